From an optimization exercise on the open Yosys and OpenROAD flow, aimed at small area; shortcuts taken in it are not production practice. RTL that was checked went through simulation tests only; none was proved equivalent to the original. The runs stand in the order in which they began. Some may have run side by side, so a run need not build on the results above it, and the first need not be the original design. Not every run is shown, and edits may drop behaviour that the tests do not exercise. For runs 11, 17 and 21, only the layout was checked, not whether the RTL still works. Power and IR drop assume default switching activity.

File: design/flow/design.v
`timescale 1ns / 1ps
module main_ctrl(clk, rst, config_load, config_done, ifmap_ready, wght_ready, op_go, op_done, bias_write,
                 psum_split_condense, maxpooling, tile_order_first, tile_order_last,
                 ifmapR, ifmapC, ofmapR, ofmapC, kernelR, kernelC, inchannel, outchannel,
                 load_wght, data_ready, sum_in_bias, tile_done, current_state,
                 ofmap_en, ofmap_addrin,
                 ifmap_en_b, wght_en_b, ofmap_en_a, ofmap_en_b, bias_en_a, bias_en_b,
                 bias_addr_b, ifmap_addr_b, wght_addr_b, ofmap_addr_a, ofmap_addr_b,
                 ifmap_wen_b, wght_wen_b, ofmap_wen_a, ofmap_wen_b, bias_wen_a, bias_wen_b);
parameter wd=8;
parameter idle=4'd0, load_tile_config=4'd1, load_data_b=4'd2, load_data=4'd3, PE_shift_wght=4'd4, slice_check=4'd5, MAC_op=4'd6, offload_ofmap=4'd7, ready_go=4'd8, pooling=4'd9;
input clk,rst, config_load, config_done, ifmap_ready, wght_ready, op_go, op_done, bias_write;
input psum_split_condense,maxpooling,tile_order_first,tile_order_last;
input [5:0] ifmapR,ifmapC,ofmapR,ofmapC;
input [2:0] kernelR,kernelC;
input [9:0] inchannel;
input [4:0] outchannel;
output load_wght,data_ready,sum_in_bias,tile_done;
reg load_wght,data_ready,tile_done;
output [3:0] current_state;
reg [3:0] current_state, next_state;
reg ifmap_loaded, wght_loaded, bias_loaded, wght_shift_done, check_done;
wire slice_done,ofmap_write;
reg [1:0] substate_slccheck;
reg [2:0] Kridx,Kcidx;
reg [5:0] Oridx,Ocidx;
reg [9:0] Psplitidx;
reg [1:0] Ochidx;
wire [9:0] n_psum_slices,npslccon,npslcinch;
wire [1:0] outchsplit;
wire [5:0] Orref,Ocref;
wire [2:0] Krref,Kcref;
wire [1:0] Ochref,ofmap_order_ovf;
wire [9:0] Psplitref;
wire [3:0] slice_order_ovf;
reg [9:0] slc_ifmap_addr_base,slc_ifmap_addr_mv,slc_iaddrb_ps,slc_iaddrb_kc;
wire [9:0] slc_ofmap_addr_sumin;
reg [9:0] slc_ofmap_addr_base,slc_ofmap_addr_mv;
reg [9:0] slc_wght_addr_base,slc_waddrb_out,slc_waddrb_kc,slc_waddrb_kr;
reg [2:0] slc_wght_addr_mv;
reg [9:0] i2dsize,krichsize,k2dichsize;
reg [9:0] o2dsize;
reg poolwrite;
wire [4:0] pool_order_ovf;
input ofmap_en;
input [9:0] ofmap_addrin;
output ifmap_en_b,wght_en_b,ofmap_en_a,ofmap_en_b,bias_en_a,bias_en_b;
reg ifmap_en_b,wght_en_b,ofmap_en_a,ofmap_en_b,bias_en_a,bias_en_b;
output bias_addr_b;
output [9:0] ifmap_addr_b;
output [9:0] wght_addr_b;
output [9:0] ofmap_addr_a,ofmap_addr_b;
output [7:0] ifmap_wen_b,wght_wen_b,bias_wen_a,bias_wen_b;
reg [7:0] ifmap_wen_b,wght_wen_b,bias_wen_a,bias_wen_b;
output [15:0] ofmap_wen_a,ofmap_wen_b;
reg [15:0] ofmap_wen_a,ofmap_wen_b;
reg [9:0] ofbufD0,ofbufD1,ofbufD2,ofbufD3,ofbufD4,ofbufD5,ofbufD6,ofbufD7,ofbufD8,ofbufD9,ofbufDa,ofbufDb,ofbufDc,ofbufDd,ofbufDe,ofbufDf,ofbufDg,ofbufDh;
reg [17:0] ofbufshift_wen,ofbufshift_done;
assign npslccon={7'd0,kernelC};
assign npslcinch={3'd0, inchannel[9:3] + ( |inchannel[2:0] ) };
assign n_psum_slices=psum_split_condense ? npslccon : npslcinch;
assign outchsplit=outchannel[4:3] + ( |outchannel[2:0] );
assign Orref=ofmapR-1'b1;
assign Ocref=ofmapC-1'b1;
assign Krref=kernelR-1'b1;
assign Kcref=kernelC-1'b1;
assign Ochref=outchsplit-1'b1;
assign Psplitref=n_psum_slices-1'b1;
assign slice_order_ovf={Ochidx==Ochref, Kcidx==Kcref, Kridx==Krref, Psplitidx==Psplitref};
assign ofmap_order_ovf={Ocidx==Ocref, Oridx==Orref};
assign pool_order_ovf={ofmap_order_ovf,slice_order_ovf[0],slice_order_ovf[2:1]};
assign sum_in_bias = tile_order_first ? ~((|Kcidx) | (|Kridx) | (|Psplitidx)) : 1'b0;
assign ifmap_addr_b=slc_ifmap_addr_base+slc_ifmap_addr_mv;
assign wght_addr_b=slc_wght_addr_base+slc_wght_addr_mv;
assign bias_addr_b=Ochidx[0];
assign slc_ofmap_addr_sumin=slc_ofmap_addr_base+slc_ofmap_addr_mv;
assign ofmap_addr_a = ofmap_en ? ofmap_addrin : slc_ofmap_addr_sumin;
assign ofmap_addr_b = maxpooling ? ofbufD0 : ofbufDh;
assign ofmap_write=ofbufshift_wen[17];
assign slice_done=ofbufshift_done[17];
always @(posedge clk) 
begin
    o2dsize<=ofmapR*ofmapC;
    i2dsize<=ifmapR*ifmapC;
    krichsize<=kernelR*n_psum_slices;
    k2dichsize<=krichsize*kernelC;
end
always @(posedge clk or posedge rst) 
begin
    if (rst) 
        current_state <= idle; 
    else 
        current_state <= next_state; 
end
always @(current_state or config_load or config_done or bias_write or data_ready or op_go or tile_done or check_done or wght_shift_done or slice_done or op_done or maxpooling or tile_order_first or tile_order_last) 
begin
    case (current_state)
        idle: 
        begin
            if (config_load) 
                next_state=load_tile_config;
            else 
                next_state=idle;
        end
        load_tile_config:
        begin
            if (config_done) 
            begin
                if (maxpooling || !tile_order_first) 
                    next_state=load_data; 
                else
                    next_state=load_data_b; 
            end
            else 
                next_state=load_tile_config;
        end
        load_data_b:
        begin
            if (bias_write) 
                next_state=load_data_b;
            else 
                next_state=load_data;
        end
        load_data:
        begin
            if (data_ready) 
                next_state=ready_go;
            else 
                next_state=load_data;
        end
        ready_go:
        begin
            if (op_go) 
                next_state=slice_check;
            else
                next_state=ready_go;
        end
        slice_check:
        begin
            if (tile_done) begin
                if (tile_order_last)
                    next_state=offload_ofmap;
                else
                    next_state=idle;
            end else begin
                if (maxpooling) 
                    next_state=pooling;
                else 
                begin
                    if (check_done) 
                        next_state=PE_shift_wght;
                    else 
                        next_state=slice_check;
                end
            end
        end
        PE_shift_wght:
        begin
            if (wght_shift_done) 
                next_state=MAC_op;
            else 
                next_state=PE_shift_wght;
        end
        MAC_op:
        begin
            if (slice_done) 
                next_state=slice_check;
            else 
                next_state=MAC_op;
        end
        offload_ofmap:
        begin
            if (op_done) 
                next_state=idle;
            else 
                next_state=offload_ofmap;
        end
        pooling:
        begin
            if (tile_done) 
                next_state=offload_ofmap;
            else
                next_state=pooling;
        end
        default: 
            next_state=idle;
    endcase
end
always @(current_state or ofmap_write or sum_in_bias or ofmap_en or poolwrite) 
begin
    ifmap_wen_b={8{1'b0}};
    wght_wen_b={8{1'b0}};
    bias_wen_b={8{1'b0}};
    ofmap_wen_a={16{1'b0}};
    case (current_state)
        idle: 
        begin
            bias_en_a=1'b0;
            bias_wen_a={8{1'b0}};
            load_wght=1'b0;
            wght_en_b=1'b0;
            bias_en_b=1'b0;
            ifmap_en_b=1'b0;
            ofmap_en_a=1'b0;
            ofmap_en_b=1'b0;
            ofmap_wen_b={16{1'b0}};
        end
        load_tile_config:
        begin
            bias_en_a=1'b0;
            bias_wen_a={8{1'b0}};
            load_wght=1'b0;
            wght_en_b=1'b0;
            bias_en_b=1'b0;
            ifmap_en_b=1'b0;
            ofmap_en_a=1'b0;
            ofmap_en_b=1'b0;
            ofmap_wen_b={16{1'b0}};
        end
        load_data_b:
        begin
            load_wght=1'b0;
            wght_en_b=1'b0;
            bias_en_b=1'b0;
            ifmap_en_b=1'b0;
            ofmap_en_a=1'b0;
            ofmap_en_b=1'b0;
            ofmap_wen_b={16{1'b0}};
            bias_en_a=1'b1;
            bias_wen_a={8{1'b1}};
        end
        load_data:
        begin
            bias_en_a=1'b0;
            bias_wen_a={8{1'b0}};
            load_wght=1'b0;
            wght_en_b=1'b0;
            bias_en_b=1'b0;
            ifmap_en_b=1'b0;
            ofmap_en_a=1'b0;
            ofmap_en_b=1'b0;
            ofmap_wen_b={16{1'b0}};
        end
        ready_go:
        begin
            bias_en_a=1'b0;
            bias_wen_a={8{1'b0}};
            load_wght=1'b0;
            wght_en_b=1'b0;
            bias_en_b=1'b0;
            ifmap_en_b=1'b0;
            ofmap_en_a=1'b0;
            ofmap_en_b=1'b0;
            ofmap_wen_b={16{1'b0}};
        end
        slice_check:
        begin
            bias_en_a=1'b0;
            bias_wen_a={8{1'b0}};
            load_wght=1'b0;
            wght_en_b=1'b0;
            bias_en_b=1'b0;
            ifmap_en_b=1'b0;
            ofmap_en_a=1'b0;
            ofmap_en_b=1'b0;
            ofmap_wen_b={16{1'b0}};
        end
        PE_shift_wght:
        begin
            bias_en_a=1'b0;
            bias_wen_a={8{1'b0}};
            load_wght=1'b1;
            wght_en_b=1'b1;
            bias_en_b=1'b0;
            ifmap_en_b=1'b0;
            ofmap_en_a=1'b0;
            ofmap_en_b=1'b0;
            ofmap_wen_b={16{1'b0}};
        end
        MAC_op:
        begin
            bias_en_a=1'b0;
            bias_wen_a={8{1'b0}};
            load_wght=1'b0;
            wght_en_b=1'b0;
            ifmap_en_b=1'b1;
            ofmap_en_b=1'b1;
            ofmap_wen_b={16{ofmap_write}};
            if (sum_in_bias) 
            begin
                bias_en_b=1'b1;
                ofmap_en_a=1'b0;
            end 
            else 
            begin
                bias_en_b=1'b0;
                ofmap_en_a=1'b1;
            end
        end
        offload_ofmap:
        begin
            bias_en_a=1'b0;
            bias_wen_a={8{1'b0}};
            load_wght=1'b0;
            wght_en_b=1'b0;
            bias_en_b=1'b0;
            ifmap_en_b=1'b0;
            ofmap_en_a=ofmap_en;
            ofmap_en_b=1'b0;
            ofmap_wen_b={16{1'b0}};
        end
        pooling:
        begin
            bias_en_a=1'b0;
            bias_wen_a={8{1'b0}};
            load_wght=1'b0;
            wght_en_b=1'b0;
            bias_en_b=1'b0;
            ifmap_en_b=1'b1;
            ofmap_en_a=1'b0;
            ofmap_en_b=1'b1;
            ofmap_wen_b={16{poolwrite}};
        end
        default: 
        begin
            bias_en_a=1'b0;
            bias_wen_a={8{1'b0}};
            load_wght=1'b0;
            wght_en_b=1'b0;
            bias_en_b=1'b0;
            ifmap_en_b=1'b1;
            ofmap_en_a=1'b0;
            ofmap_en_b=1'b0;
            ofmap_wen_b={16{1'b0}};
        end
    endcase
end
always @(posedge clk or posedge rst) 
begin
    if (rst) 
    begin
        ifmap_loaded<=1'b0;
        wght_loaded<=1'b0;
        bias_loaded<=1'b0;
        data_ready<=1'b0;
        Kridx<=3'd0;
        Kcidx<=3'd0;
        Oridx<=5'd0;
        Ocidx<=5'd0;
        Psplitidx<=10'd0;
        Ochidx<=1'b0;
        tile_done<=1'b0;
        check_done<=1'b0;
        substate_slccheck<=2'd0;
        slc_iaddrb_ps<=10'd0;
        slc_iaddrb_kc<=10'd0;
        slc_waddrb_out<=10'd0;
        slc_waddrb_kc<=10'd0;
        slc_waddrb_kr<=10'd0;
        slc_ifmap_addr_base<=10'd0;
        slc_ofmap_addr_base<=10'd0;
        slc_wght_addr_base<=10'd0;
        slc_ifmap_addr_mv<=10'd0;
        slc_ofmap_addr_mv<=10'd0;
        slc_wght_addr_mv<=3'd0;
        wght_shift_done<=1'b0;
        ofbufshift_done<=18'd0;
        ofbufshift_wen<=18'd0;
        poolwrite<=1'b0;
    end 
    else 
    begin
    case (current_state)
        idle: 
        begin
            ifmap_loaded<=1'b0;
            wght_loaded<=1'b0;
            bias_loaded<=1'b0;
            data_ready<=1'b0;
            Kridx<=3'd0;
            Kcidx<=3'd0;
            Oridx<=5'd0;
            Ocidx<=5'd0;
            Psplitidx<=10'd0;
            Ochidx<=1'b0;
            if (tile_order_last) 
                tile_done<=1'b0;
            else
                tile_done<=tile_done;
            check_done<=1'b0;
            substate_slccheck<=2'd0;
            slc_iaddrb_ps<=10'd0;
            slc_iaddrb_kc<=10'd0;
            slc_waddrb_out<=10'd0;
            slc_waddrb_kc<=10'd0;
            slc_waddrb_kr<=10'd0;
            slc_ifmap_addr_base<=10'd0;
            slc_ofmap_addr_base<=10'd0;
            slc_wght_addr_base<=10'd0;
            slc_ifmap_addr_mv<=10'd0;
            slc_ofmap_addr_mv<=10'd0;
            slc_wght_addr_mv<=3'd0;
            wght_shift_done<=1'b0;
            ofbufshift_done<=18'd0;
            ofbufshift_wen<=18'd0;
            poolwrite<=1'b0;
        end
        load_tile_config:
        begin
            ifmap_loaded<=1'b0;
            wght_loaded<=1'b0;
            bias_loaded<=1'b0;
            data_ready<=1'b0;
            Kridx<=3'd0;
            Kcidx<=3'd0;
            Oridx<=5'd0;
            Ocidx<=5'd0;
            Psplitidx<=10'd0;
            Ochidx<=1'b0;
            tile_done<=1'b0;
            check_done<=1'b0;
            substate_slccheck<=2'd0;
            slc_iaddrb_ps<=slc_iaddrb_ps;
            slc_iaddrb_kc<=slc_iaddrb_kc;
            slc_waddrb_out<=slc_waddrb_out;
            slc_waddrb_kc<=slc_waddrb_kc;
            slc_waddrb_kr<=slc_waddrb_kr;
            slc_ifmap_addr_base<=slc_ifmap_addr_base;
            slc_ofmap_addr_base<=slc_ofmap_addr_base;
            slc_wght_addr_base<=slc_wght_addr_base;
            slc_ifmap_addr_mv<=10'd0;
            slc_ofmap_addr_mv<=10'd0;
            slc_wght_addr_mv<=3'd0;
            wght_shift_done<=1'b0;
            ofbufshift_done<=18'd0;
            ofbufshift_wen<=18'd0;
            poolwrite<=1'b0;
        end
        load_data_b:
        begin
            if (ifmap_ready) 
                ifmap_loaded<=1'b1;
            else 
                ifmap_loaded<=ifmap_loaded;
            if (wght_ready) 
                wght_loaded<=1'b1;
            else 
                wght_loaded<=wght_loaded;
            if (!bias_write) 
                bias_loaded<=1'b1;
            else 
                bias_loaded<=bias_loaded;
            data_ready<=1'b0;
            Kridx<=3'd0;
            Kcidx<=3'd0;
            Oridx<=5'd0;
            Ocidx<=5'd0;
            Psplitidx<=10'd0;
            Ochidx<=1'b0;
            tile_done<=1'b0;
            check_done<=1'b0;
            substate_slccheck<=2'd0;
            slc_iaddrb_ps<=slc_iaddrb_ps;
            slc_iaddrb_kc<=slc_iaddrb_kc;
            slc_waddrb_out<=slc_waddrb_out;
            slc_waddrb_kc<=slc_waddrb_kc;
            slc_waddrb_kr<=slc_waddrb_kr;
            slc_ifmap_addr_base<=slc_ifmap_addr_base;
            slc_ofmap_addr_base<=slc_ofmap_addr_base;
            slc_wght_addr_base<=slc_wght_addr_base;
            slc_ifmap_addr_mv<=10'd0;
            slc_ofmap_addr_mv<=10'd0;
            slc_wght_addr_mv<=3'd0;
            wght_shift_done<=1'b0;
            ofbufshift_done<=18'd0;
            ofbufshift_wen<=18'd0;
            poolwrite<=1'b0;
        end
        load_data:
        begin
            if (ifmap_ready) 
                ifmap_loaded<=1'b1;
            else 
                ifmap_loaded<=ifmap_loaded;
            if (wght_ready) 
                wght_loaded<=1'b1;
            else 
                wght_loaded<=wght_loaded;
            if (!bias_write || !tile_order_first) 
                bias_loaded<=1'b1;
            else 
                bias_loaded<=bias_loaded;
            if (maxpooling) begin
                if (ifmap_loaded)
                    data_ready<=1'b1;
                else
                    data_ready<=data_ready;
            end else begin
                if (bias_loaded && ifmap_loaded && wght_loaded)
                    data_ready<=1'b1;
                else
                    data_ready<=data_ready;
            end
            Kridx<=3'd0;
            Kcidx<=3'd0;
            Oridx<=5'd0;
            Ocidx<=5'd0;
            Psplitidx<=10'd0;
            Ochidx<=1'b0;
            tile_done<=1'b0;
            check_done<=1'b0;
            substate_slccheck<=2'd0;
            slc_iaddrb_ps<=slc_iaddrb_ps;
            slc_iaddrb_kc<=slc_iaddrb_kc;
            slc_waddrb_out<=slc_waddrb_out;
            slc_waddrb_kc<=slc_waddrb_kc;
            slc_waddrb_kr<=slc_waddrb_kr;
            slc_ifmap_addr_base<=slc_ifmap_addr_base;
            slc_ofmap_addr_base<=slc_ofmap_addr_base;
            slc_wght_addr_base<=slc_wght_addr_base;
            slc_ifmap_addr_mv<=10'd0;
            slc_ofmap_addr_mv<=10'd0;
            slc_wght_addr_mv<=3'd0;
            wght_shift_done<=1'b0;
            ofbufshift_done<=18'd0;
            ofbufshift_wen<=18'd0;
            poolwrite<=1'b0;
        end
        ready_go:
        begin
            ifmap_loaded<=1'b0;
            wght_loaded<=1'b0;
            bias_loaded<=1'b0;
            data_ready<=1'b1;
            Kridx<=3'd0;
            Kcidx<=3'd0;
            Oridx<=5'd0;
            Ocidx<=5'd0;
            Ochidx<=1'b0;
            Psplitidx<=-10'd1;
            tile_done<=1'b0;
            check_done<=1'b0;
            substate_slccheck<=2'd0;
            slc_iaddrb_ps<=slc_iaddrb_ps;
            slc_iaddrb_kc<=slc_iaddrb_kc;
            slc_waddrb_out<=slc_waddrb_out;
            slc_waddrb_kc<=slc_waddrb_kc;
            slc_waddrb_kr<=slc_waddrb_kr;
            slc_ifmap_addr_base<=slc_ifmap_addr_base;
            slc_ofmap_addr_base<=slc_ofmap_addr_base;
            slc_wght_addr_base<=slc_wght_addr_base;
            slc_ifmap_addr_mv<=10'd0;
            slc_ofmap_addr_mv<=10'd0;
            slc_wght_addr_mv<=3'd0;
            wght_shift_done<=1'b0;
            ofbufshift_done<=18'd0;
            ofbufshift_wen<=18'd0;
            poolwrite<=1'b0;
        end
        slice_check:
        begin
            ifmap_loaded<=1'b0;
            wght_loaded<=1'b0;
            bias_loaded<=1'b0;
            data_ready<=1'b0;
            Oridx<=5'd0;
            Ocidx<=5'd0;
            slc_ifmap_addr_mv<=10'd0;
            slc_ofmap_addr_mv<=10'd0;
            slc_wght_addr_mv<=3'd0;
            wght_shift_done<=1'b0;
            ofbufshift_done<=18'd0;
            ofbufshift_wen<=18'd0;
            poolwrite<=1'b1;
            substate_slccheck<=substate_slccheck+1'b1;
            case (substate_slccheck)
                2'd0: 
                begin
                    check_done<=1'b0;
                    slc_ifmap_addr_base<=slc_ifmap_addr_base;
                    slc_ofmap_addr_base<=slc_ofmap_addr_base;
                    slc_wght_addr_base<=slc_wght_addr_base;
                    slc_iaddrb_ps<=slc_iaddrb_ps;
                    slc_iaddrb_kc<=slc_iaddrb_kc;
                    slc_waddrb_out<=slc_waddrb_out;
                    slc_waddrb_kc<=slc_waddrb_kc;
                    slc_waddrb_kr<=slc_waddrb_kr;
                    if (psum_split_condense) 
                    begin
                        Kcidx<=3'd0;
                        Kridx<=3'd0;
                        case ({slice_order_ovf[3],slice_order_ovf[0]})
                            2'b01: 
                            begin
                                tile_done<=tile_done;
                                Ochidx<=Ochidx+1'b1; 
                                Psplitidx<=10'd0;
                            end
                            2'b11: 
                            begin
                                tile_done<=1'b1;
                                Ochidx<=2'd0; 
                                Psplitidx<=10'd0;
                            end
                            default: 
                            begin
                                tile_done<=tile_done;
                                Ochidx<=Ochidx; 
                                Psplitidx<=Psplitidx+1'b1;
                            end
                        endcase
                    end 
                    else  
                    begin
                        case (slice_order_ovf)
                            4'b0001,4'b0101,4'b1001,4'b1101: 
                            begin
                                tile_done<=tile_done;
                                Ochidx<=Ochidx; 
                                Kcidx<=Kcidx;
                                Kridx<=Kridx+1'b1;
                                Psplitidx<=10'd0;
                            end
                            4'b0011,4'b1011: 
                            begin
                                tile_done<=tile_done;
                                Ochidx<=Ochidx; 
                                Kcidx<=Kcidx+1'b1;
                                Kridx<=3'd0;
                                Psplitidx<=10'd0;
                            end
                            4'b0111: 
                            begin
                                tile_done<=tile_done;
                                Ochidx<=Ochidx+1'b1; 
                                Kcidx<=3'd0;
                                Kridx<=3'd0;
                                Psplitidx<=10'd0;
                            end
                            4'b1111: 
                            begin
                                tile_done<=1'b1;
                                Ochidx<=2'd0; 
                                Kcidx<=3'd0;
                                Kridx<=3'd0;
                                Psplitidx<=10'd0;
                            end
                            default: 
                            begin
                                tile_done<=tile_done;
                                Ochidx<=Ochidx; 
                                Kcidx<=Kcidx;
                                Kridx<=Kridx;
                                Psplitidx<=Psplitidx+1'b1;
                            end
                        endcase
                    end
                end
                2'd1:  
                begin
                    check_done<=1'b0;
                    tile_done<=tile_done;
                    Ochidx<=Ochidx; 
                    Kcidx<=Kcidx;
                    Kridx<=Kridx;
                    Psplitidx<=Psplitidx;
                    slc_ofmap_addr_base<=Ochidx*o2dsize;
                    slc_ifmap_addr_base<=slc_ifmap_addr_base;
                    slc_wght_addr_base<=slc_wght_addr_base;
                    if (psum_split_condense) 
                    begin
                        slc_iaddrb_ps<=Psplitidx*ifmapR;
                        slc_iaddrb_kc<=10'd0;
                        slc_waddrb_out<=Ochidx*n_psum_slices; 
                        slc_waddrb_kc<=10'd0;
                        slc_waddrb_kr<=10'd0; 
                    end 
                    else 
                    begin
                        slc_iaddrb_ps<=Psplitidx*i2dsize;
                        slc_iaddrb_kc<=Kcidx*ifmapR+Kridx;
                        slc_waddrb_out<=Ochidx*k2dichsize;
                        slc_waddrb_kc<=Kcidx*krichsize;
                        slc_waddrb_kr<=Kridx*n_psum_slices; 
                    end
                end
                2'd2:  
                begin
                    check_done<=1'b1;
                    tile_done<=tile_done;
                    Ochidx<=Ochidx; 
                    Kcidx<=Kcidx;
                    Kridx<=Kridx;
                    Psplitidx<=Psplitidx;
                    slc_ofmap_addr_base<=slc_ofmap_addr_base;
                    slc_iaddrb_ps<=slc_iaddrb_ps;
                    slc_iaddrb_kc<=slc_iaddrb_kc;
                    slc_waddrb_out<=slc_waddrb_out;
                    slc_waddrb_kc<=slc_waddrb_kc;
                    slc_waddrb_kr<=slc_waddrb_kr;
                    if (psum_split_condense) 
                    begin
                        slc_ifmap_addr_base<=slc_iaddrb_ps;
                        slc_wght_addr_base<=(slc_waddrb_out+Psplitidx)<<3; 
                    end 
                    else 
                    begin
                        slc_ifmap_addr_base<=slc_iaddrb_kc+slc_iaddrb_ps;
                        slc_wght_addr_base<=(slc_waddrb_out+slc_waddrb_kc+slc_waddrb_kr+Psplitidx)<<3; 
                    end
                end
                default: 
                begin
                    check_done<=check_done;
                    tile_done<=tile_done;
                    Ochidx<=Ochidx; 
                    Kcidx<=Kcidx;
                    Kridx<=Kridx;
                    Psplitidx<=Psplitidx;
                    slc_ofmap_addr_base<=slc_ofmap_addr_base;
                    slc_ifmap_addr_base<=slc_ifmap_addr_base;
                    slc_wght_addr_base<=slc_wght_addr_base;
                    slc_iaddrb_ps<=slc_iaddrb_ps;
                    slc_iaddrb_kc<=slc_iaddrb_kc;
                    slc_waddrb_out<=slc_waddrb_out;
                    slc_waddrb_kc<=slc_waddrb_kc;
                    slc_waddrb_kr<=slc_waddrb_kr;
                end
            endcase
        end
        PE_shift_wght:
        begin
            ifmap_loaded<=1'b0;
            wght_loaded<=1'b0;
            bias_loaded<=1'b0;
            data_ready<=1'b0;
            Kridx<=Kridx;
            Kcidx<=Kcidx;
            Oridx<=Oridx;
            Ocidx<=Ocidx;
            Psplitidx<=Psplitidx;
            Ochidx<=Ochidx;
            tile_done<=1'b0;
            check_done<=1'b0;
            substate_slccheck<=2'd0;
            ofbufshift_done<=18'd0;
            ofbufshift_wen<=18'd0;
            slc_iaddrb_ps<=slc_iaddrb_ps;
            slc_iaddrb_kc<=slc_iaddrb_kc;
            slc_waddrb_out<=slc_waddrb_out;
            slc_waddrb_kc<=slc_waddrb_kc;
            slc_waddrb_kr<=slc_waddrb_kr;
            slc_ifmap_addr_base<=slc_ifmap_addr_base;
            slc_ofmap_addr_base<=slc_ofmap_addr_base;
            slc_wght_addr_base<=slc_wght_addr_base;
            slc_ifmap_addr_mv<=10'd0;
            slc_ofmap_addr_mv<=10'd0;
            poolwrite<=1'b0;
            if (slc_wght_addr_mv==3'd7) 
            begin
                slc_wght_addr_mv<=3'd0;
                wght_shift_done<=1'b1;
            end 
            else 
            begin
                slc_wght_addr_mv<=slc_wght_addr_mv+1'b1;
                wght_shift_done<=1'b0;
            end
        end
        MAC_op:
        begin
            ifmap_loaded<=1'b0;
            wght_loaded<=1'b0;
            bias_loaded<=1'b0;
            data_ready<=1'b0;
            Kridx<=Kridx;
            Kcidx<=Kcidx;
            Psplitidx<=Psplitidx;
            Ochidx<=Ochidx;
            tile_done<=1'b0;
            check_done<=1'b0;
            substate_slccheck<=2'd0;
            slc_iaddrb_ps<=slc_iaddrb_ps;
            slc_iaddrb_kc<=slc_iaddrb_kc;
            slc_waddrb_out<=slc_waddrb_out;
            slc_waddrb_kc<=slc_waddrb_kc;
            slc_waddrb_kr<=slc_waddrb_kr;
            slc_ifmap_addr_base<=slc_ifmap_addr_base;
            slc_ofmap_addr_base<=slc_ofmap_addr_base;
            slc_wght_addr_base<=slc_wght_addr_base;
            slc_wght_addr_mv<=3'd0;
            wght_shift_done<=1'b0;
            poolwrite<=1'b0;
            ofbufshift_done<=ofbufshift_done<<1;
            ofbufshift_wen<=ofbufshift_wen<<1;
            ofbufshift_wen[0]<=1'b1;
            case (ofmap_order_ovf)
                2'b01: 
                begin
                    ofbufshift_done[0]<=ofbufshift_done[0];
                    Ocidx<=Ocidx+1'b1;
                    Oridx<=5'd0;
                end
                2'b11:
                begin
                    ofbufshift_done[0]<=1'b1;
                    Ocidx<=Ocidx;
                    Oridx<=Oridx;
                end
                default: 
                begin
                    ofbufshift_done[0]<=ofbufshift_done[0];
                    Ocidx<=Ocidx;
                    Oridx<=Oridx+1'b1;
                end
            endcase
            slc_ifmap_addr_mv<=Ocidx*ifmapR+Oridx;
            slc_ofmap_addr_mv<=Ocidx*ofmapR+Oridx;
        end
        offload_ofmap:
        begin
            ifmap_loaded<=1'b0;
            wght_loaded<=1'b0;
            bias_loaded<=1'b0;
            data_ready<=1'b0;
            Kridx<=Kridx;
            Kcidx<=Kcidx;
            Psplitidx<=Psplitidx;
            tile_done<=1'b1;
            check_done<=1'b0;
            substate_slccheck<=2'd0;
            slc_iaddrb_ps<=slc_iaddrb_ps;
            slc_iaddrb_kc<=slc_iaddrb_kc;
            slc_waddrb_out<=slc_waddrb_out;
            slc_waddrb_kc<=slc_waddrb_kc;
            slc_waddrb_kr<=slc_waddrb_kr;
            slc_ifmap_addr_base<=slc_ifmap_addr_base;
            slc_ofmap_addr_base<=slc_ofmap_addr_base;
            slc_wght_addr_base<=slc_wght_addr_base;
            slc_ifmap_addr_mv<=10'd0;
            slc_wght_addr_mv<=3'd0;
            slc_ofmap_addr_mv<=10'd0;
            wght_shift_done<=1'b0;
            ofbufshift_done<=18'd0;
            ofbufshift_wen<=18'd0;
            Ochidx<=2'd0;
            Ocidx<=5'd0;
            Oridx<=5'd0;
            poolwrite<=1'b0;
        end
        pooling:
        begin
            ifmap_loaded<=1'b0;
            wght_loaded<=1'b0;
            bias_loaded<=1'b0;
            data_ready<=1'b0;
            check_done<=1'b0;
            substate_slccheck<=2'd0;
            slc_wght_addr_base<=slc_wght_addr_base;
            slc_wght_addr_mv<=3'd0;
            wght_shift_done<=1'b0;
            Ochidx<=2'd0;
            ofbufshift_done<=ofbufshift_done<<1;
            ofbufshift_wen<=ofbufshift_wen<<1;
            tile_done<=ofbufshift_done[1];
            poolwrite<=ofbufshift_wen[1];
            case (pool_order_ovf)
                5'b00001,5'b00101,5'b01001,5'b01101,5'b10001,5'b10101,5'b11001,5'b11101: 
                begin
                    Ocidx<=Ocidx;
                    Oridx<=Oridx;
                    Psplitidx<=Psplitidx;
                    Kcidx<=Kcidx+1'b1;
                    Kridx<=3'd0;
                    ofbufshift_done[0]<=1'b0;
                    ofbufshift_wen[0]<=1'b0;
                end
                5'b00011,5'b01011,5'b10011,5'b11011:
                begin
                    Ocidx<=Ocidx;
                    Oridx<=Oridx;
                    Psplitidx<=Psplitidx+1'b1;
                    Kcidx<=3'd0;
                    Kridx<=3'd0;
                    ofbufshift_done[0]<=1'b0;
                    ofbufshift_wen[0]<=1'b1;
                end
                5'b00111,5'b10111: 
                begin
                    Ocidx<=Ocidx;
                    Oridx<=Oridx+1'b1;
                    Psplitidx<=10'd0;
                    Kcidx<=3'd0;
                    Kridx<=3'd0;
                    ofbufshift_done[0]<=1'b0;
                    ofbufshift_wen[0]<=1'b1;
                end
                5'b01111: 
                begin
                    Ocidx<=Ocidx+1'b1;
                    Oridx<=5'd0;
                    Psplitidx<=10'd0;
                    Kcidx<=3'd0;
                    Kridx<=3'd0;
                    ofbufshift_done[0]<=1'b0;
                    ofbufshift_wen[0]<=1'b1;
                end
                5'b11111: 
                begin
                    Ocidx<=Ocidx;
                    Oridx<=Oridx;
                    Psplitidx<=Psplitidx;
                    Kcidx<=Kcidx;
                    Kridx<=Kridx;
                    ofbufshift_done[0]<=1'b1;
                    ofbufshift_wen[0]<=1'b1;
                end
                default: 
                begin
                    Ocidx<=Ocidx;
                    Oridx<=Oridx;
                    Psplitidx<=Psplitidx;
                    Kcidx<=Kcidx;
                    Kridx<=Kridx+1'b1;
                    ofbufshift_done[0]<=1'b0;
                    ofbufshift_wen[0]<=1'b0;
                end
            endcase
            slc_iaddrb_ps<=Psplitidx*i2dsize;
            slc_iaddrb_kc<={Ocidx[3:0],1'b0}*ifmapR+{Oridx[3:0],1'b0};
            slc_ifmap_addr_base<=slc_iaddrb_ps+slc_iaddrb_kc;
            slc_waddrb_out<=Kcidx*ifmapR+Kridx;  
            slc_waddrb_kc<=Psplitidx[1:0]*o2dsize;  
            slc_waddrb_kr<=Ocidx*ofmapR+Oridx;  
            slc_ifmap_addr_mv<=slc_waddrb_out;
            slc_ofmap_addr_base<=slc_waddrb_kc;
            slc_ofmap_addr_mv<=slc_waddrb_kr;
        end
        default: 
        begin
            ifmap_loaded<=1'b0;
            wght_loaded<=1'b0;
            bias_loaded<=1'b0;
            data_ready<=1'b0;
            Kridx<=Kridx;
            Kcidx<=Kcidx;
            Psplitidx<=Psplitidx;
            tile_done<=1'b0;
            check_done<=1'b0;
            substate_slccheck<=2'd0;
            slc_iaddrb_ps<=slc_iaddrb_ps;
            slc_iaddrb_kc<=slc_iaddrb_kc;
            slc_waddrb_out<=slc_waddrb_out;
            slc_waddrb_kc<=slc_waddrb_kc;
            slc_waddrb_kr<=slc_waddrb_kr;
            slc_ifmap_addr_base<=slc_ifmap_addr_base;
            slc_ofmap_addr_base<=slc_ofmap_addr_base;
            slc_wght_addr_base<=slc_wght_addr_base;
            slc_ifmap_addr_mv<=10'd0;
            slc_wght_addr_mv<=3'd0;
            slc_ofmap_addr_mv<=10'd0;
            wght_shift_done<=1'b0;
            ofbufshift_done<=18'd0;
            ofbufshift_wen<=18'd0;
            Ochidx<=2'd0;
            Ocidx<=5'd0;
            Oridx<=5'd0;
            poolwrite<=1'b0;
        end        
    endcase
    end
end
always @(posedge clk or posedge rst) 
begin
    if (rst) 
    begin
        ofbufD0<=10'd0;
        ofbufD1<=10'd0;
        ofbufD2<=10'd0;
        ofbufD3<=10'd0;
        ofbufD4<=10'd0;
        ofbufD5<=10'd0;
        ofbufD6<=10'd0;
        ofbufD7<=10'd0;
        ofbufD8<=10'd0;
        ofbufD9<=10'd0;
        ofbufDa<=10'd0;
        ofbufDb<=10'd0;
        ofbufDc<=10'd0;
        ofbufDe<=10'd0;
        ofbufDf<=10'd0;
        ofbufDg<=10'd0;
        ofbufDh<=10'd0;
    end 
    else 
    begin
        ofbufD0<=ofmap_addr_a;
        ofbufD1<=ofbufD0;
        ofbufD2<=ofbufD1;
        ofbufD3<=ofbufD2;
        ofbufD4<=ofbufD3;
        ofbufD5<=ofbufD4;
        ofbufD6<=ofbufD5;
        ofbufD7<=ofbufD6;
        ofbufD8<=ofbufD7;
        ofbufD9<=ofbufD8;
        ofbufDa<=ofbufD9;
        ofbufDb<=ofbufDa;
        ofbufDc<=ofbufDb;
        ofbufDe<=ofbufDc;
        ofbufDf<=ofbufDe;
        ofbufDg<=ofbufDf;
        ofbufDh<=ofbufDg;
    end
end
endmodule
File: design/flow/run.sh
#!/bin/bash
# synth_recipe.tcl (not shown) runs the flow's synth.tcl, then flattens the netlist and writes it again
# the make line also repeats each setting of config.mk as NAME=value (left out here)
make -C /OpenROAD-flow-scripts/flow DESIGN_CONFIG=/design/flow/config.mk WORK_HOME=/design/flow/orfs CLKGATE_MAP_FILE= SYNTH_SCRIPT=/design/flow/synth_recipe.tcl finish
File: design/flow/config.mk
export PLATFORM = sky130hd
export DESIGN_NAME = main_ctrl
export DESIGN_NICKNAME = main_ctrl
export VERILOG_FILES = /design/flow/design.v
export SDC_FILE = /design/flow/constraint.sdc
export NUM_CORES = 4
export LEC_CHECK = 0
export CAP_MARGIN = 20
export CORE_MARGIN = 2
export CORE_UTILIZATION = 40
export SLEW_MARGIN = 20
File: design/flow/constraint.sdc
create_clock -name core_clock -period 8.0 [get_ports {clk}]
set_input_delay 1.6000 -clock core_clock [delete_from_list [all_inputs] [get_ports {clk}]]
set_output_delay 1.6000 -clock core_clock [all_outputs]
set_load 0.01 [all_outputs]
==> results of run 1 <==
[worst paths after layout]
path,endpoint,slack (ns),cells after the start
setup / recovery,slc_ifmap_addr_mv[9],2.21,16
hold / removal,ofbufDh[6],0.34,0
setup reg to reg,slc_waddrb_kr[9],3.35,14
hold reg to reg,ofbufDh[6],0.34,0
max in group asynchronous,ofbufD7[8],4.66,4
min in group asynchronous,ofbufDh[0],1.49,2
[layout make-up]
type / instances / area (µm²)
multi-input combinational: 2033 / 16420
inverter: 327 / 1231
timing repair buffer: 180 / 1732
fill: 6546 / 38230
sequential: 390 / 9559
clock buffer: 60 / 1199
clock inverter: 16 / 236.5
tap: 940 / 1176
[logic make-up after synthesis]
kind of cell	Yosys count
other	1
and+or+nand+nor	774
AOI/OAI and AO/OA	529
xor gates and xnor gates	223
muxes	28
DFF	390
buffers and inverters	523
adders and majority gates	439
[cell usage after synthesis, drive strengths merged, types with 6 or more instances]
cell type	count	area [µm²]
a211oi	8	60.06
a21o	41	307.8
a21oi	136	680.7
a221o	6	60.06
a22o	30	262.8
a22oi	35	262.8
a31oi	11	68.82
and2	231	1445
and3	12	80.08
buf	84	568.1
clkbuf	112	420.4
dfrtp	350	8758
dfxtp	40	800.8
fa	174	3483
ha	265	3316
inv	325	1220
mux2	20	225.2
mux2i	8	80.08
nand2	336	1261
nand2b	16	100.1
nand3	25	125.1
nand4	6	37.54
nor2	84	315.3
nor2b	15	93.84
nor3	17	85.08
nor4	8	50.05
o211ai	7	52.55
o21a	9	67.56
o21ai	117	589.3
o21bai	50	375.4
o22ai	21	131.4
o31ai	14	105.1
or3	7	48.80
xnor2	165	1445
xor2	58	508.0
[power groups by stage]
stage | combinational (mW) | sequential (mW) | clock (mW)
global route | 1.62 | 2.31 | 2.15
floorplan | 1.03 | 2.25 | 0
finish | 1.45 | 2.29 | 2.01
global placement | 1.42 | 2.33 | 0
CTS | 1.46 | 2.29 | 2.06
detailed placement | 1.45 | 2.33 | 0
[critical path, stage by stage]
cell	delay, ns
clkdlybuf4s50_1	0.76
and2_1	0.40
fa_1	0.54
inv_1	0.06
fa_1	0.50
fa_1	0.54
inv_1	0.05
fa_1	0.45
ha_1	0.34
a21boi_0	0.16
o21a_1	0.20
o21ai_0	0.16
nand2b_1	0.08
a21oi_1	0.17
xnor2_1	0.13
o21ai_0	0.08
[layout by cell type (no fill, tap or decap), types with 6 or more instances in the layout]
cell type	count
inv_1	324
clkdlybuf4s50_1	147
dfrtp_1	350
o21a_1	9
clkbuf_8	8
o21ai_0	114
nand3_1	25
a22o_1	30
nand2_1	336
clkbuf_1	10
a21o_1	41
buf_4	32
mux2_2	20
nor2b_1	15
o31ai_1	14
dfxtp_1	40
nor4_1	8
o211ai_1	7
and2_1	230
nor2_1	84
o22ai_1	21
a21oi_1	136
mux2i_1	8
a211oi_1	8
nand2b_1	16
and3_1	11
conb_1	40
o21bai_1	50
nand4_1	6
ha_1	265
clkbuf_16	42
xor2_1	58
fa_1	174
xnor2_1	165
a22oi_1	35
nor3_1	17
a31oi_1	11
or3_1	6
a221o_1	6
[layer usage]
layer  track usage  routed length, µm  up-vias
met5             0                  0        -
met4       0.06081               1972        0
met3       0.02274               2707      102
met2        0.3552              35960      427
met1        0.2730              32090    10160
li1              -                  -     9532
[metrics by stage]
stage / area [µm²] / worst slack, ns / utilization
CTS: 31560 / 2.206 / 0.4522
global route: 31560 / 1.886 / 0.4522
detailed placement: 30120 / 1.607 / 0.4316
global placement: 30120 / 1.643 / 0.4316
floorplan: 28200 / 1.714 / -
finish: 31560 / 2.208 / 0.4522
==> summary.txt, run 1 <==
status complete, no violations; 1st-iter DRT viols 1,445; Root Buffer clkbuf_16; slew of the pin with the lowest slew margin about 0.96 ns; setup bufs post-CTS 0; Tot GR Track Use 0.2060; Slew headroom 0.3542; Placeable Area 69,790 µm²; Via-to-Cell Ratio 5.123; Clk pwr share 0.350; Unique masters post-synth between 70 and 80; Die Height ~270 µm; CTS resizes 0; Setup-failing EPs final 0; CP Data Arrival Time just over 6 ns; diode count 0; setup TNS 0 ns; clock-pin slew on the worst setup and hold paths about 0.060 ns; Worst VDD drop about 0.00016 V; yosys warns 1; non-filler cells, final between 3,000 and 4,000; GRT overflow 0; Final Critical Period between 5 and 6 ns; Initial Utilization 0.4020; die area around 72,000 µm²; Post-synth ARST share 0.8974; CTS H-tree depth 2; Synth Area in Compound Gates 0.1227; worst r2r src Ocidx[0]; switching share of power 0.3269; Tot Pwr around 5.8 mW; EDFF count, synth 0; Max-cap violations 0; Synth Area in Simple Gates 0.1345; # DRC 0; total clock sinks 390; Min Hold Slack around 0.34 ns; Area Overhead vs Synth 12.50%; combinational power share 0.252; Setup crit start ifmapR[5]; Clk Latency, worst-skew pair between 0.5 and 0.6 ns; hold buffer count at cts 0; TritonCTS Buffers 42; HP Start ofbufDg[6]; Detailed Place HPWL 54,620 µm; TritonCTS clock tree done; fin crit share 0.7240; Die X ~270 µm; final hold viol count 0; wire per inst 18.43 µm; startpoint types input port; largest family of logic cells by synthesized area adder cells; Max Clock Freq between 150 and 200 MHz; placed cell count a little under 4,000; Hold/Removal Path Class reg2reg; largest net degree at the start of global routing about 130; Clock Tree Buf Depth 3; # nets final around 3,500; Required @ worst endpoint between 8 and 9 ns; Leakage 15.49 nW; DRT Pass-1 Iters 5; Post-Synth XOR/XNOR Area 0.06963; Routed Antenna Nets 0; Crit Path Max Fanout 18; initial antenna violation count 0; Synth Area per Inst between 9 and 10 µm²; sequential fraction of the synthesis area 0.3408; Adder-Cell Fraction of Synth Area 0.2424; num rows 97; aggregate routed wire length between 70,000 and 80,000 µm; Largest regs ofbufshift_done (18), ofbufshift_wen (18); Cell Area, Synth between 20,000 and 30,000 µm²; synthesized flop and latch total slightly below 400; I/O pin count roughly 190; Crit Path Class in2reg; P per Cell Area 182.4 nW/µm²; RSZ-0062 raised after global routing no; Pins Over Slew Limit 0; routability cong. just under 0.9; Port Buf Inserts between 100 and 150; Seq pwr share 0.398; NetSw around 1.9 mW; prevailing post-synth register cell dfrtp_1; Internal around 3.9 mW; synthesized instance count about 2,900; mux contribution to synthesized area 0.01088; kind of end point of the critical path flip-flop; Vias 20,220; vias in the first global route between 20,000 and 25,000; share of cells above drive strength 1 0.04524; Worst Skew slightly above 0.03 ns; first-pass GRT wire length roughly 120,000 µm
==> run 2: changes to the inputs <==
==> design/flow/design.v (replaced) <==
`timescale 1ns / 1ps
module main_ctrl(clk, rst, config_load, config_done, ifmap_ready, wght_ready, op_go, op_done, bias_write,
                 psum_split_condense, maxpooling, tile_order_first, tile_order_last,
                 ifmapR, ifmapC, ofmapR, ofmapC, kernelR, kernelC, inchannel, outchannel,
                 load_wght, data_ready, sum_in_bias, tile_done, current_state,
                 ofmap_en, ofmap_addrin,
                 ifmap_en_b, wght_en_b, ofmap_en_a, ofmap_en_b, bias_en_a, bias_en_b,
                 bias_addr_b, ifmap_addr_b, wght_addr_b, ofmap_addr_a, ofmap_addr_b,
                 ifmap_wen_b, wght_wen_b, ofmap_wen_a, ofmap_wen_b, bias_wen_a, bias_wen_b);
input clk,rst, config_load, config_done, ifmap_ready, wght_ready, op_go, op_done, bias_write;
input psum_split_condense,maxpooling,tile_order_first,tile_order_last;
input [5:0] ifmapR,ifmapC,ofmapR,ofmapC;
input [2:0] kernelR,kernelC;
input [9:0] inchannel;
input [4:0] outchannel;
output load_wght,data_ready,sum_in_bias,tile_done;
output [3:0] current_state;
input ofmap_en;
input [9:0] ofmap_addrin;
output ifmap_en_b,wght_en_b,ofmap_en_a,ofmap_en_b,bias_en_a,bias_en_b;
output bias_addr_b;
output [9:0] ifmap_addr_b;
output [9:0] wght_addr_b;
output [9:0] ofmap_addr_a,ofmap_addr_b;
output [7:0] ifmap_wen_b,wght_wen_b,bias_wen_a,bias_wen_b;
output [15:0] ofmap_wen_a,ofmap_wen_b;
reg [3:0] current_state;
reg [3:0] next_state;
wire s_idle = ~current_state[3] & (current_state[2:0]==3'd0);
wire s_ltc  = ~current_state[3] & (current_state[2:0]==3'd1);
wire s_ldb  = ~current_state[3] & (current_state[2:0]==3'd2);
wire s_ld   = ~current_state[3] & (current_state[2:0]==3'd3);
wire s_pe   = ~current_state[3] & (current_state[2:0]==3'd4);
wire s_sc   = ~current_state[3] & (current_state[2:0]==3'd5);
wire s_mac  = ~current_state[3] & (current_state[2:0]==3'd6);
wire s_off  = ~current_state[3] & (current_state[2:0]==3'd7);
wire s_rg   =  current_state[3] & ~current_state[0];
wire s_pool =  current_state[3] &  current_state[0];
reg data_ready, tile_done, poolwrite;
reg ifmap_loaded, wght_loaded, bias_loaded;
reg [1:0] sub;
reg [4:0] cnt;           
reg [4:0] dc;            
reg wen0, wen1, dn0, dn1;
reg [2:0] Kr, Kc;
reg [9:0] Ps;
reg [1:0] Och;
reg [5:0] Orx, Ocx;
reg [9:0] XP;            
reg [7:0] QC;            
reg [6:0] lin;           
reg [9:0] R1, R2, R1o, R2o;
reg [9:0] D0,D1,D2,D3,D4,D5,D6,D7,D8,D9,D10,D11,D12,D13,D14,D15,D16;
wire [6:0] nps = psum_split_condense ? {4'd0,kernelC} : (inchannel[9:3] + (|inchannel[2:0]));
wire [1:0] ocs = outchannel[4:3] + (|outchannel[2:0]);
wire [9:0] Ps1 = Ps + 1'b1;
wire [2:0] Kr1 = Kr + 1'b1;
wire [2:0] Kc1 = Kc + 1'b1;
wire [1:0] Och1 = Och + 1'b1;
wire [5:0] Or1 = Orx + 1'b1;
wire [5:0] Oc1 = Ocx + 1'b1;
wire eP  = (Ps1 == {3'd0,nps});
wire eKr = (Kr1 == kernelR);
wire eKc = (Kc1 == kernelC);
wire eO  = (Och1 == ocs);
wire eOr = (Or1 == ofmapR);
wire eOc = (Oc1 == ofmapC);
assign sum_in_bias = tile_order_first & ~((|Kc) | (|Kr) | (|Ps));
wire check_done = (sub == 2'd3);
wire wght_shift_done = (cnt == 5'd8);
wire slice_done = (dc == 5'd18);
wire ofmap_write = (cnt == 5'd27);
always @(posedge clk or posedge rst)
    if (rst) current_state <= 4'd0;
    else current_state <= next_state;
always @* begin
    next_state = current_state;
    case (current_state)
        4'd0: if (config_load) next_state = 4'd1;
        4'd1: if (config_done) next_state = (maxpooling || !tile_order_first) ? 4'd3 : 4'd2;
        4'd2: if (!bias_write) next_state = 4'd3;
        4'd3: if (data_ready) next_state = 4'd8;
        4'd8: if (op_go) next_state = 4'd5;
        4'd5: begin
            if (tile_done) next_state = tile_order_last ? 4'd7 : 4'd0;
            else if (maxpooling) next_state = 4'd9;
            else if (check_done) next_state = 4'd4;
        end
        4'd4: if (wght_shift_done) next_state = 4'd6;
        4'd6: if (slice_done) next_state = 4'd5;
        4'd7: if (op_done) next_state = 4'd0;
        4'd9: if (tile_done) next_state = 4'd7;
        default: next_state = 4'd0;
    endcase
end
reg [2:0] Kr_n, Kc_n;
reg [9:0] Ps_n;
reg [1:0] Och_n;
reg [5:0] Or_n, Oc_n;
reg ps_inc, och_inc, td_set;
reg [3:0] lcorr;
wire [3:0] kri4 = kernelR * nps[3:0];
wire eKr_c = psum_split_condense | eKr;
wire eKc_c = psum_split_condense | eKc;
always @* begin
    Kr_n = Kr; Kc_n = Kc; Ps_n = Ps; Och_n = Och; Or_n = 6'd0; Oc_n = 6'd0;
    ps_inc = 1'b0; och_inc = 1'b0; td_set = 1'b0; lcorr = 4'd0;
    if (s_idle | s_ltc | s_ldb | s_ld) begin
        Kr_n = 3'd0; Kc_n = 3'd0; Ps_n = 10'd0; Och_n = 2'd0;
    end
    if (s_rg) begin
        Kr_n = 3'd0; Kc_n = 3'd0; Ps_n = 10'h3ff; Och_n = 2'd0;
    end
    if (s_off) Och_n = 2'd0;
    if (s_sc && sub == 2'd0) begin
        if (!eP) begin
            Ps_n = Ps1; ps_inc = 1'b1;
        end else begin
            Ps_n = 10'd0;
            if (!eKr_c) Kr_n = Kr1;
            else begin
                Kr_n = 3'd0;
                if (!eKc_c) begin
                    Kc_n = Kc1;
                    if (!psum_split_condense && kernelR == 3'd0) lcorr = nps[3:0];
                end else begin
                    Kc_n = 3'd0;
                    if (!psum_split_condense)
                        lcorr = (kernelR == 3'd0) ? nps[3:0] : ((kernelC == 3'd0) ? kri4 : 4'd0);
                    if (!eO) begin Och_n = Och1; och_inc = 1'b1; end
                    else begin Och_n = 2'd0; td_set = 1'b1; end
                end
            end
        end
    end
    if (s_mac) begin
        Or_n = Orx; Oc_n = Ocx;
        if (slice_done) begin
            Or_n = 6'd0; Oc_n = 6'd0;
        end else if (!(eOr && eOc)) begin
            if (eOr) begin Or_n = 6'd0; Oc_n = Oc1; end
            else Or_n = Or1;
        end
    end
    if (s_pool) begin
        Or_n = Orx; Oc_n = Ocx; Och_n = 2'd0;
        if (!eKr) Kr_n = Kr1;
        else begin
            Kr_n = 3'd0;
            if (!eKc) Kc_n = Kc1;
            else begin
                Kc_n = 3'd0;
                if (!eP) begin Ps_n = Ps1; ps_inc = 1'b1; end
                else begin
                    Ps_n = 10'd0;
                    if (!eOr) Or_n = Or1;
                    else begin
                        Or_n = 6'd0;
                        if (!eOc) Oc_n = Oc1;
                        else begin
                            Kr_n = Kr; Kc_n = Kc; Ps_n = Ps; Or_n = Orx; Oc_n = Ocx;
                            ps_inc = 1'b0;
                        end
                    end
                end
            end
        end
    end
end
wire [5:0] xstride = (psum_split_condense & ~maxpooling) ? 6'd1 : ifmapC;
wire [1:0] Q_n = maxpooling ? Ps_n[1:0] : Och_n;
wire Q_inc = maxpooling ? ps_inc : och_inc;
always @(posedge clk) begin
    Kr <= Kr_n; Kc <= Kc_n; Ps <= Ps_n; Och <= Och_n; Orx <= Or_n; Ocx <= Oc_n;
    XP <= (Ps_n == 10'd0) ? 10'd0 : (ps_inc ? XP + xstride : XP);
    QC <= (Q_n == 2'd0) ? 8'd0 : (Q_inc ? QC + ofmapC : QC);
    if (s_rg) lin <= 7'h7f;
    else if (s_sc && sub == 2'd0) lin <= lin + 1'b1 - {lcorr, 3'd0};
end
always @(posedge clk or posedge rst)
    if (rst) tile_done <= 1'b0;
    else if (s_idle) tile_done <= tile_order_last ? 1'b0 : tile_done;
    else if (s_sc) tile_done <= tile_done | td_set;
    else if (s_off) tile_done <= 1'b1;
    else if (s_pool) tile_done <= dn1;
    else tile_done <= 1'b0;
always @(posedge clk) begin
    ifmap_loaded <= (s_ldb | s_ld) & (ifmap_loaded | ifmap_ready);
    wght_loaded <= (s_ldb | s_ld) & (wght_loaded | wght_ready);
    bias_loaded <= (s_ldb & (bias_loaded | ~bias_write)) |
                   (s_ld & (bias_loaded | ~bias_write | ~tile_order_first));
    data_ready <= s_rg | (s_ld & (data_ready | (maxpooling ? ifmap_loaded : (bias_loaded & ifmap_loaded & wght_loaded))));
    sub <= s_sc ? sub + 1'b1 : 2'd0;
    cnt <= (s_pe | s_mac) ? ((cnt == 5'd27) ? cnt : cnt + 1'b1) : 5'd0;
    dc <= (s_mac & eOr & eOc) ? dc + 1'b1 : 5'd0;
    wen0 <= s_pool & eKr & eKc;
    dn0 <= s_pool & eKr & eKc & eP & eOr & eOc;
    wen1 <= wen0;
    dn1 <= dn0;
    poolwrite <= s_sc | (s_pool & wen1);
end
wire [9:0] Xi = XP + Kc + (maxpooling ? {Ocx[3:0],1'b0} : Ocx);
wire [6:0] Yi = Kr + (maxpooling ? {Orx[3:0],1'b0} : Orx);
wire [7:0] Uo = QC + Ocx;
always @(posedge clk) begin
    R1 <= Xi * ifmapR + Yi;
    R2 <= R1;
    R1o <= Uo * ofmapR + Orx;
    R2o <= R1o;
end
assign ifmap_addr_b = maxpooling ? R2 : R1;
wire [9:0] S = maxpooling ? R2o : R1o;
assign ofmap_addr_a = ofmap_en ? ofmap_addrin : S;
assign wght_addr_b = {lin, cnt[2:0]};
assign bias_addr_b = Och[0];
always @(posedge clk) begin
    D0 <= ofmap_addr_a; D1 <= D0; D2 <= D1; D3 <= D2; D4 <= D3; D5 <= D4; D6 <= D5; D7 <= D6;
    D8 <= D7; D9 <= D8; D10 <= D9; D11 <= D10; D12 <= D11; D13 <= D12; D14 <= D13; D15 <= D14; D16 <= D15;
end
assign ofmap_addr_b = maxpooling ? D0 : D16;
assign load_wght = s_pe;
assign wght_en_b = s_pe;
assign ifmap_en_b = s_mac | s_pool;
assign ofmap_en_b = s_mac | s_pool;
assign bias_en_a = s_ldb;
assign bias_wen_a = {8{s_ldb}};
assign bias_en_b = s_mac & sum_in_bias;
assign ofmap_en_a = (s_mac & ~sum_in_bias) | (s_off & ofmap_en);
assign ofmap_wen_b = {16{(s_mac & ofmap_write) | (s_pool & poolwrite)}};
assign ifmap_wen_b = 8'd0;
assign wght_wen_b = 8'd0;
assign bias_wen_b = 8'd0;
assign ofmap_wen_a = 16'd0;
endmodule
==> run 2 against run 1 <==
First-iteration DRC count is 69% lower. Design area shrank 46%. Still clean. Worst hold slack worse by 0.034 ns. Routed wire length shrank 59%. Synthesized cell count down 52%. Highest routed layer unchanged. Clock-buffer cell count decreased by 17. Area after synthesis decreased by 49%.
==> summary.txt, run 2 <==
share of the synthesized area in the top cell type 0.3752 (+0.06292); Leakage 7.368 nW (-52%); Vias 9,461 (-53%); GRT overflow 0 (unchanged); Root Buffer clkbuf_16; fin crit share 0.9048 (+0.1808); Via-to-Cell Ratio 4.716 (-7.9%); total clock sinks 291 (-25%); Clk Latency, worst-skew pair 0.52 ns (-0.06 ns); Area contributors post-synth dfxtp_1 (38%), ha_1 (8.7%), fa_1 (8.3%), xnor2_1 (4.2%), edfxtp_1 (3.8%); die area 37,280 µm² (-48%); Synth Area in Compound Gates 0.08714 (-0.03552); final hold viol count 0 (unchanged); Max-cap violations 0 (unchanged); Slew headroom 0.3351 (-0.01905); most frequent cells after synthesis dfxtp_1 (268), inv_1 (123), nand2_1 (106), ha_1 (99), nor2_1 (74); leading cell type in the layout, fill and taps excluded dfxtp_1; Synth Area in Simple Gates 0.1253 (-0.009244); routability cong. 0.8547 (-1.9%); Worst Skew 0.01810 ns (-0.01257 ns); Die Height 193.1 µm (-28%); Die X 193.1 µm (-28%); setup bufs post-CTS 0 (unchanged); cell taking the most area after synthesis dfxtp_1; Worst VDD drop 0.0002018 V (+26%); Initial Utilization 0.4040 (+0.002075); synthesized instance count 1,393 (-52%); DRT Pass-1 Iters 6 (+1); EDFF count, synth 18 (+18); NetSw 1.885 mW (+0.21%); largest family of logic cells by synthesized area adder cells; Max Clock Freq 138.2 MHz (-20%); dpl cell area 15,870 µm² (-47%); layout filler cell count 3,335 (-49%); slew of the pin with the lowest slew margin 0.9869 ns (+0.02554 ns); status complete, no violations; Crit Path Class in2reg; CP max-delay cell fa_1; switching share of power 0.3314 (+0.004467); Clk pwr share 0.293 (-0.057); I/O pin count 188 (unchanged); aggregate routed wire length 29,520 µm (-59%); critical path's largest stage delay 0.54 ns (-0.22 ns); setup TNS 0 ns (unchanged); Cell Area, Synth 14,300 µm² (-49%); Routed Antenna Nets 0 (unchanged); mux contribution to synthesized area 0.04156 (+0.03067); wire per inst 14.72 µm (-20%); 1st-iter DRT viols 445 (-69%); Port Buf Inserts 147 (unchanged); internal reg-to-reg setup slack 1.56 ns (-1.79 ns); most common cell in the synthesized netlist dfxtp_1; CTS H-tree depth 2 (unchanged); Detailed Place HPWL 22,000 µm (-60%); first-pass GRT wire length 47,550 µm (-59%); # nets final 1,745 (-50%); # DRC 0 (unchanged); kind of end point of the critical path flip-flop; combinational power share 0.346 (+0.094); Required @ worst endpoint 8.40 ns (-0.03 ns); fin util 0.4835 (+0.03130); CTS resizes 0 (unchanged); placed cell count 1,943 (-50%); TritonCTS Buffers 34 (-19%); hold buffer count at cts 0 (unchanged); startpoint types input port; num rows 69 (-29%); share of cells above drive strength 1 0.06736 (+0.02211); setup slack after layout 0.7618 ns (-1.446 ns); Synth Area per Inst 10.27 µm² (+6.4%); Unique masters post-synth 76 (+5.6%); largest net degree at the start of global routing 39 (-70%); Internal 3.804 mW (-1.8%); synthesized flop and latch total 291 (-25%); Clock Tree Buf Depth 3 (unchanged); non-filler cells, final 2,006 (-49%); sequential fraction of the synthesis area 0.4217 (+0.08091); clock-pin slew on the worst setup and hold paths 0.06 ns (about the same); P per Cell Area 332.4 nW/µm² (+82%); CP Data Arrival Time 7.64 ns (+1.42 ns); commonest cells after routing, fill and taps aside dfxtp_1 (268), clkdlybuf4s50_1 (146), inv_1 (123); area occupied by multi-input gates 7305 µm² (-56%); Final Critical Period 7.238 ns (+1.446 ns); Crit Path Max Fanout 15 (-3); initial antenna violation count 1 (+1); Sequential Area 6031 µm² (-37%); RSZ-0062 raised after global routing no; prevailing post-synth register cell dfxtp_1; Adder-Cell Fraction of Synth Area 0.1699 (-0.07248); Setup-failing EPs final 0 (unchanged); yosys warns 1 (unchanged); vias in the first global route 9,406 (-55%); Pins Over Slew Limit 0 (unchanged); TritonCTS clock tree done; Final Instance Area 17,110 µm² (-46%); Hold/Removal Path Class reg2reg; Tot GR Track Use 0.1600 (-0.04599); Post-synth ARST share 0.01718 (-0.8803); Place WS 0.2123 ns (-1.395 ns); Area Overhead vs Synth 19.67%; Placeable Area 35,400 µm² (-49%); Post-Synth XOR/XNOR Area 0.07603 (+0.006400); Seq pwr share 0.362 (-0.036)
## run 2: changes by cell type in the layout (fill, tap and decap cells not counted), sizes merged, moves of 115 or more
cell   previous run  this run
dfrtp           350         5
nand2           336       106
dfxtp            40       268
inv             326       125
and2            231        40
ha              265        99
fa              174        59
## run 2: path summary, 6_finish.rpt
check	from	endpoint	depth (start not counted)
min reg2reg	D11[9]	D12[9]	0
max in group asynchronous	rst	current_state[0]	2
min	D11[9]	D12[9]	0
max reg2reg	Ocx[0]	R1[9]	26
max	maxpooling	R1[9]	28
min in group asynchronous	rst	current_state[2]	2
## run 2: layout make-up
cell class | count | share of cell area
Sequential cell | 291 | 0.3524
Inverter | 123 | 0.02698
Timing Repair Buffer | 152 | 0.08788
Clock buffer | 43 | 0.05651
Antenna cell | 1 | 0.0001462
Multi-Input combinational cell | 916 | 0.4268
Clock inverter | 19 | 0.01557
Tap cell | 461 | 0.03370
## run 2: power by group through the flow
stage / Sequential, mW / Combinational, mW / Clock [mW]
6_report: 2.06 / 1.97 / 1.66
5_1_grt: 2.11 / 2.27 / 1.76
4_1_cts: 2.07 / 2.00 / 1.71
3_5_place_dp: 2.09 / 1.98 / 0
3_3_place_gp: 2.08 / 1.95 / 0
2_1_floorplan: 1.99 / 1.49 / 0
## run 2: cell families after synthesis
| group | after synthesis |
|---|---|
| simple gates | 357 |
| flops | 291 |
| buf+inv | 225 |
| compound gates | 193 |
| fa+ha+maj | 159 |
| xor+xnor | 112 |
| mux | 55 |
| other cells | 1 |
## run 2: layer usage
layer  track usage  routed length, µm
met1        0.2141              13940
met2        0.2611              13510
met3       0.03385               1507
met4       0.04604                565
met5             0                  0
## run 2: worst max-delay path: cells and delay by family
| kind | cells | cell delay [ns] |
|---|---|---|
| buffers and inverters | 8 | 0.69 |
| and+or+nand+nor | 5 | 0.72 |
| adders and majority gates | 8 | 3.25 |
| xor gates and xnor gates | 4 | 0.86 |
| AOI/OAI and AO/OA | 3 | 0.51 |
## run 2: metrics by stage
stage	power (mW)	hold WS, ns
after CTS	5.777	0.3107
after detailed placement	4.068	0.3121
after global routing	6.144	0.3125
after floorplan	3.487	0.3096
after global placement	4.030	0.3103
final	5.689	0.3071
==> run 3: changes to the inputs <==
==> design/flow/flow/run.sh (new file) <==
#!/bin/bash
# Standard ORFS layout with two changes: port buffers use the smallest buffer
# cell, and clock tree synthesis inserts no dummy loads.
set -euo pipefail
bash standard.sh \
  BUFFER_PORTS_ARGS="-buffer_cell sky130_fd_sc_hd__buf_1" \
  CTS_ARGS="-sink_clustering_enable -repair_clock_nets -dont_use_dummy_load -buf_list {sky130_fd_sc_hd__clkbuf_16} -sink_clustering_size 30 -sink_clustering_max_diameter 80" \
  finish > standard.log 2>&1
==> design/flow/standard.sh (new file) <==
#!/bin/bash
# synth_recipe.tcl (not shown) runs the flow's synth.tcl, then flattens the netlist and writes it again
# the make line also repeats each setting of config.mk as NAME=value (left out here)
make -C /OpenROAD-flow-scripts/flow DESIGN_CONFIG=/design/flow/config.mk WORK_HOME=/design/flow/orfs CLKGATE_MAP_FILE= SYNTH_SCRIPT=/design/flow/synth_recipe.tcl "${@:-finish}"
--- a/design/flow/config.mk
+++ b/design/flow/config.mk
@@ -9,3 +9,3 @@
 export CORE_MARGIN = 2
-export CORE_UTILIZATION = 40
+export CORE_UTILIZATION = 65
 export SLEW_MARGIN = 20
removed: design/flow/run.sh
==> run 3 against run 2 <==
Largest power group unchanged. Cell count fell by 11%. Highest routed layer unchanged. Design area fell by 12%. Core utilization rose by 21 points. Total power fell by 18%.
==> summary.txt, run 3 <==
most frequent cells after synthesis dfxtp_1 (268), inv_1 (123), nand2_1 (106), ha_1 (99), nor2_1 (74); Final Critical Period 7.315 ns (+0.07663 ns); Vias 9,534 (+0.77%); first-pass GRT wire length 45,950 µm (-3.4%); kind of end point of the critical path flip-flop; Initial Utilization 0.6594 (+0.2554); TritonCTS Buffers 16 (-53%); EDFF count, synth 18 (unchanged); cell taking the most area after synthesis dfxtp_1; CTS resizes 0 (unchanged); Synth Area in Compound Gates 0.08714 (unchanged); Worst Skew 0.03956 ns (+0.02146 ns); P per Cell Area 308.5 nW/µm² (-7.2%); yosys warns 1 (unchanged); Root Buffer clkbuf_16; GRT overflow 0 (unchanged); total clock sinks 291 (unchanged); Area Overhead vs Synth 5.888%; die area 23,200 µm² (-38%); Max Clock Freq 136.7 MHz (-1.0%); final hold viol count 0 (unchanged); Max-cap violations 0 (unchanged); Leakage 6.602 nW (-10%); Post-Synth XOR/XNOR Area 0.07603 (unchanged); slew of the pin with the lowest slew margin 0.9663 ns (-0.02065 ns); status complete, no violations; wire per inst 15.33 µm (+4.1%); prevailing post-synth register cell dfxtp_1; mux contribution to synthesized area 0.04156 (unchanged); met3 Use GR 0.03043 (-0.003414); Crit Path Class in2reg; setup slack after layout 0.6852 ns (-0.07664 ns); sequential fraction of the synthesis area 0.4217 (unchanged); DRT Pass-1 Iters 4 (-2); Die Height 152.3 µm (-21%); Worst VDD drop 0.0002685 V (+33%); CP Data Arrival Time 7.66 ns (+0.02 ns); Routed Antenna Nets 0 (unchanged); Setup-failing EPs final 0 (unchanged); placed cell count 1,763 (-9.3%); Pins Over Slew Limit 0 (unchanged); Via-to-Cell Ratio 5.356 (+14%); synthesized flop and latch total 291 (unchanged); fin crit share 0.9144 (+0.009579); Slew headroom 0.3392 (+0.004064); Final Instance Area 15,140 µm² (-12%); Synth Area per Inst 10.27 µm² (unchanged); largest net degree at the start of global routing 48 (+23%); share of cells above drive strength 1 0.04136 (-0.02600); num rows 54 (-22%); initial antenna violation count 1 (unchanged); Tot GR Track Use 0.2395 (+0.07946); leading cell type in the layout, fill and taps excluded dfxtp_1; setup TNS 0 ns (unchanged); met1 Use GR 0.3376 (+0.1235); share of the synthesized area in the top cell type 0.3752 (unchanged); GR Util met2 0.4028 (+0.1417); non-filler cells, final 1,780 (-11%); Clk Latency, worst-skew pair 0.50 ns (-0.02 ns); aggregate routed wire length 27,280 µm (-7.6%); 1st-iter DRT viols 403 (-9.4%); dpl cell area 14,740 µm² (-7.1%); Top Usage Layer GRT met2; synthesized instance count 1,393 (unchanged); setup bufs post-CTS 0 (unchanged); startpoint types input port; Post-synth ARST share 0.01718 (unchanged); # DRC 0 (unchanged); commonest cells after routing, fill and taps aside dfxtp_1 (268), buf_1 (146), inv_1 (123); most common cell in the synthesized netlist dfxtp_1; Placeable Area 21,690 µm² (-39%); vias in the first global route 9,175 (-2.5%); Crit Path Max Fanout 9 (-6); Unique masters post-synth 76 (unchanged); routability cong. 0.8865 (+3.7%); Required @ worst endpoint 8.34 ns (-0.06 ns); Adder-Cell Fraction of Synth Area 0.1699 (unchanged); Synth Area in Simple Gates 0.1253 (unchanged); Place WS 0.1966 ns (-0.01576 ns); I/O pin count 188 (unchanged); Hold/Removal Path Class reg2reg; largest family of logic cells by synthesized area adder cells; Cell Area, Synth 14,300 µm² (unchanged); # nets final 1,728 (-0.97%); RSZ-0062 raised after global routing no; Die X 152.3 µm (-21%); hold buffer count at cts 0 (unchanged); Port Buf Inserts 147 (unchanged); Clock Tree Buf Depth 3 (unchanged); clock-pin slew on the worst setup and hold paths 0.10 ns (+0.04 ns); Detailed Place HPWL 20,990 µm (-4.6%); TritonCTS clock tree done; CTS H-tree depth 1 (-1); Area contributors post-synth dfxtp_1 (38%), ha_1 (8.7%), fa_1 (8.3%), xnor2_1 (4.2%), edfxtp_1 (3.8%); layout filler cell count 1,710 (-49%)
-- run 3: cell counts after synthesis --
Identical to the previous run, type by type.
-- run 3: per-stage QoR --
step           power, mW    util  hold WS (ns)
2_1_floorplan      3.487       -        0.3096
3_5_place_dp       3.905  0.6796        0.3121
3_3_place_gp       3.845  0.6796        0.3097
4_1_cts            4.718  0.6981        0.3114
5_1_grt            5.056  0.6981        0.3105
6_report           4.672  0.6982        0.3090
-- run 3: layout make-up --
class	instances	area, µm²	share of cell area
diodes	1	2.502	0.0001652
clock buffers	16	400.4	0.02644
inverters	123	461.7	0.03049
multi-input cells	916	7300	0.4820
flip-flops and latches	291	6031	0.3982
well taps	280	350.3	0.02313
repair buffers	153	598.1	0.03949
-- run 3: kinds of logic after synthesis --
group	Yosys count
mux	55
buf+inv	225
compound gates	193
flops	291
other cells	1
xor+xnor	112
fa+ha+maj	159
simple gates	357
-- run 3: worst max-delay path, stage by stage --
cell and delay (ns):
clkbuf_2 0.21, mux2_2 0.37, fa_1 0.51, inv_1 0.07, fa_1 0.46, inv_1 0.07, a21oi_1 0.05, o21ai_0 0.24
xor2_1 0.23, nand2_1 0.10, fa_1 0.50, inv_1 0.05, fa_1 0.47, inv_1 0.05, fa_1 0.50, fa_1 0.55
inv_1 0.04, ha_1 0.32, nor2b_1 0.14, o21a_1 0.19, nor4_1 0.19, nor3_1 0.10, xor3_1 0.38, xnor2_1 0.15
xnor2_1 0.12
-- run 3: report_power, final --
group	internal [mW]	switching (mW)	total, mW
clock	0.359	0.437	0.796
combinational	0.787	1.03	1.81
sequential	1.84	0.223	2.06
total	2.98	1.69	4.67
-- run 3: worst paths after layout --
kind | from | endpoint | slack, ns | cells after the start
max in group asynchronous | rst | current_state[1] | 6.84 | 2
setup / recovery | maxpooling | R1[9] | 0.69 | 25
setup reg to reg | Ocx[1] | R1[9] | 1.50 | 24
hold reg to reg | D13[6] | D14[6] | 0.31 | 0
hold / removal | D13[6] | D14[6] | 0.31 | 0
min in group asynchronous | rst | current_state[0] | 0.95 | 2
-- run 3: routing by layer --
layer  share of wire  up-vias
met4           0.013        0
li1                -     4713
met1            0.47     4538
met5               0        -
met2            0.47      253
met3           0.055       30
==> run 4: changes to the inputs <==
==> design/flow/flow/run.sh (replaced) <==
#!/bin/bash
# Standard ORFS layout with two changes: port buffers use the smallest buffer
# cell, and clock tree synthesis inserts no dummy loads.
set -euo pipefail
bash standard.sh \
  BUFFER_PORTS_ARGS="-buffer_cell sky130_fd_sc_hd__buf_1" \
  CTS_ARGS="-sink_clustering_enable -repair_clock_nets -dont_use_dummy_load -buf_list {sky130_fd_sc_hd__clkbuf_8} -sink_clustering_size 16 -sink_clustering_max_diameter 60" \
  finish > standard.log 2>&1
==> run 4 against run 3 <==
Maximum frequency grew 0.47%. Combinational power is essentially flat. Core utilization shrank 0.26 points. Sequential power is essentially flat. Via count grew 0.66%. Clock skew grew 0.016 ns. Die area is the same. Setup slack gained 0.034 ns. Design area shrank 0.37%. Sequential share of layout area grew 0.15 points. First-iteration DRC count grew 8.9%. Highest routed layer unchanged.
==> summary.txt, run 4 <==
Area Overhead vs Synth 5.495%; vias in the first global route 9,217 (+0.46%); most frequent cells after synthesis dfxtp_1 (268), inv_1 (123), nand2_1 (106), ha_1 (99), nor2_1 (74); most common cell in the synthesized netlist dfxtp_1; setup bufs post-CTS 0 (unchanged); Routed Antenna Nets 0 (unchanged); final hold viol count 0 (unchanged); startpoint types input port; fin crit share 0.9101 (-0.004300); Placeable Area 21,690 µm² (unchanged); largest family of logic cells by synthesized area adder cells; cell mode on critical path fa_1; 1st-iter DRT viols 439 (+8.9%); share of cells above drive strength 1 0.04708 (+0.005721); Detailed Place HPWL 20,990 µm (unchanged); P per Cell Area 303.8 nW/µm² (-1.5%); Synth Area in Simple Gates 0.1253 (unchanged); Min Hold Slack 0.2995 ns (-0.009430 ns); DRT Pass-1 Iters 4 (unchanged); Buf/Inv on CP 6 (unchanged); Worst VDD drop 0.0002176 V (-19%); Place WS 0.1966 ns (unchanged); Vias 9,597 (+0.66%); Cell Area, Synth 14,300 µm² (unchanged); yosys warns 1 (unchanged); Pins Over Slew Limit 0 (unchanged); # DRC 0 (unchanged); clock-pin slew on the worst setup and hold paths 0.09 ns (about the same); Tot GR Track Use 0.2390 (-0.0004481); Slew headroom 0.3114 (-0.02781); GRT overflow 0 (unchanged); synthesized instance count 1,393 (unchanged); mux contribution to synthesized area 0.04156 (unchanged); Max-cap violations 0 (unchanged); EDFF count, synth 18 (unchanged); commonest cells after routing, fill and taps aside dfxtp_1 (268), buf_1 (146), inv_1 (123); status complete, no violations; Post-Synth XOR/XNOR Area 0.07603 (unchanged); Die Height 152.3 µm (unchanged); Root Buffer clkbuf_8; wire per inst 15.17 µm (-1.0%); aggregate routed wire length 27,140 µm (-0.51%); CTS H-tree depth 1 (unchanged); Clk Latency, worst-skew pair 0.55 ns (+0.05 ns); CTS resizes 0 (unchanged); fin util 0.6956 (-0.002596); Crit Path Max Fanout 9 (unchanged); Initial Utilization 0.6594 (unchanged); Area contributors post-synth dfxtp_1 (38%), ha_1 (8.7%), fa_1 (8.3%), xnor2_1 (4.2%), edfxtp_1 (3.8%); die area 23,200 µm² (unchanged); CP max-delay cell fa_1; setup slack after layout 0.7196 ns (+0.03440 ns); RSZ-0062 raised after global routing no; sequential fraction of the synthesis area 0.4217 (unchanged); largest net degree at the start of global routing 48 (unchanged); Post-synth ARST share 0.01718 (unchanged); Via-to-Cell Ratio 5.364 (+0.15%); Max Clock Freq 137.4 MHz (+0.47%); Final Critical Period 7.280 ns (-0.03440 ns); Unique masters post-synth 76 (unchanged); Leakage 6.584 nW (-0.26%); cell family with most CP delay adder cells; TritonCTS Buffers 25 (+9); first-pass GRT wire length 45,930 µm (about the same); Clock Tree Buf Depth 3 (unchanged); Port Buf Inserts 147 (unchanged); I/O pin count 188 (unchanged); kind of end point of the critical path flip-flop; synthesized flop and latch total 291 (unchanged); setup TNS 0 ns (unchanged); Synth Area per Inst 10.27 µm² (unchanged); Die X 152.3 µm (unchanged); leading cell type in the layout, fill and taps excluded dfxtp_1; # nets final 1,737 (+0.52%); cell taking the most area after synthesis dfxtp_1; critical path's largest stage delay 0.55 ns (about the same); total clock sinks 291 (unchanged); Required @ worst endpoint 8.38 ns (+0.04 ns); Crit Path Class in2reg; Adder-Cell Fraction of Synth Area 0.1699 (unchanged); share of the synthesized area in the top cell type 0.3752 (unchanged); routability cong. 0.8865 (unchanged); slew of the pin with the lowest slew margin 1.007 ns (+0.04066 ns); TritonCTS clock tree done; Synth Area in Compound Gates 0.08714 (unchanged); num rows 54 (unchanged); Setup-failing EPs final 0 (unchanged); CP Data Arrival Time 7.66 ns (about the same); Worst Skew 0.05550 ns (+0.01594 ns); prevailing post-synth register cell dfxtp_1; Hold/Removal Path Class reg2reg; initial antenna violation count 1 (unchanged); hold buffer count at cts 0 (unchanged)
run 4: cell counts after synthesis:
No cell type changed its count.
run 4: path summary, 6_finish.rpt:
kind                             from                to  slack (ns)  depth (start not counted)
max                        maxpooling             R1[9]        0.72                         25
min                             D6[7]             D7[7]        0.30                          0
max reg2reg                    Ocx[0]             R1[9]        1.46                         26
min reg2reg                     D6[7]             D7[7]        0.30                          0
max in group asynchronous         rst         tile_done        6.89                          2
min in group asynchronous         rst  current_state[2]        0.92                          2
run 4: area by class of cell:
class | count | area [µm²]
Multi-Input combinational cell | 916 | 7300
Fill cell | 1728 | 6601
Sequential cell | 291 | 6031
Timing Repair Buffer | 153 | 598.1
Inverter | 123 | 461.7
Tap cell | 280 | 350.3
Clock buffer | 25 | 344.1
Antenna cell | 1 | 2.502
run 4: metal layers:
layer,track usage,wire length (µm),up-vias
met2,0.3981,12570,269
met3,0.03043,1596,34
met1,0.3399,12560,4572
met4,0.04717,416,0
met5,0,0,-
li1,-,-,4722
run 4: per-stage QoR:
step	instance area, µm²	power, mW	instances
3_5_place_dp	14740	3.905	1763
3_3_place_gp	14740	3.845	1763
5_1_grt	15080	4.975	1788
2_1_floorplan	14450	3.487	1432
6_report	15090	4.583	1789
4_1_cts	15080	4.631	1788
run 4: logic make-up after synthesis:
kind of cell               count (synthesis)
and+or+nand+nor                          357
DFF                                      291
buffers and inverters                    225
AOI/OAI and AO/OA                        193
adders and majority gates                159
xor gates and xnor gates                 112
muxes                                     55
other                                      1
run 4: power breakdown:
part	switching, mW	internal [mW]	total [mW]
Combinational	1.02	0.786	1.81
Clock	0.433	0.279	0.712
Sequential	0.221	1.84	2.06
Total	1.68	2.90	4.58
==> run 5: changes to the inputs <==
--- a/design/flow/design.v
+++ b/design/flow/design.v
@@ -43,3 +43,3 @@
 reg [4:0] dc;            
-reg wen0, wen1, dn0, dn1;
+reg wen1, dn1, pf;       
 reg [2:0] Kr, Kc;
@@ -49,5 +49,4 @@
 reg [9:0] XP;            
-reg [7:0] QC;            
 reg [6:0] lin;           
-reg [9:0] R1, R2, R1o, R2o;
+reg [9:0] R1, R1o;
 reg [9:0] D0,D1,D2,D3,D4,D5,D6,D7,D8,D9,D10,D11,D12,D13,D14,D15,D16;
@@ -67,3 +66,2 @@
 wire eOc = (Oc1 == ofmapC);
-assign sum_in_bias = tile_order_first & ~((|Kc) | (|Kr) | (|Ps));
 wire check_done = (sub == 2'd3);
@@ -146,3 +144,4 @@
         Or_n = Orx; Oc_n = Ocx; Och_n = 2'd0;
-        if (!eKr) Kr_n = Kr1;
+        if (pf & ~tile_done) ;
+        else if (!eKr) Kr_n = Kr1;
         else begin
@@ -169,5 +168,5 @@
 end
+wire cur_nz = (s_pool & ~pf) ? ((|Kc_n) | (|Kr_n) | (|Ps_n)) : ((|Kc) | (|Kr) | (|Ps));
+assign sum_in_bias = tile_order_first & ~cur_nz;
 wire [5:0] xstride = (psum_split_condense & ~maxpooling) ? 6'd1 : ifmapC;
-wire [1:0] Q_n = maxpooling ? Ps_n[1:0] : Och_n;
-wire Q_inc = maxpooling ? ps_inc : och_inc;
 always @(posedge clk) begin
@@ -175,3 +174,2 @@
     XP <= (Ps_n == 10'd0) ? 10'd0 : (ps_inc ? XP + xstride : XP);
-    QC <= (Q_n == 2'd0) ? 8'd0 : (Q_inc ? QC + ofmapC : QC);
     if (s_rg) lin <= 7'h7f;
@@ -195,20 +193,19 @@
     dc <= (s_mac & eOr & eOc) ? dc + 1'b1 : 5'd0;
-    wen0 <= s_pool & eKr & eKc;
-    dn0 <= s_pool & eKr & eKc & eP & eOr & eOc;
-    wen1 <= wen0;
-    dn1 <= dn0;
+    pf <= s_sc;
+    wen1 <= s_pool & ~pf & eKr & eKc;
+    dn1 <= s_pool & ~pf & eKr & eKc & eP & eOr & eOc;
     poolwrite <= s_sc | (s_pool & wen1);
 end
-wire [9:0] Xi = XP + Kc + (maxpooling ? {Ocx[3:0],1'b0} : Ocx);
-wire [6:0] Yi = Kr + (maxpooling ? {Orx[3:0],1'b0} : Orx);
-wire [7:0] Uo = QC + Ocx;
+wire [2:0] Kcm = pf ? 3'd0 : Kc;
+wire [2:0] Krm = pf ? 3'd0 : Kr;
+wire [9:0] Xi = XP + Kcm + (maxpooling ? {Ocx[3:0],1'b0} : Ocx);
+wire [6:0] Yi = Krm + (maxpooling ? {Orx[3:0],1'b0} : Orx);
+wire [1:0] Q = maxpooling ? (s_pool ? Ps[1:0] : 2'd0) : Och;
+wire [7:0] Uo = (Q[0] ? {2'd0,ofmapC} : 8'd0) + (Q[1] ? {1'b0,ofmapC,1'b0} : 8'd0) + Ocx;
 always @(posedge clk) begin
     R1 <= Xi * ifmapR + Yi;
-    R2 <= R1;
     R1o <= Uo * ofmapR + Orx;
-    R2o <= R1o;
-end
-assign ifmap_addr_b = maxpooling ? R2 : R1;
-wire [9:0] S = maxpooling ? R2o : R1o;
-assign ofmap_addr_a = ofmap_en ? ofmap_addrin : S;
+end
+assign ifmap_addr_b = R1;
+assign ofmap_addr_a = ofmap_en ? ofmap_addrin : R1o;
 assign wght_addr_b = {lin, cnt[2:0]};
==> run 5 against run 4 <==
Global-route usage up 0.71 points. Clock skew increased by 0.0083 ns. Total power grew 18%. Critical path depth decreased by 8. Core utilization down 0.12 points. Worst hold slack better by 0.011 ns. Setup slack lost 0.052 ns. First-iteration DRC count increased by 36%. Clock power fell by 6.6%. Critical path type is now in2out. Critical endpoint is now sum_in_bias.
==> summary.txt, run 5 <==
Area contributors post-synth dfxtp_1 (36%), fa_1 (9.2%), ha_1 (8.6%), xnor2_1 (4.2%), buf_4 (3.9%); final hold viol count 0 (unchanged); setup bufs post-CTS 0 (unchanged); Pins Over Slew Limit 0 (unchanged); slew of the pin with the lowest slew margin 0.8034 ns (-0.2035 ns); Placeable Area 20,820 µm² (-4.0%); Setup-failing EPs final 0 (unchanged); Final Critical Period 7.332 ns (+0.05162 ns); DR WL met3 1477 µm (-7.5%); 1st-iter DRT viols 598 (+36%); kind of end point of the critical path output pin; Post-Synth XOR/XNOR Area 0.06939 (-0.006633); P per Cell Area 374.8 nW/µm² (+23%); most common cell in the synthesized netlist dfxtp_1; Internal 3.192 mW (+9.9%); I/O pin count 188 (unchanged); synthesized flop and latch total 262 (-10%); Adder-Cell Fraction of Synth Area 0.1791 (+0.009168); most frequent cells after synthesis dfxtp_1 (245), inv_1 (120), nand2_1 (109), ha_1 (94), nor2_1 (89); worst r2r src current_state[3]; Root Buffer clkbuf_8; share of cells above drive strength 1 0.05544 (+0.008362); TritonCTS clock tree done; Unique masters post-synth 79 (+3.9%); # DRC 0 (unchanged); Met2 Wirelength 12,640 µm (+0.51%); Hold/Removal Path Class reg2reg; clock-pin slew on the worst setup and hold paths 0.10 ns (about the same); Clk pwr share 0.123 (-0.032); CTS H-tree depth 1 (unchanged); hold buffer count at cts 0 (unchanged); num rows 53 (-1.9%); non-filler cells, final 1,772 (-0.95%); Min Hold Slack 0.3103 ns (+0.01070 ns); Crit Path Class in2out; Synth Area per Inst 9.904 µm² (-3.5%); TritonCTS Buffers 24 (-4.0%); Metal-1 WL 12,500 µm (-0.45%); max layer used met4; Max Clock Freq 136.4 MHz (-0.70%); Routed Antenna Nets 0 (unchanged); Tot GR Track Use 0.2461 (+0.007065); Leakage 6.359 nW (-3.4%); Post-synth ARST share 0.01908 (+0.001902); commonest cells after routing, fill and taps aside dfxtp_1 (245), buf_1 (146), inv_1 (120); leading cell type in the layout, fill and taps excluded dfxtp_1; aggregate routed wire length 27,190 µm (+0.15%); share of the synthesized area in the top cell type 0.3589 (-0.01628); Required @ worst endpoint 6.40 ns (-1.98 ns); Slew headroom 0.4644 (+0.1531); DRT Pass-1 Iters 5 (+1); diode count 0 (-1); total clock sinks 262 (-10%); Clock Tree Buf Depth 3 (unchanged); Clk Latency, worst-skew pair 0.56 ns (about the same); Die X 149.0 µm (-2.2%); first-pass GRT wire length 44,440 µm (-3.2%); CP Data Arrival Time 5.73 ns (-1.93 ns); Crit Path Max Fanout 5 (-4); CTS resizes 0 (unchanged); synthesized instance count 1,380 (-0.93%); Port Buf Inserts 147 (unchanged); # nets final 1,725 (-0.69%); fin util 0.6944 (-0.001239); cell taking the most area after synthesis dfxtp_1; Worst VDD drop 0.0003307 V (+52%); routability cong. 0.9192 (+3.7%); Cell Area, Synth 13,670 µm² (-4.4%); fin crit share 0.9165 (+0.006452); NetSw 2.227 mW (+33%); setup TNS 0 ns (unchanged); Via-to-Cell Ratio 5.341 (-0.44%); combinational power share 0.515 (+0.120); mux contribution to synthesized area 0.03186 (-0.009698); sequential fraction of the synthesis area 0.3944 (-0.02730); initial antenna violation count 0 (-1); Initial Utilization 0.6564 (-0.003046); largest net degree at the start of global routing 23 (-52%); GRT overflow 0 (unchanged); Tot Pwr 5.420 mW (+18%); Vias 9,464 (-1.4%); Setup crit start inchannel[1]; largest family of logic cells by synthesized area adder cells; Worst Skew 0.06384 ns (+0.008343 ns); EDFF count, synth 12 (-6); Seq pwr share 0.363 (-0.087); Synth Area in Compound Gates 0.08734 (+0.0001995); Max-cap violations 0 (unchanged); Area Overhead vs Synth 5.795%; yosys warns 1 (unchanged); Synth Area in Simple Gates 0.1566 (+0.03136); startpoint types input port; HP Start D6[1]; Detailed Place HPWL 21,160 µm (+0.83%); die area 22,200 µm² (-4.3%); status complete, no violations; switching share of power 0.4110 (+0.04471); RSZ-0062 raised after global routing no; wire per inst 15.34 µm (+1.1%); vias in the first global route 8,965 (-2.7%); Die Height 149.0 µm (-2.2%); placed cell count 1,748 (-0.85%); prevailing post-synth register cell dfxtp_1
[run 5: cell count changes in the layout (fill, tap and decap cells not counted), moves of 7 or more]
cell and change:
a21oi_1 -7, and2_1 +22, dfxtp_1 -23, mux2i_1 -17, nor2_1 +15, o21ai_0 -14
[run 5: cell families (layout without fill, tap and decap cells)]
family,after synthesis,in the layout
compound gates,182,182
xor+xnor,102,102
fa+ha+maj,158,158
buf+inv,223,301
flops,262,262
mux,39,39
other cells,1,40
simple gates,413,413
[run 5: worst paths after layout]
kind	endpoint	slack [ns]	cells after the start
setup / recovery	sum_in_bias	0.67	17
hold / removal	D7[1]	0.31	0
setup reg to reg	R1o[9]	0.93	29
hold reg to reg	D7[1]	0.31	0
max in group asynchronous	current_state[1]	6.85	2
min in group asynchronous	tile_done	0.94	2
[run 5: stage by stage]
| stage | worst slack (ns) | area (µm²) |
|---|---|---|
| after global placement | 0.4749 | 14130 |
| after detailed placement | 0.2340 | 14130 |
| final | 0.6679 | 14460 |
| after CTS | 0.7443 | 14460 |
| after global routing | 0.3000 | 14460 |
| after floorplan | 0.4392 | 13810 |
[run 5: routing by layer]
| metal | vias up | track usage |
|---|---|---|
| met5 | - | 0 |
| met4 | 0 | 0.06476 |
| met3 | 53 | 0.03272 |
| met2 | 250 | 0.4058 |
| met1 | 4466 | 0.3446 |
| li1 | 4695 | - |
[run 5: cell type report]
| cell class | instances | area (µm²) |
|---|---|---|
| clock buffer | 24 | 330.3 |
| fill | 1634 | 6364 |
| inverter | 120 | 450.4 |
| multi-input combinational | 934 | 7316 |
| sequential | 262 | 5390 |
| tap | 275 | 344.1 |
| timing repair buffer | 157 | 628.1 |
[run 5: critical path, stage by stage]
cell and delay [ns]:
buf_1 0.07, or3_1 0.36, ha_1 0.21, ha_1 0.25
xor2_1 0.18, o21ai_0 0.37, xnor2_1 0.18, nor4_4 0.35
o211ai_1 0.20, buf_4 0.20, or3_1 0.37, a211oi_1 0.27
a311oi_1 0.10, nor4_1 0.55, a311oi_1 0.19, nor2_1 0.12
buf_1 0.16
[run 5: power groups by stage]
stage               sequential (mW)  clock [mW]  combinational [mW]
floorplan                      1.90           0                2.23
global placement               1.98           0                2.71
detailed placement             1.99           0                2.79
CTS                            1.97       0.689                2.82
global route                   2.01       0.737                3.23
finish                         1.97       0.665                2.79
==> run 6: changes to the inputs <==
==> design/flow/flow/run.sh (replaced) <==
#!/bin/bash
# Standard ORFS layout with two changes: port buffers use the smallest buffer
# cell, and clock tree synthesis inserts no dummy loads.
set -euo pipefail
bash standard.sh \
  BUFFER_PORTS_ARGS="-buffer_cell sky130_fd_sc_hd__buf_1" \
  CTS_ARGS="-sink_clustering_enable -repair_clock_nets -dont_use_dummy_load -buf_list {sky130_fd_sc_hd__clkbuf_4} -sink_clustering_size 10 -sink_clustering_max_diameter 40" \
  finish > standard.log 2>&1
==> run 6 against run 5 <==
Core utilization is 0.23 points lower. Total power is 0.89% lower. Worst hold slack worse by 0.015 ns. Critical path type unchanged.
==> summary.txt, run 6 <==
WHS Endpoint D5[1]; share of cells above drive strength 1 0.06358 (+0.008132); Place WS 0.2340 ns (unchanged); setup bufs post-CTS 0 (unchanged); # DRC 0 (unchanged); layout filler cell count 1,647 (+0.80%); Crit Reg-Reg Endpoint R1o[9]; Sequential Area 5390 µm² (unchanged); prevailing post-synth register cell dfxtp_1; Cell Area, Synth 13,670 µm² (unchanged); status complete, no violations; Worst Skew 0.1078 ns (+0.04395 ns); CTS resizes 0 (unchanged); Required @ worst endpoint 6.40 ns (about the same); Synth Area per Inst 9.904 µm² (unchanged); Hold/Removal Path Class reg2reg; most common cell in the synthesized netlist dfxtp_1; internal reg-to-reg setup slack 0.85 ns (-0.08 ns); Vias 9,537 (+0.77%); Crit Path Class in2out; initial antenna violation count 2 (+2); clock-pin slew on the worst setup and hold paths 0.11 ns (about the same); worst r2r src current_state[3]; die area 22,200 µm² (unchanged); Die Height 149.0 µm (unchanged); Crit Path Max Fanout 5 (unchanged); commonest cells after routing, fill and taps aside dfxtp_1 (245), buf_1 (146), inv_1 (120); wire per inst 15.39 µm (+0.31%); Placeable Area 20,820 µm² (unchanged); CTS H-tree depth 2 (+1); fin crit share 0.9178 (+0.001242); Area contributors post-synth dfxtp_1 (36%), fa_1 (9.2%), ha_1 (8.6%), xnor2_1 (4.2%), buf_4 (3.9%); Slew headroom 0.4545 (-0.009889); Root Buffer clkbuf_4; num rows 53 (unchanged); aggregate routed wire length 27,500 µm (+1.2%); synthesized instance count 1,380 (unchanged); TritonCTS Buffers 37 (+54%); most frequent cells after synthesis dfxtp_1 (245), inv_1 (120), nand2_1 (109), ha_1 (94), nor2_1 (89); leading cell type in the layout, fill and taps excluded dfxtp_1; Max Clock Freq 136.2 MHz (-0.13%); I/O pin count 188 (unchanged); share of the synthesized area in the top cell type 0.3589 (unchanged); first-pass GRT wire length 44,650 µm (+0.47%); FF-to-FF path depth 29 (unchanged); HP Start D4[1]; RSZ-0062 raised after global routing no; final hold viol count 0 (unchanged); 1st-iter DRT viols 698 (+17%); kind of end point of the critical path output pin; Initial Utilization 0.6564 (unchanged); Via-to-Cell Ratio 5.337 (about the same); Post-synth ARST share 0.01908 (unchanged); # nets final 1,738 (+0.75%); Area Overhead vs Synth 5.447%; EDFF count, synth 12 (unchanged); Setup-failing EPs final 0 (unchanged); setup TNS 0 ns (unchanged); startpoint types input port; largest net degree at the start of global routing 23 (unchanged); Unique masters post-synth 79 (unchanged); area occupied by multi-input gates 7316 µm² (unchanged); Max-cap violations 0 (unchanged); TritonCTS clock tree done; routability cong. 0.9192 (unchanged); setup slack after layout 0.6580 ns (-0.009937 ns); Pins Over Slew Limit 0 (unchanged); Clk Latency, worst-skew pair 0.67 ns (+0.11 ns); GRT overflow 0 (unchanged); Port Buf Inserts 147 (unchanged); cell taking the most area after synthesis dfxtp_1; Hold Path Depth 0 (unchanged); P per Cell Area 372.7 nW/µm² (-0.56%); sequential fraction of the synthesis area 0.3944 (unchanged); CP Data Arrival Time 5.74 ns (about the same); Routed Antenna Nets 0 (unchanged); Leakage 6.357 nW (about the same); hold buffer count at cts 0 (unchanged); Detailed Place HPWL 21,160 µm (unchanged); Clock Tree Buf Depth 3 (unchanged); slew of the pin with the lowest slew margin 0.8182 ns (+0.01483 ns); Worst VDD drop 0.0003267 V (-1.2%); Die X 149.0 µm (unchanged); DRT Pass-1 Iters 8 (+3); synthesized flop and latch total 262 (unchanged); vias in the first global route 9,076 (+1.2%); Tot GR Track Use 0.2496 (+0.003445); yosys warns 1 (unchanged); Final Critical Period 7.342 ns (+0.009937 ns); total clock sinks 262 (unchanged)
==> run 6: cell families after synthesis <==
| family | count (synthesis) | share of synthesized area |
|---|---|---|
| simple gates | 413 | 0.1566 |
| flops | 262 | 0.3944 |
| buf+inv | 223 | 0.08102 |
| compound gates | 182 | 0.08734 |
| fa+ha+maj | 158 | 0.1791 |
| xor+xnor | 102 | 0.06940 |
| mux | 39 | 0.03186 |
| other cells | 1 | 0.0002744 |
==> run 6: final cells by class <==
class,count,area share
Antenna cell,2,0.0003473
Sequential cell,262,0.3740
Clock buffer,37,0.01927
Timing Repair Buffer,157,0.04358
Tap cell,275,0.02388
Inverter,120,0.03126
Multi-Input combinational cell,934,0.5076
==> run 6: worst max-delay path by stage <==
stage | start | to | slack, ns | cells past startpoint
4_1_cts | inchannel[1] | sum_in_bias | 0.74 | 17
2_1_floorplan | maxpooling | R1[9] | 0.44 | 27
3_5_place_dp | maxpooling | R1o[9] | 0.23 | 28
6_report | inchannel[1] | sum_in_bias | 0.66 | 17
3_3_place_gp | maxpooling | R1o[9] | 0.47 | 28
5_1_grt | current_state[3] | R1o[9] | 0.29 | 29
==> run 6: layer usage <==
metal / track usage / part of all wire / wire length (µm) / up-vias
met3: 0.04128 / 0.055 / 1503 / 38
met4: 0.07333 / 0.019 / 522 / 0
met5: 0 / 0 / 0 / -
met1: 0.3414 / 0.46 / 12600 / 4484
li1: - / - / - / 4736
met2: 0.4108 / 0.47 / 12880 / 279
==> run 6: worst max-delay path, stage by stage <==
cell,delay (ns)
buf_1,0.07
or3_1,0.36
ha_1,0.21
ha_1,0.25
xor2_1,0.18
o21ai_0,0.35
xnor2_1,0.18
nor4_4,0.34
o211ai_1,0.20
buf_4,0.20
or3_1,0.37
a211oi_1,0.27
a311oi_1,0.10
nor4_1,0.58
a311oi_1,0.20
nor2_1,0.12
buf_1,0.16
==> run 6: where the power goes <==
part           switching, mW  internal, mW  total (mW)
clock network          0.404         0.213       0.617
logic                   1.59          1.20        2.79
registers              0.243          1.72        1.97
total                   2.23          3.14        5.37
==> run 6: stage by stage <==
stage / hold slack (ns) / utilization / cells / instance area (µm²) / power [mW]
floorplan: 0.3096 / - / 1419 / 13810 / 4.134
global placement: 0.3098 / 0.6785 / 1748 / 14130 / 4.695
detailed placement: 0.3121 / 0.6785 / 1748 / 14130 / 4.783
CTS: 0.3182 / 0.6919 / 1785 / 14410 / 5.428
global route: 0.3247 / 0.6921 / 1787 / 14410 / 5.928
finish: 0.2956 / 0.6921 / 1787 / 14410 / 5.371
==> run 7: changes to the inputs <==
--- a/design/flow/flow/run.sh
+++ b/design/flow/flow/run.sh
@@ -7,2 +7,2 @@
   CTS_ARGS="-sink_clustering_enable -repair_clock_nets -dont_use_dummy_load -buf_list {sky130_fd_sc_hd__clkbuf_4} -sink_clustering_size 10 -sink_clustering_max_diameter 40" \
-  finish > standard.log 2>&1
+  SKIP_REPAIR_TIE_FANOUT=1 finish > standard.log 2>&1
==> run 7 against run 6 <==
Largest cell class unchanged. Largest power group unchanged. Critical path type unchanged. Cell count fell by 2.2%. Worst hold slack got worse by 0.014 ns. Critical endpoint unchanged. Still clean. Sequential share of layout area rose by 0.37 points.
==> summary.txt, run 7 <==
status complete, no violations; largest net degree at the start of global routing 41 (+78%); setup bufs post-CTS 0 (unchanged); Clk Latency, worst-skew pair 0.65 ns (-0.02 ns); Final Critical Period 7.288 ns (-0.05353 ns); final hold viol count 0 (unchanged); EDFF count, synth 12 (unchanged); Setup crit end sum_in_bias; CP Data Arrival Time 5.69 ns (-0.05 ns); Initial Utilization 0.6564 (unchanged); Crit Reg-Reg Endpoint R1o[9]; total clock sinks 262 (unchanged); Worst VDD drop 0.0003375 V (+3.3%); critical path's largest stage delay 0.52 ns (-0.06 ns); Slew headroom 0.4851 (+0.03057); dpl cell area 13,990 µm² (-0.98%); share of cells above drive strength 1 0.06590 (+0.002321); setup TNS 0 ns (unchanged); share of the synthesized area in the top cell type 0.3589 (unchanged); non-filler cells, final 1,748 (-2.2%); Max Clock Freq 137.2 MHz (+0.73%); kind of end point of the critical path output pin; Port Buf Inserts 147 (unchanged); cell taking the most area after synthesis dfxtp_1; Crit Path Max Fanout 10 (+5); sequential fraction of the synthesis area 0.3944 (unchanged); internal reg-to-reg setup slack 1.10 ns (+0.25 ns); GRT overflow 0 (unchanged); placed cell count 1,710 (-2.2%); synthesized flop and latch total 262 (unchanged); 1st-iter DRT viols 582 (-17%); RSZ-0062 raised after global routing no; fin crit share 0.9111 (-0.006691); Root Buffer clkbuf_4; Clock Tree Buf Depth 3 (unchanged); Crit Path Class in2out; commonest cells after routing, fill and taps aside dfxtp_1 (245), buf_1 (146), inv_1 (120); prevailing post-synth register cell dfxtp_1; FF-to-FF path depth 30 (+3.4%); hold buffer count at cts 0 (unchanged); vias in the first global route 8,982 (-1.0%); die area 22,200 µm² (unchanged); Max-cap violations 0 (unchanged); slew of the pin with the lowest slew margin 0.7723 ns (-0.04586 ns); yosys warns 1 (unchanged); CTS resizes 0 (unchanged); P per Cell Area 374.5 nW/µm² (+0.47%); Via-to-Cell Ratio 5.357 (+0.38%); Die Height 149.0 µm (unchanged); CP max-delay cell nor4_1; Cell Area, Synth 13,670 µm² (unchanged); Area Overhead vs Synth 4.412%; I/O pin count 188 (unchanged); # nets final 1,700 (-2.2%); num rows 53 (unchanged); Tot Pwr 5.344 mW (-0.51%); Detailed Place HPWL 20,690 µm (-2.2%); Routed Antenna Nets 0 (unchanged); layout filler cell count 1,723 (+4.6%); worst-path cell chain buf_1 -> or3_1 -> ha_1 -> ha_1 -> nand3_1 -> mux2_2 -> xnor2_1 -> nor3b_1 -> nor2_1 -> buf_4 -> or3_1 -> a211oi_1 -> a311oi_1 -> nor4_1 -> a311oi_1 -> nor2_1 -> buf_1; Vias 9,364 (-1.8%); synthesized instance count 1,380 (unchanged); Hold/Removal Path Class reg2reg; first-pass GRT wire length 44,040 µm (-1.4%); clock-pin slew on the worst setup and hold paths 0.10 ns (about the same); Worst Skew 0.07512 ns (-0.03267 ns); CTS H-tree depth 2 (unchanged); Area contributors post-synth dfxtp_1 (36%), fa_1 (9.2%), ha_1 (8.6%), xnor2_1 (4.2%), buf_4 (3.9%); Setup crit start inchannel[1]; leading cell type in the layout, fill and taps excluded dfxtp_1; most common cell in the synthesized netlist dfxtp_1; Post-synth ARST share 0.01908 (unchanged); Final Instance Area 14,270 µm² (-0.98%); Pins Over Slew Limit 0 (unchanged); # DRC 0 (unchanged); DRT Pass-1 Iters 5 (-3); most frequent cells after synthesis dfxtp_1 (245), inv_1 (120), nand2_1 (109), ha_1 (94), nor2_1 (89); startpoint types input port; number of gates on the worst path with buffers counted 17 (unchanged); aggregate routed wire length 26,810 µm (-2.5%); cell family with most CP delay simple AND/OR/NAND/NOR gates; Synth Area per Inst 9.904 µm² (unchanged); Required @ worst endpoint 6.40 ns (about the same); Leakage 6.235 nW (-1.9%); Buf/Inv on CP 3 (unchanged); routability cong. 0.8799 (-4.3%); Die X 149.0 µm (unchanged); TritonCTS Buffers 37 (unchanged); Placeable Area 20,820 µm² (unchanged); Unique masters post-synth 79 (unchanged); Setup-failing EPs final 0 (unchanged); Tot GR Track Use 0.2446 (-0.004911); worst r2r src current_state[0]; TritonCTS clock tree done; initial antenna violation count 0 (-2); wire per inst 15.34 µm (-0.32%)
run 7: where the power goes:
group | switching (mW) | internal [mW] | total [mW]
Clock | 0.406 | 0.213 | 0.619
Combinational | 1.58 | 1.19 | 2.77
Sequential | 0.233 | 1.72 | 1.96
run 7: stage by stage:
stage	hold slack (ns)	utilization	setup WS [ns]
floorplan	0.3096	-	0.4392
global placement	0.3104	0.6719	0.4400
detailed placement	0.3121	0.6719	0.2418
CTS	0.2818	0.6852	0.7368
global route	0.2571	0.6852	0.4212
finish	0.2814	0.6853	0.7115
run 7: worst register-to-register path: cells and delay by family (launching register included):
| kind | cells | cell delay (ns) |
|---|---|---|
| adders and majority gates | 8 | 3.47 |
| DFF | 1 | 0.33 |
| xor gates and xnor gates | 3 | 0.37 |
| AOI/OAI and AO/OA | 6 | 0.94 |
| and+or+nand+nor | 6 | 1.05 |
| buffers and inverters | 7 | 0.56 |
run 7: cell families after synthesis:
kind of cell    count (synthesis)  share of synthesized area
fa+ha+maj                     158                     0.1791
xor+xnor                      102                    0.06940
buf+inv                       223                    0.08102
other cells                     1                  0.0002744
mux                            39                    0.03186
flops                         262                     0.3944
compound gates                182                    0.08734
simple gates                  413                     0.1566
run 7: layout make-up:
class | instances | area [µm²] | area share
Multi-Input combinational cell | 895 | 7169 | 0.5024
Inverter | 120 | 450.4 | 0.03157
Sequential cell | 262 | 5390 | 0.3777
Clock buffer | 37 | 277.8 | 0.01947
Timing Repair Buffer | 158 | 635.6 | 0.04454
Tap cell | 275 | 344.1 | 0.02411
Antenna cell | 1 | 2.502 | 0.0001754
run 7: metal layers:
layer,GRT usage,wire length [µm],part of all wire
met5,0,0,0
met4,0.05048,432,0.016
met3,0.04557,1552,0.058
met2,0.4124,12580,0.47
met1,0.3319,12250,0.46
run 7: how the worst min path moves through the flow:
| stage | from | end | cells past startpoint | slack, ns |
|---|---|---|---|---|
| after floorplan | D9[0] | D10[0] | 0 | 0.31 |
| after global placement | D3[4] | D4[4] | 0 | 0.31 |
| after detailed placement | D11[1] | D12[1] | 0 | 0.31 |
| after CTS | D10[6] | D11[6] | 0 | 0.28 |
| after global routing | D10[6] | D11[6] | 0 | 0.26 |
| final | D10[6] | D11[6] | 0 | 0.28 |
==> run 8: changes to the inputs <==
==> design/flow/flow/run.sh (replaced) <==
#!/bin/bash
# Standard ORFS layout (standard.sh, standard synthesis) with three changes:
#  - port buffers use the smallest buffer cell (buf_1),
#  - clock tree synthesis inserts no dummy loads and builds the tree from clkbuf_4,
#  - constant outputs share one tie cell instead of one tie cell each.
set -euo pipefail
bash standard.sh \
  BUFFER_PORTS_ARGS="-buffer_cell sky130_fd_sc_hd__buf_1" \
  CTS_ARGS="-sink_clustering_enable -repair_clock_nets -dont_use_dummy_load -buf_list {sky130_fd_sc_hd__clkbuf_4} -sink_clustering_size 10 -sink_clustering_max_diameter 40" \
  SKIP_REPAIR_TIE_FANOUT=1 \
  finish > standard.log 2>&1
==> run 8 against run 7 <==
Via count unchanged. Worst hold slack stayed put. Critical endpoint unchanged. First-iteration DRC count unchanged. Core utilization unchanged. Maximum frequency unchanged. Global-route usage did not move. Sequential power about the same. Setup slack is the same. Synthesized cell count unchanged. Clock skew did not move. Still clean. Routed wire length stayed put.
==> summary.txt, run 8 <==
status complete, no violations; Via-to-Cell Ratio 5.357 (unchanged); Crit Path Class in2out; TritonCTS Buffers 37 (unchanged); Setup-failing EPs final 0 (unchanged); P per Cell Area 374.5 nW/µm² (unchanged); largest net degree at the start of global routing 41 (unchanged); vias in the first global route 8,982 (unchanged); FF-to-FF path depth 30 (unchanged); layout filler cell count 1,723 (unchanged); Tot GR Track Use 0.2446 (unchanged); Worst VDD drop 0.0003375 V (unchanged); Area contributors post-synth dfxtp_1 (36%), fa_1 (9.2%), ha_1 (8.6%), xnor2_1 (4.2%), buf_4 (3.9%); synthesized flop and latch total 262 (unchanged); hold buffer count at cts 0 (unchanged); yosys warns 1 (unchanged); Slew headroom 0.4851 (unchanged); Hold/Removal Path Class reg2reg; GRT overflow 0 (unchanged); Cell Area, Synth 13,670 µm² (unchanged); final hold viol count 0 (unchanged); Pins Over Slew Limit 0 (unchanged); synthesized instance count 1,380 (unchanged); Vias 9,364 (unchanged); RSZ-0062 raised after global routing no; wire per inst 15.34 µm (unchanged); first-pass GRT wire length 44,040 µm (unchanged); Placeable Area 20,820 µm² (unchanged); Final Critical Period 7.288 ns (unchanged); share of the synthesized area in the top cell type 0.3589 (unchanged); Clock Tree Buf Depth 3 (unchanged); DRT Pass-1 Iters 5 (unchanged); Crit Path Max Fanout 10 (unchanged); num rows 53 (unchanged); leading cell type in the layout, fill and taps excluded dfxtp_1; Die X 149.0 µm (unchanged); Worst Skew 0.07512 ns (unchanged); CTS H-tree depth 2 (unchanged); total clock sinks 262 (unchanged); die area 22,200 µm² (unchanged); Detailed Place HPWL 20,690 µm (unchanged); EDFF count, synth 12 (unchanged); slew of the pin with the lowest slew margin 0.7723 ns (unchanged); sequential fraction of the synthesis area 0.3944 (unchanged); commonest cells after routing, fill and taps aside dfxtp_1 (245), buf_1 (146), inv_1 (120); # nets final 1,700 (unchanged); clock-pin slew on the worst setup and hold paths 0.10 ns (about the same); Initial Utilization 0.6564 (unchanged); share of cells above drive strength 1 0.06590 (unchanged); Unique masters post-synth 79 (unchanged); Max Clock Freq 137.2 MHz (unchanged); prevailing post-synth register cell dfxtp_1; cell taking the most area after synthesis dfxtp_1; Leakage 6.235 nW (unchanged); kind of end point of the critical path output pin; Hold Path Depth 0 (unchanged); routability cong. 0.8799 (unchanged); Max-cap violations 0 (unchanged); startpoint types input port; Final Instance Area 14,270 µm² (unchanged); Synth Area per Inst 9.904 µm² (unchanged); Root Buffer clkbuf_4; 1st-iter DRT viols 582 (unchanged); Post-synth ARST share 0.01908 (unchanged); most common cell in the synthesized netlist dfxtp_1; CTS resizes 0 (unchanged); # DRC 0 (unchanged); aggregate routed wire length 26,810 µm (unchanged); I/O pin count 188 (unchanged); Die Height 149.0 µm (unchanged); Routed Antenna Nets 0 (unchanged); CP Data Arrival Time 5.69 ns (about the same); Port Buf Inserts 147 (unchanged); fin crit share 0.9111 (unchanged); dpl cell area 13,990 µm² (unchanged); Clk Latency, worst-skew pair 0.65 ns (about the same); Required @ worst endpoint 6.40 ns (about the same); setup TNS 0 ns (unchanged); setup bufs post-CTS 0 (unchanged); most frequent cells after synthesis dfxtp_1 (245), inv_1 (120), nand2_1 (109), ha_1 (94), nor2_1 (89); TritonCTS clock tree done; initial antenna violation count 0 (unchanged); Area Overhead vs Synth 4.412% (unchanged)
[run 8: cell counts after synthesis]
No cell type changed its count.
[run 8: layer usage]
| metal | share of wire | wire [µm] | track usage |
|---|---|---|---|
| met1 | 0.46 | 12250 | 0.3319 |
| met2 | 0.47 | 12580 | 0.4124 |
| met3 | 0.058 | 1552 | 0.04557 |
| met4 | 0.016 | 432 | 0.05048 |
| met5 | 0 | 0 | 0 |
[run 8: layout make-up]
cell class	instances	area (µm²)	area share
Multi-Input combinational cell	895	7169	0.5024
Timing Repair Buffer	158	635.6	0.04454
Sequential cell	262	5390	0.3777
Tap cell	275	344.1	0.02411
Antenna cell	1	2.502	0.0001754
Clock buffer	37	277.8	0.01947
Inverter	120	450.4	0.03157
[run 8: cell families after synthesis]
| kind of cell | count (synthesis) | share of synthesized area |
|---|---|---|
| compound gates | 182 | 0.08734 |
| xor+xnor | 102 | 0.06940 |
| fa+ha+maj | 158 | 0.1791 |
| buf+inv | 223 | 0.08102 |
| flops | 262 | 0.3944 |
| mux | 39 | 0.03186 |
| other cells | 1 | 0.0002744 |
| simple gates | 413 | 0.1566 |
[run 8: path summary, 6_finish.rpt]
| check | startpoint | end | slack (ns) |
|---|---|---|---|
| setup / recovery | inchannel[1] | sum_in_bias | 0.71 |
| hold / removal | D10[6] | D11[6] | 0.28 |
| setup reg to reg | current_state[0] | R1o[9] | 1.10 |
| hold reg to reg | D10[6] | D11[6] | 0.28 |
| max in group asynchronous | rst | current_state[3] | 6.96 |
| min in group asynchronous | rst | current_state[2] | 0.84 |
[run 8: power by group]
| part | switching, mW | internal [mW] |
|---|---|---|
| clock network | 0.406 | 0.213 |
| logic | 1.58 | 1.19 |
| registers | 0.233 | 1.72 |
[run 8: stage by stage]
stage | hold slack (ns) | worst slack (ns) | utilization | power [mW] | instances
finish | 0.2814 | 0.7115 | 0.6853 | 5.344 | 1748
global route | 0.2571 | 0.4212 | 0.6852 | 5.895 | 1747
CTS | 0.2818 | 0.7368 | 0.6852 | 5.419 | 1747
detailed placement | 0.3121 | 0.2418 | 0.6719 | 4.766 | 1710
global placement | 0.3104 | 0.4400 | 0.6719 | 4.704 | 1710
floorplan | 0.3096 | 0.4392 | - | 4.134 | 1380
[run 8: worst max-delay path, stage by stage]
cell and delay [ns]:
buf_1 0.07, or3_1 0.36, ha_1 0.22, ha_1 0.25, nand3_1 0.11, mux2_2 0.38, xnor2_1 0.13, nor3b_1 0.38
nor2_1 0.23, buf_4 0.21, or3_1 0.44, a211oi_1 0.27, a311oi_1 0.09, nor4_1 0.52, a311oi_1 0.18, nor2_1 0.11
buf_1 0.16
==> run 9: changes to the inputs <==
==> design/flow/run.sh (new file) <==
#!/bin/bash
# synth_recipe.tcl (not shown) runs the flow's synth.tcl, then flattens the netlist and writes it again
# the make line also repeats each setting of config.mk as NAME=value (left out here)
make -C /OpenROAD-flow-scripts/flow DESIGN_CONFIG=/design/flow/config.mk WORK_HOME=/design/flow/orfs CLKGATE_MAP_FILE= SYNTH_SCRIPT=/design/flow/synth_recipe.tcl finish
removed: design/flow/flow/run.sh
removed: design/flow/standard.sh
==> run 9 against run 8 <==
First-iteration DRC count grew 5.3%. Setup slack lost 0.46 ns. Clock-buffer cell count shrank 4. Critical endpoint unchanged. Highest routed layer unchanged. Sequential share of layout area shrank 4.1 points. Non-clock buffer count grew 3.
==> summary.txt, run 9 <==
Sequential Area 5390 µm² (unchanged); setup slack after layout 0.2539 ns (-0.4577 ns); most frequent cells after synthesis dfxtp_1 (245), inv_1 (120), nand2_1 (109), ha_1 (94), nor2_1 (89); Worst Skew 0.01699 ns (-0.05813 ns); fin crit share 0.9683 (+0.05721); synthesized flop and latch total 262 (unchanged); Leakage 7.044 nW (+13%); Routed Antenna Nets 0 (unchanged); yosys warns 1 (unchanged); initial antenna violation count 0 (unchanged); share of the synthesized area in the top cell type 0.3589 (unchanged); area occupied by multi-input gates 7327 µm² (+2.2%); Tot GR Track Use 0.2864 (+0.04175); Via-to-Cell Ratio 5.432 (+1.4%); prevailing post-synth register cell dfxtp_1; largest net degree at the start of global routing 23 (-44%); # DRC 0 (unchanged); setup TNS 0 ns (unchanged); P per Cell Area 393.0 nW/µm² (+4.9%); Tot Pwr 6.288 mW (+18%); Final Critical Period 7.746 ns (+0.4577 ns); final hold viol count 0 (unchanged); Unique masters post-synth 79 (unchanged); Place WS 0.1332 ns (-0.1086 ns); Area contributors post-synth dfxtp_1 (36%), fa_1 (9.2%), ha_1 (8.6%), xnor2_1 (4.2%), buf_4 (3.9%); Root Buffer clkbuf_16; kind of end point of the critical path output pin; Max-cap violations 0 (unchanged); Die X 149.0 µm (unchanged); Max Clock Freq 129.1 MHz (-5.9%); TritonCTS clock tree done; synthesized instance count 1,380 (unchanged); status complete, no violations; Worst VDD drop 0.0003046 V (-9.8%); Initial Utilization 0.6564 (unchanged); Post-synth ARST share 0.01908 (unchanged); dpl cell area 15,060 µm² (+7.7%); num rows 53 (unchanged); aggregate routed wire length 31,560 µm (+18%); commonest cells after routing, fill and taps aside dfxtp_1 (245), clkdlybuf4s50_1 (146), inv_1 (120); Placeable Area 20,820 µm² (unchanged); 1st-iter DRT viols 613 (+5.3%); clock-pin slew on the worst setup and hold paths 0.07 ns (-0.03 ns); Port Buf Inserts 147 (unchanged); Pins Over Slew Limit 0 (unchanged); Final Instance Area 16,000 µm² (+12%); fin util 0.7685 (+0.08322); sequential fraction of the synthesis area 0.3944 (unchanged); Synth Area per Inst 9.904 µm² (unchanged); total clock sinks 262 (unchanged); startpoint types input port; Crit Path Max Fanout 9 (-1); wire per inst 17.54 µm (+14%); EDFF count, synth 12 (unchanged); Slew headroom 0.4699 (-0.01520); # nets final 1,731 (+1.8%); GRT overflow 0 (unchanged); leading cell type in the layout, fill and taps excluded dfxtp_1; Hold/Removal Path Class reg2reg; layout filler cell count 1,382 (-20%); Cell Area, Synth 13,670 µm² (unchanged); CP Data Arrival Time 6.15 ns (+0.46 ns); die area 22,200 µm² (unchanged); Crit Path Class in2out; DRT Pass-1 Iters 6 (+1); Setup-failing EPs final 0 (unchanged); first-pass GRT wire length 50,890 µm (+16%); Area Overhead vs Synth 17.09%; Die Height 149.0 µm (unchanged); Detailed Place HPWL 22,210 µm (+7.3%); Clk Latency, worst-skew pair 0.53 ns (-0.12 ns); CTS H-tree depth 1 (-1); RSZ-0062 raised after global routing no; diode count 0 (-1); cell taking the most area after synthesis dfxtp_1; Clock Tree Buf Depth 3 (unchanged); slew of the pin with the lowest slew margin 0.7884 ns (+0.01606 ns); most common cell in the synthesized netlist dfxtp_1; I/O pin count 188 (unchanged); routability cong. 0.9065 (+3.0%); TritonCTS Buffers 26 (-30%); Vias 9,778 (+4.4%); vias in the first global route 9,874 (+9.9%); share of cells above drive strength 1 0.07344 (+0.007546); Required @ worst endpoint 6.40 ns (about the same)
## run 9: logic make-up after synthesis
logic type               Yosys count  share of synthesized area
buffers and inverters            223                    0.08102
multiplexers                      39                    0.03186
other                              1                  0.0002744
AO/OA/AOI/OAI                    182                    0.08734
adder cells (fa/ha/maj)          158                     0.1791
AND/OR/NAND/NOR                  413                     0.1566
XOR/XNOR                         102                    0.06940
flip-flops                       262                     0.3944
## run 9: final timing paths
path	start	endpoint	slack, ns	cells past startpoint
worst max-delay path	inchannel[1]	sum_in_bias	0.25	16
worst min-delay path	D14[2]	D15[2]	0.32	0
worst max register to register	current_state[3]	R1o[9]	0.68	29
worst min register to register	D14[2]	D15[2]	0.32	0
max in group asynchronous	rst	current_state[1]	6.45	2
min in group asynchronous	rst	tile_done	1.36	2
## run 9: cell type report
| class | instances | share of cell area |
|---|---|---|
| inverters | 120 | 0.02815 |
| clock inverters | 15 | 0.01071 |
| clock buffers | 33 | 0.04676 |
| multi-input cells | 934 | 0.4579 |
| flip-flops and latches | 262 | 0.3368 |
| repair buffers | 161 | 0.09820 |
| well taps | 275 | 0.02150 |
## run 9: power by group
group,internal (mW),total (mW),switching (mW),leakage (nW)
sequential,1.73,1.99,0.264,2.25
clock,0.744,1.30,0.552,0.458
combinational,1.36,3.00,1.64,4.34
## run 9: critical path, stage by stage
cell and delay [ns]:
clkdlybuf4s50_1 0.39, or3_1 0.36, ha_1 0.22, ha_1 0.32
mux2i_4 0.22, xor2_1 0.17, nand4_1 0.14, nor4_4 0.32
o21ai_2 0.18, or3_1 0.45, a31oi_2 0.21, or3b_2 0.49
nor4_4 0.26, a311oi_1 0.14, nor2_1 0.12, clkdlybuf4s50_1 0.55
## run 9: repair_timing
item                                   CTS  global route
hold buffers                             0             0
resized for setup                        0             4
setup endpoints to repair                0             2
endpoints found under the hold margin    0             0
buffers inserted                         0             1
## run 9: per-stage QoR
stage	std cells	hold slack, ns
5_1_grt	1800	0.3314
4_1_cts	1799	0.3217
6_report	1800	0.3178
3_5_place_dp	1751	0.3121
2_1_floorplan	1419	0.3096
3_3_place_gp	1751	0.3102
## run 9: per-layer routing
layer  vias to the layer above  share of wire  global-route usage  routed length (µm)
li1                       4732              -                   -                   -
met1                      4655           0.42              0.3685               13380
met2                       321           0.49              0.4984               15600
met3                        70          0.051             0.03945                1599
met4                         0          0.031             0.09667                 978
met5                         -              0                   0                   0
==> run 10: changes to the inputs <==
==> design/flow/flow/run.sh (new file) <==
#!/bin/bash
# Standard ORFS layout (standard.sh, standard synthesis) with three changes:
#  - port buffers use the smallest buffer cell (buf_1),
#  - clock tree synthesis inserts no dummy loads and builds the tree from clkbuf_4,
#  - constant outputs share one tie cell instead of one tie cell each.
set -euo pipefail
bash standard.sh \
  BUFFER_PORTS_ARGS="-buffer_cell sky130_fd_sc_hd__buf_1" \
  CTS_ARGS="-sink_clustering_enable -repair_clock_nets -dont_use_dummy_load -buf_list {sky130_fd_sc_hd__clkbuf_2} -sink_clustering_size 6 -sink_clustering_max_diameter 25" \
  SKIP_REPAIR_TIE_FANOUT=1 \
  finish > standard.log 2>&1
==> design/flow/standard.sh (new file) <==
#!/bin/bash
# synth_recipe.tcl (not shown) runs the flow's synth.tcl, then flattens the netlist and writes it again
# the make line also repeats each setting of config.mk as NAME=value (left out here)
make -C /OpenROAD-flow-scripts/flow DESIGN_CONFIG=/design/flow/config.mk WORK_HOME=/design/flow/orfs CLKGATE_MAP_FILE= SYNTH_SCRIPT=/design/flow/synth_recipe.tcl "${@:-finish}"
removed: design/flow/run.sh
==> run 10 against run 9 <==
Still clean. Non-clock buffer count decreased by 3. Area after synthesis unchanged. Design area decreased by 10%. Via count decreased by 2.6%. Critical path depth increased by 1. Core utilization decreased by 8.0 points. Synthesized cell count unchanged. Critical path type unchanged.
==> summary.txt, run 10 <==
Vias 9,527 (-2.6%); Unique masters post-synth 79 (unchanged); most common cell in the synthesized netlist dfxtp_1; Area contributors post-synth dfxtp_1 (36%), fa_1 (9.2%), ha_1 (8.6%), xnor2_1 (4.2%), buf_4 (3.9%); Final Critical Period 7.323 ns (-0.4228 ns); commonest cells after routing, fill and taps aside dfxtp_1 (245), buf_1 (146), inv_1 (120); status complete, no violations; Synth Area in Compound Gates 0.08734 (unchanged); # DRC 0 (unchanged); largest family of logic cells by synthesized area adder cells; DRT Pass-1 Iters 8 (+2); Leakage 6.344 nW (-9.9%); Detailed Place HPWL 20,690 µm (-6.8%); Via-to-Cell Ratio 5.358 (-1.4%); 1st-iter DRT viols 503 (-18%); num rows 53 (unchanged); internal reg-to-reg setup slack 1.14 ns (+0.46 ns); Area Overhead vs Synth 4.834%; CP max-delay cell nor4_1; Final Instance Area 14,330 µm² (-10%); sequential fraction of the synthesis area 0.3944 (unchanged); Clk Latency, worst-skew pair 0.77 ns (+0.24 ns); Max Clock Freq 136.6 MHz (+5.8%); CTS resizes 0 (unchanged); P per Cell Area 375.8 nW/µm² (-4.4%); share of cells above drive strength 1 0.08455 (+0.01111); dpl cell area 13,990 µm² (-7.1%); RSZ-0062 raised after global routing no; placed cell count 1,710 (-2.3%); worst-path cell chain buf_1 -> or3_1 -> ha_1 -> ha_1 -> nand3_1 -> mux2_2 -> xnor2_1 -> nor3b_1 -> nor2_1 -> buf_4 -> or3_1 -> a211oi_1 -> a311oi_1 -> nor4_1 -> a311oi_1 -> nor2_1 -> buf_1; Root Buffer clkbuf_2; Clock Tree Buf Depth 3 (unchanged); mux contribution to synthesized area 0.03186 (unchanged); hold buffer count at cts 0 (unchanged); first-pass GRT wire length 44,410 µm (-13%); Required @ worst endpoint 6.40 ns (about the same); prevailing post-synth register cell dfxtp_1; cell taking the most area after synthesis dfxtp_1; wire per inst 15.11 µm (-14%); Crit Reg-Reg Endpoint R1o[9]; Synth Area per Inst 9.904 µm² (unchanged); initial antenna violation count 0 (unchanged); setup bufs post-CTS 0 (unchanged); Synth Area in Simple Gates 0.1566 (unchanged); FF-to-FF path depth 30 (+3.4%); routability cong. 0.8799 (-2.9%); Post-synth ARST share 0.01908 (unchanged); Tot GR Track Use 0.2482 (-0.03817); Hold/Removal Path Class reg2reg; Crit Path Class in2out; Die X 149.0 µm (unchanged); Hold Path Depth 0 (unchanged); EDFF count, synth 12 (unchanged); I/O pin count 188 (unchanged); Max-cap violations 0 (unchanged); synthesized flop and latch total 262 (unchanged); TritonCTS Buffers 67 (+160%); GRT overflow 0 (unchanged); Die Height 149.0 µm (unchanged); die area 22,200 µm² (unchanged); Worst VDD drop 0.0003359 V (+10%); non-filler cells, final 1,778 (-1.2%); yosys warns 1 (unchanged); WHS Endpoint D13[0]; Adder-Cell Fraction of Synth Area 0.1791 (unchanged); setup TNS 0 ns (unchanged); final hold viol count 0 (unchanged); fin util 0.6881 (-0.08046); largest net degree at the start of global routing 41 (+78%); Worst Skew 0.08846 ns (+0.07147 ns); Port Buf Inserts 147 (unchanged); Placeable Area 20,820 µm² (unchanged); critical path's largest stage delay 0.57 ns (+0.02 ns); share of the synthesized area in the top cell type 0.3589 (unchanged); HP Start D12[0]; total clock sinks 262 (unchanged); CTS H-tree depth 3 (+2); # nets final 1,730 (-0.058%); Crit Path Max Fanout 10 (+1); slew of the pin with the lowest slew margin 0.8005 ns (+0.01208 ns); Initial Utilization 0.6564 (unchanged); Routed Antenna Nets 0 (unchanged); leading cell type in the layout, fill and taps excluded dfxtp_1; clock-pin slew on the worst setup and hold paths 0.10 ns (+0.03 ns); aggregate routed wire length 26,870 µm (-15%); Slew headroom 0.4663 (-0.003558); TritonCTS clock tree done; Post-Synth XOR/XNOR Area 0.06939 (unchanged); kind of end point of the critical path output pin; Cell Area, Synth 13,670 µm² (unchanged); startpoint types input port; vias in the first global route 9,311 (-5.7%); Setup-failing EPs final 0 (unchanged); worst r2r src current_state[3]; fin crit share 0.9154 (-0.05285); Pins Over Slew Limit 0 (unchanged); CP Data Arrival Time 5.72 ns (-0.43 ns); most frequent cells after synthesis dfxtp_1 (245), inv_1 (120), nand2_1 (109), ha_1 (94), nor2_1 (89); synthesized instance count 1,380 (unchanged)
==> run 10: worst max-delay path by stage <==
stage                       startpoint     endpoint  slack (ns)
final                     inchannel[1]  sum_in_bias        0.68
after global routing      inchannel[1]  sum_in_bias        0.42
after CTS                 inchannel[1]  sum_in_bias        0.74
after detailed placement    maxpooling       R1o[9]        0.24
after global placement      maxpooling       R1o[9]        0.44
after floorplan             maxpooling        R1[9]        0.44
==> run 10: per-layer routing <==
layer  track usage  wire [µm]
met1        0.3248      12120
met2        0.4085      12440
met3       0.05015       1487
met4       0.09381        823
met5      0.002273          0
==> run 10: worst max-delay path: cells and delay by family <==
family,cells,cell delay (ns)
compound gates,3,0.55
xor+xnor,1,0.13
fa+ha+maj,2,0.47
buf+inv,3,0.44
mux,1,0.38
simple gates,7,2.16
==> run 10: power breakdown <==
group	switching (mW)	leakage (nW)	internal [mW]
clock	0.442	0.278	0.217
sequential	0.233	2.25	1.72
combinational	1.57	3.82	1.19
==> run 10: cell families (layout without fill, tap and decap cells) <==
| kind of cell | count (synthesis) | after routing |
|---|---|---|
| simple gates | 413 | 413 |
| compound gates | 182 | 182 |
| buf+inv | 223 | 345 |
| other cells | 1 | 2 |
| fa+ha+maj | 158 | 158 |
| xor+xnor | 102 | 102 |
| mux | 39 | 39 |
| flops | 262 | 262 |
==> run 10: final cells by class <==
type | instances | area (µm²)
tap | 275 | 344.1
sequential | 262 | 5390
multi-input combinational | 895 | 7169
fill | 1717 | 6495
clock buffer | 67 | 335.3
antenna | 1 | 2.502
inverter | 120 | 450.4
timing repair buffer | 158 | 635.6
==> run 10: per-stage QoR <==
step	setup WS (ns)	total power, mW	hold WS [ns]
global placement	0.4400	4.704	0.3104
global route	0.4202	5.954	0.2395
finish	0.6767	5.384	0.2500
floorplan	0.4392	4.134	0.3096
CTS	0.7368	5.462	0.2494
detailed placement	0.2418	4.766	0.3121
==> run 11: changes to the inputs <==
--- a/design/flow/design.v
+++ b/design/flow/design.v
@@ -40,6 +40,5 @@
 reg ifmap_loaded, wght_loaded, bias_loaded;
-reg [1:0] sub;
 reg [4:0] cnt;           
 reg [4:0] dc;            
-reg wen1, dn1, pf;       
+reg wen1, dn1;
 reg [2:0] Kr, Kc;
@@ -66,3 +65,4 @@
 wire eOc = (Oc1 == ofmapC);
-wire check_done = (sub == 2'd3);
+wire check_done = (dc[1:0] == 2'd3);
+wire pf = s_pool & dc[0];       
 wire wght_shift_done = (cnt == 5'd8);
@@ -112,3 +112,3 @@
     if (s_off) Och_n = 2'd0;
-    if (s_sc && sub == 2'd0) begin
+    if (s_sc && dc[1:0] == 2'd0) begin
         if (!eP) begin
@@ -168,3 +168,3 @@
 end
-wire cur_nz = (s_pool & ~pf) ? ((|Kc_n) | (|Kr_n) | (|Ps_n)) : ((|Kc) | (|Kr) | (|Ps));
+wire cur_nz = (s_pool & ~dc[0]) ? ((|Kc_n) | (|Kr_n) | (|Ps_n)) : ((|Kc) | (|Kr) | (|Ps));
 assign sum_in_bias = tile_order_first & ~cur_nz;
@@ -175,3 +175,3 @@
     if (s_rg) lin <= 7'h7f;
-    else if (s_sc && sub == 2'd0) lin <= lin + 1'b1 - {lcorr, 3'd0};
+    else if (s_sc && dc[1:0] == 2'd0) lin <= lin + 1'b1 - {lcorr, 3'd0};
 end
@@ -190,6 +190,4 @@
     data_ready <= s_rg | (s_ld & (data_ready | (maxpooling ? ifmap_loaded : (bias_loaded & ifmap_loaded & wght_loaded))));
-    sub <= s_sc ? sub + 1'b1 : 2'd0;
     cnt <= (s_pe | s_mac) ? ((cnt == 5'd27) ? cnt : cnt + 1'b1) : 5'd0;
-    dc <= (s_mac & eOr & eOc) ? dc + 1'b1 : 5'd0;
-    pf <= s_sc;
+    dc <= (s_sc | (s_mac & eOr & eOc & ~slice_done)) ? dc + 1'b1 : 5'd0;
     wen1 <= s_pool & ~pf & eKr & eKc;
--- a/design/flow/flow/run.sh
+++ b/design/flow/flow/run.sh
@@ -8,3 +8,3 @@
   BUFFER_PORTS_ARGS="-buffer_cell sky130_fd_sc_hd__buf_1" \
-  CTS_ARGS="-sink_clustering_enable -repair_clock_nets -dont_use_dummy_load -buf_list {sky130_fd_sc_hd__clkbuf_2} -sink_clustering_size 6 -sink_clustering_max_diameter 25" \
+  CTS_ARGS="-sink_clustering_enable -repair_clock_nets -dont_use_dummy_load -buf_list {sky130_fd_sc_hd__clkbuf_4} -sink_clustering_size 10 -sink_clustering_max_diameter 40" \
   SKIP_REPAIR_TIE_FANOUT=1 \
==> run 11 against run 10 <==
Critical path type unchanged. Largest power group unchanged. Die area grew 0.83%. Highest routed layer unchanged. Non-clock buffer count stayed put. Largest cell class unchanged. Register-to-register slack better by 0.04 ns.
==> summary.txt, run 11 <==
startpoint types input port; prevailing post-synth register cell dfxtp_1; fin crit share 0.8982 (-0.01724); Hold/Removal Path Class reg2reg; TritonCTS Buffers 38 (-43%); Die Height 149.6 µm (+0.42%); die area 22,390 µm² (+0.83%); 1st-iter DRT viols 574 (+14%); Clk Latency, worst-skew pair 0.65 ns (-0.12 ns); EDFF count, synth 12 (unchanged); Pins Over Slew Limit 0 (unchanged); mux contribution to synthesized area 0.02796 (-0.003903); TritonCTS clock tree done; aggregate routed wire length 26,610 µm (-0.99%); Max Clock Freq 139.2 MHz (+1.9%); Adder-Cell Fraction of Synth Area 0.1766 (-0.002436); HP Start D8[3]; Synth Area per Inst 10.05 µm² (+1.4%); Crit Path Max Fanout 8 (-2); Synth Area in Compound Gates 0.1022 (+0.01487); most frequent cells after synthesis dfxtp_1 (242), inv_1 (130), ha_1 (93), nand2_1 (89), nor2_1 (83); NetSw 2.053 mW (-8.7%); Detailed Place HPWL 20,300 µm (-1.9%); Via-to-Cell Ratio 5.379 (+0.39%); setup slack after layout 0.8146 ns (+0.1379 ns); routability cong. 0.8734 (-0.74%); vias in the first global route 8,839 (-5.1%); CTS resizes 0 (unchanged); most common cell in the synthesized netlist dfxtp_1; Required @ worst endpoint 6.40 ns (about the same); Post-Synth XOR/XNOR Area 0.07225 (+0.002857); kind of end point of the critical path output pin; status complete, no violations; Placeable Area 20,890 µm² (+0.32%); Final Critical Period 7.185 ns (-0.1379 ns); FF-to-FF path depth 31 (+3.3%); RSZ-0062 raised after global routing no; commonest cells after routing, fill and taps aside dfxtp_1 (242), buf_1 (146), inv_1 (130); DRT Pass-1 Iters 5 (-3); wire per inst 15.30 µm (+1.2%); Area Overhead vs Synth 4.284%; Internal 2.966 mW (-5.4%); Area contributors post-synth dfxtp_1 (35%), fa_1 (9.1%), ha_1 (8.4%), xnor2_1 (4.8%), buf_4 (3.9%); Worst VDD drop 0.0004035 V (+20%); Clock Tree Buf Depth 3 (unchanged); Die X 149.6 µm (+0.42%); total clock sinks 259 (-1.1%); largest net degree at the start of global routing 41 (unchanged); Slew headroom 0.2504 (-0.2160); largest family of logic cells by synthesized area adder cells; Tot GR Track Use 0.2410 (-0.007202); Vias 9,354 (-1.8%); synthesized instance count 1,372 (-0.58%); Max-cap violations 0 (unchanged); cell taking the most area after synthesis dfxtp_1; initial antenna violation count 2 (+2); Place WS 0.2192 ns (-0.02261 ns); # nets final 1,689 (-2.4%); num rows 53 (unchanged); Cell Area, Synth 13,780 µm² (+0.86%); Setup crit start inchannel[1]; GRT overflow 0 (unchanged); yosys warns 1 (unchanged); combinational power share 0.498 (-0.016); CTS H-tree depth 2 (-1); # DRC 0 (unchanged); sequential fraction of the synthesis area 0.3867 (-0.007722); Initial Utilization 0.6599 (+0.003547); Port Buf Inserts 147 (unchanged); switching share of power 0.4090 (-0.008566); Setup-failing EPs final 0 (unchanged); Post-synth ARST share 0.01931 (+0.0002210); Root Buffer clkbuf_4; share of the synthesized area in the top cell type 0.3515 (-0.007419); final hold viol count 0 (unchanged); Hold Path Depth 0 (unchanged); Worst Skew 0.1200 ns (+0.03152 ns); Routed Antenna Nets 0 (unchanged); I/O pin count 188 (unchanged); P per Cell Area 349.1 nW/µm² (-7.1%); Leakage 6.234 nW (-1.7%); setup TNS 0 ns (unchanged); share of cells above drive strength 1 0.07250 (-0.01205); synthesized flop and latch total 259 (-1.1%); slew of the pin with the lowest slew margin 1.119 ns (+0.3187 ns); Synth Area in Simple Gates 0.1493 (-0.007327); placed cell count 1,699 (-0.64%); Seq pwr share 0.380 (+0.016); first-pass GRT wire length 43,310 µm (-2.5%); setup bufs post-CTS 0 (unchanged); worst r2r src current_state[0]; non-filler cells, final 1,739 (-2.2%); Clk pwr share 0.122 (about the same); Crit Path Class in2out; Unique masters post-synth 84 (+6.3%); CP Data Arrival Time 5.59 ns (-0.13 ns); clock-pin slew on the worst setup and hold paths 0.07 ns (-0.03 ns); leading cell type in the layout, fill and taps excluded dfxtp_1; hold buffer count at cts 0 (unchanged)
[run 11: changes by cell type after synthesis, sizes merged, moves of 6 or more]
cell / previous run / this run
nand2: 109 / 89
a21oi: 46 / 59
nor2b: 25 / 38
inv: 120 / 130
xnor2: 65 / 75
xor2: 33 / 23
and2: 63 / 56
mux2i: 13 / 7
nor2: 89 / 83
[run 11: routing by layer]
metal  GRT usage  routed length, µm  vias to the layer above
li1            -                  -                     4659
met1      0.3379              12200                     4369
met2      0.3791              12190                      279
met3     0.04207               1533                       47
met4     0.08143                681                        0
met5           0                  0                        -
[run 11: power by group through the flow]
stage / clock, mW / combinational, mW / sequential [mW]
floorplan: 0 / 2.06 / 1.85
global placement: 0 / 2.44 / 1.93
detailed placement: 0 / 2.51 / 1.93
CTS: 0.643 / 2.53 / 1.91
global route: 0.697 / 2.87 / 1.95
finish: 0.614 / 2.50 / 1.90
[run 11: critical path: stages]
cell and delay, ns:
buf_1 0.06, or3_1 0.36, ha_1 0.21, ha_1 0.29, mux2i_1 0.33, xnor2_1 0.13
nor3b_2 0.25, o2111ai_4 0.30, or3_1 0.61, o221ai_1 0.25, a21oi_1 0.12, nor4_1 0.37
nand4_1 0.26, a211oi_2 0.27, buf_1 0.18
[run 11: worst paths after layout]
| path | endpoint | slack, ns |
|---|---|---|
| setup / recovery | bias_en_b | 0.81 |
| hold / removal | D9[3] | 0.30 |
| setup reg to reg | R1[9] | 1.18 |
| hold reg to reg | D9[3] | 0.30 |
| max in group asynchronous | current_state[2] | 6.97 |
| min in group asynchronous | current_state[1] | 0.86 |
[run 11: final cells by class]
| class | count | area (µm²) |
|---|---|---|
| inverter | 130 | 488.0 |
| antenna | 2 | 5.005 |
| timing repair buffer | 158 | 635.6 |
| clock buffer | 38 | 285.3 |
| tap | 275 | 344.1 |
| sequential | 259 | 5330 |
| multi-input combinational | 877 | 7287 |
| fill | 1716 | 6514 |
[run 11: cell families (layout without fill, tap and decap cells)]
family,count (synthesis),count (layout)
compound gates,201,201
xor+xnor,104,104
fa+ha+maj,157,157
buf+inv,236,326
flops,259,259
mux,35,35
other cells,1,3
simple gates,379,379
[run 11: through the flow]
stage	area (µm²)	power [mW]	hold WS (ns)	utilization
final	14380	5.018	0.3016	0.6882
after global routing	14380	5.512	0.3072	0.6882
after detailed placement	14080	4.442	0.3121	0.6743
after CTS	14370	5.086	0.2998	0.6879
after floorplan	13780	3.903	0.3096	-
after global placement	14080	4.369	0.3097	0.6743
==> run 12: changes to the inputs <==
--- a/design/flow/design.v
+++ b/design/flow/design.v
@@ -40,5 +40,6 @@
 reg ifmap_loaded, wght_loaded, bias_loaded;
+reg [1:0] sub;
 reg [4:0] cnt;           
 reg [4:0] dc;            
-reg wen1, dn1;
+reg wen1, dn1, pf;       
 reg [2:0] Kr, Kc;
@@ -65,4 +66,3 @@
 wire eOc = (Oc1 == ofmapC);
-wire check_done = (dc[1:0] == 2'd3);
-wire pf = s_pool & dc[0];       
+wire check_done = (sub == 2'd3);
 wire wght_shift_done = (cnt == 5'd8);
@@ -112,3 +112,3 @@
     if (s_off) Och_n = 2'd0;
-    if (s_sc && dc[1:0] == 2'd0) begin
+    if (s_sc && sub == 2'd0) begin
         if (!eP) begin
@@ -168,3 +168,3 @@
 end
-wire cur_nz = (s_pool & ~dc[0]) ? ((|Kc_n) | (|Kr_n) | (|Ps_n)) : ((|Kc) | (|Kr) | (|Ps));
+wire cur_nz = (s_pool & ~pf) ? ((|Kc_n) | (|Kr_n) | (|Ps_n)) : ((|Kc) | (|Kr) | (|Ps));
 assign sum_in_bias = tile_order_first & ~cur_nz;
@@ -175,3 +175,3 @@
     if (s_rg) lin <= 7'h7f;
-    else if (s_sc && dc[1:0] == 2'd0) lin <= lin + 1'b1 - {lcorr, 3'd0};
+    else if (s_sc && sub == 2'd0) lin <= lin + 1'b1 - {lcorr, 3'd0};
 end
@@ -190,4 +190,6 @@
     data_ready <= s_rg | (s_ld & (data_ready | (maxpooling ? ifmap_loaded : (bias_loaded & ifmap_loaded & wght_loaded))));
+    sub <= s_sc ? sub + 1'b1 : 2'd0;
     cnt <= (s_pe | s_mac) ? ((cnt == 5'd27) ? cnt : cnt + 1'b1) : 5'd0;
-    dc <= (s_sc | (s_mac & eOr & eOc & ~slice_done)) ? dc + 1'b1 : 5'd0;
+    dc <= (s_mac & eOr & eOc) ? dc + 1'b1 : 5'd0;
+    pf <= s_sc;
     wen1 <= s_pool & ~pf & eKr & eKc;
--- a/design/flow/flow/run.sh
+++ b/design/flow/flow/run.sh
@@ -8,3 +8,3 @@
   BUFFER_PORTS_ARGS="-buffer_cell sky130_fd_sc_hd__buf_1" \
-  CTS_ARGS="-sink_clustering_enable -repair_clock_nets -dont_use_dummy_load -buf_list {sky130_fd_sc_hd__clkbuf_4} -sink_clustering_size 10 -sink_clustering_max_diameter 40" \
+  CTS_ARGS="-sink_clustering_enable -repair_clock_nets -dont_use_dummy_load -buf_list {sky130_fd_sc_hd__clkbuf_4} -sink_clustering_size 12 -sink_clustering_max_diameter 45" \
   SKIP_REPAIR_TIE_FANOUT=1 \
==> run 12 against run 11 <==
Setup slack worse by 0.14 ns. Combinational power up 11%. Maximum frequency down 1.9%. Routed wire length about the same. Sequential power up 3%. Synthesized cell count up 0.58%. Cell count up 0.12%. Still clean.
==> summary.txt, run 12 <==
CP Data Arrival Time 5.72 ns (+0.13 ns); most common cell in the synthesized netlist dfxtp_1; commonest cells after routing, fill and taps aside dfxtp_1 (245), buf_1 (146), inv_1 (120); P per Cell Area 372.1 nW/µm² (+6.6%); clock-pin slew on the worst setup and hold paths 0.11 ns (+0.04 ns); Slew headroom 0.4885 (+0.2381); status complete, no violations; 1st-iter DRT viols 553 (-3.7%); area occupied by multi-input gates 7169 µm² (-1.6%); Crit Path Max Fanout 10 (+2); largest net degree at the start of global routing 41 (unchanged); routability cong. 0.8799 (+0.74%); setup TNS 0 ns (unchanged); Tot Pwr 5.292 mW (+5.4%); FF-to-FF path depth 30 (-3.2%); slew of the pin with the lowest slew margin 0.7673 ns (-0.3519 ns); Area Overhead vs Synth 4.065%; share of the synthesized area in the top cell type 0.3589 (+0.007419); Post-synth ARST share 0.01908 (-0.0002210); die area 22,200 µm² (-0.83%); wire per inst 15.28 µm (-0.12%); Tot GR Track Use 0.2411 (about the same); Worst Skew 0.1238 ns (+0.003859 ns); CP max-delay cell nor4_1; number of gates on the worst path with buffers counted 17 (+2); sequential fraction of the synthesis area 0.3944 (+0.007722); setup bufs post-CTS 0 (unchanged); most frequent cells after synthesis dfxtp_1 (245), inv_1 (120), nand2_1 (109), ha_1 (94), nor2_1 (89); kind of end point of the critical path output pin; internal reg-to-reg setup slack 1.10 ns (-0.08 ns); EDFF count, synth 12 (unchanged); WHS Endpoint D7[6]; Hold/Removal Path Class reg2reg; num rows 53 (unchanged); Setup-failing EPs final 0 (unchanged); Initial Utilization 0.6564 (-0.003547); synthesized instance count 1,380 (+0.58%); Max Clock Freq 136.6 MHz (-1.9%); met3 Use GR 0.04067 (-0.001400); synthesized flop and latch total 262 (+1.2%); met1 Use GR 0.3317 (-0.006261); Pins Over Slew Limit 0 (unchanged); worst-path cell chain buf_1 -> or3_1 -> ha_1 -> ha_1 -> nand3_1 -> mux2_2 -> xnor2_1 -> nor3b_1 -> nor2_1 -> buf_4 -> or3_1 -> a211oi_1 -> a311oi_1 -> nor4_1 -> a311oi_1 -> nor2_1 -> buf_1; worst r2r src current_state[0]; initial antenna violation count 0 (-2); Min Hold Slack 0.2837 ns (-0.01790 ns); fin crit share 0.9152 (+0.01706); diode count 0 (-2); Clk Latency, worst-skew pair 0.73 ns (+0.08 ns); Hold Path Depth 0 (unchanged); Synth Area per Inst 9.904 µm² (-1.4%); Unique masters post-synth 79 (-6.0%); share of cells above drive strength 1 0.06207 (-0.01043); I/O pin count 188 (unchanged); cell taking the most area after synthesis dfxtp_1; GRT overflow 0 (unchanged); Root Buffer clkbuf_4; TritonCTS Buffers 31 (-18%); Leakage 6.208 nW (-0.42%); Port Buf Inserts 147 (unchanged); aggregate routed wire length 26,600 µm (about the same); Max-cap violations 0 (unchanged); total clock sinks 262 (+1.2%); Die X 149.0 µm (-0.41%); HP Start D6[6]; first-pass GRT wire length 43,610 µm (+0.70%); RSZ-0062 raised after global routing no; leading cell type in the layout, fill and taps excluded dfxtp_1; Placeable Area 20,820 µm² (-0.32%); TritonCTS clock tree done; Via-to-Cell Ratio 5.331 (-0.89%); Top Usage Layer GRT met2; Detailed Place HPWL 20,690 µm (+1.9%); Required @ worst endpoint 6.40 ns (about the same); Vias 9,281 (-0.78%); layout filler cell count 1,734 (+1.0%); critical path's largest stage delay 0.57 ns (-0.04 ns); CTS resizes 0 (unchanged); Routed Antenna Nets 0 (unchanged); Area contributors post-synth dfxtp_1 (36%), fa_1 (9.2%), ha_1 (8.6%), xnor2_1 (4.2%), buf_4 (3.9%); # DRC 0 (unchanged); DRT Pass-1 Iters 5 (unchanged); GR Util met2 0.4037 (+0.02456); Crit Reg-Reg Endpoint R1o[9]; prevailing post-synth register cell dfxtp_1; Crit Path Class in2out; Buf/Inv on CP 3 (+1); # nets final 1,694 (+0.30%); Sequential Area 5390 µm² (+1.1%); Worst VDD drop 0.0003389 V (-16%); startpoint types input port; Die Height 149.0 µm (-0.41%); cell family with most CP delay simple AND/OR/NAND/NOR gates; Clock Tree Buf Depth 3 (unchanged); final hold viol count 0 (unchanged); hold buffer count at cts 0 (unchanged); Setup crit start inchannel[1]; Final Critical Period 7.322 ns (+0.1365 ns); CTS H-tree depth 1 (-1); Cell Area, Synth 13,670 µm² (-0.85%); vias in the first global route 8,908 (+0.78%); yosys warns 1 (unchanged)
run 12: cell types whose count changed after synthesis, sizes merged, moves of 6 or more:
cell,change
nor2,+6
xor2,+10
and2,+7
inv,-10
nor2b,-13
a21oi,-13
xnor2,-10
nand2,+20
mux2i,+6
run 12: stage by stage:
| step | util | setup WS (ns) | cells | area [µm²] |
|---|---|---|---|---|
| detailed placement | 0.6719 | 0.2418 | 1710 | 13990 |
| global placement | 0.6719 | 0.4400 | 1710 | 13990 |
| CTS | 0.6830 | 0.7368 | 1741 | 14220 |
| finish | 0.6830 | 0.6781 | 1741 | 14220 |
| floorplan | - | 0.4392 | 1380 | 13670 |
| global route | 0.6830 | 0.4202 | 1741 | 14220 |
run 12: power by group:
group | internal [mW] | switching (mW)
registers | 1.72 | 0.233
clock network | 0.176 | 0.388
logic | 1.19 | 1.58
total | 3.09 | 2.20
run 12: metal layers:
layer / wire length (µm) / up-vias
li1: - / 4678
met1: 12310 / 4339
met2: 12440 / 226
met3: 1373 / 38
met4: 481 / 0
met5: 0 / -
run 12: area by class of cell:
cell class                 instances  area share
inverter                         120     0.03167
timing repair buffer             158     0.04469
clock buffer                      31     0.01636
multi-input combinational        895      0.5041
tap                              275     0.02419
sequential                       262      0.3790
run 12: cell families after synthesis:
kind of cell | Yosys count | share of synthesized area
flip-flops | 262 | 0.3944
adder cells (fa/ha/maj) | 158 | 0.1791
multiplexers | 39 | 0.03186
AO/OA/AOI/OAI | 182 | 0.08734
other | 1 | 0.0002744
AND/OR/NAND/NOR | 413 | 0.1566
buffers and inverters | 223 | 0.08102
XOR/XNOR | 102 | 0.06940
run 12: worst max-delay path by stage:
stage | to | slack, ns
after CTS | sum_in_bias | 0.74
after detailed placement | R1o[9] | 0.24
after floorplan | R1[9] | 0.44
after global placement | R1o[9] | 0.44
after global routing | sum_in_bias | 0.42
final | sum_in_bias | 0.68
run 12: worst register-to-register path, delay by kind of cell, from the launching register on:
kind / cells / cell delay, ns
simple gates: 6 / 1.08
fa+ha+maj: 8 / 3.48
buf+inv: 7 / 0.55
xor+xnor: 3 / 0.37
compound gates: 6 / 0.95
flops: 1 / 0.33
==> run 13: changes to the inputs <==
--- a/design/flow/design.v
+++ b/design/flow/design.v
@@ -173,3 +173,3 @@
     Kr <= Kr_n; Kc <= Kc_n; Ps <= Ps_n; Och <= Och_n; Orx <= Or_n; Ocx <= Oc_n;
-    XP <= (Ps_n == 10'd0) ? 10'd0 : (ps_inc ? XP + xstride : XP);
+    XP <= (Ps_n == 10'd0) ? (maxpooling ? {5'd0, Oc_n[3:0], 1'b0} : {7'd0, Kc_n}) : (ps_inc ? XP + xstride : XP);
     if (s_rg) lin <= 7'h7f;
@@ -200,3 +200,3 @@
 wire [2:0] Krm = pf ? 3'd0 : Kr;
-wire [9:0] Xi = XP + Kcm + (maxpooling ? {Ocx[3:0],1'b0} : Ocx);
+wire [9:0] Xi = XP + (maxpooling ? {3'd0, Kcm} : {4'd0, Ocx});
 wire [6:0] Yi = Krm + (maxpooling ? {Orx[3:0],1'b0} : Orx);
--- a/design/flow/flow/run.sh
+++ b/design/flow/flow/run.sh
@@ -8,3 +8,3 @@
   BUFFER_PORTS_ARGS="-buffer_cell sky130_fd_sc_hd__buf_1" \
-  CTS_ARGS="-sink_clustering_enable -repair_clock_nets -dont_use_dummy_load -buf_list {sky130_fd_sc_hd__clkbuf_4} -sink_clustering_size 12 -sink_clustering_max_diameter 45" \
+  CTS_ARGS="-sink_clustering_enable -repair_clock_nets -dont_use_dummy_load -buf_list {sky130_fd_sc_hd__clkbuf_4} -sink_clustering_size 10 -sink_clustering_max_diameter 40" \
   SKIP_REPAIR_TIE_FANOUT=1 \
==> run 13 against run 12 <==
Sequential share of layout area increased by 0.51 points. Register-to-register slack got worse by 0.08 ns. Flip-flop and latch count unchanged. Total power increased by 3.9%. Largest cell class unchanged. Sequential power increased by 4%. Core utilization increased by 1.2 points. Global-route usage increased by 0.79 points. First-iteration DRC count decreased by 4.5%. Area after synthesis decreased by 0.32%. Design area decreased by 0.22%. Routed wire length increased by 1.9%. Still clean on timing, DRC and antenna. Highest routed layer unchanged. Combinational power increased by 3%.
==> summary.txt, run 13 <==
total clock sinks 262 (unchanged); Pins Over Slew Limit 0 (unchanged); 1st-iter DRT viols 528 (-4.5%); leading cell type in the layout, fill and taps excluded dfxtp_1; placed cell count 1,679 (-1.8%); diode count 0 (unchanged); Initial Utilization 0.6668 (+0.01048); most frequent cells after synthesis dfxtp_1 (239), inv_1 (123), nand2_1 (110), ha_1 (91), nor2_1 (78); routability cong. 0.8770 (-0.33%); vias in the first global route 9,078 (+1.9%); die area 22,130 µm² (-0.32%); Synth Area per Inst 10.04 µm² (+1.4%); startpoint types input port; num rows 52 (-1.9%); Cell Area, Synth 13,620 µm² (-0.32%); Slew headroom 0.3350 (-0.1535); # DRC 0 (unchanged); Post-synth ARST share 0.01908 (unchanged); Setup-failing EPs final 0 (unchanged); non-filler cells, final 1,718 (-1.3%); CTS H-tree depth 2 (+1); setup TNS 0 ns (unchanged); Port Buf Inserts 147 (unchanged); Leakage 6.141 nW (-1.1%); Place WS 0.2315 ns (-0.01032 ns); Via-to-Cell Ratio 5.454 (+2.3%); status complete, no violations; yosys warns 1 (unchanged); Vias 9,370 (+0.96%); Required @ worst endpoint 6.40 ns (about the same); Die X 148.8 µm (-0.16%); Seq pwr share 0.369 (about the same); most common cell in the synthesized netlist dfxtp_1; GRT overflow 0 (unchanged); initial antenna violation count 0 (unchanged); aggregate routed wire length 27,110 µm (+1.9%); I/O pin count 188 (unchanged); synthesized flop and latch total 262 (unchanged); Final Critical Period 7.181 ns (-0.1413 ns); synthesized instance count 1,357 (-1.7%); sequential fraction of the synthesis area 0.4001 (+0.005676); final hold viol count 0 (unchanged); slew of the pin with the lowest slew margin 0.9975 ns (+0.2302 ns); Internal 3.273 mW (+5.8%); Hold Path Depth 0 (unchanged); # nets final 1,670 (-1.4%); kind of end point of the critical path output pin; prevailing post-synth register cell dfxtp_1; Max Clock Freq 139.3 MHz (+2.0%); share of the synthesized area in the top cell type 0.3512 (-0.007663); dpl cell area 13,900 µm² (-0.65%); Hold/Removal Path Class reg2reg; Area contributors post-synth dfxtp_1 (35%), fa_1 (8.8%), ha_1 (8.4%), xnor2_1 (4.8%), edfxtp_1 (4.0%); wire per inst 15.78 µm (+3.3%); Die Height 148.8 µm (-0.16%); cell taking the most area after synthesis dfxtp_1; FF-to-FF path depth 28 (-6.7%); Clk pwr share 0.112 (+0.005); Tot GR Track Use 0.2490 (+0.007861); CTS resizes 0 (unchanged); switching share of power 0.4047 (-0.01064); EDFF count, synth 18 (+6); Placeable Area 20,430 µm² (-1.9%); DRT Pass-1 Iters 5 (unchanged); Worst Skew 0.1198 ns (-0.004000 ns); Routed Antenna Nets 0 (unchanged); Detailed Place HPWL 20,850 µm (+0.75%); Max-cap violations 0 (unchanged); Clk Latency, worst-skew pair 0.65 ns (-0.08 ns); share of cells above drive strength 1 0.07044 (+0.008368); setup slack after layout 0.8194 ns (+0.1413 ns); CP Data Arrival Time 5.58 ns (-0.14 ns); P per Cell Area 387.5 nW/µm² (+4.1%); Area Overhead vs Synth 4.170%; Worst VDD drop 0.0003971 V (+17%); TritonCTS clock tree done; layout filler cell count 1,661 (-4.2%); Root Buffer clkbuf_4; fin crit share 0.8976 (-0.01766); combinational power share 0.519 (-0.005); commonest cells after routing, fill and taps aside dfxtp_1 (239), buf_1 (146), inv_1 (123); Min Hold Slack 0.2620 ns (-0.02174 ns); first-pass GRT wire length 44,370 µm (+1.7%); hold buffer count at cts 0 (unchanged); Crit Path Max Fanout 16 (+6); RSZ-0062 raised after global routing no; setup bufs post-CTS 0 (unchanged); NetSw 2.225 mW (+1.2%); largest net degree at the start of global routing 41 (unchanged); Crit Path Class in2out; Clock Tree Buf Depth 3 (unchanged); Unique masters post-synth 91 (+15%); Final Instance Area 14,190 µm² (-0.22%); clock-pin slew on the worst setup and hold paths 0.09 ns (-0.02 ns); TritonCTS Buffers 39 (+26%)
-- run 13: cell count changes after synthesis, sizes merged, moves of 5 or more --
cell / before / now
and2: 63 / 69
and3: 4 / 10
buf: 78 / 84
dfxtp: 245 / 239
edfxtp: 12 / 18
nand2b: 24 / 16
nor2: 89 / 78
nor2b: 25 / 12
nor3: 13 / 18
o22ai: 3 / 8
xnor2: 65 / 76
-- run 13: logic make-up after synthesis --
logic type | count (synthesis) | synth area share
and+or+nand+nor | 389 | 0.1461
AOI/OAI and AO/OA | 180 | 0.09166
adders and majority gates | 152 | 0.1725
buffers and inverters | 228 | 0.08459
other | 1 | 0.0002753
muxes | 37 | 0.03169
xor gates and xnor gates | 108 | 0.07311
DFF | 262 | 0.4001
-- run 13: path summary, 6_finish.rpt --
| kind | start | end | slack, ns |
|---|---|---|---|
| worst max-delay path | inchannel[1] | sum_in_bias | 0.82 |
| worst max register to register | current_state[3] | R1o[9] | 1.02 |
| worst min-delay path | D7[8] | D8[8] | 0.26 |
| worst min register to register | D7[8] | D8[8] | 0.26 |
| min in group asynchronous | rst | current_state[2] | 0.88 |
| max in group asynchronous | rst | tile_done | 6.93 |
-- run 13: per-layer routing --
| metal | track usage | wire (µm) | vias to the layer above | part of all wire |
|---|---|---|---|---|
| li1 | - | - | 4629 | - |
| met1 | 0.3315 | 12330 | 4418 | 0.45 |
| met2 | 0.4248 | 12670 | 279 | 0.47 |
| met3 | 0.04587 | 1661 | 44 | 0.061 |
| met4 | 0.05905 | 454 | 0 | 0.017 |
| met5 | 0 | 0 | - | 0 |
-- run 13: metrics by stage --
step,power (mW),utilization
4_1_cts,5.563,0.6946
3_5_place_dp,4.919,0.6803
2_1_floorplan,4.337,-
3_3_place_gp,4.837,0.6803
5_1_grt,6.067,0.6946
6_report,5.498,0.6946
-- run 13: power groups by stage --
| stage | sequential [mW] | combinational (mW) | clock [mW] |
|---|---|---|---|
| finish | 2.03 | 2.85 | 0.616 |
| detailed placement | 2.06 | 2.86 | 0 |
| floorplan | 1.94 | 2.39 | 0 |
| global placement | 2.04 | 2.79 | 0 |
| CTS | 2.04 | 2.88 | 0.644 |
| global route | 2.08 | 3.29 | 0.698 |
-- run 13: area by class of cell --
| class | count | area (µm²) | area share |
|---|---|---|---|
| multi-input cells | 867 | 7020 | 0.4947 |
| flip-flops and latches | 262 | 5450 | 0.3841 |
| repair buffers | 157 | 628.1 | 0.04426 |
| inverters | 123 | 461.7 | 0.03253 |
| well taps | 270 | 337.8 | 0.02381 |
| clock buffers | 39 | 292.8 | 0.02063 |
-- run 13: worst max-delay path, stage by stage --
cell and delay [ns]:
buf_1 0.06, or3_1 0.36, ha_1 0.20, ha_1 0.23
xor2_1 0.31, o21ai_0 0.16, xnor2_1 0.23, o2111ai_2 0.23
a211oi_4 0.51, a311oi_1 0.15, a211oi_1 0.22, and4_1 0.67
nand4_1 0.23, a21oi_1 0.24, buf_1 0.18
==> run 14: changes to the inputs <==
--- a/design/flow/config.mk
+++ b/design/flow/config.mk
@@ -9,3 +9,3 @@
 export CORE_MARGIN = 2
-export CORE_UTILIZATION = 65
+export CORE_UTILIZATION = 80
 export SLEW_MARGIN = 20
==> run 14 against run 13 <==
Total power rose by 5.4%. Critical path depth is 12 higher. Non-clock buffer count fell by 1. Routed wire length rose by 14%. Register-to-register slack worse by 0.09 ns. First-iteration DRC count grew 70%. Still clean. Sequential power about the same. Highest routed layer is now met5. Flip-flop and latch count stayed put. Core utilization increased by 15 points. Via count is 6.1% higher. Global-route usage is 10 points higher. Clock-buffer cell count fell by 1.
==> summary.txt, run 14 <==
status complete, no violations; Leakage 6.129 nW (-0.18%); combinational power share 0.539 (+0.020); cell taking the most area after synthesis dfxtp_1; Die X 134.5 µm (-9.6%); CP max-delay cell fa_1; prevailing post-synth register cell dfxtp_1; Tot GR Track Use 0.3536 (+0.1046); GRT overflow 0 (unchanged); Clk Latency, worst-skew pair 0.68 ns (+0.03 ns); Max-cap violations 0 (unchanged); final hold viol count 0 (unchanged); num rows 47 (-9.6%); initial antenna violation count 3 (+3); P per Cell Area 410.4 nW/µm² (+5.9%); yosys warns 1 (unchanged); TritonCTS clock tree done; hold buffer count at cts 0 (unchanged); HP Start D9[6]; Die Height 134.5 µm (-9.6%); Worst Skew 0.07220 ns (-0.04763 ns); DRT Pass-1 Iters 5 (unchanged); RSZ-0062 raised after global routing no; CP Data Arrival Time 7.94 ns (+2.36 ns); Internal 3.316 mW (+1.3%); non-filler cells, final 1,669 (-2.9%); Hold/Removal Path Class reg2reg; most frequent cells after synthesis dfxtp_1 (239), inv_1 (123), nand2_1 (110), ha_1 (91), nor2_1 (78); Synth Area per Inst 10.04 µm² (unchanged); Initial Utilization 0.8186 (+0.1518); Final Critical Period 7.396 ns (+0.2154 ns); Post-synth ARST share 0.01908 (unchanged); synthesized instance count 1,357 (unchanged); Max Clock Freq 135.2 MHz (-2.9%); Tot Pwr 5.795 mW (+5.4%); CTS H-tree depth 2 (unchanged); first-pass GRT wire length 49,890 µm (+12%); share of cells above drive strength 1 0.06846 (-0.001977); share of the synthesized area in the top cell type 0.3512 (unchanged); Cell Area, Synth 13,620 µm² (unchanged); Pins Over Slew Limit 0 (unchanged); # nets final 1,668 (-0.12%); startpoint types input port; total clock sinks 262 (unchanged); Detailed Place HPWL 23,600 µm (+13%); CTS resizes 0 (unchanged); worst r2r src current_state[3]; slew of the pin with the lowest slew margin 0.9163 ns (-0.08114 ns); aggregate routed wire length 30,940 µm (+14%); Crit Path Max Fanout 27 (+11); Area contributors post-synth dfxtp_1 (35%), fa_1 (8.8%), ha_1 (8.4%), xnor2_1 (4.8%), edfxtp_1 (4.0%); Area Overhead vs Synth 3.646%; 1st-iter DRT viols 896 (+70%); Port Buf Inserts 147 (unchanged); kind of end point of the critical path flip-flop; EDFF count, synth 18 (unchanged); Vias 9,937 (+6.1%); Required @ worst endpoint 8.54 ns (+2.14 ns); placed cell count 1,628 (-3.0%); setup TNS 0 ns (unchanged); Setup crit start maxpooling; Clk pwr share 0.109 (-0.003); Min Hold Slack 0.3045 ns (+0.04253 ns); I/O pin count 188 (unchanged); setup bufs post-CTS 0 (unchanged); # DRC 0 (unchanged); leading cell type in the layout, fill and taps excluded dfxtp_1; largest net degree at the start of global routing 41 (unchanged); NetSw 2.479 mW (+11%); Via-to-Cell Ratio 5.954 (+9.2%); layout filler cell count 915 (-45%); Clock Tree Buf Depth 3 (unchanged); die area 18,090 µm² (-18%); wire per inst 18.54 µm (+18%); Setup-failing EPs final 0 (unchanged); routability cong. 0.9158 (+4.4%); vias in the first global route 10,130 (+12%); Seq pwr share 0.352 (-0.017); sequential fraction of the synthesis area 0.4001 (unchanged); Routed Antenna Nets 0 (unchanged); Crit Path Class in2reg; critical path's largest stage delay 0.53 ns (-0.14 ns); cell mode on critical path fa_1; most common cell in the synthesized netlist dfxtp_1; TritonCTS Buffers 38 (-2.6%); synthesized flop and latch total 262 (unchanged); fin crit share 0.9245 (+0.02692); Placeable Area 16,640 µm² (-19%); Unique masters post-synth 91 (unchanged); switching share of power 0.4278 (+0.02315); Slew headroom 0.3891 (+0.05410); clock-pin slew on the worst setup and hold paths 0.09 ns (about the same); Worst VDD drop 0.0006429 V (+62%); commonest cells after routing, fill and taps aside dfxtp_1 (239), buf_1 (147), inv_1 (123); Root Buffer clkbuf_4
==> run 14: cell families after synthesis <==
| group | Yosys count | synth area share |
|---|---|---|
| adders and majority gates | 152 | 0.1725 |
| and+or+nand+nor | 389 | 0.1461 |
| DFF | 262 | 0.4001 |
| buffers and inverters | 228 | 0.08459 |
| other | 1 | 0.0002753 |
| xor gates and xnor gates | 108 | 0.07311 |
| muxes | 37 | 0.03169 |
| AOI/OAI and AO/OA | 180 | 0.09166 |
==> run 14: layout make-up <==
| cell class | instances | area (µm²) | area share |
|---|---|---|---|
| multi-input combinational | 867 | 7020 | 0.4972 |
| sequential | 262 | 5450 | 0.3860 |
| timing repair buffer | 156 | 619.3 | 0.04386 |
| inverter | 123 | 461.7 | 0.03270 |
| clock buffer | 38 | 285.3 | 0.02020 |
| tap | 220 | 275.3 | 0.01949 |
| antenna | 3 | 7.507 | 0.0005317 |
==> run 14: routing by layer <==
| metal | track usage | vias to the layer above | share of wire |
|---|---|---|---|
| met2 | 0.5833 | 507 | 0.48 |
| met3 | 0.09384 | 144 | 0.083 |
| met5 | 0 | - | 0.00048 |
| met1 | 0.4291 | 4673 | 0.38 |
| met4 | 0.1819 | 2 | 0.052 |
| li1 | - | 4611 | - |
==> run 14: path summary, 6_finish.rpt <==
path	cells past startpoint	to	slack (ns)
max	27	R1[9]	0.60
min	0	D10[6]	0.30
max reg2reg	28	R1o[9]	0.93
min reg2reg	0	D10[6]	0.30
max in group asynchronous	2	current_state[3]	7.00
min in group asynchronous	2	current_state[2]	0.81
==> run 14: power groups by stage <==
stage               logic [mW]  clock network, mW  registers, mW
detailed placement        3.06                  0           2.06
finish                    3.12              0.634           2.04
CTS                       3.10              0.642           2.04
global placement          2.76                  0           2.03
floorplan                 2.39                  0           1.94
global route              3.44              0.696           2.08
==> run 14: stage by stage <==
| step | setup WS (ns) | utilization | area (µm²) |
|---|---|---|---|
| final | 0.6040 | 0.8484 | 14120 |
| after detailed placement | -0.05313 | 0.8308 | 13830 |
| after global routing | 0.2574 | 0.8484 | 14120 |
| after floorplan | 0.5977 | - | 13620 |
| after global placement | 0.3301 | 0.8308 | 13830 |
| after CTS | 0.6474 | 0.8480 | 14110 |
==> run 14: critical path, delay by kind of cell <==
family / cells / cell delay, ns
XOR/XNOR: 4 / 0.66
AND/OR/NAND/NOR: 3 / 0.47
buffers and inverters: 6 / 0.82
adder cells (fa/ha/maj): 7 / 3.04
AO/OA/AOI/OAI: 7 / 1.34
==> run 15: changes to the inputs <==
--- a/design/flow/config.mk
+++ b/design/flow/config.mk
@@ -7,5 +7,5 @@
 export LEC_CHECK = 0
-export CAP_MARGIN = 20
+export CAP_MARGIN = 0
 export CORE_MARGIN = 2
-export CORE_UTILIZATION = 80
-export SLEW_MARGIN = 20
+export CORE_UTILIZATION = 65
+export SLEW_MARGIN = 0
==> run 15 against run 14 <==
Still clean. Cell count grew 3.1%. Worst hold slack lost 0.046 ns. Register-to-register slack gained 0.04 ns. Synthesized cell count is the same. Critical path type unchanged. Critical endpoint unchanged.
==> summary.txt, run 15 <==
sequential fraction of the synthesis area 0.4001 (unchanged); HP Start D14[7]; TritonCTS Buffers 40 (+5.3%); Via-to-Cell Ratio 5.455 (-8.4%); aggregate routed wire length 27,200 µm (-12%); Post-synth ARST share 0.01908 (unchanged); Hold/Removal Path Class reg2reg; slew of the pin with the lowest slew margin 0.9973 ns (+0.08093 ns); Min Hold Slack 0.2582 ns (-0.04632 ns); WHS Endpoint D15[7]; Placeable Area 20,430 µm² (+23%); status complete, no violations; fin crit share 0.8977 (-0.02681); EDFF count, synth 18 (unchanged); Max-cap violations 0 (unchanged); Leakage 6.145 nW (+0.26%); synthesized instance count 1,357 (unchanged); Place WS 0.2409 ns (+0.2941 ns); share of the synthesized area in the top cell type 0.3512 (unchanged); most frequent cells after synthesis dfxtp_1 (239), inv_1 (123), nand2_1 (110), ha_1 (91), nor2_1 (78); startpoint types input port; Routed Antenna Nets 0 (unchanged); internal reg-to-reg setup slack 0.97 ns (+0.04 ns); placed cell count 1,679 (+3.1%); setup slack after layout 0.8185 ns (+0.2145 ns); Crit Path Class in2reg; DRT Pass-1 Iters 5 (unchanged); # nets final 1,671 (+0.18%); worst r2r src current_state[3]; Hold Path Depth 0 (unchanged); Crit Reg-Reg Endpoint R1o[9]; cell taking the most area after synthesis dfxtp_1; Setup-failing EPs final 0 (unchanged); TritonCTS clock tree done; final hold viol count 0 (unchanged); Area contributors post-synth dfxtp_1 (35%), fa_1 (8.8%), ha_1 (8.4%), xnor2_1 (4.8%), edfxtp_1 (4.0%); Area Overhead vs Synth 4.243%; Worst VDD drop 0.0003919 V (-39%); CTS H-tree depth 2 (unchanged); FF-to-FF path depth 28 (unchanged); clock-pin slew on the worst setup and hold paths 0.09 ns (about the same); setup TNS 0 ns (unchanged); kind of end point of the critical path flip-flop; Setup crit start maxpooling; share of cells above drive strength 1 0.07108 (+0.002619); prevailing post-synth register cell dfxtp_1; 1st-iter DRT viols 523 (-42%); routability cong. 0.8770 (-4.2%); commonest cells after routing, fill and taps aside dfxtp_1 (239), buf_1 (146), inv_1 (123); yosys warns 1 (unchanged); Initial Utilization 0.6668 (-0.1518); Unique masters post-synth 91 (unchanged); total clock sinks 262 (unchanged); Die Height 148.8 µm (+11%); GRT overflow 0 (unchanged); synthesized flop and latch total 262 (unchanged); wire per inst 15.82 µm (-15%); Worst Skew 0.1157 ns (+0.04352 ns); num rows 52 (+11%); RSZ-0062 raised after global routing no; P per Cell Area 388.4 nW/µm² (-5.4%); Cell Area, Synth 13,620 µm² (unchanged); initial antenna violation count 1 (-2); Slew headroom 0.3352 (-0.05395); Detailed Place HPWL 20,860 µm (-12%); Synth Area per Inst 10.04 µm² (unchanged); die area 22,130 µm² (+22%); Tot GR Track Use 0.2506 (-0.1030); hold buffer count at cts 0 (unchanged); largest net degree at the start of global routing 41 (unchanged); CTS resizes 0 (unchanged); # DRC 0 (unchanged); Die X 148.8 µm (+11%); Max Clock Freq 139.2 MHz (+3.0%); Required @ worst endpoint 8.41 ns (-0.13 ns); Port Buf Inserts 147 (unchanged); Clk Latency, worst-skew pair 0.65 ns (-0.03 ns); setup bufs post-CTS 0 (unchanged); Root Buffer clkbuf_4; Crit Path Max Fanout 25 (-7.4%); fin util 0.6951 (-0.1533); Pins Over Slew Limit 0 (unchanged); leading cell type in the layout, fill and taps excluded dfxtp_1; Clock Tree Buf Depth 3 (unchanged); Final Critical Period 7.181 ns (-0.2145 ns); CP Data Arrival Time 7.60 ns (-0.34 ns); Vias 9,382 (-5.6%); most common cell in the synthesized netlist dfxtp_1; I/O pin count 188 (unchanged); non-filler cells, final 1,720 (+3.1%); vias in the first global route 9,131 (-9.9%); first-pass GRT wire length 44,660 µm (-10%)
run 15: cell counts after synthesis:
Identical to the previous run, type by type.
run 15: through the flow:
step	power [mW]	cell area, µm²
4_1_cts	5.577	14200
3_3_place_gp	4.837	13900
6_report	5.515	14200
5_1_grt	6.085	14200
2_1_floorplan	4.337	13620
3_5_place_dp	4.923	13900
run 15: power breakdown:
group / internal [mW] / switching, mW
registers: 1.76 / 0.265
clock network: 0.229 / 0.398
logic: 1.29 / 1.57
total: 3.28 / 2.24
run 15: critical path, stage by stage:
cell and delay [ns]:
clkbuf_2 0.17, buf_4 0.36, o21ai_0 0.17, ha_1 0.23, fa_1 0.44, a21o_1 0.21, a21oi_1 0.21, nor2b_1 0.07
o21ai_0 0.15, nand2b_1 0.14, xor2_1 0.20, and2_1 0.20, fa_1 0.47, inv_1 0.05, fa_1 0.48, inv_1 0.06
fa_1 0.54, inv_1 0.06, fa_1 0.52, inv_1 0.04, ha_1 0.32, a21oi_1 0.22, o21bai_1 0.09, a21oi_1 0.18
xnor2_1 0.15, xnor2_1 0.16, xnor2_1 0.09
run 15: area by class of cell:
cell class	count	area, µm²
repair buffers	157	628.1
clock buffers	40	300.3
fillers	1643	6228
multi-input cells	867	7020
flip-flops and latches	262	5450
well taps	270	337.8
inverters	123	461.7
diodes	1	2.502
run 15: kinds of logic after synthesis:
kind of cell / count (synthesis) / synth area share
simple gates: 389 / 0.1461
fa+ha+maj: 152 / 0.1725
flops: 262 / 0.4001
other cells: 1 / 0.0002753
compound gates: 180 / 0.09166
mux: 37 / 0.03169
buf+inv: 228 / 0.08459
xor+xnor: 108 / 0.07311
run 15: how the worst max path moves through the flow:
stage,endpoint,cells after the start
floorplan,R1[9],27
global placement,R1[9],27
detailed placement,R1[9],27
CTS,R1[9],27
global route,R1[9],27
finish,R1[9],27
run 15: per-layer routing:
layer | up-vias | global-route usage | part of all wire
met2 | 295 | 0.4252 | 0.47
met5 | - | 0 | 0
li1 | 4624 | - | -
met3 | 52 | 0.05199 | 0.060
met4 | 0 | 0.06095 | 0.020
met1 | 4411 | 0.3311 | 0.45
==> run 16: changes to the inputs <==
--- a/design/flow/flow/run.sh
+++ b/design/flow/flow/run.sh
@@ -8,3 +8,3 @@
   BUFFER_PORTS_ARGS="-buffer_cell sky130_fd_sc_hd__buf_1" \
-  CTS_ARGS="-sink_clustering_enable -repair_clock_nets -dont_use_dummy_load -buf_list {sky130_fd_sc_hd__clkbuf_4} -sink_clustering_size 10 -sink_clustering_max_diameter 40" \
+  CTS_ARGS="-sink_clustering_enable -repair_clock_nets -dont_use_dummy_load -buf_list {sky130_fd_sc_hd__clkbuf_4} -sink_clustering_size 10 -sink_clustering_max_diameter 60" \
   SKIP_REPAIR_TIE_FANOUT=1 \
--- a/design/flow/config.mk
+++ b/design/flow/config.mk
@@ -7,5 +7,5 @@
 export LEC_CHECK = 0
-export CAP_MARGIN = 0
+export CAP_MARGIN = 20
 export CORE_MARGIN = 2
 export CORE_UTILIZATION = 65
-export SLEW_MARGIN = 0
+export SLEW_MARGIN = 20
==> run 16 against run 15 <==
Die area unchanged. Combinational power about the same. Core utilization down 0.22 points. Register-to-register slack about the same. Critical path depth up 2. Total power down 0.73%. Clock power down 5.7%. Via count down 0.19%. Synthesized cell count unchanged. Clock skew down 0.043 ns. Sequential power about the same. Non-clock buffer count unchanged. Critical path type unchanged. Critical endpoint is now R1o[9].
==> summary.txt, run 16 <==
# nets final 1,665 (-0.36%); Initial Utilization 0.6668 (unchanged); RSZ-0062 raised after global routing no; Area Overhead vs Synth 3.913%; Setup-failing EPs final 0 (unchanged); Cell Area, Synth 13,620 µm² (unchanged); Routed Antenna Nets 0 (unchanged); internal reg-to-reg setup slack 0.98 ns (about the same); share of the synthesized area in the top cell type 0.3512 (unchanged); Crit Path Max Fanout 7 (-72%); kind of end point of the critical path flip-flop; Via-to-Cell Ratio 5.463 (+0.16%); initial antenna violation count 0 (-1); Vias 9,364 (-0.19%); Synth Area per Inst 10.04 µm² (unchanged); fin crit share 0.8968 (about the same); dpl cell area 13,900 µm² (unchanged); leading cell type in the layout, fill and taps excluded dfxtp_1; # DRC 0 (unchanged); synthesized instance count 1,357 (unchanged); first-pass GRT wire length 44,270 µm (-0.88%); Hold Path Depth 0 (unchanged); DRT Pass-1 Iters 5 (unchanged); layout filler cell count 1,666 (+1.4%); I/O pin count 188 (unchanged); Port Buf Inserts 147 (unchanged); Area contributors post-synth dfxtp_1 (35%), fa_1 (8.8%), ha_1 (8.4%), xnor2_1 (4.8%), edfxtp_1 (4.0%); slew of the pin with the lowest slew margin 0.9969 ns (-0.0003650 ns); WHS Endpoint D4[7]; clock-pin slew on the worst setup and hold paths 0.10 ns (about the same); final hold viol count 0 (unchanged); Worst VDD drop 0.0003985 V (+1.7%); yosys warns 1 (unchanged); Detailed Place HPWL 20,850 µm (about the same); Placeable Area 20,430 µm² (unchanged); Unique masters post-synth 91 (unchanged); Crit Reg-Reg Endpoint R1o[9]; Tot GR Track Use 0.2488 (-0.001767); hold buffer count at cts 0 (unchanged); most frequent cells after synthesis dfxtp_1 (239), inv_1 (123), nand2_1 (110), ha_1 (91), nor2_1 (78); status complete, no violations; CP Data Arrival Time 7.69 ns (+0.09 ns); HP Start D3[7]; CTS H-tree depth 2 (unchanged); Die Height 148.8 µm (unchanged); CP max-delay cell fa_1; worst r2r src current_state[3]; share of cells above drive strength 1 0.06722 (-0.003862); Clock Tree Buf Depth 3 (unchanged); P per Cell Area 386.8 nW/µm² (-0.41%); wire per inst 15.83 µm (about the same); sequential fraction of the synthesis area 0.4001 (unchanged); Pins Over Slew Limit 0 (unchanged); commonest cells after routing, fill and taps aside dfxtp_1 (239), buf_1 (146), inv_1 (123); most common cell in the synthesized netlist dfxtp_1; cell taking the most area after synthesis dfxtp_1; TritonCTS clock tree done; routability cong. 0.8770 (unchanged); Root Buffer clkbuf_4; Post-synth ARST share 0.01908 (unchanged); total clock sinks 262 (unchanged); setup TNS 0 ns (unchanged); Hold/Removal Path Class reg2reg; num rows 52 (unchanged); Required @ worst endpoint 8.52 ns (+0.11 ns); startpoint types input port; Worst Skew 0.07307 ns (-0.04264 ns); CTS resizes 0 (unchanged); Clk Latency, worst-skew pair 0.62 ns (-0.03 ns); 1st-iter DRT viols 493 (-5.7%); die area 22,130 µm² (unchanged); Max Clock Freq 139.4 MHz (about the same); setup bufs post-CTS 0 (unchanged); Slew headroom 0.3354 (about the same); EDFF count, synth 18 (unchanged); vias in the first global route 9,041 (-0.99%); Final Instance Area 14,160 µm² (-0.32%); aggregate routed wire length 27,130 µm (-0.28%); Die X 148.8 µm (unchanged); Max-cap violations 0 (unchanged); prevailing post-synth register cell dfxtp_1; Final Critical Period 7.174 ns (-0.007126 ns); largest net degree at the start of global routing 41 (unchanged); TritonCTS Buffers 34 (-15%); Leakage 6.118 nW (-0.45%); synthesized flop and latch total 262 (unchanged); FF-to-FF path depth 28 (unchanged); critical path's largest stage delay 0.52 ns (-0.02 ns); Crit Path Class in2reg; GRT overflow 0 (unchanged)
run 16: cell counts after synthesis:
No cell type changed its count.
run 16: metrics by stage:
step | utilization | hold slack [ns] | power [mW] | std cells | setup WS, ns
finish | 0.6929 | 0.2887 | 5.475 | 1714 | 0.8256
global route | 0.6928 | 0.2680 | 6.037 | 1713 | 0.4848
CTS | 0.6928 | 0.2849 | 5.533 | 1713 | 0.8759
detailed placement | 0.6803 | 0.3121 | 4.919 | 1679 | 0.2315
global placement | 0.6803 | 0.3095 | 4.837 | 1679 | 0.4337
floorplan | - | 0.3096 | 4.337 | 1357 | 0.5977
run 16: how the worst max path moves through the flow:
stage / start / to / slack [ns] / depth (start not counted)
after floorplan: maxpooling / R1[9] / 0.60 / 27
after global placement: maxpooling / R1[9] / 0.43 / 27
after detailed placement: maxpooling / R1[9] / 0.23 / 27
after CTS: maxpooling / R1[9] / 0.88 / 27
after global routing: maxpooling / R1[9] / 0.48 / 27
final: maxpooling / R1o[9] / 0.83 / 29
run 16: report_power, final:
group | leakage [nW] | internal, mW | switching, mW
clock | 0.156 | 0.197 | 0.394
combinational | 3.71 | 1.29 | 1.57
sequential | 2.25 | 1.76 | 0.262
run 16: cell families (layout without fill, tap and decap cells):
kind of cell | count (synthesis) | count (layout) | share of synthesized area
DFF | 262 | 262 | 0.4001
buffers and inverters | 228 | 314 | 0.08459
adders and majority gates | 152 | 152 | 0.1725
and+or+nand+nor | 389 | 389 | 0.1461
muxes | 37 | 37 | 0.03169
xor gates and xnor gates | 108 | 108 | 0.07311
other | 1 | 2 | 0.0002753
AOI/OAI and AO/OA | 180 | 180 | 0.09166
run 16: cell type report:
class                   count  area [µm²]  share of cell area
diodes                      1       2.502           0.0001768
clock buffers              34       255.2             0.01803
inverters                 123       461.7             0.03261
multi-input cells         867        7020              0.4959
flip-flops and latches    262        5450              0.3850
well taps                 270       337.8             0.02386
repair buffers            157       628.1             0.04437
run 16: metal layers:
layer  GRT usage  wire length, µm  part of all wire
met2      0.4183            12510              0.46
met3     0.04343             1659             0.061
met5           0                0                 0
met1      0.3342            12340              0.45
met4     0.06857              618             0.023
run 16: critical path, delay by kind of cell:
family / cells / cell delay, ns
adder cells (fa/ha/maj): 8 / 3.43
buffers and inverters: 7 / 0.47
AO/OA/AOI/OAI: 6 / 1.12
AND/OR/NAND/NOR: 5 / 0.62
XOR/XNOR: 3 / 0.43
==> run 17: changes to the inputs <==
--- a/design/flow/design.v
+++ b/design/flow/design.v
@@ -68,3 +68,3 @@
 wire wght_shift_done = (cnt == 5'd8);
-wire slice_done = (dc == 5'd18);
+wire slice_done = (dc == 5'd3);    
 wire ofmap_write = (cnt == 5'd27);
@@ -192,3 +192,3 @@
     cnt <= (s_pe | s_mac) ? ((cnt == 5'd27) ? cnt : cnt + 1'b1) : 5'd0;
-    dc <= (s_mac & eOr & eOc) ? dc + 1'b1 : 5'd0;
+    dc <= (s_mac & eOr & eOc) ? {dc[3:0], dc[4] ^ dc[2]} : 5'd1;
     pf <= s_sc;
--- a/design/flow/flow/run.sh
+++ b/design/flow/flow/run.sh
@@ -8,3 +8,3 @@
   BUFFER_PORTS_ARGS="-buffer_cell sky130_fd_sc_hd__buf_1" \
-  CTS_ARGS="-sink_clustering_enable -repair_clock_nets -dont_use_dummy_load -buf_list {sky130_fd_sc_hd__clkbuf_4} -sink_clustering_size 10 -sink_clustering_max_diameter 60" \
+  CTS_ARGS="-sink_clustering_enable -repair_clock_nets -dont_use_dummy_load -buf_list {sky130_fd_sc_hd__clkbuf_4} -sink_clustering_size 10 -sink_clustering_max_diameter 40" \
   SKIP_REPAIR_TIE_FANOUT=1 \
==> run 17 against run 16 <==
Routed wire length is 3.1% lower. Largest cell class unchanged. Sequential power down 6%. Cell count up 2.0%. Highest routed layer unchanged. Critical endpoint is now ofmap_en_a.
==> summary.txt, run 17 <==
Leakage 6.126 nW (+0.14%); Tot Pwr 4.952 mW (-9.5%); Tot GR Track Use 0.2452 (-0.003636); Detailed Place HPWL 20,280 µm (-2.7%); yosys warns 1 (unchanged); prevailing post-synth register cell dfxtp_1; largest net degree at the start of global routing 41 (unchanged); final hold viol count 0 (unchanged); setup bufs post-CTS 0 (unchanged); setup TNS 0 ns (unchanged); Area contributors post-synth dfxtp_1 (35%), fa_1 (8.8%), ha_1 (8.1%), xnor2_1 (5.0%), edfxtp_1 (4.0%); Place WS 0.3448 ns (+0.1133 ns); Worst Skew 0.08614 ns (+0.01306 ns); GRT overflow 0 (unchanged); slew of the pin with the lowest slew margin 0.7533 ns (-0.2436 ns); CTS H-tree depth 2 (unchanged); leading cell type in the layout, fill and taps excluded dfxtp_1; startpoint types input port; Vias 9,346 (-0.19%); Placeable Area 20,820 µm² (+1.9%); synthesized instance count 1,377 (+1.5%); TritonCTS Buffers 39 (+15%); Die X 149.1 µm (+0.19%); Initial Utilization 0.6568 (-0.009998); Cell Area, Synth 13,680 µm² (+0.39%); num rows 53 (+1.9%); setup slack after layout 0.7978 ns (-0.02780 ns); hold buffer count at cts 0 (unchanged); Min Hold Slack 0.2877 ns (-0.0009780 ns); die area 22,220 µm² (+0.38%); first-pass GRT wire length 44,050 µm (-0.50%); Required @ worst endpoint 6.40 ns (-2.12 ns); layout filler cell count 1,704 (+2.3%); initial antenna violation count 1 (+1); status complete, no violations; # DRC 0 (unchanged); I/O pin count 188 (unchanged); Hold/Removal Path Class reg2reg; total clock sinks 262 (unchanged); aggregate routed wire length 26,270 µm (-3.1%); DRT Pass-1 Iters 5 (unchanged); Crit Path Max Fanout 13 (+6); Synth Area per Inst 9.932 µm² (-1.1%); cell taking the most area after synthesis dfxtp_1; # nets final 1,692 (+1.6%); Via-to-Cell Ratio 5.347 (-2.1%); share of the synthesized area in the top cell type 0.3498 (-0.001382); Worst VDD drop 0.0005620 V (+41%); Pins Over Slew Limit 0 (unchanged); P per Cell Area 346.6 nW/µm² (-10%); RSZ-0062 raised after global routing no; most frequent cells after synthesis dfxtp_1 (239), inv_1 (126), nand2_1 (114), ha_1 (89), nor2_1 (81); wire per inst 15.03 µm (-5.0%); Setup-failing EPs final 0 (unchanged); share of cells above drive strength 1 0.06997 (+0.002752); kind of end point of the critical path output pin; routability cong. 0.9148 (+4.3%); dpl cell area 13,990 µm² (+0.68%); EDFF count, synth 18 (unchanged); Max Clock Freq 138.8 MHz (-0.39%); Final Instance Area 14,290 µm² (+0.94%); Max-cap violations 0 (unchanged); fin crit share 0.9003 (+0.003475); clock-pin slew on the worst setup and hold paths 0.10 ns (about the same); vias in the first global route 9,088 (+0.52%); CP Data Arrival Time 5.60 ns (-2.09 ns); Crit Path Class in2out; Routed Antenna Nets 0 (unchanged); Final Critical Period 7.202 ns (+0.02780 ns); Root Buffer clkbuf_4; CTS resizes 0 (unchanged); sequential fraction of the synthesis area 0.3985 (-0.001574); Clk Latency, worst-skew pair 0.63 ns (about the same); commonest cells after routing, fill and taps aside dfxtp_1 (239), buf_1 (146), inv_1 (126); Area Overhead vs Synth 4.473%; Unique masters post-synth 82 (-9.9%); Slew headroom 0.4978 (+0.1624); TritonCTS clock tree done; Post-synth ARST share 0.01908 (unchanged); synthesized flop and latch total 262 (unchanged); most common cell in the synthesized netlist dfxtp_1; Die Height 149.1 µm (+0.19%); 1st-iter DRT viols 422 (-14%); Clock Tree Buf Depth 3 (unchanged); Port Buf Inserts 147 (unchanged)
## run 17: kinds of logic (layout without fill, tap and decap cells)
group / count (synthesis) / after routing / synth area share
flip-flops: 262 / 262 / 0.3985
buffers and inverters: 232 / 327 / 0.08499
AND/OR/NAND/NOR: 401 / 401 / 0.1520
multiplexers: 31 / 31 / 0.02498
adder cells (fa/ha/maj): 149 / 149 / 0.1692
other: 1 / 2 / 0.0002742
XOR/XNOR: 107 / 107 / 0.07483
AO/OA/AOI/OAI: 194 / 194 / 0.09514
## run 17: where the power goes
part / internal, mW / total, mW / switching (mW) / leakage [nW]
Clock: 0.224 / 0.622 / 0.398 / 0.179
Sequential: 1.71 / 1.90 / 0.196 / 2.25
Combinational: 1.09 / 2.43 / 1.34 / 3.70
## run 17: cell type report
class                      instances  area, µm²  area share
antenna                            1      2.502   0.0001751
clock buffer                      39      292.8     0.02049
inverter                         127      476.7     0.03336
multi-input combinational        883       7064      0.4944
sequential                       262       5450      0.3814
tap                              275      344.1     0.02408
timing repair buffer             161      658.1     0.04606
## run 17: stage by stage
stage,std cells,utilization
6_report,1748,0.6862
5_1_grt,1748,0.6862
4_1_cts,1747,0.6861
3_5_place_dp,1708,0.6720
3_3_place_gp,1708,0.6720
2_1_floorplan,1377,-
## run 17: worst paths after layout
| check | endpoint | cells past startpoint | startpoint | slack (ns) |
|---|---|---|---|---|
| min in group asynchronous | current_state[0] | 2 | rst | 0.84 |
| hold / removal | D8[0] | 0 | D7[0] | 0.29 |
| max in group asynchronous | current_state[3] | 2 | rst | 6.94 |
| setup / recovery | ofmap_en_a | 16 | inchannel[1] | 0.80 |
| hold reg to reg | D8[0] | 0 | D7[0] | 0.29 |
| setup reg to reg | R1o[9] | 30 | current_state[3] | 1.16 |
## run 17: routing by layer
layer	up-vias	share of wire	wire, µm	global-route usage
li1	4688	-	-	-
met2	220	0.48	12500	0.4076
met3	44	0.045	1180	0.04067
met4	0	0.020	523	0.06952
met5	-	0	0	0
met1	4394	0.46	12070	0.3328
## run 17: worst max-delay path: stages
cell	delay (ns)
buf_1	0.07
or3_1	0.36
ha_1	0.23
ha_1	0.32
mux2i_1	0.34
xnor2_1	0.14
a211oi_2	0.28
o211ai_2	0.18
nor3_4	0.52
nor2_2	0.19
a211oi_2	0.29
o211ai_1	0.11
and4bb_1	0.38
a31oi_4	0.15
o31a_1	0.30
buf_1	0.14
==> run 18: changes to the inputs <==
--- a/design/flow/design.v
+++ b/design/flow/design.v
@@ -68,3 +68,3 @@
 wire wght_shift_done = (cnt == 5'd8);
-wire slice_done = (dc == 5'd3);    
+wire slice_done = (dc == 5'd18);
 wire ofmap_write = (cnt == 5'd27);
@@ -192,3 +192,3 @@
     cnt <= (s_pe | s_mac) ? ((cnt == 5'd27) ? cnt : cnt + 1'b1) : 5'd0;
-    dc <= (s_mac & eOr & eOc) ? {dc[3:0], dc[4] ^ dc[2]} : 5'd1;
+    dc <= (s_mac & eOr & eOc) ? dc + 1'b1 : 5'd0;
     pf <= s_sc;
--- a/design/flow/flow/run.sh
+++ b/design/flow/flow/run.sh
@@ -9,3 +9,3 @@
   CTS_ARGS="-sink_clustering_enable -repair_clock_nets -dont_use_dummy_load -buf_list {sky130_fd_sc_hd__clkbuf_4} -sink_clustering_size 10 -sink_clustering_max_diameter 40" \
-  SKIP_REPAIR_TIE_FANOUT=1 \
+  SKIP_REPAIR_TIE_FANOUT=1 GPL_KEEP_OVERFLOW=0 \
   finish > standard.log 2>&1
==> run 18 against run 17 <==
Routed wire length increased by 5.5%. Combinational power increased by 17%. Worst hold slack got worse by 0.027 ns. Clock skew decreased by 0.0092 ns.
==> summary.txt, run 18 <==
Final Instance Area 14,120 µm² (-1.2%); aggregate routed wire length 27,730 µm (+5.5%); Detailed Place HPWL 21,380 µm (+5.4%); status complete, no violations; TritonCTS clock tree done; wire per inst 16.24 µm (+8.1%); Post-Synth XOR/XNOR Area 0.07311 (-0.001725); clock-pin slew on the worst setup and hold paths 0.09 ns (about the same); worst r2r src current_state[0]; first-pass GRT wire length 46,460 µm (+5.5%); Tot Pwr 5.496 mW (+11%); total clock sinks 262 (unchanged); Area Overhead vs Synth 3.665%; Clk pwr share 0.112 (-0.014); Tot GR Track Use 0.2603 (+0.01507); switching share of power 0.4084 (+0.01725); Routed Antenna Nets 0 (unchanged); Vias 9,368 (+0.24%); Final Critical Period 7.495 ns (+0.2933 ns); placed cell count 1,669 (-2.3%); mux contribution to synthesized area 0.03169 (+0.006711); setup bufs post-CTS 0 (unchanged); yosys warns 1 (unchanged); FF-to-FF path depth 28 (-6.7%); non-filler cells, final 1,707 (-2.3%); RSZ-0062 raised after global routing no; EDFF count, synth 18 (unchanged); most frequent cells after synthesis dfxtp_1 (239), inv_1 (123), nand2_1 (110), ha_1 (91), nor2_1 (78); num rows 52 (-1.9%); largest net degree at the start of global routing 41 (unchanged); Post-synth ARST share 0.01908 (unchanged); DRT Pass-1 Iters 5 (unchanged); vias in the first global route 9,467 (+4.2%); initial antenna violation count 0 (-1); Synth Area in Simple Gates 0.1461 (-0.005920); Worst VDD drop 0.0002868 V (-49%); Placeable Area 20,430 µm² (-1.9%); TritonCTS Buffers 38 (-2.6%); I/O pin count 188 (unchanged); combinational power share 0.516 (+0.026); Area contributors post-synth dfxtp_1 (35%), fa_1 (8.8%), ha_1 (8.4%), xnor2_1 (4.8%), edfxtp_1 (4.0%); sequential fraction of the synthesis area 0.4001 (+0.001574); routability cong. 0.9256 (+1.2%); GRT overflow 0 (unchanged); dpl cell area 13,830 µm² (-1.2%); CTS H-tree depth 2 (unchanged); NetSw 2.245 mW (+16%); Required @ worst endpoint 6.40 ns (about the same); Synth Area in Compound Gates 0.09166 (-0.003482); Die X 148.8 µm (-0.19%); layout filler cell count 1,670 (-2.0%); Max-cap violations 0 (unchanged); Clock Tree Buf Depth 3 (unchanged); P per Cell Area 389.1 nW/µm² (+12%); die area 22,130 µm² (-0.38%); Crit Path Class in2out; kind of end point of the critical path output pin; share of cells above drive strength 1 0.06472 (-0.005255); diode count 0 (-1); CP Data Arrival Time 5.90 ns (+0.30 ns); Die Height 148.8 µm (-0.19%); slew of the pin with the lowest slew margin 0.9805 ns (+0.2272 ns); Hold/Removal Path Class reg2reg; synthesized instance count 1,357 (-1.5%); Leakage 6.087 nW (-0.64%); largest family of logic cells by synthesized area adder cells; prevailing post-synth register cell dfxtp_1; final hold viol count 0 (unchanged); Adder-Cell Fraction of Synth Area 0.1725 (+0.003240); Synth Area per Inst 10.04 µm² (+1.1%); Max Clock Freq 133.4 MHz (-3.9%); Seq pwr share 0.372 (-0.012); startpoint types input port; share of the synthesized area in the top cell type 0.3512 (+0.001382); internal reg-to-reg setup slack 0.97 ns (-0.19 ns); 1st-iter DRT viols 450 (+6.6%); # DRC 0 (unchanged); Pins Over Slew Limit 0 (unchanged); Unique masters post-synth 91 (+11%); Clk Latency, worst-skew pair 0.63 ns (about the same); fin crit share 0.9369 (+0.03666); most common cell in the synthesized netlist dfxtp_1; leading cell type in the layout, fill and taps excluded dfxtp_1; Setup-failing EPs final 0 (unchanged); Port Buf Inserts 147 (unchanged); Worst Skew 0.07697 ns (-0.009163 ns); Crit Path Max Fanout 22 (+9); Root Buffer clkbuf_4; Via-to-Cell Ratio 5.488 (+2.6%); commonest cells after routing, fill and taps aside dfxtp_1 (239), buf_1 (146), inv_1 (123); Slew headroom 0.3463 (-0.1515); Initial Utilization 0.6668 (+0.009998); # nets final 1,659 (-2.0%); Min Hold Slack 0.2606 ns (-0.02713 ns); Setup crit end sum_in_bias; synthesized flop and latch total 262 (unchanged); Setup crit start inchannel[1]; cell taking the most area after synthesis dfxtp_1; fin util 0.6913 (+0.005051); Internal 3.251 mW (+7.8%); Cell Area, Synth 13,620 µm² (-0.39%); Crit Reg-Reg Endpoint R1o[9]
==> run 18: cell types whose count changed in the layout (fill, tap and decap cells not counted), sizes merged, moves of 6 or more <==
| cell | before | now |
|---|---|---|
| o21ai | 47 | 38 |
| xor2 | 23 | 29 |
| o22ai | 2 | 8 |
| nor2b | 35 | 12 |
| and2 | 41 | 69 |
| nand2b | 23 | 16 |
| a31oi | 12 | 6 |
| buf | 160 | 146 |
| nand3 | 24 | 33 |
==> run 18: critical path, cell delays in order <==
cell,delay (ns)
buf_1,0.07
or3_1,0.36
ha_1,0.19
ha_1,0.22
xor2_1,0.33
o21ai_0,0.16
xnor2_1,0.21
o2111ai_2,0.22
a211oi_4,0.75
a311oi_1,0.15
a211oi_1,0.27
and4_1,0.68
nand4_1,0.24
a21oi_1,0.21
buf_1,0.19
==> run 18: worst min-delay path by stage <==
| stage | from | end | slack [ns] | depth (start not counted) |
|---|---|---|---|---|
| 2_1_floorplan | D9[0] | D10[0] | 0.31 | 0 |
| 3_3_place_gp | D11[4] | D12[4] | 0.31 | 0 |
| 3_5_place_dp | D2[5] | D3[5] | 0.31 | 0 |
| 4_1_cts | D7[8] | D8[8] | 0.26 | 0 |
| 5_1_grt | D4[2] | D5[2] | 0.23 | 0 |
| 6_report | D7[8] | D8[8] | 0.26 | 0 |
==> run 18: power groups by stage <==
stage	combinational, mW	clock [mW]	sequential, mW
2_1_floorplan	2.39	0	1.94
3_3_place_gp	2.78	0	2.06
3_5_place_dp	2.85	0	2.07
4_1_cts	2.87	0.639	2.05
5_1_grt	3.28	0.684	2.09
6_report	2.84	0.615	2.04
==> run 18: cell families after synthesis <==
family | Yosys count
XOR/XNOR | 108
flip-flops | 262
other | 1
adder cells (fa/ha/maj) | 152
buffers and inverters | 228
AO/OA/AOI/OAI | 180
multiplexers | 37
AND/OR/NAND/NOR | 389
==> run 18: metal layers <==
layer  up-vias  part of all wire  global-route usage
met5         -                 0                   0
met4         0             0.025             0.07810
met3        54             0.056             0.04128
met2       288              0.47              0.4382
met1      4424              0.45              0.3491
li1       4602                 -                   -
==> run 18: through the flow <==
stage,setup WS [ns],setup TNS (ns)
floorplan,0.5977,0
global placement,-0.7980,-3.716
detailed placement,-0.1240,-0.2053
CTS,0.5230,0
global route,0.1053,0
finish,0.5046,0
==> run 18: final cells by class <==
type | instances | area (µm²) | area share
multi-input combinational | 867 | 7032 | 0.4979
inverter | 123 | 461.7 | 0.03269
timing repair buffer | 147 | 555.5 | 0.03934
sequential | 262 | 5450 | 0.3859
clock buffer | 38 | 285.3 | 0.02020
tap | 270 | 337.8 | 0.02392
==> run 18: timing repair <==
action                                  CTS  global route
endpoints found under the setup margin    0             2
gates resized for setup                   0             1
hold buffers                              0             0
==> run 19: changes to the inputs <==
==> design/flow/flow/run.sh (replaced) <==
#!/bin/bash
# Standard ORFS layout (standard.sh, standard synthesis) with these changes:
#  - port buffers use the smallest buffer cell (buf_1),
#  - clock tree synthesis inserts no dummy loads and builds the tree from clkbuf_4,
#  - constant outputs share one tie cell instead of one tie cell each,
set -euo pipefail
bash standard.sh \
  BUFFER_PORTS_ARGS="-buffer_cell sky130_fd_sc_hd__buf_1" \
  CTS_ARGS="-sink_clustering_enable -repair_clock_nets -dont_use_dummy_load -buf_list {sky130_fd_sc_hd__clkbuf_4} -sink_clustering_size 10 -sink_clustering_max_diameter 40" \
  SKIP_REPAIR_TIE_FANOUT=1 \
  GPL_KEEP_OVERFLOW=0 \
  finish > standard.log 2>&1
==> run 19 against run 18 <==
Flip-flop and latch count unchanged. Largest cell class unchanged. Still clean. Maximum frequency did not move. Worst hold slack unchanged.
==> summary.txt, run 19 <==
Worst VDD drop 0.0002868 V (unchanged); most frequent cells after synthesis dfxtp_1 (239), inv_1 (123), nand2_1 (110), ha_1 (91), nor2_1 (78); share of cells above drive strength 1 0.06472 (unchanged); Area contributors post-synth dfxtp_1 (35%), fa_1 (8.8%), ha_1 (8.4%), xnor2_1 (4.8%), edfxtp_1 (4.0%); diode count 0 (unchanged); P per Cell Area 389.1 nW/µm² (unchanged); Hold Path Depth 0 (unchanged); Detailed Place HPWL 21,380 µm (unchanged); Port Buf Inserts 147 (unchanged); synthesized instance count 1,357 (unchanged); largest net degree at the start of global routing 41 (unchanged); Setup-failing EPs final 0 (unchanged); TritonCTS clock tree done; Synth Area per Inst 10.04 µm² (unchanged); setup TNS 0 ns (unchanged); final hold viol count 0 (unchanged); Vias 9,368 (unchanged); first-pass GRT wire length 46,460 µm (unchanged); Crit Reg-Reg Endpoint R1o[9]; num rows 52 (unchanged); commonest cells after routing, fill and taps aside dfxtp_1 (239), buf_1 (146), inv_1 (123); layout filler cell count 1,670 (unchanged); die area 22,130 µm² (unchanged); fin util 0.6913 (unchanged); Crit Path Max Fanout 22 (unchanged); Cell Area, Synth 13,620 µm² (unchanged); mux contribution to synthesized area 0.03169 (unchanged); Pins Over Slew Limit 0 (unchanged); wire per inst 16.24 µm (unchanged); Final Critical Period 7.495 ns (unchanged); Worst Skew 0.07697 ns (unchanged); CTS H-tree depth 2 (unchanged); status complete, no violations; worst r2r src current_state[0]; HP Start D7[8]; slew of the pin with the lowest slew margin 0.9805 ns (unchanged); clock-pin slew on the worst setup and hold paths 0.09 ns (about the same); # nets final 1,659 (unchanged); TritonCTS Buffers 38 (unchanged); Clock Tree Buf Depth 3 (unchanged); Unique masters post-synth 91 (unchanged); sequential fraction of the synthesis area 0.4001 (unchanged); hold buffer count at cts 0 (unchanged); internal reg-to-reg setup slack 0.97 ns (about the same); initial antenna violation count 0 (unchanged); largest family of logic cells by synthesized area adder cells; Placeable Area 20,430 µm² (unchanged); routability cong. 0.9256 (unchanged); yosys warns 1 (unchanged); Required @ worst endpoint 6.40 ns (about the same); Adder-Cell Fraction of Synth Area 0.1725 (unchanged); Clk Latency, worst-skew pair 0.63 ns (about the same); I/O pin count 188 (unchanged); prevailing post-synth register cell dfxtp_1; WHS Endpoint D8[8]; vias in the first global route 9,467 (unchanged); Leakage 6.087 nW (unchanged); Root Buffer clkbuf_4; Die X 148.8 µm (unchanged); # DRC 0 (unchanged); Routed Antenna Nets 0 (unchanged); EDFF count, synth 18 (unchanged); Area Overhead vs Synth 3.665% (unchanged); GRT overflow 0 (unchanged); Post-synth ARST share 0.01908 (unchanged); fin crit share 0.9369 (unchanged); Hold/Removal Path Class reg2reg; Synth Area in Simple Gates 0.1461 (unchanged); Via-to-Cell Ratio 5.488 (unchanged); kind of end point of the critical path output pin; share of the synthesized area in the top cell type 0.3512 (unchanged); DRT Pass-1 Iters 5 (unchanged); Post-Synth XOR/XNOR Area 0.07311 (unchanged); Min Hold Slack 0.2606 ns (unchanged); Initial Utilization 0.6668 (unchanged); 1st-iter DRT viols 450 (unchanged); synthesized flop and latch total 262 (unchanged); total clock sinks 262 (unchanged); Slew headroom 0.3463 (unchanged); Crit Path Class in2out; Synth Area in Compound Gates 0.09166 (unchanged); leading cell type in the layout, fill and taps excluded dfxtp_1; startpoint types input port; Tot GR Track Use 0.2603 (unchanged); CP Data Arrival Time 5.90 ns (about the same); Die Height 148.8 µm (unchanged); most common cell in the synthesized netlist dfxtp_1; cell taking the most area after synthesis dfxtp_1; Max Clock Freq 133.4 MHz (unchanged); RSZ-0062 raised after global routing no; Max-cap violations 0 (unchanged); aggregate routed wire length 27,730 µm (unchanged); FF-to-FF path depth 28 (unchanged); setup bufs post-CTS 0 (unchanged)
[run 19: cell families after synthesis]
family | after synthesis
xor gates and xnor gates | 108
muxes | 37
adders and majority gates | 152
other | 1
AOI/OAI and AO/OA | 180
and+or+nand+nor | 389
buffers and inverters | 228
DFF | 262
[run 19: worst max-delay path: stages]
cell and delay (ns):
buf_1 0.07, or3_1 0.36, ha_1 0.19, ha_1 0.22, xor2_1 0.33, o21ai_0 0.16
xnor2_1 0.21, o2111ai_2 0.22, a211oi_4 0.75, a311oi_1 0.15, a211oi_1 0.27, and4_1 0.68
nand4_1 0.24, a21oi_1 0.21, buf_1 0.19
[run 19: per-stage QoR]
step	cell area, µm²	setup slack [ns]	total power [mW]	cells
3_5_place_dp	13830	-0.1240	4.921	1669
6_report	14120	0.5046	5.496	1707
4_1_cts	14110	0.5230	5.558	1707
3_3_place_gp	13820	-0.7980	4.834	1669
5_1_grt	14120	0.1053	6.060	1707
2_1_floorplan	13620	0.5977	4.337	1357
[run 19: routing by layer]
metal  up-vias  GRT usage  wire length [µm]
met5         -          0                 0
met4         0    0.07810               691
met3        54    0.04128              1550
met2       288     0.4382             13080
met1      4424     0.3491             12410
li1       4602          -                 -
[run 19: repair_timing]
item	4_1_cts	5_1_grt
endpoints found under the hold margin	0	0
endpoints found under the setup margin	0	2
gates resized for setup	0	1
[run 19: worst max path at each step]
stage                      start          end  slack (ns)  depth (start not counted)
floorplan             maxpooling        R1[9]        0.60                         27
global placement      maxpooling       R1o[9]       -0.80                         27
detailed placement    maxpooling       R1o[9]       -0.12                         29
CTS                   maxpooling       R1o[9]        0.52                         29
global route          maxpooling        R1[9]        0.11                         29
finish              inchannel[1]  sum_in_bias        0.50                         15
[run 19: area by class of cell]
cell class | instances | area [µm²] | share of cell area
Timing Repair Buffer | 147 | 555.5 | 0.03934
Tap cell | 270 | 337.8 | 0.02392
Clock buffer | 38 | 285.3 | 0.02020
Multi-Input combinational cell | 867 | 7032 | 0.4979
Inverter | 123 | 461.7 | 0.03269
Sequential cell | 262 | 5450 | 0.3859
[run 19: where the power goes]
part	leakage [nW]	switching [mW]	internal [mW]	total, mW
clock network	0.175	0.397	0.218	0.615
registers	2.25	0.280	1.76	2.04
logic	3.66	1.57	1.27	2.84
==> run 20: changes to the inputs <==
--- a/design/flow/flow/run.sh
+++ b/design/flow/flow/run.sh
@@ -8,3 +8,3 @@
   BUFFER_PORTS_ARGS="-buffer_cell sky130_fd_sc_hd__buf_1" \
-  CTS_ARGS="-sink_clustering_enable -repair_clock_nets -dont_use_dummy_load -buf_list {sky130_fd_sc_hd__clkbuf_4} -sink_clustering_size 10 -sink_clustering_max_diameter 40" \
+  CTS_ARGS="-sink_clustering_enable -repair_clock_nets -dont_use_dummy_load -buf_list {sky130_fd_sc_hd__clkbuf_4} -sink_clustering_size 12 -sink_clustering_max_diameter 40" \
   SKIP_REPAIR_TIE_FANOUT=1 \
==> run 20 against run 19 <==
Sequential power about the same. Critical path depth unchanged. Largest power group unchanged. Still clean. Critical endpoint unchanged. Combinational power about the same. Register-to-register slack gained 0.02 ns. Routed wire length is essentially flat. Highest routed layer unchanged. Total power fell by 0.45%. Largest cell class unchanged. First-iteration DRC count shrank 6.7%.
==> summary.txt, run 20 <==
status complete, no violations; Via-to-Cell Ratio 5.479 (-0.16%); Routed Antenna Nets 0 (unchanged); share of cells above drive strength 1 0.06276 (-0.001957); Clk pwr share 0.108 (-0.004); Leakage 6.073 nW (-0.23%); dpl cell area 13,830 µm² (unchanged); most frequent cells after synthesis dfxtp_1 (239), inv_1 (123), nand2_1 (110), ha_1 (91), nor2_1 (78); share of the synthesized area in the top cell type 0.3512 (unchanged); Cell Area, Synth 13,620 µm² (unchanged); Die X 148.8 µm (unchanged); area occupied by multi-input gates 7032 µm² (unchanged); NetSw 2.237 mW (-0.34%); aggregate routed wire length 27,740 µm (about the same); RSZ-0062 raised after global routing no; synthesized flop and latch total 262 (unchanged); # nets final 1,656 (-0.18%); Min Hold Slack 0.2426 ns (-0.01790 ns); Placeable Area 20,430 µm² (unchanged); P per Cell Area 388.0 nW/µm² (-0.29%); Final Instance Area 14,100 µm² (-0.16%); Die Height 148.8 µm (unchanged); Worst VDD drop 0.0002844 V (-0.81%); sequential fraction of the synthesis area 0.4001 (unchanged); yosys warns 1 (unchanged); final hold viol count 0 (unchanged); Max-cap violations 0 (unchanged); num rows 52 (unchanged); Port Buf Inserts 147 (unchanged); die area 22,130 µm² (unchanged); Worst Skew 0.07270 ns (-0.004275 ns); Sequential Area 5450 µm² (unchanged); Tot Pwr 5.471 mW (-0.45%); 1st-iter DRT viols 420 (-6.7%); Crit Path Class in2out; layout filler cell count 1,680 (+0.60%); GRT overflow 0 (unchanged); Initial Utilization 0.6668 (unchanged); wire per inst 16.28 µm (+0.21%); slew of the pin with the lowest slew margin 1.046 ns (+0.06582 ns); Crit Path Max Fanout 22 (unchanged); leading cell type in the layout, fill and taps excluded dfxtp_1; # DRC 0 (unchanged); Required @ worst endpoint 6.40 ns (about the same); setup bufs post-CTS 0 (unchanged); Clk Latency, worst-skew pair 0.63 ns (about the same); Post-synth ARST share 0.01908 (unchanged); Vias 9,337 (-0.33%); Synth Area per Inst 10.04 µm² (unchanged); fin crit share 0.9342 (-0.002706); Max Clock Freq 133.8 MHz (+0.29%); Pins Over Slew Limit 0 (unchanged); Tot GR Track Use 0.2603 (unchanged); largest net degree at the start of global routing 41 (unchanged); vias in the first global route 9,415 (-0.55%); Slew headroom 0.3024 (-0.04388); CTS H-tree depth 2 (unchanged); EDFF count, synth 18 (unchanged); TritonCTS Buffers 35 (-7.9%); synthesized instance count 1,357 (unchanged); kind of end point of the critical path output pin; startpoint types input port; Root Buffer clkbuf_4; Unique masters post-synth 91 (unchanged); diode count 0 (unchanged); most common cell in the synthesized netlist dfxtp_1; switching share of power 0.4089 (+0.0004726); Area contributors post-synth dfxtp_1 (35%), fa_1 (8.8%), ha_1 (8.4%), xnor2_1 (4.8%), edfxtp_1 (4.0%); Internal 3.234 mW (-0.53%); first-pass GRT wire length 46,400 µm (-0.13%); cell taking the most area after synthesis dfxtp_1; TritonCTS clock tree done; Setup-failing EPs final 0 (unchanged); Area Overhead vs Synth 3.499%; commonest cells after routing, fill and taps aside dfxtp_1 (239), buf_1 (146), inv_1 (123); prevailing post-synth register cell dfxtp_1; Seq pwr share 0.374 (+0.002); I/O pin count 188 (unchanged); Hold/Removal Path Class reg2reg; DRT Pass-1 Iters 5 (unchanged); combinational power share 0.519 (+0.003); total clock sinks 262 (unchanged); Final Critical Period 7.474 ns (-0.02165 ns); CP Data Arrival Time 5.87 ns (-0.03 ns); initial antenna violation count 0 (unchanged); routability cong. 0.9256 (unchanged); clock-pin slew on the worst setup and hold paths 0.11 ns (+0.02 ns); Clock Tree Buf Depth 3 (unchanged); Detailed Place HPWL 21,380 µm (unchanged)
-- run 20: kinds of logic after synthesis --
group,synth area share
xor gates and xnor gates,0.07311
buffers and inverters,0.08459
muxes,0.03169
and+or+nand+nor,0.1461
AOI/OAI and AO/OA,0.09166
DFF,0.4001
other,0.0002753
adders and majority gates,0.1725
-- run 20: power by group through the flow --
stage	clock (mW)	sequential, mW	combinational (mW)
6_report	0.590	2.04	2.84
3_5_place_dp	0	2.07	2.85
5_1_grt	0.663	2.09	3.28
2_1_floorplan	0	1.94	2.39
3_3_place_gp	0	2.06	2.78
4_1_cts	0.614	2.05	2.87
-- run 20: worst max-delay path, cell delays in order --
cell and delay (ns):
buf_1 0.07, or3_1 0.36, ha_1 0.19, ha_1 0.22, xor2_1 0.33, o21ai_0 0.16, xnor2_1 0.22, o2111ai_2 0.23
a211oi_4 0.78, a311oi_1 0.15, a211oi_1 0.26, and4_1 0.67, nand4_1 0.22, a21oi_1 0.21, buf_1 0.18
-- run 20: path summary, 6_finish.rpt --
| path | start | endpoint | slack [ns] | cells after the start |
|---|---|---|---|---|
| setup reg to reg | current_state[0] | R1o[9] | 0.99 | 28 |
| min in group asynchronous | rst | current_state[3] | 0.88 | 2 |
| hold reg to reg | D4[2] | D5[2] | 0.24 | 0 |
| setup / recovery | inchannel[1] | sum_in_bias | 0.53 | 15 |
| max in group asynchronous | rst | current_state[0] | 6.92 | 2 |
| hold / removal | D4[2] | D5[2] | 0.24 | 0 |
-- run 20: metal layers --
layer,vias up,share of wire,GRT usage
met3,58,0.053,0.04128
met4,0,0.026,0.07857
met2,276,0.47,0.4356
li1,4586,-,-
met5,-,0,0
met1,4417,0.45,0.3510
-- run 20: timing repair --
item | in CTS | in global routing
setup endpoints to repair | 0 | 1
gates resized for setup | 0 | 1
hold buffers | 0 | 0
hold endpoints to repair | 0 | 0
-- run 20: cell type report --
cell class | instances | share of cell area
well taps | 270 | 0.02396
clock buffers | 35 | 0.01864
flip-flops and latches | 262 | 0.3865
repair buffers | 147 | 0.03940
inverters | 123 | 0.03274
multi-input cells | 867 | 0.4987
-- run 20: through the flow --
step                      setup WS [ns]  instances  utilization  setup TNS, ns
final                            0.5262       1704       0.6902              0
after detailed placement        -0.1240       1669       0.6769        -0.2053
after CTS                        0.5375       1704       0.6897              0
after global placement          -0.7980       1669       0.6766         -3.716
after global routing             0.1065       1704       0.6902              0
after floorplan                  0.5977       1357            -              0
==> run 21: changes to the inputs <==
--- a/design/flow/design.v
+++ b/design/flow/design.v
@@ -168,3 +168,4 @@
 end
-wire cur_nz = (s_pool & ~pf) ? ((|Kc_n) | (|Kr_n) | (|Ps_n)) : ((|Kc) | (|Kr) | (|Ps));
+wire reg_nz = (|Kc) | (|Kr) | (|Ps);
+wire cur_nz = (s_pool & ~pf) ? (~(eKr & eKc & eP) | (eOr & eOc & reg_nz)) : reg_nz;
 assign sum_in_bias = tile_order_first & ~cur_nz;
--- a/design/flow/flow/run.sh
+++ b/design/flow/flow/run.sh
@@ -8,3 +8,3 @@
   BUFFER_PORTS_ARGS="-buffer_cell sky130_fd_sc_hd__buf_1" \
-  CTS_ARGS="-sink_clustering_enable -repair_clock_nets -dont_use_dummy_load -buf_list {sky130_fd_sc_hd__clkbuf_4} -sink_clustering_size 12 -sink_clustering_max_diameter 40" \
+  CTS_ARGS="-sink_clustering_enable -repair_clock_nets -dont_use_dummy_load -buf_list {sky130_fd_sc_hd__clkbuf_4} -sink_clustering_size 10 -sink_clustering_max_diameter 40" \
   SKIP_REPAIR_TIE_FANOUT=1 \
==> run 21 against run 20 <==
Critical path depth up 14. Critical endpoint is now R1o[9]. Combinational power down about 20%. Routed wire length down 4.0%. Critical path type is now in2reg.
==> summary.txt, run 21 <==
synthesized instance count 1,336 (-1.5%); leading cell type in the layout, fill and taps excluded dfxtp_1; Die X 148.8 µm (about the same); most common cell in the synthesized netlist dfxtp_1; Area contributors post-synth dfxtp_1 (35%), fa_1 (8.8%), ha_1 (8.4%), xnor2_1 (4.7%), edfxtp_1 (4.6%); P per Cell Area 341.6 nW/µm² (-12%); Max Clock Freq 135.9 MHz (+1.6%); 1st-iter DRT viols 450 (+7.1%); DRT Pass-1 Iters 6 (+1); Synth Area per Inst 10.20 µm² (+1.6%); die area 22,140 µm² (about the same); synthesized flop and latch total 262 (unchanged); startpoint types input port; WHS Endpoint D9[3]; Hold/Removal Path Class reg2reg; Setup-failing EPs final 0 (unchanged); Pins Over Slew Limit 0 (unchanged); critical path's largest stage delay 0.52 ns (-0.26 ns); HP Start D8[3]; Crit Path Max Fanout 33 (+50%); Hold Path Depth 0 (unchanged); TritonCTS clock tree done; setup TNS 0 ns (unchanged); Die Height 148.8 µm (about the same); Port Buf Inserts 147 (unchanged); # DRC 0 (unchanged); RSZ-0062 raised after global routing no; Initial Utilization 0.6671 (about the same); yosys warns 1 (unchanged); num rows 52 (unchanged); # nets final 1,644 (-0.72%); initial antenna violation count 3 (+3); Vias 9,176 (-1.7%); internal reg-to-reg setup slack 0.90 ns (-0.09 ns); slew of the pin with the lowest slew margin 1.003 ns (-0.04306 ns); TritonCTS Buffers 38 (+8.6%); EDFF count, synth 21 (+3); setup slack after layout 0.6407 ns (+0.1145 ns); share of the synthesized area in the top cell type 0.3466 (-0.004568); Placeable Area 20,430 µm² (unchanged); worst r2r src current_state[0]; status complete, no violations; clock-pin slew on the worst setup and hold paths 0.10 ns (about the same); Detailed Place HPWL 20,620 µm (-3.5%); fin crit share 0.9199 (-0.01431); cell taking the most area after synthesis dfxtp_1; Area Overhead vs Synth 3.947%; CP Data Arrival Time 7.88 ns (+2.01 ns); Min Hold Slack 0.2624 ns (+0.01978 ns); routability cong. 0.8828 (-4.6%); wire per inst 15.72 µm (-3.4%); Cell Area, Synth 13,630 µm² (about the same); cell mode on critical path inv_1; CP max-delay cell fa_1; Clk Latency, worst-skew pair 0.61 ns (-0.02 ns); largest net degree at the start of global routing 41 (unchanged); Via-to-Cell Ratio 5.417 (-1.1%); Leakage 6.251 nW (+2.9%); I/O pin count 188 (unchanged); FF-to-FF path depth 28 (unchanged); Slew headroom 0.3311 (+0.02870); Required @ worst endpoint 8.52 ns (+2.12 ns); Routed Antenna Nets 0 (unchanged); commonest cells after routing, fill and taps aside dfxtp_1 (236), buf_1 (146), inv_1 (116); Tot GR Track Use 0.2509 (-0.009349); Unique masters post-synth 82 (-9.9%); vias in the first global route 9,187 (-2.4%); Place WS -0.1509 ns (-0.02696 ns); GRT overflow 0 (unchanged); final hold viol count 0 (unchanged); Clock Tree Buf Depth 3 (unchanged); Worst VDD drop 0.0002728 V (-4.1%); share of cells above drive strength 1 0.06470 (+0.001936); Worst Skew 0.06470 ns (-0.007999 ns); sequential fraction of the synthesis area 0.4021 (+0.002020); hold buffer count at cts 0 (unchanged); Max-cap violations 0 (unchanged); Root Buffer clkbuf_4; first-pass GRT wire length 44,590 µm (-3.9%); Crit Path Class in2reg; Post-synth ARST share 0.01908 (unchanged); total clock sinks 262 (unchanged); prevailing post-synth register cell dfxtp_1; aggregate routed wire length 26,630 µm (-4.0%); most frequent cells after synthesis dfxtp_1 (236), inv_1 (116), nand2_1 (107), ha_1 (91), and2_1 (79); kind of end point of the critical path flip-flop; CTS H-tree depth 2 (unchanged); Crit Reg-Reg Endpoint R1o[9]; Final Critical Period 7.359 ns (-0.1145 ns)
[run 21: changes by cell type in the layout (fill, tap and decap cells not counted), moves of 4 or more]
cell / delta
and4_1: -4
mux2i_1: +9
inv_1: -7
and3_1: +5
o211ai_1: +5
nor2_1: -5
a21oi_1: -9
o21ai_0: +4
nand3_1: -4
and2_1: +11
[run 21: power by group]
| group | total (mW) | leakage [nW] | switching [mW] | internal, mW |
|---|---|---|---|---|
| Sequential | 1.95 | 2.26 | 0.222 | 1.73 |
| Combinational | 2.28 | 3.81 | 1.25 | 1.03 |
| Clock | 0.614 | 0.175 | 0.395 | 0.219 |
| Total | 4.84 | 6.25 | 1.87 | 2.97 |
[run 21: layout make-up]
type	instances	area [µm²]
inverters	117	439.2
well taps	270	337.8
diodes	2	5.005
multi-input cells	858	7064
clock buffers	38	285.3
fillers	1638	6262
repair buffers	147	555.5
flip-flops and latches	262	5480
[run 21: worst max-delay path: cells and delay by family]
| kind | cells | cell delay [ns] |
|---|---|---|
| xor gates and xnor gates | 3 | 0.43 |
| buffers and inverters | 8 | 0.92 |
| AOI/OAI and AO/OA | 6 | 0.96 |
| adders and majority gates | 8 | 3.40 |
| and+or+nand+nor | 4 | 0.53 |
[run 21: logic make-up after synthesis]
group / Yosys count / share of synthesized area
and+or+nand+nor: 387 / 0.1488
DFF: 262 / 0.4021
buffers and inverters: 216 / 0.08005
AOI/OAI and AO/OA: 164 / 0.08051
adders and majority gates: 151 / 0.1717
xor gates and xnor gates: 108 / 0.07803
muxes: 47 / 0.03856
other: 1 / 0.0002751
[run 21: worst max-delay path by stage]
stage / start / to / slack [ns] / depth (start not counted)
5_1_grt: maxpooling / R1o[9] / 0.14 / 28
4_1_cts: maxpooling / R1o[9] / 0.52 / 29
2_1_floorplan: maxpooling / R1o[9] / 0.60 / 29
3_5_place_dp: maxpooling / R1o[9] / -0.15 / 29
3_3_place_gp: maxpooling / R1[9] / -0.81 / 27
6_report: maxpooling / R1o[9] / 0.64 / 29
[run 21: timing repair]
item | in CTS | in global routing
gates resized for setup | 0 | 1
setup buffers | 0 | 0
endpoints found under the setup margin | 0 | 1
endpoints found under the hold margin | 0 | 0
[run 21: through the flow]
stage,total power [mW],instance area [µm²],cells,util
5_1_grt,5.307,14170,1694,0.6935
3_3_place_gp,4.187,13870,1654,0.6788
4_1_cts,4.913,14150,1692,0.6928
3_5_place_dp,4.270,13870,1654,0.6788
6_report,4.840,14170,1694,0.6935
2_1_floorplan,3.801,13630,1336,-
[run 21: metal layers]
layer  track usage  up-vias  routed length, µm
met3       0.04098       62               1645
met5             0        -                 13
met4       0.08381        2                750
met2        0.4243      296              12470
li1              -     4513                  -
met1        0.3306     4303              11750

-- separate check: timing with driven ports --
In the flow no input, the clock included, has a driving cell. The finished layouts below were timed again as built, in two steps. Step 1, drivers: a clkbuf_16 drives clk and a buf_2 each remaining input, both assumed. Step 2 also shifts input and output timing later by t, the mid clock arrival at the registers, as if the neighbouring blocks saw the same clock. Slacks: ideal / step 1 / step 2; pairs: ideal / step 1.
run | shift t [ns] | slack for setup (ns) | hold WS [ns]
run 1 | 0.625 | 2.208 / 2.247 / 1.622 | 0.341 / 0.341 / 0.341
run 2 | 0.560 | 0.762 / 0.748 / 0.188 | 0.307 / 0.307 / 0.307
run 3 | 0.526 | 0.685 / 0.615 / 0.089 | 0.309 / 0.309 / 0.309
run 4 | 0.566 | 0.720 / 0.644 / 0.079 | 0.300 / 0.300 / 0.300
run 5 | 0.573 | 0.668 / 0.648 / 0.231 | 0.310 / 0.310 / 0.310
run 6 | 0.660 | 0.658 / 0.638 / 0.203 | 0.296 / 0.296 / 0.296
run 7 | 0.647 | 0.712 / 0.692 / 0.176 | 0.281 / 0.281 / 0.281
run 8 | 0.647 | 0.712 / 0.692 / 0.176 | 0.281 / 0.281 / 0.281
run 9 | 0.573 | 0.254 / 0.232 / -0.071 | 0.318 / 0.318 / 0.318
run 10 | 0.764 | 0.677 / 0.657 / 0.187 | 0.250 / 0.250 / 0.250
run 11 | 0.633 | 0.815 / 0.794 / 0.165 | 0.302 / 0.302 / 0.302
run 12 | 0.698 | 0.678 / 0.659 / 0.198 | 0.284 / 0.284 / 0.284
run 13 | 0.622 | 0.819 / 0.796 / 0.208 | 0.262 / 0.262 / 0.262
run 14 | 0.689 | 0.604 / 0.619 / -0.070 | 0.305 / 0.305 / 0.305
run 15 | 0.633 | 0.819 / 0.828 / 0.194 | 0.258 / 0.258 / 0.258
run 16 | 0.621 | 0.826 / 0.806 / 0.212 | 0.289 / 0.289 / 0.289
run 17 | 0.627 | 0.798 / 0.779 / 0.335 | 0.288 / 0.288 / 0.288
run 18 | 0.632 | 0.505 / 0.478 / -0.051 | 0.261 / 0.261 / 0.261
run 19 | 0.632 | 0.505 / 0.478 / -0.051 | 0.261 / 0.261 / 0.261
run 20 | 0.621 | 0.526 / 0.499 / -0.032 | 0.243 / 0.243 / 0.243
run 21 | 0.625 | 0.641 / 0.664 / 0.039 | 0.262 / 0.262 / 0.262
With both steps, setup timing fails in 5 of these runs, where it was met with ideal ports. The setup slack of run 14, which loses most, moves by +0.015 ns with the drivers and by -0.674 ns with both steps.
